What follows belongs to an exercise in optimizing a design on an open flow for small area; a production flow would make more cautious choices. In this exercise RTL edits were held to simulation tests only and were not proved equivalent to the original. Runs are listed by start time; runs that overlapped did not see each other's results, and the first one shown may already differ from the original design. Not every run is shown, and edits may drop behaviour that the tests do not exercise. Power figures rest on the tool's default switching activity, not on a simulated workload.

===== flow/config.mk =====
export PLATFORM = sky130hd
export DESIGN_NAME = Remoto
export DESIGN_NICKNAME = Remoto
export VERILOG_FILES = /design/flow/design.v
export SDC_FILE = /design/flow/constraint.sdc
export NUM_CORES = 4
export LEC_CHECK = 0
export CAP_MARGIN = 20
export CORE_MARGIN = 2
export CORE_UTILIZATION = 40
export SLEW_MARGIN = 20

===== flow/constraint.sdc =====
create_clock -name core_clock -period 14.0 [get_ports {clk}]
set_input_delay 2.8000 -clock core_clock [delete_from_list [all_inputs] [get_ports {clk}]]
set_output_delay 2.8000 -clock core_clock [all_outputs]
set_load 0.01 [all_outputs]

===== flow/design.v =====
module ula(clock,rst,a,b,r,op,sb,sa,enable,sinA, sinB);
	input [7:0]a;
	input [7:0]b;
	input op;
	input clock;
	input rst;
	output reg [8:0]r;
	output sa, sb;
	input sinA;
	input sinB;
	reg saa;
	reg sbb;
	reg sinal;
	input enable;
	reg [6:0]aa;
	reg [6:0]bb;
	reg [7:0]rr;
	reg [7:0]rr_n;
	reg sinal_n;
	always @(*) begin
		saa = sinA;
		sbb = sinB;
		aa = a[6:0];
		bb = b[6:0];
		rr_n = rr;
		sinal_n = sinal;
		case(op)
			0: begin
				if(saa == 0 && sbb == 0)begin
					rr_n = aa + bb;
					sinal_n = 0;
				end
				if(saa == 1 && sbb == 0)begin
					if(aa > bb)begin
						rr_n = aa - bb;
						sinal_n = saa;
					end
					else begin
						rr_n = bb - aa;
						sinal_n = sbb;
					end
				end
				if(saa == 0 && sbb == 1)begin
					if(aa > bb)begin
						rr_n = aa - bb;
						sinal_n = saa;
					end
					else begin
						rr_n = bb - aa;
						sinal_n = sbb;
					end
				end
				if(saa == 1 && sbb == 1)begin
					rr_n = aa + bb;
					sinal_n = 1;
				end
			end	
			1: begin
			sbb = ~sbb;
			if(saa == 0 && sbb == 0)begin
					rr_n = aa + bb;
					sinal_n = 0;
				end
				if(saa == 1 && sbb == 0)begin
					if(aa > bb)begin
						rr_n = aa - bb;
						sinal_n = saa;
					end
					else begin
						rr_n = bb - aa;
						sinal_n = sbb;
					end
				end
				if(saa == 0 && sbb == 1)begin
					if(aa > bb)begin
						rr_n = aa - bb;
						sinal_n = saa;
					end
					else begin
						rr_n = bb - aa;
						sinal_n = sbb;
					end
				end
				if(saa == 1 && sbb == 1)begin
					rr_n = aa + bb;
					sinal_n = 1;
				end
			end	
		endcase
	end
	always @(posedge clock) begin
		if (rst) begin
			rr <= 0;
			sinal <= 0;
		end
		else begin
			rr <= rr_n;
			sinal <= sinal_n;
		end
	end
	always @(posedge clock) begin
		if (rst) begin
			r <= 0;
		end
		else if (rr==0) begin
			r[8] <= 1;
			r[7:0] <= rr;
		end
		else begin
			r[8] <= ~sinal;
			r[7:0] <= rr;
		end
	end
	assign sa = saa;
	assign sb = sbb;
endmodule
module bcdout(saida,saida1,saida2,in,enable);
	input [8:0] in;
	output reg [6:0]saida;
	output reg [6:0]saida1;
	output reg [6:0]saida2;
	input enable;
	reg sinal;
	reg [7:0]uni;
	reg [7:0]dez;
	reg [7:0]dezz;
	reg [7:0]cen;
	reg [6:0] su, sd, sc;
	reg [7:0] aux;
	always @(*) begin
		sinal = 0;
		aux = 0;
		uni = 0;
		dezz = 0;
		dez = 0;
		cen = 0;
		if (enable) begin
			sinal = in[8];
			aux[7:0] = in[7:0];
			uni = aux%10;
			dezz = aux%100;
			dez = dezz/10;
			cen = aux/100;
			case(uni)
				8'b00000000: 
					saida = 7'b0000001;
	            8'b00000001: 
					saida = 7'b1001111;
	            8'b00000010: 
					saida = 7'b0010010;
	            8'b00000011: 
					saida = 7'b0000110;
	            8'b00000100: 
					saida = 7'b1001100;
	            8'b00000101: 
					saida = 7'b0100100;
	            8'b00000110: 
					saida = 7'b0100000;
	            8'b00000111: 
					saida = 7'b0001111;
	            8'b00001000: 
					saida = 7'b0000000;
	            8'b00001001: 
					saida = 7'b0000100;
				default:
					saida = 7'b1111110;
        endcase
        		case(dez)
				8'b00000000: 
					saida1 = 7'b0000001;
	            8'b00000001: 
					saida1 = 7'b1001111;
	            8'b00000010: 
					saida1 = 7'b0010010;
	            8'b00000011: 
					saida1 = 7'b0000110;
	            8'b00000100: 
					saida1 = 7'b1001100;
	            8'b00000101: 
					saida1 = 7'b0100100;
	            8'b00000110: 
					saida1 = 7'b0100000;
	            8'b00000111: 
					saida1 = 7'b0001111;
	            8'b00001000: 
					saida1 = 7'b0000000;
	            8'b00001001: 
					saida1 = 7'b0000100;
				default:
					saida1 = 7'b1111110;
        endcase
        case(cen)
				8'b00000000: 
					saida2 = 7'b0000001;
	            8'b00000001: 
					saida2 = 7'b1001111;
				8'b00000010: 
					saida2 = 7'b0010010;
				default:
					saida2 = 7'b1111110;
        endcase
		end
		else begin
				saida = 7'b1111111;
				saida1 = 7'b1111111;
				saida2 = 7'b1111111;
			end	
	end
endmodule
module Remoto(clk,rst,entrada,comando,su,sd,suB,sdB,saida_1,saida1_1,saida2_1,soma_result_1,sinal_A,sinal_B);
parameter inicia            = 2'b00;   
parameter inicia_1          = 2'b01;    
parameter leitura           = 2'b10; 
parameter zera_B    = 3'b010;
parameter zera_tudo = 3'b011;
parameter soma      = 3'b100;
parameter sub       = 3'b101;
parameter muda_sinal= 3'b110;
parameter  DESLIGADO = 0;
parameter  ESPERA = 1;
parameter limite_um      =  4095; 
parameter lid_zero      =  3594;  
parameter  RECEBE_A_DEZ = 2;
parameter  RECEBE_A_UNI = 3;
parameter  MUDA_SINAL_A = 4;
parameter  RECEBE_A_DEZ_B = 5;
parameter  RECEBE_A_UNI_B = 6;
parameter  MUDA_SINAL_B = 7;
parameter  ZERA_TUDO = 8;	
parameter lid_um  			=  3281;  
parameter tempo_zero      =  648;
parameter tempo_bit  =  312;
input         clk;      
input         rst;
input         entrada;    
output reg [7:0] comando;
output reg[6:0] su;
output reg[6:0] sd;
output reg[6:0] suB;
output reg[6:0] sdB; 
wire [8:0] soma_result;
output reg [8:0] soma_result_1;
reg [4:0] estado_m;
reg [7:0] vetorA;
reg [7:0] vetorA_aux;
reg [7:0] vetorA_2;
reg [7:0] vetorA_1;
reg [7:0] vetorB;
reg [7:0] vetorB_aux;
reg [7:0] vetorB_1;
reg [7:0] vetorB_2;
reg on;
output reg sinal_A;
output reg sinal_B;
reg    [11:0] contado_inicial;            
reg           contado_inicial_flag;      
reg [26:0]delay;
reg [2:0]op;
wire [6:0] saida;
wire [6:0] saida1;
wire [6:0] saida2;
output [6:0] saida_1;
output [6:0] saida1_1;
output [6:0] saida2_1;
reg    [11:0] contador_inicial;           
reg           contador_inicial_flag;    
reg    [11:0] contagem;           
reg           contagem_flag;     
reg     [5:0] bitcount;              
reg     [1:0] estado;             
reg    [31:0] dados_control;        
reg nova_mensagem;
reg    [8:0] sr;
reg   [26:0] dl;        
assign saida_1 = saida;
assign saida1_1 = saida1;
assign saida2_1 = saida2;
ula G1(.clock(clk),.rst(rst),.a(vetorA),.b(vetorB),.r(soma_result),.op(op), .enable(on), .sinA(sinal_A),.sinB(sinal_B));
bcdout G2(.saida(saida),.saida1(saida1),.saida2(saida2),.in(soma_result_1),.enable(on));
always @(posedge clk )
if (rst)
			 contado_inicial <= 0;
else if ((estado == inicia) && !entrada)
			 contado_inicial <= contado_inicial + 1'b1;
		else                           
			 contado_inicial <= 0;	              		 	
always @(posedge clk)	
if (rst)
			 contador_inicial <= 0;
else if ((estado == inicia_1) && entrada)
			 contador_inicial <= contador_inicial + 1'b1;
		else  
			 contador_inicial <= 0;	            		 	
always @(posedge clk )
if (rst)
			 contagem <= 0;
else if ((estado == leitura) && entrada)
			 contagem <= contagem + 1'b1;
		else
			 contagem <= 1'b0;        
always @(posedge clk)
if (rst)
	     bitcount <= 6'b0;
else if (estado == leitura)
		begin
			if (contagem == tempo_bit)
					bitcount <= bitcount + 1'b1; 
		end   
	  else
	     bitcount <= 6'b0;
always @(posedge clk) 
		if (rst)
			estado <= inicia;
		else
			case (estado)
 			    inicia  : if (contado_inicial > lid_zero)  
			  	              estado <= inicia_1; 
			    inicia_1: if (contador_inicial > lid_um)
			  	              estado <= leitura;
			    leitura : if ((contagem >= limite_um) || (bitcount >= 33))
			  					      estado <= inicia;
	        default  : estado <= inicia; 
			 endcase
always @(posedge clk)
	  if (rst)
			 dados_control <= 0;
	  else if (estado == leitura)
		begin
			 if (contagem >= tempo_zero) 
			    dados_control[bitcount-1'b1] <= 1'b1;  
		end
		else
			 dados_control <= 0;
always @(posedge clk)
	  if (rst) begin
			comando <= 0;
			nova_mensagem <= 1'b0;
	  end
	  else if (bitcount == 32) begin
			 if (dados_control[31:24] == ~dados_control[23:16])
			 begin		
				comando[7:0] <= dados_control[23:16]; 
			 	nova_mensagem <= 1'b1;
			 end
			 else
				  nova_mensagem <= 1'b0 ;
		end
		else begin
			nova_mensagem <= 1'b0 ;
		end
always @(posedge clk) begin
	sr = soma_result_1;
	dl = delay;
	if (rst) begin
		estado_m <= DESLIGADO;
		on <= 0;
		op <= 1;
		vetorA <= 8'b11111111;
		vetorB <= 8'b11111111;
		sinal_A <= 0;
		sinal_B <= 0;
		soma_result_1 <= 0;
		delay <= 0;
	end
	else begin
	if(sr==0)begin
		sr=9'b000000000;
	end
	else if(!on && sr[8]==0) begin
		sr[8]=1'b1;
	end
	case(estado_m)
		DESLIGADO: begin
				if(comando == 8'b00010010 && nova_mensagem)begin
					estado_m <= ESPERA;
					on <= 1;
					vetorA<=0;
					vetorB<=0;
					op<=0;
					if(soma_result==0)begin
						sr=9'b000000000;
					end
				end
			end
		ESPERA:begin
				if(comando == 8'b00010010 && nova_mensagem)begin 
					vetorA<=8'b11111111;
					vetorB<=8'b11111111;
					sr = 9'b100000000;
					estado_m <= DESLIGADO;
					on<=0;
				end
				else if(comando == 8'b00001111)begin  
					estado_m <=  RECEBE_A_DEZ;
					vetorA<=0;
					sinal_A<=0;
					sr = 9'b100000000;
				end
				else if(comando == 8'b00010000)begin  
					estado_m <=  ZERA_TUDO;
					vetorA<=0;
					vetorB<=0;
					sinal_A<=0;
					sinal_B<=0;
					sr = 9'b100000000;
				end
				else if(comando == 8'b00010011)begin 
					estado_m <= RECEBE_A_DEZ_B;
					vetorB<=0;
					sinal_B<=0;
					sr = 9'b100000000;
				end
				else if(comando == 8'b00011010)begin 
					op<=0;
					if(soma_result==0)begin
						sr=9'b000000000;
					end
					else begin
						sr = soma_result;
					end
				end
				else if(comando == 8'b00011110)begin 
					op<=1;
					if(soma_result==0)begin
						sr=9'b000000000;
					end
					else begin
					sr = soma_result;
					end
				end
			end
		ZERA_TUDO:begin
				estado_m <= RECEBE_A_DEZ;
				sr = 9'b100000000;
		end
		RECEBE_A_DEZ_B:begin
				if(comando >= 0 && comando < 10)begin
					vetorB <=comando;
					sinal_B <=0;
					estado_m <= RECEBE_A_UNI_B;
					dl = 0;
				end
			end	
		RECEBE_A_DEZ:begin
				if(comando >= 0 && comando < 10)begin
					vetorA <= comando;
					sinal_A <=0;
					estado_m <= RECEBE_A_UNI;
					dl = 0;
				end
			end	
		RECEBE_A_UNI:begin
			dl = dl + 1'b1;
				if((dl > 78125 && (comando >= 0 && comando < 10)) && nova_mensagem)begin
					vetorA<=vetorA * 10 + comando;
					estado_m <= MUDA_SINAL_A;
					dl = 0;
				end
				else if((dl > 78125 && comando > 9) && nova_mensagem)begin
					estado_m <= MUDA_SINAL_A;
					dl = 0;
				end
			end
		RECEBE_A_UNI_B:begin
			dl = dl + 1'b1;
				if((dl > 78125 && (comando >= 0 && comando < 10)) && nova_mensagem)begin
					vetorB<=vetorB * 10 + comando;
					estado_m <= MUDA_SINAL_B;
					dl = 0;
				end
				else if((dl > 78125 && comando > 9) && nova_mensagem)begin
					estado_m <= MUDA_SINAL_B;
					dl = 0;
				end
			end
		MUDA_SINAL_A:begin
			if(comando == 8'b00001100)begin
				sinal_A<=~sinal_A;
				estado_m <=ESPERA;
			end
			else if(comando > 9 && comando != 8'b00001100)begin
				estado_m <=ESPERA;
			end
		end
		MUDA_SINAL_B:begin
			if(comando == 8'b00001100 )begin
				sinal_B<=~sinal_B;
				estado_m <=ESPERA;
			end
			else if(comando > 9 && comando != 8'b00001100)begin
				estado_m <=ESPERA;
			end
		end
	endcase	
	soma_result_1 <= sr;
	delay <= dl;
	end
end
always @(*) begin
		vetorA_1 = 0;
		vetorA_2 = 0;
		su = 7'b1111111;
		sd = 7'b1111111;
		if(vetorA > 200) begin
			su = 7'b1111111;
			sd = 7'b1111111;
		end
		else begin
			vetorA_1 = vetorA%10;
			vetorA_2 = vetorA/10;
			case(vetorA_1)
				0: 
					su = 7'b0000001;
	            1: 
					su = 7'b1001111;
	            2: 
					su = 7'b0010010;
	            3: 
					su = 7'b0000110;
	            4: 
					su = 7'b1001100;
	            5: 
					su = 7'b0100100;
	            6: 
					su = 7'b0100000;
	            7: 
					su = 7'b0001111;
	            8: 
					su = 7'b0000000;
	            9: 
					su = 7'b0000100;
        endcase
	        case(vetorA_2)
		        	0: 
		        		sd = 7'b0000001;
			        1: 
			        	sd = 7'b1001111;
			        2: 
			        	sd = 7'b0010010;
			        3: 
			        	sd = 7'b0000110;
			        4: 
			        	sd = 7'b1001100;
			        5: 
			        	sd = 7'b0100100;
			        6: 
			        	sd = 7'b0100000;
			        7: 
			        	sd = 7'b0001111;
			        8: 
			        	sd = 7'b0000000;
			        9: 
			        	sd = 7'b0000100;
			endcase
		end	
	end
	always @(*) begin
		vetorB_1 = 0;
		vetorB_2 = 0;
		suB = 7'b1111111;
		sdB = 7'b1111111;
		if(vetorB > 200) begin
			suB = 7'b1111111;
			sdB = 7'b1111111;
		end
		else begin
			vetorB_1 = vetorB%10;
			vetorB_2 = vetorB/10;
			case(vetorB_1)
					0: 
						suB = 7'b0000001;
		            1: 
						suB = 7'b1001111;
		            2: 
						suB = 7'b0010010;
		            3: 
						suB = 7'b0000110;
		            4: 
						suB = 7'b1001100;
		            5: 
						suB = 7'b0100100;
		            6: 
						suB = 7'b0100000;
		            7: 
						suB = 7'b0001111;
		            8: 
						suB = 7'b0000000;
		            9: 
						suB = 7'b0000100;
	        endcase
	        case(vetorB_2)
		        	0: 
		        		sdB = 7'b0000001;
			        1: 
			        	sdB = 7'b1001111;
			        2: 
			        	sdB = 7'b0010010;
			        3: 
			        	sdB = 7'b0000110;
			        4: 
			        	sdB = 7'b1001100;
			        5: 
			        	sdB = 7'b0100100;
			        6: 
			        	sdB = 7'b0100000;
			        7: 
			        	sdB = 7'b0001111;
			        8: 
			        	sdB = 7'b0000000;
			        9: 
			        	sdB = 7'b0000100;
			endcase
		end
	end	
endmodule

===== flow/run.sh =====
#!/bin/bash
# synth_recipe.tcl (not shown) runs the flow's synth.tcl, then flattens the netlist and writes it again
# the make line also repeats each setting of config.mk as NAME=value (left out here)
make -C /OpenROAD-flow-scripts/flow DESIGN_CONFIG=/design/flow/config.mk WORK_HOME=/design/flow/orfs CLKGATE_MAP_FILE= SYNTH_SCRIPT=/design/flow/synth_recipe.tcl finish

==> notes.md, run 1 <==
Run status - finished clean
Number of vias per cell - 5.84
Syn. warnings - 4
Fin area - 16,200 um2
Worst hold path depth - 1
Seq/Total Area, Yosys - 20.1%
GP Congestion - 0.899
Post-synthesis cell count - 1,971
Setup bufs post-CTS - 0
PD cells - 277 nW/um2
CP Class - reg2out
CP arrival - 6860 ps
Total grt overflow - 0
Per-cell routed wire length - 15.5 um
CP max FO - 26
Syn Area/Cell - 7.43 um2
Layout Cells excl Fill - 2,460
Max-cap violation count - 0
Cell Area, Placed - 15,600 um2
Hold buffer count at CTS - 0
DP Cell Count - 2,428
Largest net degree at the start of global routing - 62
Longest Clk Path Bufs - 2
Rel. slew slack - 33.2%
Worst Path Required - 11,200 ps
Initial Utilization - 40.3%
CTS buffer count - 17
Core box area - 36,300 um2
Detailed Route WL - 38.1 mm
Initial DRC count - 895
Worst hold slack - 436 ps
Fillers - 3,598
I/O pin cnt - 71
Worst Hold Class - reg2reg
Clock slew at reported path FFs - 70 ps
Post-synth cell types - 104
Peak supply drop - 0.257 mV
Synth Net Count - 2,095
Detail Placement HPWL - 27.9 mm
Tightest Pin Transition - 997 ps
Root Buffer - clkbuf_16
Most frequent cells in the layout - nor2_1 (232), nand2_1 (153), dfxtp_1 (147), a21oi_1 (147), o21ai_0 (127)
Yosys reg bits - 147
Die area - 38,200 um2
Unrepaired setup endpoints after global routing - false
Final min period - 9660 ps
Total chip power - 4.49 mW
Total Neg Setup Slack - 0 ps
Crit path launch type - flop
Nets - 2,103
Vias - 14,400
GRT Util Overall - 19.5%
# DRC - 0
Share of cells above drive strength 1 - 6.02%
Final setup vio count - 0
# rows - 70
Initial antenna violation count - 0
Number of global-route vias before repair - 13,100
CTS tree - yes
Worst Reg-to-Reg Cells - 13
Die H - 195 um
Number of hold violations in the final report - 0
Clock latency (worst-skew pair) - 430 ps
Synthesized cell area - 14,600 um2
Post-synth top flop - dfxtp_1
Crit. End Element - primary output
Leakage power - 6.47 nW
Die width - 195 um
DRT Pass-1 Iters - 5
PostCTS Resize Cnt - 0
FMAX - 103 MHz
Pre-CTS WS - 4860 ps
I/O Buffers - 70
Global-route wire length before repair - 64.0 mm
Synth async-reset ratio - 0%
Final worst slack - 4340 ps
Number of flops mapped to enable cells by yosys - 0
Sink Count - 147
N_diodes - 0
Final period util - 69.0%
Final Skew - 15.4 ps
Post-route antenna net violation count - 0
Slew Limit Fails - 0
Final Util - 44.7%
H-tree lvl count - 4
Commonest non-fill, non-tap cell in the layout - nor2_1
Area grow syn2layout - 10.9%
registers in the layout, summed over array words and instances, names as in the netlist:
register	flops
delay	27
estado	2
vetorA	8
nova_mensagem	1
contagem	12
sinal_B	1
comando	8
contador_inicial	12
contado_inicial	12
soma_result_1	9
dados_control	16
sinal_A	1
G1.rr	8
estado_m	4
G1.r	9
on	1
G1.sinal	1
vetorB	8
bitcount	6
op	1
worst paths after layout:
check	from	end	slack (ps)
worst min register to register	G1.sinal	G1.r[8]	440
worst min-delay path	G1.sinal	G1.r[8]	440
worst max-delay path	soma_result_1[6]	saida1_1[0]	4340
worst max register to register	vetorB[3]	G1.rr[5]	9880
layer usage:
metal	up-vias	global-route usage, %	share of wire, %
met1	6760	26.5	49
met5	-	0	0
li1	7216	-	-
met4	0	4.04	1.2
met2	351	33.4	46
met3	31	2.28	4.0
critical path, stage by stage, from the launching register on:
cell,delay [ps]
dfxtp_1,880
o31ai_1,270
inv_1,110
ha_1,240
o21a_1,260
nor3_1,500
mux2i_1,270
nor2_1,60
ha_1,210
a21oi_1,160
inv_1,90
ha_1,290
o21ai_1,380
nand2b_1,190
nor3_1,400
a21oi_1,180
a221o_1,370
nor3_1,210
nor2_1,100
and2_1,180
inv_1,60
ha_1,150
a21oi_1,70
o31ai_1,260
clkdlybuf4s50_1,570
synth_stat cells (18+ instances only):
cell type  instances  area share (%)
nor3_1            65             2.2
nand3_1           78             2.7
inv_1             79             2.0
a21oi_1          147             5.0
nand2b_1          24             1.0
nor2_1           232             5.9
xor2_1            38             2.3
ha_1             114             9.7
nand2_1          153             3.9
xnor2_1           62             3.7
a21o_1            27             1.4
buf_2             18            0.62
o21a_1            21             1.1
mux2i_1           59             4.0
dfxtp_1          147              20
o21ai_0          127             4.3
o211ai_1          22             1.1
o31ai_1           29             1.5
clkbuf_1          68             1.7
and2_1            20            0.85
nor4_1            22            0.94
nor2b_1           35             1.5
and3_1            32             1.4
a31oi_1           22            0.94
power breakdown:
group | switching [mW] | internal, mW
clock | 0.217 | 0.242
sequential | 0.0844 | 0.459
combinational | 2.04 | 1.45
layout make-up:
type | instances | area [um2] | share of cell area [%]
Tap cell | 468 | 586 | 3.61
Timing Repair Buffer | 90 | 846 | 5.21
Multi-Input combinational cell | 1643 | 11000 | 67.4
Clock inverter | 15 | 188 | 1.16
Sequential cell | 147 | 2940 | 18.1
Inverter | 80 | 300 | 1.85
Clock buffer | 17 | 425 | 2.62
cells by family (layout without fill, tap and decap cells):
family,Yosys count,count (layout),share of synthesized area [%]
buffers and inverters,181,202,5.18
adders and majority gates,127,127,11.1
xor gates and xnor gates,102,102,6.20
and+or+nand+nor,760,760,25.6
AOI/OAI and AO/OA,577,577,26.3
muxes,77,77,5.52
DFF,147,147,20.1
==> inputs of run 2 (changes only) <==
==> flow/design.v (replaced) <==
module ula(clock,a_dez,a_uni,b_dez,b_uni,op,sinA,sinB,r);
	input clock;
	input [3:0] a_dez, a_uni, b_dez, b_uni;
	input op;
	input sinA;
	input sinB;
	output reg [9:0] r;
	reg [8:0] rr;
	reg sinal;
	wire sub = sinA ^ sinB ^ op;
	wire ge = {a_dez, a_uni} >= {b_dez, b_uni};
	wire ca = sub & ~ge;
	wire cb = sub & ge;
	wire [3:0] au = ca ? 4'd9 - a_uni : a_uni;
	wire [3:0] at = ca ? 4'd9 - a_dez : a_dez;
	wire [3:0] bu = cb ? 4'd9 - b_uni : b_uni;
	wire [3:0] bt = cb ? 4'd9 - b_dez : b_dez;
	wire [4:0] s0 = au + bu + sub;
	wire c0 = (s0 >= 5'd10);
	wire [3:0] u = c0 ? s0 - 5'd10 : s0;
	wire [4:0] s1 = at + bt + c0;
	wire c1 = (s1 >= 5'd10);
	wire [3:0] t = c1 ? s1 - 5'd10 : s1;
	always @(posedge clock) begin
		rr <= {c1 & ~sub, t, u};
		sinal <= sinA ^ ca;
		r <= {(rr == 9'd0) | ~sinal, rr};
	end
endmodule
module bcdout(saida,saida1,saida2,h,t,u,enable);
	input h;
	input [3:0] t;
	input [3:0] u;
	input enable;
	output [6:0] saida;
	output [6:0] saida1;
	output [6:0] saida2;
	seg7 U(.d(u), .off(~enable), .s(saida));
	seg7 D(.d(t), .off(~enable), .s(saida1));
	assign saida2 = enable ? (h ? 7'b1001111 : 7'b0000001) : 7'b1111111;
endmodule
module Remoto(clk,rst,entrada,comando,su,sd,suB,sdB,saida_1,saida1_1,saida2_1,soma_result_1,sinal_A,sinal_B);
input         clk;
input         rst;
input         entrada;
output reg [7:0] comando;
output [6:0] su;
output [6:0] sd;
output [6:0] suB;
output [6:0] sdB;
output [6:0] saida_1;
output [6:0] saida1_1;
output [6:0] saida2_1;
output [8:0] soma_result_1;
output reg sinal_A;
output reg sinal_B;
localparam [1:0] INICIA = 2'b00, INICIA_1 = 2'b01, LEITURA = 2'b10;
reg [1:0]  estado;
reg [11:0] cnt;         
reg [5:0]  bitcount;    
reg [7:0]  rbuf;        
reg        cur;         
reg        chk;         
reg        nova_mensagem;
wire st_ini  = (estado == INICIA);
wire st_ini1 = (estado == INICIA_1);
wire st_leit = (estado == LEITURA);
wire t_ini   = &{cnt[11], cnt[10], cnt[9], cnt[3], cnt[1], cnt[0]};         
wire t_ini1  = &{cnt[11], cnt[10], cnt[7], cnt[6], cnt[4], cnt[1]};         
wire c_full  = &cnt;                                                      
wire c_bit   = (cnt == 12'd312);
wire c_one   = (cnt >= 12'd648);
wire bc33    = bitcount[5] & bitcount[0];                                 
wire bc32    = bitcount[5] & ~bitcount[0];                                
wire lvl     = st_ini ? ~entrada : entrada;
wire leave   = (st_ini & t_ini) | (st_ini1 & t_ini1) | (st_leit & (c_full | bc33));
always @(posedge clk)
	if (rst | leave | ~lvl)
		cnt <= 12'd0;
	else
		cnt <= cnt + 1'b1;
always @(posedge clk)
	if (rst)
		estado <= INICIA;
	else if (st_ini & t_ini)
		estado <= INICIA_1;
	else if (st_ini1 & t_ini1)
		estado <= LEITURA;
	else if (leave)
		estado <= INICIA;
always @(posedge clk)
	if (rst | ~st_leit)
		bitcount <= 6'd0;
	else if (c_bit)
		bitcount <= bitcount + 1'b1;
always @(posedge clk)
	if (st_leit) begin
		if (c_bit) begin
			cur <= 1'b0;
			if (bitcount <= 6'd24) begin
				rbuf <= {cur, rbuf[7:1]};
				chk  <= 1'b1;
			end else begin
				rbuf <= {rbuf[0], rbuf[7:1]};
				chk  <= chk & (cur ^ rbuf[0]);
			end
		end else if (c_one)
			cur <= 1'b1;
	end
wire valido = chk & (cur ^ rbuf[0]);
always @(posedge clk)
	if (rst) begin
		comando <= 8'd0;
		nova_mensagem <= 1'b0;
	end else begin
		nova_mensagem <= bc32 & valido;
		if (bc32 & valido)
			comando <= {rbuf[0], rbuf[7:1]};
	end
localparam [3:0] DESLIGADO = 4'b0000,
                 ESPERA    = 4'b0001,
                 ZERA_TUDO = 4'b0011,
                 DEZ_A     = 4'b0100,
                 DEZ_B     = 4'b0101,
                 UNI_A     = 4'b1000,
                 UNI_B     = 4'b1001,
                 MUDA_A    = 4'b1100,
                 MUDA_B    = 4'b1101;
reg [3:0]  estado_m;
reg [3:0]  a_dez, a_uni, b_dez, b_uni;
reg        op;
reg [26:0] delay;
wire off     = (estado_m == DESLIGADO);
wire digito  = (comando < 8'd10);
wire liga    = (comando == 8'h12) & nova_mensagem;
wire em_uni  = estado_m[3] & ~estado_m[2];
wire [26:0] dl = delay + 1'b1;
wire espera  = dl > 27'd78125;
wire [9:0] soma_result;
reg  [9:0] res;
assign soma_result_1 = {res[9], res[8] * 8'd100 + res[7:4] * 8'd10 + res[3:0]};
always @(posedge clk)
	if (em_uni)
		delay <= dl;
	else
		delay <= 27'd0;
always @(posedge clk)
	if (rst) begin
		estado_m <= DESLIGADO;
		sinal_A <= 1'b0;
		sinal_B <= 1'b0;
		res <= 10'd0;
	end else
		case (estado_m)
			DESLIGADO:
				if (liga) begin
					estado_m <= ESPERA;
					a_dez <= 4'd0; a_uni <= 4'd0;
					b_dez <= 4'd0; b_uni <= 4'd0;
					op <= 1'b0;
				end
			ESPERA:
				if (liga) begin
					estado_m <= DESLIGADO;
					res <= 10'h200;
				end else if (comando == 8'h0F) begin
					estado_m <= DEZ_A;
					a_dez <= 4'd0; a_uni <= 4'd0;
					sinal_A <= 1'b0;
					res <= 10'h200;
				end else if (comando == 8'h10) begin
					estado_m <= ZERA_TUDO;
					a_dez <= 4'd0; a_uni <= 4'd0;
					b_dez <= 4'd0; b_uni <= 4'd0;
					sinal_A <= 1'b0;
					sinal_B <= 1'b0;
					res <= 10'h200;
				end else if (comando == 8'h13) begin
					estado_m <= DEZ_B;
					b_dez <= 4'd0; b_uni <= 4'd0;
					sinal_B <= 1'b0;
					res <= 10'h200;
				end else if (comando == 8'h1A) begin
					op <= 1'b0;
					res <= soma_result;
				end else if (comando == 8'h1E) begin
					op <= 1'b1;
					res <= soma_result;
				end
			ZERA_TUDO: begin
				estado_m <= DEZ_A;
				res <= 10'h200;
			end
			DEZ_A:
				if (digito) begin
					a_uni <= comando[3:0];
					sinal_A <= 1'b0;
					estado_m <= UNI_A;
				end
			DEZ_B:
				if (digito) begin
					b_uni <= comando[3:0];
					sinal_B <= 1'b0;
					estado_m <= UNI_B;
				end
			UNI_A:
				if (espera & nova_mensagem) begin
					if (digito) begin
						a_dez <= a_uni; a_uni <= comando[3:0];
					end
					estado_m <= MUDA_A;
				end
			UNI_B:
				if (espera & nova_mensagem) begin
					if (digito) begin
						b_dez <= b_uni; b_uni <= comando[3:0];
					end
					estado_m <= MUDA_B;
				end
			MUDA_A:
				if (comando == 8'h0C) begin
					sinal_A <= ~sinal_A;
					estado_m <= ESPERA;
				end else if (~digito)
					estado_m <= ESPERA;
			MUDA_B:
				if (comando == 8'h0C) begin
					sinal_B <= ~sinal_B;
					estado_m <= ESPERA;
				end else if (~digito)
					estado_m <= ESPERA;
			default: ;
		endcase
ula G1(.clock(clk), .a_dez(a_dez), .a_uni(a_uni), .b_dez(b_dez), .b_uni(b_uni),
       .op(op), .sinA(sinal_A), .sinB(sinal_B), .r(soma_result));
bcdout G2(.saida(saida_1), .saida1(saida1_1), .saida2(saida2_1),
          .h(res[8]), .t(res[7:4]), .u(res[3:0]), .enable(~off));
seg7 DA0(.d(a_uni), .off(off), .s(su));
seg7 DA1(.d(a_dez), .off(off), .s(sd));
seg7 DB0(.d(b_uni), .off(off), .s(suB));
seg7 DB1(.d(b_dez), .off(off), .s(sdB));
endmodule
module seg7(input [3:0] d, input off, output [6:0] s);
	wire A = d[3], B = d[2], C = d[1], D = d[0];
	wire sa = A | C | (B & D) | (~B & ~D);
	wire sb = ~B | (~C & ~D) | (C & D);
	wire sc = B | ~C | D;
	wire sd = A | (~B & ~D) | (~B & C) | (C & ~D) | (B & ~C & D);
	wire se = (~B & ~D) | (C & ~D);
	wire sf = A | (~C & ~D) | (B & ~C) | (B & ~D);
	wire sg = A | (~B & C) | (B & ~C) | (C & ~D);
	assign s = ~({sa, sb, sc, sd, se, sf, sg} & {7{~off}});
endmodule
--- a/flow/config.mk
+++ b/flow/config.mk
@@ -5,6 +5,7 @@
 export SDC_FILE = /design/flow/constraint.sdc
 export NUM_CORES = 4
 export LEC_CHECK = 0
+export ABC_AREA = 1
 export CAP_MARGIN = 20
 export CORE_MARGIN = 2
 export CORE_UTILIZATION = 40
==> run 2 against run 1 <==
  * Sequential power fell by 15%
  * First-iteration DRC count fell by 59%
  * Register-to-register slack got worse by 2200 ps
  * Area after synthesis fell by 49%
  * Critical endpoint is now soma_result_1[7]
==> notes.md, run 2 <==
Most frequent cells in the layout - nand2_1 (204), nor2_1 (179), inv_1 (144)
CP max FO - 7 (-73%)
Crit path launch type - flop
CTS tree - yes
Max-cap violation count - 0 (unchanged)
Top-count cell post-synth - nand2_1
Number of hold violations in the final report - 0 (unchanged)
Synthesized cell area - 7450 um2 (-49%)
Die area - 19,700 um2 (-48%)
Peak supply drop - 0.121 mV (-53%)
Leakage power - 3.63 nW (-44%)
Worst Path Required - 11,200 ps (about the same)
Rel. slew slack - 30.9% (-2.3 points)
PD cells - 212 nW/um2 (-23%)
Nets - 1,169 (-44%)
Die width - 140 um (-28%)
Top reg by flops - delay
Grt peak-use layer - met2
Longest Clk Path Bufs - 2 (unchanged)
Sw Share - 39.2% (-13 points)
Detailed Route WL - 17.6 mm (-54%)
Total Neg Setup Slack - 0 ps (unchanged)
Biggest regs - delay (27), cnt (12)
Psw - 0.743 mW (-68%)
CP Class - reg2out
Final min period - 6380 ps (-3280 ps)
Top area cells in the synthesized netlist - dfxtp_1 (25%), edfxtp_1 (11%), nand2_1 (10%)
GP Congestion - 0.869 (-3.3%)
Core box area - 18,100 um2 (-50%)
Largest register FFs - 27 (unchanged)
Met3 Track Usage GR - 3.28% (+1.0 points)
Synth Net Count - 1,106 (-47%)
Per-cell routed wire length - 13.0 um (-16%)
PostCTS Resize Cnt - 0 (unchanged)
Clock slew at reported path FFs - 50 ps (-20 ps)
Synth async-reset ratio - 0% (unchanged)
Number of vias per cell - 4.93 (-15%)
Tightest Pin Transition - 1030 ps (+38.1 ps)
Setup bufs post-CTS - 0 (unchanged)
Worst Hold Class - reg2reg
Vias - 6,672 (-54%)
Total grt overflow - 0 (unchanged)
Die H - 140 um (-28%)
I/O pin cnt - 71 (unchanged)
Worst hold slack - 351 ps (-84.7 ps)
Initial antenna violation count - 0 (unchanged)
Global-route wire length before repair - 30.2 mm (-53%)
Syn Area/Cell - 7.12 um2 (-4.2%)
N_diodes - 0 (unchanged)
# rows - 49 (-30%)
Internal power - 1.15 mW (-47%)
Slew Limit Fails - 0 (unchanged)
Final period util - 45.6% (-23 points)
Reg power frac - 24.2% (+12 points)
Clock latency (worst-skew pair) - 420 ps (about the same)
CP arrival - 3580 ps (-3280 ps)
Fillers - 1,830 (-49%)
Hold buffer count at CTS - 0 (unchanged)
DRT Pass-1 Iters - 5 (unchanged)
Cell taking the most area after synthesis - dfxtp_1
Final setup vio count - 0 (unchanged)
Syn. warnings - 2 (-2)
Post-synthesis cell count - 1,047 (-47%)
Post-synth top flop - dfxtp_1
Area grow syn2layout - 19.7%
H-tree lvl count - 4 (unchanged)
Number of flops mapped to enable cells by yosys - 27 (+27)
Commonest non-fill, non-tap cell in the layout - nand2_1
# DRC - 0 (unchanged)
Sink Count - 119 (-19%)
Final Skew - 11.6 ps (-3.78 ps)
Post-route antenna net violation count - 0 (unchanged)
Post-synth top cells - nand2_1 (204), nor2_1 (179), inv_1 (144), dfxtp_1 (92), a21oi_1 (65)
Clk pwr share - 23.6% (+13 points)
Share of cells above drive strength 1 - 4.72% (-1.3 points)
Largest net degree at the start of global routing - 31 (-50%)
GRT Util Overall - 18.7% (-0.83 points)
Final Util - 49.1% (+4.4 points)
Seq/Total Area, Yosys - 35.6% (+16 points)
Number of global-route vias before repair - 6,470 (-51%)
Met2 capacity usage during global routing - 31.5% (-1.9 points)
Combinational Power Share - 52.2% (-26 points)
Total chip power - 1.89 mW (-58%)
Crit. End Element - primary output
GRT met1 Usage - 24.5% (-1.9 points)
FMAX - 157 MHz (+51%)
Root Buffer - clkbuf_16
Unrepaired setup endpoints after global routing - false
Run status - finished clean
Yosys reg bits - 119 (-19%)
Initial Utilization - 41.1% (+0.75 points)
Initial DRC count - 368 (-59%)
Detail Placement HPWL - 13.6 mm (-51%)
Post-synth cell types - 47 (-55%)
CTS buffer count - 17 (unchanged)
Area share of the largest cell type after synthesis - 24.7% (+4.6 points)
I/O Buffers - 69 (-1.4%)
[run 2: cell types whose count changed after synthesis, sizes merged, moves of 56 or more]
| cell | delta |
|---|---|
| nand2 | +56 |
| o21ai | -74 |
| inv | +67 |
| ha | -64 |
| mux2i | -60 |
| a21oi | -84 |
[run 2: kinds of logic (layout without fill, tap and decap cells)]
family / count (synthesis) / after routing / synth area share [%]
fa+ha+maj: 56 / 56 / 10.0
compound gates: 171 / 171 / 13.3
xor+xnor: 28 / 28 / 3.29
flops: 119 / 119 / 35.6
simple gates: 498 / 498 / 28.5
buf+inv: 174 / 250 / 9.20
other cells: 1 / 1 / 0.0503
[run 2: critical path, cell delays in order, from the launching register on]
cell and delay (ps):
dfxtp_1 460, inv_1 130, ha_1 320, ha_1 230, fa_1 390, xor2_1 160
ha_1 280, ha_1 320, a21oi_1 180, xor2_1 150, clkdlybuf4s50_1 550
[run 2: path summary, 6_finish.rpt]
check / startpoint / endpoint / slack, ps / cells past startpoint
worst max-delay path: res[5] / soma_result_1[7] / 7620 / 10
worst max register to register: b_uni[1] / G1.rr[7] / 7690 / 31
worst min register to register: G1.rr[2] / G1.r[2] / 350 / 0
worst min-delay path: G1.rr[2] / G1.r[2] / 350 / 0
[run 2: area by class of cell]
cell class / instances / area [um2] / share of cell area, %
multi-input cells: 754 / 4120 / 46.2
flip-flops and latches: 119 / 2650 / 29.8
repair buffers: 71 / 706 / 7.92
inverters: 147 / 552 / 6.19
clock buffers: 18 / 429 / 4.81
well taps: 229 / 287 / 3.21
clock inverters: 14 / 173 / 1.94
[run 2: metal layers]
layer | vias to the layer above | wire (um)
met5 | - | 0
met4 | 0 | 192
met3 | 13 | 518
met2 | 110 | 8200
met1 | 3007 | 8650
li1 | 3542 | -
[run 2: power by group through the flow]
stage	Sequential, mW	Clock, mW	Combinational (mW)
finish	0.459	0.446	0.989
global route	0.466	0.471	1.11
CTS	0.460	0.454	0.997
detailed placement	0.466	0	0.989
global placement	0.466	0	0.977
floorplan	0.450	0	0.643
[run 2: metrics by stage]
step,area [um2],setup WS [ps],cells
3_3_place_gp,8310,8040,1320
3_5_place_dp,8310,7780,1320
5_1_grt,8910,6980,1352
4_1_cts,8910,7590,1352
2_1_floorplan,7450,8470,1047
6_report,8910,7620,1352
==> inputs of run 3 (changes only) <==
--- a/flow/config.mk
+++ b/flow/config.mk
@@ -8,5 +8,5 @@
 export ABC_AREA = 1
 export CAP_MARGIN = 20
 export CORE_MARGIN = 2
-export CORE_UTILIZATION = 40
+export CORE_UTILIZATION = 70
 export SLEW_MARGIN = 20
==> run 3 against run 2 <==
  * Design area decreased by 2.0%
  * Still clean
  * Utilization is 35 points higher
  * Die area decreased by 42%
==> notes.md, run 3 <==
Run status - finished clean
Number of flops mapped to enable cells by yosys - 27 (unchanged)
PD cells - 214 nW/um2 (+0.94%)
Longest Clk Path Bufs - 2 (unchanged)
Tightest Pin Transition - 986 ps (-49.0 ps)
GRT met1 Usage - 41.8% (+17 points)
Most frequent cells in the layout - nand2_1 (204), nor2_1 (179), inv_1 (144)
CTS buffer count - 17 (unchanged)
WP buf/inv - 7 (+5)
Number of global-route vias before repair - 6,507 (+0.57%)
Biggest regs - delay (27), cnt (12)
I/O Buffers - 69 (unchanged)
Total grt overflow - 0 (unchanged)
Synth async-reset ratio - 0% (unchanged)
Worst hold slack - 353 ps (+2.31 ps)
Met2 capacity usage during global routing - 53.2% (+22 points)
Setup bufs post-CTS - 0 (unchanged)
# rows - 37 (-24%)
Crit. End Element - flop
Nets - 1,168 (-0.086%)
Final Skew - 4.99 ps (-6.62 ps)
Critical-path cell with the highest stage delay - nor2_1
Fillers - 653 (-64%)
Initial Utilization - 72.2% (+31 points)
CP peak stage delay - 490 ps (-60 ps)
Commonest non-fill, non-tap cell in the layout - nand2_1
Largest register FFs - 27 (unchanged)
Clock slew at reported path FFs - 60 ps (about the same)
Post-synth top flop - dfxtp_1
Rel. slew slack - 34.2% (+3.3 points)
Total chip power - 1.87 mW (-1.1%)
I/O pin cnt - 71 (unchanged)
Final worst slack - 7390 ps (-229 ps)
Syn. warnings - 2 (unchanged)
Critical R2R Launch - b_uni[1]
Seq/Total Area, Yosys - 35.6% (unchanged)
Top-count cell post-synth - nand2_1
Detailed Route WL - 17.9 mm (+2.1%)
Grt peak-use layer - met2
H-tree lvl count - 4 (unchanged)
Initial DRC count - 612 (+66%)
Largest net degree at the start of global routing - 47 (+52%)
Final period util - 47.2% (+1.6 points)
Number of hold violations in the final report - 0 (unchanged)
DP Cell Count - 1,226 (-7.1%)
CTS tree - yes
N_diodes - 0 (unchanged)
FMAX - 151 MHz (-3.5%)
Clock latency (worst-skew pair) - 530 ps (+110 ps)
CP dominant cell by count - inv_1
# DRC - 0 (unchanged)
Post-route antenna net violation count - 0 (unchanged)
Peak supply drop - 0.319 mV (+160%)
Vias - 7,089 (+6.3%)
Leakage power - 3.60 nW (-0.92%)
Post-synth cell types - 47 (unchanged)
Syn Area/Cell - 7.12 um2 (unchanged)
DRT Pass-1 Iters - 5 (unchanged)
GP Congestion - 0.919 (+5.7%)
CP Class - reg2reg
Slew Limit Fails - 0 (unchanged)
Worst Reg-to-Reg Cells - 31 (unchanged)
Area grow syn2layout - 17.3%
Worst hold path depth - 0 (unchanged)
Synth Net Count - 1,106 (unchanged)
Worst Path Required - 14,410 ps (+3210 ps)
Initial antenna violation count - 0 (unchanged)
Top area cells in the synthesized netlist - dfxtp_1 (25%), edfxtp_1 (11%), nand2_1 (10%)
Yosys reg bits - 119 (unchanged)
Post-synth top cells - nand2_1 (204), nor2_1 (179), inv_1 (144), dfxtp_1 (92), a21oi_1 (65)
Delay-heaviest family, CP - adder cells
CP arrival - 7020 ps (+3440 ps)
Root Buffer - clkbuf_8
Met3 Track Usage GR - 7.48% (+4.2 points)
Layout Cells excl Fill - 1,258 (-7.0%)
R2r setup slk - 7390 ps (-300 ps)
Share of cells above drive strength 1 - 4.55% (-0.17 points)
Die width - 107 um (-24%)
Total Neg Setup Slack - 0 ps (unchanged)
Final setup vio count - 0 (unchanged)
Post-synthesis cell count - 1,047 (unchanged)
RR Endpoint - G1.rr[7]
Core box area - 10,300 um2 (-43%)
PostCTS Resize Cnt - 0 (unchanged)
Area share of the largest cell type after synthesis - 24.7% (unchanged)
Crit path launch type - flop
Hold buffer count at CTS - 0 (unchanged)
Die H - 107 um (-24%)
GRT Util Overall - 32.5% (+14 points)
Worst hold start - G1.rr[7]
Number of vias per cell - 5.64 (+14%)
Top reg by flops - delay
Pre-CTS WS - 7800 ps (+21.2 ps)
Unrepaired setup endpoints after global routing - false
Die area - 11,500 um2 (-42%)
Destination of the worst hold path - G1.r[7]
Worst Hold Class - reg2reg
Detail Placement HPWL - 12.5 mm (-7.9%)
Synthesized cell area - 7450 um2 (unchanged)
Per-cell routed wire length - 14.3 um (+9.7%)
Max-cap violation count - 0 (unchanged)
Final min period - 6610 ps (+229 ps)
Cell taking the most area after synthesis - dfxtp_1
CP max FO - 9 (+2)
Sink Count - 119 (unchanged)
Global-route wire length before repair - 29.7 mm (-1.7%)
[run 3: cell counts after synthesis]
No cell type changed its count.
[run 3: stage by stage]
stage | util [%] | cell area (um2)
after global routing | 84.6 | 8740
final | 84.6 | 8740
after global placement | 79.3 | 8190
after CTS | 84.5 | 8730
after detailed placement | 79.3 | 8190
after floorplan | - | 7450
[run 3: power breakdown]
part | internal (mW) | total, mW | switching, mW | leakage (nW)
Sequential | 0.419 | 0.460 | 0.0412 | 1.00
Combinational | 0.451 | 1.02 | 0.565 | 2.34
Clock | 0.238 | 0.397 | 0.158 | 0.253
[run 3: metal layers]
metal  part of all wire (%)  wire length (um)
met1                     43              7760
met3                    6.0              1080
met5                      0                 0
met2                     48              8660
met4                    2.4               434
[run 3: final cells by class]
class | instances | area (um2) | area share (%)
Inverter | 147 | 552 | 6.32
Sequential cell | 119 | 2650 | 30.4
Tap cell | 136 | 170 | 1.95
Clock inverter | 12 | 103 | 1.17
Clock buffer | 20 | 435 | 4.98
Multi-Input combinational cell | 754 | 4130 | 47.2
Timing Repair Buffer | 70 | 698 | 7.99
[run 3: how the worst max path moves through the flow]
stage	to	from	cells past startpoint	slack (ps)
2_1_floorplan	G1.rr[7]	b_uni[1]	31	8470
3_3_place_gp	G1.rr[7]	b_uni[1]	31	8140
3_5_place_dp	G1.rr[7]	b_uni[1]	31	7800
4_1_cts	soma_result_1[7]	res[5]	10	7430
5_1_grt	G1.rr[7]	b_uni[1]	31	6960
6_report	G1.rr[7]	b_uni[1]	31	7390
[run 3: cell families (layout without fill, tap and decap cells)]
| kind of cell | Yosys count | after routing | share of synthesized area, % |
|---|---|---|---|
| DFF | 119 | 119 | 35.6 |
| adders and majority gates | 56 | 56 | 10.0 |
| other | 1 | 1 | 0.0503 |
| AOI/OAI and AO/OA | 171 | 171 | 13.3 |
| xor gates and xnor gates | 28 | 28 | 3.29 |
| and+or+nand+nor | 498 | 498 | 28.5 |
| buffers and inverters | 174 | 249 | 9.20 |
[run 3: worst register-to-register path: cells and delay by family (launching register included)]
family                   cells  cell delay (ps)
flip-flops                   1              470
buffers and inverters        7              810
XOR/XNOR                     4              770
AND/OR/NAND/NOR              8             1150
AO/OA/AOI/OAI                5              980
adder cells (fa/ha/maj)      7             2280
==> inputs of run 4 (changes only) <==
--- a/flow/config.mk
+++ b/flow/config.mk
@@ -9,4 +9,7 @@
 export CAP_MARGIN = 20
 export CORE_MARGIN = 2
 export CORE_UTILIZATION = 70
+export CTS_BUF_LIST = sky130_fd_sc_hd__clkbuf_4
+export CTS_CLUSTER_DIAMETER = 100
+export CTS_CLUSTER_SIZE = 30
 export SLEW_MARGIN = 20
==> run 4 against run 3 <==
  * Still clean
  * Register-to-register slack gained 290 ps
  * Cell count is the same
  * Clock skew grew 10 ps
  * Worst hold slack gained 4.3 ps
  * Via count shrank 2.4%
  * Critical endpoint is now soma_result_1[7]
==> notes.md, run 4 <==
Run status - finished clean
Slew Limit Fails - 0 (unchanged)
Global-route wire length before repair - 27.8 mm (-6.6%)
GRT Util Overall - 30.1% (-2.4 points)
Worst Reg-to-Reg Cells - 31 (unchanged)
Final min period - 6570 ps (-38.7 ps)
Top reg by flops - delay
Post-synth top flop - dfxtp_1
Final setup vio count - 0 (unchanged)
Nets - 1,168 (unchanged)
Number of hold violations in the final report - 0 (unchanged)
Critical-path cell with the highest stage delay - clkdlybuf4s50_1
# rows - 37 (unchanged)
Peak supply drop - 0.288 mV (-9.8%)
CP max FO - 7 (-2)
Number of flops mapped to enable cells by yosys - 27 (unchanged)
Max-cap violation count - 0 (unchanged)
Final Skew - 15.3 ps (+10.3 ps)
Synth async-reset ratio - 0% (unchanged)
Detailed Route WL - 16.6 mm (-7.4%)
CP dominant cell by count - ha_1
Die width - 107 um (unchanged)
CTS tree - yes
H-tree lvl count - 4 (unchanged)
Sink Count - 119 (unchanged)
Post-synthesis cell count - 1,047 (unchanged)
I/O pin cnt - 71 (unchanged)
Cell taking the most area after synthesis - dfxtp_1
Leakage power - 3.47 nW (-3.5%)
Number of global-route vias before repair - 6,190 (-4.9%)
Tightest Pin Transition - 1020 ps (+29.5 ps)
Worst Hold Class - reg2reg
Critical R2R Launch - b_uni[1]
WP buf/inv - 2 (-5)
Share of cells above drive strength 1 - 4.63% (+0.089 points)
RR Endpoint - G1.rr[7]
Initial DRC count - 478 (-22%)
Commonest non-fill, non-tap cell in the layout - nand2_1
CP arrival - 3770 ps (-3250 ps)
Die H - 107 um (unchanged)
Largest register FFs - 27 (unchanged)
Total Neg Setup Slack - 0 ps (unchanged)
Seq/Total Area, Yosys - 35.6% (unchanged)
Synth Net Count - 1,106 (unchanged)
PostCTS Resize Cnt - 0 (unchanged)
Destination of the worst hold path - G1.r[7]
Hold buffer count at CTS - 0 (unchanged)
Yosys reg bits - 119 (unchanged)
Met3 Wirelength - 851 um (-21%)
Final worst slack - 7430 ps (+38.7 ps)
Worst Path Required - 11,200 ps (-3210 ps)
I/O Buffers - 69 (unchanged)
Top area cells in the synthesized netlist - dfxtp_1 (25%), edfxtp_1 (11%), nand2_1 (10%)
Worst hold start - G1.rr[7]
Top-count cell post-synth - nand2_1
Post-synthesis xor/xnor area fraction - 3.29% (unchanged)
Clock slew at reported path FFs - 100 ps (+40 ps)
Worst hold path depth - 0 (unchanged)
Area share of the largest cell type after synthesis - 24.7% (unchanged)
FMAX - 152 MHz (+0.59%)
Post-synth top cells - nand2_1 (204), nor2_1 (179), inv_1 (144), dfxtp_1 (92), a21oi_1 (65)
Longest Clk Path Bufs - 2 (unchanged)
Number of vias per cell - 5.50 (-2.4%)
GP Congestion - 0.919 (unchanged)
Post-route antenna net violation count - 0 (unchanged)
Setup bufs post-CTS - 0 (unchanged)
# DRC - 0 (unchanged)
R2r setup slk - 7680 ps (+290 ps)
Area grow syn2layout - 13.4%
Largest net degree at the start of global routing - 47 (unchanged)
CP peak stage delay - 550 ps (+60 ps)
Mux share of post-synthesis cell area - 0% (unchanged)
Pre-CTS WS - 7800 ps (unchanged)
Die area - 11,500 um2 (unchanged)
Biggest regs - delay (27), cnt (12)
Root Buffer - clkbuf_4
Initial antenna violation count - 0 (unchanged)
PD cells - 198 nW/um2 (-7.7%)
Largest family of logic cells by synthesized area - simple AND/OR/NAND/NOR gates
Most frequent cells in the layout - nand2_1 (204), nor2_1 (179), inv_1 (144)
Total grt overflow - 0 (unchanged)
Fillers - 724 (+11%)
Top sig layer - met4
DRT Pass-1 Iters - 5 (unchanged)
Met2 wire len - 7.89 mm (-8.9%)
Post-synth cell types - 47 (unchanged)
Syn. warnings - 2 (unchanged)
CP Class - reg2out
Syn Area/Cell - 7.12 um2 (unchanged)
Core box area - 10,300 um2 (unchanged)
WL met1 - 7.58 mm (-2.3%)
Clock latency (worst-skew pair) - 550 ps (+20 ps)
Rel. slew slack - 32.2% (-2.0 points)
Synthesized cell area - 7450 um2 (unchanged)
Crit path launch type - flop
CTS buffer count - 17 (unchanged)
Adder-Cell Fraction of Synth Area - 10.0% (unchanged)
Detail Placement HPWL - 12.5 mm (unchanged)
Delay-heaviest family, CP - adder cells
Unrepaired setup endpoints after global routing - false
Crit. End Element - primary output
Synth Area in Compound Gates - 13.3% (unchanged)
Cell Chain, Critical Path - inv_1, ha_1, ha_1, fa_1, xor2_1, ha_1, ha_1, a21oi_1, xor2_1, clkdlybuf4s50_1
Final period util - 46.9% (-0.28 points)
Vias - 6,917 (-2.4%)
Post-synthesis simple-gate area fraction - 28.5% (unchanged)
Initial Utilization - 72.2% (unchanged)
Per-cell routed wire length - 13.2 um (-7.4%)
N_diodes - 0 (unchanged)
[run 4: cell counts after synthesis]
No cell type changed its count.
[run 4: cell families (layout without fill, tap and decap cells)]
logic type               after synthesis  in the layout
buffers and inverters                174            249
XOR/XNOR                              28             28
AND/OR/NAND/NOR                      498            498
flip-flops                           119            119
adder cells (fa/ha/maj)               56             56
other                                  1              1
AO/OA/AOI/OAI                        171            171
[run 4: final cells by class]
class | count | area [um2] | share of cell area, %
inverters | 147 | 552 | 6.53
flip-flops and latches | 119 | 2650 | 31.4
clock inverters | 13 | 106 | 1.26
well taps | 136 | 170 | 2.01
clock buffers | 19 | 143 | 1.69
multi-input cells | 754 | 4130 | 48.8
repair buffers | 70 | 698 | 8.27
[run 4: worst max-delay path by stage]
stage / from / endpoint / slack, ps / depth (start not counted)
2_1_floorplan: b_uni[1] / G1.rr[7] / 8470 / 31
3_3_place_gp: b_uni[1] / G1.rr[7] / 8140 / 31
3_5_place_dp: b_uni[1] / G1.rr[7] / 7800 / 31
4_1_cts: res[5] / soma_result_1[7] / 7400 / 10
5_1_grt: b_uni[1] / G1.rr[7] / 7140 / 31
6_report: res[5] / soma_result_1[7] / 7430 / 10
[run 4: power breakdown]
group / switching (mW) / internal (mW) / leakage, nW
clock network: 0.133 / 0.0900 / 0.128
logic: 0.542 / 0.450 / 2.34
registers: 0.0392 / 0.418 / 1.00
total: 0.714 / 0.958 / 3.47
[run 4: routing by layer]
layer / up-vias / GRT usage (%)
met3: 31 / 7.48
met1: 3173 / 39.8
met2: 179 / 48.9
met4: 0 / 8.81
met5: - / 0
li1: 3534 / -
[run 4: through the flow]
stage                     cell area, um2  util (%)  instances  hold slack [ps]  total power [mW]
after floorplan                     7450         -       1047              326              1.09
after global placement              8190      79.3       1226              342              1.42
after detailed placement            8190      79.3       1226              340              1.45
after CTS                           8440      81.7       1258              357              1.67
after global routing                8450      81.8       1258              366              1.80
final                               8450      81.8       1258              357              1.67
==> inputs of run 5 (changes only) <==
--- a/flow/design.v
+++ b/flow/design.v
@@ -4,10 +4,13 @@
 	input op;
 	input sinA;
 	input sinB;
-	output reg [9:0] r;
-	reg [8:0] rr;
-	reg sinal;
-	wire sub = sinA ^ sinB ^ op;
+	output [9:0] r;
+	reg op1, op2;
+	always @(posedge clock) begin
+		op1 <= op;
+		op2 <= op1;
+	end
+	wire sub = sinA ^ sinB ^ op2;
 	wire ge = {a_dez, a_uni} >= {b_dez, b_uni};
 	wire ca = sub & ~ge;
 	wire cb = sub & ge;
@@ -21,11 +24,8 @@
 	wire [4:0] s1 = at + bt + c0;
 	wire c1 = (s1 >= 5'd10);
 	wire [3:0] t = c1 ? s1 - 5'd10 : s1;
-	always @(posedge clock) begin
-		rr <= {c1 & ~sub, t, u};
-		sinal <= sinA ^ ca;
-		r <= {(rr == 9'd0) | ~sinal, rr};
-	end
+	wire [8:0] mag = {c1 & ~sub, t, u};
+	assign r = {(mag == 9'd0) | ~(sinA ^ ca), mag};
 endmodule
 module bcdout(saida,saida1,saida2,h,t,u,enable);
 	input h;
@@ -69,16 +69,29 @@
 wire t_ini1  = &{cnt[11], cnt[10], cnt[7], cnt[6], cnt[4], cnt[1]};         
 wire c_full  = &cnt;                                                      
 wire c_bit   = (cnt == 12'd312);
-wire c_one   = (cnt >= 12'd648);
+wire c_one   = (cnt == 12'd648);
 wire bc33    = bitcount[5] & bitcount[0];                                 
 wire bc32    = bitcount[5] & ~bitcount[0];                                
 wire lvl     = st_ini ? ~entrada : entrada;
 wire leave   = (st_ini & t_ini) | (st_ini1 & t_ini1) | (st_leit & (c_full | bc33));
+wire [12:0] cnt_c;
+wire [6:0]  bc_c;
+assign cnt_c[0] = 1'b1;
+assign bc_c[0]  = 1'b1;
+genvar gi;
+generate
+	for (gi = 0; gi < 12; gi = gi + 1) begin : cnt_inc
+		assign cnt_c[gi+1] = cnt_c[gi] & cnt[gi];
+	end
+	for (gi = 0; gi < 6; gi = gi + 1) begin : bc_inc
+		assign bc_c[gi+1] = bc_c[gi] & bitcount[gi];
+	end
+endgenerate
 always @(posedge clk)
 	if (rst | leave | ~lvl)
 		cnt <= 12'd0;
 	else
-		cnt <= cnt + 1'b1;
+		cnt <= cnt ^ cnt_c[11:0];
 always @(posedge clk)
 	if (rst)
 		estado <= INICIA;
@@ -92,7 +105,7 @@
 	if (rst | ~st_leit)
 		bitcount <= 6'd0;
 	else if (c_bit)
-		bitcount <= bitcount + 1'b1;
+		bitcount <= bitcount ^ bc_c[5:0];
 always @(posedge clk)
 	if (st_leit) begin
 		if (c_bit) begin
@@ -130,20 +143,25 @@
 reg [3:0]  a_dez, a_uni, b_dez, b_uni;
 reg        op;
 reg [26:0] delay;
+reg        espera;
 wire off     = (estado_m == DESLIGADO);
 wire digito  = (comando < 8'd10);
 wire liga    = (comando == 8'h12) & nova_mensagem;
 wire em_uni  = estado_m[3] & ~estado_m[2];
-wire [26:0] dl = delay + 1'b1;
-wire espera  = dl > 27'd78125;
+wire dl_z26 = ~|delay[25:0];
+wire dl_fb  = delay[26] ^ delay[4] ^ delay[1] ^ delay[0] ^ dl_z26;
 wire [9:0] soma_result;
 reg  [9:0] res;
-assign soma_result_1 = {res[9], res[8] * 8'd100 + res[7:4] * 8'd10 + res[3:0]};
-always @(posedge clk)
-	if (em_uni)
-		delay <= dl;
-	else
-		delay <= 27'd0;
+wire [6:0] res_meio = {res[7:4], 2'b00} + res[7:4] + res[3:1] + (res[8] ? 7'd50 : 7'd0);
+assign soma_result_1 = {res[9], res_meio, res[0]};
+always @(posedge clk)
+	if (em_uni) begin
+		delay  <= {delay[25:0], dl_fb};
+		espera <= (delay == 27'h2e182ff) | (espera & ~(delay[26] & dl_z26));
+	end else begin
+		delay  <= 27'd1;
+		espera <= 1'b0;
+	end
 always @(posedge clk)
 	if (rst) begin
 		estado_m <= DESLIGADO;
--- a/flow/config.mk
+++ b/flow/config.mk
@@ -9,7 +9,7 @@
 export CAP_MARGIN = 20
 export CORE_MARGIN = 2
 export CORE_UTILIZATION = 70
-export CTS_BUF_LIST = sky130_fd_sc_hd__clkbuf_4
+export CTS_BUF_LIST = sky130_fd_sc_hd__clkbuf_8
 export CTS_CLUSTER_DIAMETER = 100
 export CTS_CLUSTER_SIZE = 30
 export SLEW_MARGIN = 20
==> run 5 against run 4 <==
  * Clock-buffer cell count is 10 lower
  * Design area is 14% lower
  * Sequential share of layout area is 0.56 points higher
  * Utilization is 1.1 points higher
  * Worst setup slack worse by 80 ps
  * Wire length is 10% lower
  * Critical endpoint is now res[9]
  * Largest cell class unchanged
  * Highest routed layer unchanged
==> notes.md, run 5 <==
Vias - 5,782 (-16%)
Final min period - 6650 ps (+80.1 ps)
GRT Util Overall - 31.4% (+1.3 points)
N_diodes - 0 (unchanged)
Total grt overflow - 0 (unchanged)
Critical-path cell with the highest stage delay - edfxtp_1
Largest register FFs - 27 (unchanged)
Seq. cell area - 2310 um2 (-13%)
PostCTS Resize Cnt - 0 (unchanged)
Critical R2R Launch - b_uni[1]
CP arrival - 6960 ps (+3190 ps)
Number of flops mapped to enable cells by yosys - 27 (unchanged)
Die width - 98.8 um (-7.8%)
Post-synth top flop - dfxtp_1
Post-synth top cells - inv_1 (133), nand2_1 (120), nor2_1 (120), dfxtp_1 (75), a21oi_1 (62)
RR Endpoint - res[9]
Core box area - 8720 um2 (-16%)
Critical path depth - 34 (+24)
Run status - finished clean
Initial DRC count - 381 (-20%)
Initial antenna violation count - 0 (unchanged)
Clock latency (worst-skew pair) - 370 ps (-180 ps)
Hold buffer count at CTS - 0 (unchanged)
I/O Buffers - 69 (unchanged)
R2r setup slk - 7350 ps (-330 ps)
Delay-heaviest family, CP - adder cells
Commonest non-fill, non-tap cell in the layout - inv_1
# rows - 34 (-8.1%)
Per-cell routed wire length - 14.8 um (+12%)
Synth async-reset ratio - 0% (unchanged)
GP Congestion - 0.908 (-1.2%)
Worst Hold Class - reg2reg
Destination of the worst hold path - G1.op2
Synth Net Count - 900 (-19%)
CP dominant cell by count - nand2_1
Die area - 9770 um2 (-15%)
DP Cell Count - 989 (-19%)
Share of cells above drive strength 1 - 4.90% (+0.27 points)
Most frequent cells in the layout - inv_1 (132), nand2_1 (120), nor2_1 (120)
Slew Limit Fails - 0 (unchanged)
Worst hold start - G1.op1
Rel. slew slack - 38.2% (+6.0 points)
Max-cap violation count - 0 (unchanged)
Peak supply drop - 0.130 mV (-55%)
Top area cells in the synthesized netlist - dfxtp_1 (24%), edfxtp_1 (13%), ha_1 (11%)
Nets - 957 (-18%)
Detailed Route WL - 14.9 mm (-10%)
Final period util - 47.5% (+0.57 points)
Number of global-route vias before repair - 5,760 (-6.9%)
Biggest regs - delay (27), cnt (12), res (10)
I/O pin cnt - 71 (unchanged)
FMAX - 150 MHz (-1.2%)
Tightest Pin Transition - 918 ps (-97.2 ps)
Longest Clk Path Bufs - 2 (unchanged)
Seq/Total Area, Yosys - 36.7% (+1.1 points)
CP max FO - 8 (+1)
Initial Utilization - 72.2% (about the same)
Worst hold path depth - 0 (unchanged)
Crit. End Element - flop
DRT Pass-1 Iters - 7 (+2)
Area grow syn2layout - 14.9%
Final setup vio count - 0 (unchanged)
Unrepaired setup endpoints after global routing - false
Area share of the largest cell type after synthesis - 23.8% (-0.88 points)
CP Class - reg2reg
Detail Placement HPWL - 11.3 mm (-9.7%)
PD cells - 223 nW/um2 (+13%)
Root Buffer - clkbuf_8
Syn. warnings - 2 (unchanged)
Layout Cells excl Fill - 1,006 (-20%)
CTS buffer count - 9 (-8)
Multi-input logic area - 3320 um2 (-19%)
Top-count cell post-synth - inv_1
Final Skew - 12.9 ps (-2.43 ps)
Setup bufs post-CTS - 0 (unchanged)
Global-route wire length before repair - 25.3 mm (-8.7%)
Number of vias per cell - 5.75 (+4.5%)
Sink Count - 102 (-14%)
Worst Path Required - 14,310 ps (+3110 ps)
Top reg by flops - delay
CTS tree - yes
CP peak stage delay - 470 ps (-80 ps)
Crit path launch type - flop
Clock slew at reported path FFs - 110 ps (about the same)
Synthesized cell area - 6300 um2 (-15%)
Syn Area/Cell - 7.53 um2 (+5.8%)
Number of hold violations in the final report - 0 (unchanged)
Fillers - 550 (-24%)
Die H - 98.8 um (-7.8%)
WP buf/inv - 5 (+3)
Total Neg Setup Slack - 0 ps (unchanged)
Largest net degree at the start of global routing - 44 (-6.4%)
Post-synth cell types - 46 (-2.1%)
Leakage power - 2.99 nW (-14%)
H-tree lvl count - 3 (-1)
Worst Reg-to-Reg Cells - 34 (+9.7%)
Cell taking the most area after synthesis - dfxtp_1
Post-synthesis cell count - 836 (-20%)
Post-route antenna net violation count - 0 (unchanged)
# DRC - 0 (unchanged)
Yosys reg bits - 102 (-14%)
==> run 5: cell count changes after synthesis, moves of 6 or more <==
cell,delta
nor2_1,-59
nand2_1,-84
nand3b_1,-7
inv_1,-11
inv_2,+8
nand4_1,+6
nor3_1,-10
dfxtp_1,-17
nand3_1,-10
==> run 5: cell families (layout without fill, tap and decap cells) <==
logic type | Yosys count | after routing | synth area share (%)
AND/OR/NAND/NOR | 328 | 328 | 22.9
XOR/XNOR | 19 | 19 | 2.86
AO/OA/AOI/OAI | 156 | 156 | 14.1
adder cells (fa/ha/maj) | 61 | 61 | 12.8
buffers and inverters | 169 | 231 | 10.5
flip-flops | 102 | 102 | 36.7
other | 1 | 1 | 0.0596
==> run 5: final cells by class <==
| class | count | area share, % |
|---|---|---|
| Inverter | 144 | 7.47 |
| Timing Repair Buffer | 71 | 9.86 |
| Multi-Input combinational cell | 565 | 45.9 |
| Clock inverter | 7 | 1.19 |
| Tap cell | 108 | 1.87 |
| Clock buffer | 9 | 1.71 |
| Sequential cell | 102 | 32.0 |
==> run 5: per-stage QoR <==
stage / hold slack (ps) / setup slack (ps) / utilization (%) / total power, mW / instance area, um2
floorplan: 310 / 8270 / - / 1.04 / 6300
global placement: 317 / 7970 / 80.4 / 1.36 / 7010
detailed placement: 316 / 7540 / 80.4 / 1.40 / 7010
CTS: 347 / 7500 / 82.8 / 1.59 / 7220
global route: 369 / 6600 / 82.9 / 1.75 / 7230
finish: 350 / 7350 / 82.9 / 1.62 / 7230
==> run 5: report_power, final <==
group / switching, mW / total (mW) / internal [mW]
clock: 0.118 / 0.190 / 0.0725
combinational: 0.601 / 1.06 / 0.461
sequential: 0.0314 / 0.363 / 0.331
==> run 5: how the worst max path moves through the flow <==
stage | start | to | slack, ps
floorplan | b_uni[1] | res[9] | 8270
global placement | b_uni[1] | res[9] | 7970
detailed placement | b_uni[1] | res[9] | 7540
CTS | b_uni[1] | res[9] | 7500
global route | b_uni[1] | res[9] | 6600
finish | b_uni[1] | res[9] | 7350
==> run 5: metal layers <==
metal	vias to the layer above	part of all wire, %	global-route usage [%]
met4	0	3.3	14.0
met2	231	52	55.7
li1	2845	-	-
met1	2656	39	36.5
met3	50	6.3	6.31
met5	-	0	0
==> run 5: worst register-to-register path, delay by kind of cell, from the launching register on <==
family / cells / cell delay, ps
AO/OA/AOI/OAI: 6 / 780
XOR/XNOR: 3 / 670
adder cells (fa/ha/maj): 7 / 2410
buffers and inverters: 5 / 550
flip-flops: 1 / 470
AND/OR/NAND/NOR: 13 / 1700
==> inputs of run 6 (changes only) <==
==> flow/flow/run.sh (new file) <==
#!/bin/bash
# The standard layout with three changes:
#  - synthesis leaves adders to ABC instead of mapping them to the library's
#    adder cells first (ADDER_MAP_FILE empty);
#  - ABC maps for area without the buffering and upsizing passes of ORFS's
#    area script (flow/abc_area.script, used through a copy of ORFS's scripts
#    folder for the synthesis step only);
#  - the port buffers are the smallest buffer instead of the one buffer_ports
#    picks by default.
set -euo pipefail
here=$(pwd)
rm -rf "$here/synth_scripts"
cp -r "$FLOW_HOME/scripts" "$here/synth_scripts"
cp "$here/flow/abc_area.script" "$here/synth_scripts/abc_area.script"
export ADDER_MAP_FILE=
export BUFFER_PORTS_ARGS="-buffer_cell sky130_fd_sc_hd__buf_1"
SCRIPTS_DIR="$here/synth_scripts" bash standard.sh synth > synth.log 2>&1
bash standard.sh > layout.log 2>&1
==> flow/flow/abc_area.script (new file) <==
strash
dc2
dch -f
map -a
topo
dnsize -c
==> flow/standard.sh (new file) <==
#!/bin/bash
# synth_recipe.tcl (not shown) runs the flow's synth.tcl, then flattens the netlist and writes it again
# the make line also repeats each setting of config.mk as NAME=value (left out here)
make -C /OpenROAD-flow-scripts/flow DESIGN_CONFIG=/design/flow/config.mk WORK_HOME=/design/flow/orfs CLKGATE_MAP_FILE= SYNTH_SCRIPT=/design/flow/synth_recipe.tcl "${@:-finish}"
removed: flow/run.sh
==> run 6 against run 5 <==
  * Still clean on timing, DRC and antenna
  * Sequential share of layout area is 6.2 points higher
  * Worst hold slack worse by 11 ps
  * Critical endpoint is now saida1_1[0]
  * Register-to-register slack improved by 1000 ps
==> notes.md, run 6 <==
Run status - finished clean
Destination of the worst hold path - G1.op2
Clk pwr share - 15.6% (+3.8 points)
Combinational Power Share - 54.6% (-11 points)
CP arrival - 3040 ps (-3920 ps)
Worst Path Required - 11,200 ps (-3110 ps)
RR Endpoint - res[9]
Reg power frac - 29.7% (+7.3 points)
Sw Share - 49.4% (+2.9 points)
Post-route antenna net violation count - 0 (unchanged)
Die H - 92.7 um (-6.2%)
Longest Clk Path Bufs - 2 (unchanged)
Detailed Route WL - 13.1 mm (-12%)
Number of global-route vias before repair - 4,982 (-14%)
Synth async-reset ratio - 0% (unchanged)
I/O pin cnt - 71 (unchanged)
Crit path launch type - flop
Rel. slew slack - 33.8% (-4.5 points)
Die width - 92.7 um (-6.2%)
Synth Net Count - 781 (-13%)
Psw - 0.601 mW (-20%)
Top area cells in the synthesized netlist - dfxtp_1 (27%), edfxtp_1 (15%), nor2_1 (12%)
Critical R2R Launch - a_uni[1]
Tightest Pin Transition - 987 ps (+69.2 ps)
Number of flops mapped to enable cells by yosys - 27 (unchanged)
Final Util - 78.7% (-4.2 points)
Peak supply drop - 0.105 mV (-19%)
Unrepaired setup endpoints after global routing - false
Final period util - 41.7% (-5.7 points)
Largest register FFs - 27 (unchanged)
Worst Reg-to-Reg Cells - 34 (unchanged)
Seq/Total Area, Yosys - 42.0% (+5.3 points)
N_diodes - 0 (unchanged)
Internal power - 0.616 mW (-29%)
GP Congestion - 1.01 (+11%)
Total chip power - 1.22 mW (-25%)
Post-synthesis cell count - 778 (-6.9%)
Cell Area, Placed - 5850 um2 (-17%)
Root Buffer - clkbuf_8
Hold buffer count at CTS - 0 (unchanged)
Number of hold violations in the final report - 0 (unchanged)
GRT Util Overall - 31.0% (-0.34 points)
DRT Pass-1 Iters - 8 (+1)
Slew Limit Fails - 0 (unchanged)
Final setup vio count - 0 (unchanged)
Nets - 855 (-11%)
Area share of the largest cell type after synthesis - 27.3% (+3.4 points)
Setup bufs post-CTS - 0 (unchanged)
R2r setup slk - 8370 ps (+1020 ps)
Core box area - 7690 um2 (-12%)
Leakage power - 2.15 nW (-28%)
Cell taking the most area after synthesis - dfxtp_1
Critical-path cell with the highest stage delay - clkinv_1
Worst Hold Class - reg2reg
Worst hold start - G1.op1
CP Class - reg2out
Global-route wire length before repair - 21.7 mm (-14%)
Area grow syn2layout - 9.88%
Layout Cells excl Fill - 959 (-4.7%)
Syn Area/Cell - 7.08 um2 (-6.0%)
Post-synth cell types - 34 (-26%)
# rows - 32 (-5.9%)
Most frequent cells in the layout - nor2_1 (174), clkinv_1 (133), nand2_1 (97)
PostCTS Resize Cnt - 0 (unchanged)
PD cells - 201 nW/um2 (-9.9%)
DP Cell Count - 943 (-4.7%)
Clock latency (worst-skew pair) - 380 ps (about the same)
CP peak stage delay - 920 ps (+450 ps)
H-tree lvl count - 3 (unchanged)
Clock slew at reported path FFs - 100 ps (about the same)
Initial Utilization - 71.6% (-0.55 points)
Commonest non-fill, non-tap cell in the layout - nor2_1
FMAX - 171 MHz (+14%)
CTS tree - yes
Crit. End Element - primary output
Sink Count - 102 (unchanged)
Fin area - 6050 um2 (-16%)
Yosys reg bits - 102 (unchanged)
Top-count cell post-synth - nor2_1
CTS buffer count - 9 (unchanged)
Final min period - 5840 ps (-805 ps)
Vias - 5,422 (-6.2%)
CP max FO - 43 (+35)
Detail Placement HPWL - 9.78 mm (-14%)
Number of vias per cell - 5.65 (-1.6%)
Largest net degree at the start of global routing - 44 (unchanged)
Post-synth top cells - nor2_1 (174), clkinv_1 (133), nand2_1 (97), dfxtp_1 (75), o21ai_0 (74)
Syn. warnings - 2 (unchanged)
Worst hold path depth - 0 (unchanged)
CP dominant cell by count - nor2_1
I/O Buffers - 69 (unchanged)
Initial antenna violation count - 0 (unchanged)
# DRC - 0 (unchanged)
Total grt overflow - 0 (unchanged)
Worst hold slack - 339 ps (-11.2 ps)
Post-synth top flop - dfxtp_1
Per-cell routed wire length - 13.6 um (-8.0%)
Cell Chain, Critical Path - nor2_1, nand2_1, nor2_1, clkinv_1, o21ai_0, buf_1
Max-cap violation count - 0 (unchanged)
Share of cells above drive strength 1 - 1.98% (-2.9 points)
Pre-CTS WS - 8580 ps (+1030 ps)
Die area - 8590 um2 (-12%)
Initial DRC count - 375 (-1.6%)
Final worst slack - 8160 ps (+805 ps)
Top reg by flops - delay
Total Neg Setup Slack - 0 ps (unchanged)
Synthesized cell area - 5510 um2 (-13%)
Biggest regs - delay (27), cnt (12), res (10)
Final Skew - 10.8 ps (-2.06 ps)
## run 6: cell count changes after synthesis, moves of 6 or more
cell      change
inv_1       -133
o21ai_0      +14
inv_2        -10
a31oi_1      +10
nand3_1      -12
clkinv_1    +132
nand2_1      -23
clkbuf_1     -16
fa_1          -6
nor2_1       +54
a22oi_1      +13
xor2_1       +11
a21oi_1      -20
ha_1         -55
## run 6: cell families (layout without fill, tap and decap cells)
family	count (synthesis)	count (layout)	synth area share [%]
simple gates	329	329	24.3
other cells	1	1	0.0681
compound gates	170	170	17.9
flops	102	102	42.0
buf+inv	140	219	10.0
xor+xnor	33	33	5.25
fa+ha+maj	3	3	0.545
## run 6: worst max path at each step
stage | start | to | slack (ps) | cells after the start
3_5_place_dp | a_uni[1] | res[9] | 8580 | 33
6_report | estado_m[0] | saida1_1[0] | 8160 | 6
4_1_cts | estado_m[0] | saida1_1[0] | 8190 | 6
3_3_place_gp | estado_m[0] | saida2_1[2] | 8650 | 6
2_1_floorplan | estado_m[0] | saida2_1[2] | 9160 | 6
5_1_grt | a_uni[1] | res[9] | 7840 | 33
## run 6: power groups by stage
stage	Sequential (mW)	Combinational [mW]	Clock (mW)
CTS	0.361	0.659	0.190
finish	0.362	0.665	0.190
floorplan	0.361	0.498	0
global placement	0.367	0.636	0
detailed placement	0.368	0.655	0
global route	0.366	0.745	0.203
## run 6: layer usage
layer  vias up  part of all wire (%)  track usage (%)
met5         -                     0                0
met3        26                   6.0             5.61
met2       211                    50             55.6
met4         0                   1.8             10.4
li1       2719                     -                -
met1      2466                    42             37.7
## run 6: worst max-delay path, delay by kind of cell, from the launching register on
kind	cells	cell delay, ps
buffers and inverters	2	1110
AND/OR/NAND/NOR	3	790
AO/OA/AOI/OAI	1	400
flip-flops	1	380
## run 6: cell type report
type                            count  area, um2
Clock buffer                        9        124
Clock inverter                      7       78.8
Fill cell                         576       1640
Inverter                          133        499
Multi-Input combinational cell    536       2640
Sequential cell                   102       2310
Tap cell                          102        128
Timing Repair Buffer               70        267
==> inputs of run 7 (changes only) <==
--- a/flow/design.v
+++ b/flow/design.v
@@ -11,21 +11,32 @@
 		op2 <= op1;
 	end
 	wire sub = sinA ^ sinB ^ op2;
-	wire ge = {a_dez, a_uni} >= {b_dez, b_uni};
-	wire ca = sub & ~ge;
-	wire cb = sub & ge;
-	wire [3:0] au = ca ? 4'd9 - a_uni : a_uni;
-	wire [3:0] at = ca ? 4'd9 - a_dez : a_dez;
-	wire [3:0] bu = cb ? 4'd9 - b_uni : b_uni;
-	wire [3:0] bt = cb ? 4'd9 - b_dez : b_dez;
-	wire [4:0] s0 = au + bu + sub;
-	wire c0 = (s0 >= 5'd10);
-	wire [3:0] u = c0 ? s0 - 5'd10 : s0;
-	wire [4:0] s1 = at + bt + c0;
-	wire c1 = (s1 >= 5'd10);
-	wire [3:0] t = c1 ? s1 - 5'd10 : s1;
+	wire [3:0] bu, bt;
+	bcd9 N2(.d(b_uni), .c(sub), .q(bu));
+	bcd9 N3(.d(b_dez), .c(sub), .q(bt));
+	wire c0, c1;
+	wire [3:0] xu, xt;
+	bcdadd S0(.a(a_uni), .b(bu), .ci(sub), .s(xu), .co(c0));
+	bcdadd S1(.a(a_dez), .b(bt), .ci(c0), .s(xt), .co(c1));
+	wire neg = sub & ~c1;
+	wire uz = (xu == 4'd0);
+	wire [3:0] nu = uz ? 4'd0 : 4'd10 - xu;
+	wire [3:0] nt = uz ? 4'd10 - xt : 4'd9 - xt;
+	wire [3:0] u = neg ? nu : xu;
+	wire [3:0] t = neg ? nt : xt;
+	wire ca = neg;
 	wire [8:0] mag = {c1 & ~sub, t, u};
 	assign r = {(mag == 9'd0) | ~(sinA ^ ca), mag};
+endmodule
+module bcd9(input [3:0] d, input c, output [3:0] q);
+	assign q = c ? {~(d[3] | d[2] | d[1]), d[2] ^ d[1], d[1], ~d[0]} : d;
+endmodule
+module bcdadd(input [3:0] a, input [3:0] b, input ci, output [3:0] s, output co);
+	wire [4:0] x = a + b + ci;
+	assign co = x[4] | (x[3] & (x[2] | x[1]));
+	wire k1 = x[1] & co;
+	wire k2 = (x[2] & co) | (x[2] & k1) | (co & k1);
+	assign s = {x[3] ^ k2, x[2] ^ co ^ k1, x[1] ^ co, x[0]};
 endmodule
 module bcdout(saida,saida1,saida2,h,t,u,enable);
 	input h;
@@ -65,24 +76,22 @@
 wire st_ini  = (estado == INICIA);
 wire st_ini1 = (estado == INICIA_1);
 wire st_leit = (estado == LEITURA);
-wire t_ini   = &{cnt[11], cnt[10], cnt[9], cnt[3], cnt[1], cnt[0]};         
-wire t_ini1  = &{cnt[11], cnt[10], cnt[7], cnt[6], cnt[4], cnt[1]};         
-wire c_full  = &cnt;                                                      
-wire c_bit   = (cnt == 12'd312);
-wire c_one   = (cnt == 12'd648);
+localparam [11:0] CNT_312 = 12'h548, CNT_648 = 12'h270, CNT_3282 = 12'h4d6, CNT_3595 = 12'hd00;
+wire cnt_z11 = ~|cnt[10:0];
+wire cnt_fb  = cnt[11] ^ cnt[5] ^ cnt[3] ^ cnt[0] ^ cnt_z11;
+wire t_ini   = (cnt[10:0] == CNT_3595[10:0]);                             
+wire t_ini1  = ({cnt[11:4], cnt[2:1]} == {CNT_3282[11:4], CNT_3282[2:1]});  
+wire c_full  = cnt[11] & cnt_z11;                                         
+wire c_bit   = (cnt == CNT_312);
+wire c_one   = (cnt == CNT_648);
 wire bc33    = bitcount[5] & bitcount[0];                                 
 wire bc32    = bitcount[5] & ~bitcount[0];                                
 wire lvl     = st_ini ? ~entrada : entrada;
 wire leave   = (st_ini & t_ini) | (st_ini1 & t_ini1) | (st_leit & (c_full | bc33));
-wire [12:0] cnt_c;
 wire [6:0]  bc_c;
-assign cnt_c[0] = 1'b1;
 assign bc_c[0]  = 1'b1;
 genvar gi;
 generate
-	for (gi = 0; gi < 12; gi = gi + 1) begin : cnt_inc
-		assign cnt_c[gi+1] = cnt_c[gi] & cnt[gi];
-	end
 	for (gi = 0; gi < 6; gi = gi + 1) begin : bc_inc
 		assign bc_c[gi+1] = bc_c[gi] & bitcount[gi];
 	end
@@ -91,7 +100,7 @@
 	if (rst | leave | ~lvl)
 		cnt <= 12'd0;
 	else
-		cnt <= cnt ^ cnt_c[11:0];
+		cnt <= {cnt[10:0], cnt_fb};
 always @(posedge clk)
 	if (rst)
 		estado <= INICIA;
==> run 7 against run 6 <==
  * Still clean
  * Wire length decreased by 0.38%
  * Global-route usage is 0.064 points higher
  * Cell count fell by 0.83%
  * Worst hold slack better by 16 ps
  * Clock skew up 2.9 ps
  * Non-clock buffer count unchanged
  * Maximum frequency up 4.8%
  * Utilization hardly changed
  * Sequential share of layout area increased by 0.21 points
  * Sequential cell count unchanged
  * Highest routed layer unchanged
==> notes.md, run 7 <==
Unrepaired setup endpoints after global routing - false
Syn. warnings - 2 (unchanged)
Met3 Wirelength - 768 um (-1.7%)
Post-synthesis cell count - 770 (-1.0%)
Top reg by flops - delay
Yosys reg bits - 102 (unchanged)
DRT Pass-1 Iters - 8 (unchanged)
CP Class - reg2out
Setup bufs post-CTS - 0 (unchanged)
Nets - 847 (-0.94%)
Crit. End Element - primary output
N_diodes - 0 (unchanged)
Seq/Total Area, Yosys - 42.2% (+0.20 points)
Post-synth top flop - dfxtp_1
Total Neg Setup Slack - 0 ps (unchanged)
Synth async-reset ratio - 0% (unchanged)
Top-count cell post-synth - nor2_1
Final period util - 39.8% (-1.9 points)
Max-cap violation count - 0 (unchanged)
Worst Hold Class - reg2reg
Clock latency (worst-skew pair) - 360 ps (-20 ps)
Post-route antenna net violation count - 0 (unchanged)
Synth Net Count - 773 (-1.0%)
CTS tree - yes
Commonest non-fill, non-tap cell in the layout - nor2_1
Fin area - 6020 um2 (-0.56%)
Number of flops mapped to enable cells by yosys - 27 (unchanged)
Number of hold violations in the final report - 0 (unchanged)
Cell Chain, Critical Path - clkinv_1, nor2_1, nor2_1, xor2_1, nand2_1, o21ai_0, maj3_1, a21oi_1, clkinv_1, nor2_1, o31ai_1, buf_1
Final setup vio count - 0 (unchanged)
PostCTS Resize Cnt - 0 (unchanged)
CP dominant cell by count - nor2_1
# DRC - 0 (unchanged)
# rows - 32 (unchanged)
Critical-path cell with the highest stage delay - dfxtp_1
Crit path launch type - flop
CP arrival - 2780 ps (-260 ps)
I/O Buffers - 69 (unchanged)
Cell Area, Placed - 5820 um2 (-0.45%)
Core box area - 7650 um2 (-0.52%)
Clock slew at reported path FFs - 110 ps (about the same)
Area share of the largest cell type after synthesis - 27.4% (+0.13 points)
Area grow syn2layout - 9.79% (about the same)
Worst Path Required - 11,200 ps (about the same)
Largest net degree at the start of global routing - 45 (+2.3%)
Number of global-route vias before repair - 4,911 (-1.4%)
CP max FO - 7 (-84%)
FMAX - 179 MHz (+4.8%)
Final min period - 5580 ps (-269 ps)
Tightest Pin Transition - 886 ps (-101 ps)
Largest register FFs - 27 (unchanged)
Die width - 92.5 um (-0.23%)
Post-synth cell types - 32 (-5.9%)
Top sig layer - met4
Syn Area/Cell - 7.12 um2 (+0.56%)
Initial antenna violation count - 0 (unchanged)
Biggest regs - delay (27), cnt (12), res (10)
Die area - 8550 um2 (-0.46%)
Total grt overflow - 0 (unchanged)
Longest Clk Path Bufs - 2 (unchanged)
CP peak stage delay - 470 ps (-450 ps)
Root Buffer - clkbuf_8
Hold buffer count at CTS - 0 (unchanged)
GRT Util Overall - 31.1% (+0.064 points)
Run status - finished clean
Initial Utilization - 71.7% (about the same)
Detail Placement HPWL - 9.83 mm (+0.54%)
Die H - 92.5 um (-0.23%)
WL met1 - 5.62 mm (+1.1%)
Slew Limit Fails - 0 (unchanged)
Number of vias per cell - 5.75 (+1.8%)
Final Skew - 13.8 ps (+2.94 ps)
Cell taking the most area after synthesis - dfxtp_1
GP Congestion - 0.925 (-8.3%)
Rel. slew slack - 40.7% (+6.9 points)
H-tree lvl count - 3 (unchanged)
Most frequent cells in the layout - nor2_1 (160), clkinv_1 (126), nand2_1 (110)
Sink Count - 102 (unchanged)
Global-route wire length before repair - 21.8 mm (+0.25%)
I/O pin cnt - 71 (unchanged)
Detailed Route WL - 13.0 mm (-0.38%)
Met2 wire len - 6.40 mm (-1.8%)
Synthesized cell area - 5480 um2 (-0.48%)
CTS buffer count - 9 (unchanged)
Vias - 5,472 (+0.92%)
Worst hold slack - 354 ps (+15.6 ps)
Post-synth top cells - nor2_1 (160), clkinv_1 (127), nand2_1 (110), dfxtp_1 (75), o21ai_0 (57)
WP buf/inv - 3 (+1)
Per-cell routed wire length - 13.7 um (+0.46%)
Delay-heaviest family, CP - compound AO/OA/AOI/OAI gates
Share of cells above drive strength 1 - 2.47% (+0.49 points)
Fillers - 595 (+3.3%)
Initial DRC count - 394 (+5.1%)
Top area cells in the synthesized netlist - dfxtp_1 (27%), edfxtp_1 (15%), nor2_1 (11%)
[run 7: cell types whose count changed in the layout (fill, tap and decap cells not counted), sizes merged, moves of 6 or more]
| cell | delta |
|---|---|
| o21ai | -17 |
| nor2 | -14 |
| nand2 | +13 |
| nor3 | +13 |
| nor4 | +7 |
| clkinv | -6 |
| o31ai | +6 |
[run 7: worst paths after layout]
path,startpoint,cells after the start,slack [ps],to
max,res[5],12,8420,soma_result_1[7]
min,G1.op1,0,350,G1.op2
max reg2reg,sinal_B,26,9000,res[9]
min reg2reg,G1.op1,0,350,G1.op2
[run 7: through the flow]
| step | std cells | worst slack (ps) | util, % |
|---|---|---|---|
| final | 951 | 8420 | 78.7 |
| after global routing | 951 | 8200 | 78.7 |
| after CTS | 951 | 8200 | 78.7 |
| after detailed placement | 935 | 8590 | 76.1 |
| after global placement | 935 | 8740 | 76.1 |
| after floorplan | 770 | 8960 | - |
[run 7: area by class of cell]
cell class              count  area [um2]  share of cell area, %
clock buffers               9         124                   2.06
clock inverters             7        71.3                   1.19
inverters                 127         477                   7.92
multi-input cells         534        2640                   43.9
flip-flops and latches    102        2310                   38.4
well taps                 102         128                   2.12
repair buffers             70         267                   4.43
[run 7: kinds of logic after synthesis]
| kind of cell | after synthesis | synth area share, % |
|---|---|---|
| other | 1 | 0.0684 |
| XOR/XNOR | 35 | 5.59 |
| AND/OR/NAND/NOR | 348 | 26.4 |
| flip-flops | 102 | 42.2 |
| AO/OA/AOI/OAI | 148 | 15.7 |
| buffers and inverters | 134 | 9.66 |
| adder cells (fa/ha/maj) | 2 | 0.365 |
[run 7: layer usage]
metal	track usage [%]	vias up
met5	0	-
met4	11.2	0
met3	3.58	30
met2	54.2	238
li1	-	2718
met1	40.0	2486
[run 7: worst reg2reg max path: cells and delay by family (launching register included)]
kind | cells | cell delay [ps]
simple gates | 16 | 2330
compound gates | 5 | 1010
flops | 1 | 400
xor+xnor | 2 | 380
fa+ha+maj | 1 | 380
buf+inv | 2 | 340
Power of run 7 is not shown: the default activity estimate is doubtful for this run.
==> inputs of run 8 (changes only) <==
--- a/flow/flow/run.sh
+++ b/flow/flow/run.sh
@@ -2,7 +2,8 @@
 # The standard layout with three changes:
 #  - synthesis leaves adders to ABC instead of mapping them to the library's
 #    adder cells first (ADDER_MAP_FILE empty);
-#  - ABC maps for area without the buffering and upsizing passes of ORFS's
+#  - ABC restructures the logic (&deepsyn) and maps it for area (amap),
+#    without the buffering and upsizing passes of ORFS's
 #    area script (flow/abc_area.script, used through a copy of ORFS's scripts
 #    folder for the synthesis step only);
 #  - the port buffers are the smallest buffer instead of the one buffer_ports
==> flow/flow/abc_area.script (replaced) <==
strash
&get -n
&deepsyn -T 20
&put
dch -f
amap -m -F 3 -A 10
topo
dnsize -c
==> run 8 against run 7 <==
  * Still clean
  * Cell count is 11% lower
  * Sequential share of layout area is 2.5 points higher
  * Worst setup slack worse by 340 ps
  * Non-clock buffer count is 2 higher
  * Design area is 6.2% lower
  * Register-to-register slack worse by 920 ps
  * Clock-buffer cell count stayed put
  * Die area is 6.7% lower
  * Critical path depth is 25 higher
  * Critical endpoint is now res[9]
  * Largest cell class unchanged
==> notes.md, run 8 <==
Run status - finished clean
CP max FO - 11 (+4)
Critical-path cell with the highest stage delay - dfxtp_1
Hold buffer count at CTS - 0 (unchanged)
GP Congestion - 0.985 (+6.5%)
Final worst slack - 8080 ps (-341 ps)
Clock latency (worst-skew pair) - 360 ps (about the same)
Max-cap violation count - 0 (unchanged)
DP Cell Count - 830 (-11%)
I/O pin cnt - 71 (unchanged)
FMAX - 169 MHz (-5.8%)
Final min period - 5920 ps (+341 ps)
Yosys reg bits - 102 (unchanged)
Biggest regs - delay (27), cnt (12), res (10)
Synth async-reset ratio - 0% (unchanged)
Pre-CTS WS - 8210 ps (-382 ps)
# rows - 31 (-3.1%)
Worst hold slack - 347 ps (-7.42 ps)
Syn Area/Cell - 7.65 um2 (+7.5%)
Final period util - 42.3% (+2.4 points)
Tightest Pin Transition - 1090 ps (+204 ps)
Root Buffer - clkbuf_8
Worst Hold Class - reg2reg
Initial Utilization - 71.4% (-0.26 points)
Total grt overflow - 0 (unchanged)
CP Class - reg2reg
Final setup vio count - 0 (unchanged)
Global-route wire length before repair - 19.5 mm (-11%)
Rel. slew slack - 26.5% (-14 points)
Die H - 89.3 um (-3.4%)
Synthesized cell area - 5100 um2 (-7.0%)
Detailed Route WL - 12.1 mm (-7.4%)
Seq/Total Area, Yosys - 45.4% (+3.2 points)
Number of flops mapped to enable cells by yosys - 27 (unchanged)
Worst Path Required - 14,310 ps (+3110 ps)
Nets - 745 (-12%)
Vias - 5,102 (-6.8%)
Initial antenna violation count - 0 (unchanged)
Unrepaired setup endpoints after global routing - false
Crit path launch type - flop
Die width - 89.3 um (-3.4%)
Top reg by flops - delay
Initial DRC count - 384 (-2.5%)
Total Neg Setup Slack - 0 ps (unchanged)
Area grow syn2layout - 10.8%
# DRC - 0 (unchanged)
Area share of the largest cell type after synthesis - 29.5% (+2.1 points)
N_diodes - 0 (unchanged)
Clock slew at reported path FFs - 100 ps (about the same)
CTS tree - yes
Die area - 7980 um2 (-6.7%)
Core box area - 7140 um2 (-6.7%)
Longest Clk Path Bufs - 2 (unchanged)
I/O Buffers - 69 (unchanged)
Post-synth cell types - 44 (+38%)
Number of vias per cell - 6.03 (+4.8%)
Slew Limit Fails - 0 (unchanged)
Share of cells above drive strength 1 - 2.41% (-0.064 points)
Post-synth top cells - nor2_1 (128), clkinv_1 (102), dfxtp_1 (75), nand2_1 (49), o21ai_0 (49)
Most frequent cells in the layout - nor2_1 (128), clkinv_1 (102), dfxtp_1 (75)
CTS buffer count - 9 (unchanged)
Crit. End Element - flop
CP arrival - 6230 ps (+3450 ps)
Detail Placement HPWL - 9.03 mm (-8.2%)
H-tree lvl count - 3 (unchanged)
Post-synth top flop - dfxtp_1
Cell taking the most area after synthesis - dfxtp_1
Sink Count - 102 (unchanged)
Post-synthesis cell count - 666 (-14%)
WP buf/inv - 5 (+2)
Delay-heaviest family, CP - compound AO/OA/AOI/OAI gates
Setup bufs post-CTS - 0 (unchanged)
GRT Util Overall - 31.1% (about the same)
Top-count cell post-synth - nor2_1
Post-route antenna net violation count - 0 (unchanged)
Top area cells in the synthesized netlist - dfxtp_1 (29%), edfxtp_1 (16%), nor2_1 (9.4%)
Largest net degree at the start of global routing - 31 (-31%)
Synth Net Count - 669 (-13%)
Number of global-route vias before repair - 4,500 (-8.4%)
DRT Pass-1 Iters - 5 (-3)
Syn. warnings - 2 (unchanged)
PostCTS Resize Cnt - 0 (unchanged)
Layout Cells excl Fill - 846 (-11%)
Commonest non-fill, non-tap cell in the layout - nor2_1
Largest register FFs - 27 (unchanged)
CP peak stage delay - 400 ps (-70 ps)
Number of hold violations in the final report - 0 (unchanged)
Per-cell routed wire length - 14.3 um (+4.1%)
Final Skew - 9.56 ps (-4.21 ps)
-- run 8: cell types whose count changed after synthesis, moves of 9 or more --
cell | previous run | this run
nor2_1 | 160 | 128
or2_0 | 0 | 9
clkinv_1 | 127 | 102
xnor2_1 | 14 | 1
xor2_1 | 21 | 1
o22ai_1 | 2 | 35
nand2_1 | 110 | 49
-- run 8: logic make-up (layout without fill, tap and decap cells) --
kind of cell    count (synthesis)  after routing  share of synthesized area (%)
compound gates                173            173                           21.0
xor+xnor                        2              2                          0.344
buf+inv                       109            190                           8.54
simple gates                  279            279                           24.6
other cells                     1              1                         0.0736
flops                         102            102                           45.4
-- run 8: cell type report --
cell class              count  area (um2)
well taps                  99         124
inverters                 102         383
clock buffers               9         124
multi-input cells         455        2350
clock inverters             7        73.8
flip-flops and latches    102        2310
fillers                   520        1490
repair buffers             72         282
-- run 8: final timing paths --
path	start	to	slack, ps	cells after the start
worst max-delay path	sinal_B	res[9]	8080	37
worst min-delay path	G1.op1	G1.op2	350	0
worst max register to register	sinal_B	res[9]	8080	37
worst min register to register	G1.op1	G1.op2	350	0
-- run 8: per-layer routing --
| metal | global-route usage (%) | vias to the layer above | part of all wire (%) |
|---|---|---|---|
| li1 | - | 2506 | - |
| met2 | 52.7 | 261 | 49 |
| met4 | 13.0 | 0 | 2.3 |
| met1 | 39.0 | 2301 | 41 |
| met5 | 0 | - | 0 |
| met3 | 5.91 | 34 | 8.3 |
-- run 8: through the flow --
step                      utilization [%]  area (um2)
final                                79.1        5650
after global routing                 79.1        5650
after CTS                            79.1        5650
after detailed placement             76.4        5450
after global placement               76.4        5450
after floorplan                         -        5100
Power of run 8 is not shown: the default activity estimate is doubtful for this run.
==> inputs of run 9 (changes only) <==
--- a/flow/design.v
+++ b/flow/design.v
@@ -157,20 +157,18 @@
 wire digito  = (comando < 8'd10);
 wire liga    = (comando == 8'h12) & nova_mensagem;
 wire em_uni  = estado_m[3] & ~estado_m[2];
-wire dl_z26 = ~|delay[25:0];
+wire dl_z25 = ~|delay[24:0];
+wire dl_z26 = dl_z25 & ~delay[25];
 wire dl_fb  = delay[26] ^ delay[4] ^ delay[1] ^ delay[0] ^ dl_z26;
 wire [9:0] soma_result;
 reg  [9:0] res;
 wire [6:0] res_meio = {res[7:4], 2'b00} + res[7:4] + res[3:1] + (res[8] ? 7'd50 : 7'd0);
 assign soma_result_1 = {res[9], res_meio, res[0]};
-always @(posedge clk)
-	if (em_uni) begin
-		delay  <= {delay[25:0], dl_fb};
-		espera <= (delay == 27'h2e182ff) | (espera & ~(delay[26] & dl_z26));
-	end else begin
-		delay  <= 27'd1;
-		espera <= 1'b0;
-	end
+always @(posedge clk) begin
+	delay  <= {delay[25:0], em_uni & dl_fb};
+	espera <= em_uni & ((delay == 27'h170c17f) |
+	                    (espera & ~(~delay[26] & delay[25] & dl_z25)));
+end
 always @(posedge clk)
 	if (rst) begin
 		estado_m <= DESLIGADO;
==> run 9 against run 8 <==
  * Synthesized cell count is 4.7% lower
  * Clock-buffer cell count stayed put
  * Global-route usage is 1.6 points lower
  * Wire length is 5.1% lower
  * Register-to-register slack worse by 90 ps
  * Area after synthesis is 2.7% lower
  * Largest cell class is now flip-flops and latches
==> notes.md, run 9 <==
Sink Count - 102 (unchanged)
Global-route wire length before repair - 18.1 mm (-7.1%)
Number of vias per cell - 6.05 (+0.35%)
# DRC - 0 (unchanged)
Final min period - 6490 ps (+569 ps)
Initial Utilization - 72.6% (+1.2 points)
Total Neg Setup Slack - 0 ps (unchanged)
Largest register FFs - 27 (unchanged)
FMAX - 154 MHz (-8.8%)
Post-synthesis cell count - 635 (-4.7%)
GRT Util Overall - 29.5% (-1.6 points)
Pre-CTS WS - 7980 ps (-235 ps)
Top reg by flops - delay
Detailed Route WL - 11.5 mm (-5.1%)
Number of global-route vias before repair - 4,252 (-5.5%)
Biggest regs - delay (27), cnt (12), res (10)
PD cells - 208 nW/um2
Clock slew at reported path FFs - 100 ps (about the same)
Largest net degree at the start of global routing - 29 (-6.5%)
CTS tree - yes
Die H - 88.2 um (-1.3%)
Worst Reg-to-Reg Cells - 32 (-14%)
Most frequent cells in the layout - nor2_1 (110), clkinv_1 (89), dfxtp_1 (75)
Worst Hold Class - reg2reg
Final Skew - 9.18 ps (-0.379 ps)
Final setup vio count - 0 (unchanged)
Per-cell routed wire length - 14.1 um (-1.0%)
CP Class - reg2out
Seq/Total Area, Yosys - 46.6% (+1.3 points)
Core box area - 6830 um2 (-4.3%)
Final worst slack - 7510 ps (-569 ps)
Peak supply drop - 0.157 mV
Root Buffer - clkbuf_8
Detail Placement HPWL - 8.57 mm (-5.1%)
Post-route antenna net violation count - 0 (unchanged)
Tightest Pin Transition - 940 ps (-150 ps)
Post-synth top flop - dfxtp_1
Multi-input logic area - 2260 um2 (-3.6%)
Vias - 4,908 (-3.8%)
Seq. cell area - 2310 um2 (unchanged)
Syn Area/Cell - 7.81 um2 (+2.1%)
CP max FO - 9 (-2)
Cell taking the most area after synthesis - dfxtp_1
Post-synth cell types - 40 (-9.1%)
Initial antenna violation count - 0 (unchanged)
Top-count cell post-synth - nor2_1
Run status - finished clean
Hold buffer count at CTS - 0 (unchanged)
I/O Buffers - 69 (unchanged)
Setup bufs post-CTS - 0 (unchanged)
Area share of the largest cell type after synthesis - 30.3% (+0.82 points)
Total chip power - 1.14 mW
Slew Limit Fails - 0 (unchanged)
Worst hold path depth - 0 (unchanged)
PostCTS Resize Cnt - 0 (unchanged)
Syn. warnings - 2 (unchanged)
H-tree lvl count - 3 (unchanged)
Initial DRC count - 301 (-22%)
Crit path launch type - flop
Rel. slew slack - 36.4% (+9.9 points)
Number of hold violations in the final report - 0 (unchanged)
Longest Clk Path Bufs - 2 (unchanged)
N_diodes - 0 (unchanged)
I/O pin cnt - 71 (unchanged)
Commonest non-fill, non-tap cell in the layout - nor2_1
Final period util - 46.3% (+4.1 points)
Leakage power - 1.83 nW
Area grow syn2layout - 10.8% (about the same)
Max-cap violation count - 0 (unchanged)
Die area - 7770 um2 (-2.6%)
Clock latency (worst-skew pair) - 360 ps (about the same)
Unrepaired setup endpoints after global routing - false
Share of cells above drive strength 1 - 2.24% (-0.17 points)
Yosys reg bits - 102 (unchanged)
Nets - 713 (-4.3%)
Die width - 88.2 um (-1.3%)
Fillers - 514 (-1.2%)
CP arrival - 3690 ps (-2540 ps)
DRT Pass-1 Iters - 5 (unchanged)
Total grt overflow - 0 (unchanged)
GP Congestion - 0.935 (-5.1%)
Crit. End Element - primary output
Post-synth top cells - nor2_1 (110), clkinv_1 (88), dfxtp_1 (75), o21ai_0 (60)
Number of flops mapped to enable cells by yosys - 27 (unchanged)
Synthesized cell area - 4960 um2 (-2.7%)
Worst Path Required - 11,200 ps (-3110 ps)
# rows - 30 (-3.2%)
Top area cells in the synthesized netlist - dfxtp_1 (30%), edfxtp_1 (16%), nor2_1 (8.3%)
Synth async-reset ratio - 0% (unchanged)
CTS buffer count - 9 (unchanged)
Synth Net Count - 638 (-4.6%)
==> run 9: cell count changes in the layout (fill, tap and decap cells not counted), sizes merged, moves of 3 or more <==
| cell | delta |
|---|---|
| or2 | +4 |
| a311o | -3 |
| a21o | -3 |
| nand2 | -7 |
| o21ai | +11 |
| a21oi | +7 |
| clkinv | -16 |
| nand4 | -7 |
| or3 | +3 |
| nor4 | -4 |
| nor2 | -18 |
==> run 9: worst max-delay path, stage by stage, from the launching register on <==
cell	delay, ps
dfxtp_1	490
clkinv_1	220
o22ai_1	200
a21oi_1	120
nor2_1	140
nor2_1	60
nor2_1	140
nor2_1	70
a31oi_1	230
o22ai_1	120
and2_0	200
nor2_1	150
nor2_1	70
nor2_1	130
or2_0	150
and2_0	190
a31oi_1	120
nor2_1	180
nor2_1	70
a21oi_1	110
buf_1	160
==> run 9: final timing paths <==
path / startpoint / end / slack (ps)
worst max register to register: sinal_B / res[9] / 7990
worst min register to register: G1.op1 / G1.op2 / 350
worst max-delay path: res[5] / soma_result_1[7] / 7510
worst min-delay path: G1.op1 / G1.op2 / 350
==> run 9: cell families (layout without fill, tap and decap cells) <==
kind of cell,after synthesis,in the layout,share of synthesized area [%]
flops,102,102,46.6
other cells,1,1,0.0756
simple gates,253,253,23.6
compound gates,184,184,22.0
buf+inv,95,175,7.72
==> run 9: stage by stage <==
| step | util (%) | hold WS, ps | cells | area, um2 |
|---|---|---|---|---|
| floorplan | - | 310 | 635 | 4960 |
| global placement | 77.6 | 315 | 795 | 5300 |
| detailed placement | 77.6 | 313 | 795 | 5300 |
| CTS | 80.4 | 352 | 811 | 5500 |
| global route | 80.4 | 354 | 811 | 5500 |
| finish | 80.4 | 350 | 811 | 5500 |
==> run 9: metal layers <==
metal | vias to the layer above | global-route usage [%] | share of wire (%)
met5 | - | 0 | 0
met4 | 0 | 11.0 | 2.2
met3 | 34 | 5.00 | 6.5
met2 | 202 | 50.2 | 48
met1 | 2247 | 37.7 | 43
li1 | 2425 | - | -
==> run 9: where the power goes <==
part | total (mW) | switching (mW) | internal [mW]
Clock | 0.185 | 0.101 | 0.0836
Sequential | 0.390 | 0.0378 | 0.352
Combinational | 0.568 | 0.380 | 0.188
==> run 9: layout make-up <==
class | count | area share (%)
flip-flops and latches | 102 | 42.1
multi-input cells | 438 | 41.2
inverters | 88 | 6.01
repair buffers | 71 | 4.99
clock buffers | 9 | 2.25
well taps | 96 | 2.19
clock inverters | 7 | 1.28
==> inputs of run 10 (changes only) <==
--- a/flow/config.mk
+++ b/flow/config.mk
@@ -8,7 +8,7 @@
 export ABC_AREA = 1
 export CAP_MARGIN = 20
 export CORE_MARGIN = 2
-export CORE_UTILIZATION = 70
+export CORE_UTILIZATION = 85
 export CTS_BUF_LIST = sky130_fd_sc_hd__clkbuf_8
 export CTS_CLUSTER_DIAMETER = 100
 export CTS_CLUSTER_SIZE = 30
==> run 10 against run 9 <==
  * The run now fails in 3_1_place_gp_skip_io
  * Synthesized cell count is the same
  * Area after synthesis is the same
==> notes.md, run 10 <==
Top-count cell post-synth - nor2_1
Seq/Total Area, Yosys - 46.6% (unchanged)
Post-synth cell types - 40 (unchanged)
Synth async-reset ratio - 0% (unchanged)
Failed at - 3_1_place_gp_skip_io
Area share of the largest cell type after synthesis - 30.3% (unchanged)
Cell taking the most area after synthesis - dfxtp_1
Post-synth top cells - nor2_1 (110), clkinv_1 (88), dfxtp_1 (75), o21ai_0 (60)
Post-synthesis cell count - 635 (unchanged)
Run status - aborted with a tool error
Syn. warnings - 2 (unchanged)
Die H - 80.4 um (-8.8%)
Initial Utilization - 89.0% (+16 points)
# rows - 27 (-10%)
Yosys reg bits - 102 (unchanged)
Top area cells in the synthesized netlist - dfxtp_1 (30%), edfxtp_1 (16%), nor2_1 (8.3%)
Synthesized cell area - 4960 um2 (unchanged)
Error msg - [ERROR GPL-0301] Utilization 103.022 % exceeds 100%.
Synth Net Count - 638 (unchanged)
Die width - 80.4 um (-8.8%)
Post-synth top flop - dfxtp_1
Syn Area/Cell - 7.81 um2 (unchanged)
Number of flops mapped to enable cells by yosys - 27 (unchanged)
[run 10: cell counts after synthesis]
No cell type changed its count.
[run 10: kinds of logic after synthesis]
kind of cell | synth area share [%]
other | 0.0756
AO/OA/AOI/OAI | 22.0
AND/OR/NAND/NOR | 23.6
buffers and inverters | 7.72
flip-flops | 46.6
==> inputs of run 11 (changes only) <==
--- a/flow/config.mk
+++ b/flow/config.mk
@@ -8,8 +8,8 @@
 export ABC_AREA = 1
 export CAP_MARGIN = 20
 export CORE_MARGIN = 2
-export CORE_UTILIZATION = 85
+export CORE_UTILIZATION = 70
 export CTS_BUF_LIST = sky130_fd_sc_hd__clkbuf_8
-export CTS_CLUSTER_DIAMETER = 100
-export CTS_CLUSTER_SIZE = 30
+export CTS_CLUSTER_DIAMETER = 150
+export CTS_CLUSTER_SIZE = 50
 export SLEW_MARGIN = 20
==> run 11 against run 10 <==
  * Now clean on timing, DRC and antenna
  * Synthesized cell count unchanged
  * Area after synthesis unchanged
==> notes.md, run 11 <==
Total grt overflow - 0
Leakage power - 1.83 nW
Synth Net Count - 638 (unchanged)
Setup bufs post-CTS - 0
Share of cells above drive strength 1 - 2.24%
Commonest non-fill, non-tap cell in the layout - nor2_1
Multi-input logic area - 2260 um2
Post-synthesis cell count - 635 (unchanged)
Total chip power - 1.14 mW
Global-route wire length before repair - 18.1 mm
Unrepaired setup endpoints after global routing - false
Top-count cell post-synth - nor2_1
Tightest Pin Transition - 940 ps
CTS tree - yes
CP max FO - 9
Worst Path Required - 11,200 ps
Nets - 713
Syn. warnings - 2 (unchanged)
CTS buffer count - 9
R2r setup slk - 7990 ps
CP Class - reg2out
Final period util - 46.3%
Rel. slew slack - 36.4%
Initial Utilization - 72.6% (-16 points)
Largest net degree at the start of global routing - 29
Initial DRC count - 301
Area share of the largest cell type after synthesis - 30.3% (unchanged)
Number of global-route vias before repair - 4,252
GRT Util Overall - 29.5%
Final Util - 80.4%
Post-route antenna net violation count - 0
Total Neg Setup Slack - 0 ps
Area grow syn2layout - 10.8%
Syn Area/Cell - 7.81 um2 (unchanged)
Synth async-reset ratio - 0% (unchanged)
Detail Placement HPWL - 8.57 mm
PD cells - 208 nW/um2
Sink Count - 102
Max-cap violation count - 0
Post-synth top flop - dfxtp_1
Run status - finished clean
Clock latency (worst-skew pair) - 360 ps
CP arrival - 3690 ps
Peak supply drop - 0.157 mV
Top reg by flops - delay
Fillers - 514
Per-cell routed wire length - 14.1 um
Layout Cells excl Fill - 811
Detailed Route WL - 11.5 mm
Top area cells in the synthesized netlist - dfxtp_1 (30%), edfxtp_1 (16%), nor2_1 (8.3%)
Die width - 88.2 um (+9.7%)
Most frequent cells in the layout - nor2_1 (110), clkinv_1 (89), dfxtp_1 (75)
Number of vias per cell - 6.05
Worst Reg-to-Reg Cells - 32
Fin area - 5500 um2
DP Cell Count - 795
Die H - 88.2 um (+9.7%)
GP Congestion - 0.935
# rows - 30 (+11%)
Cell Area, Placed - 5300 um2
Hold buffer count at CTS - 0
Synthesized cell area - 4960 um2 (unchanged)
Post-synth top cells - nor2_1 (110), clkinv_1 (88), dfxtp_1 (75), o21ai_0 (60)
Clock slew at reported path FFs - 100 ps
Root Buffer - clkbuf_8
Die area - 7770 um2
Seq. cell area - 2310 um2
# DRC - 0
Seq/Total Area, Yosys - 46.6% (unchanged)
Vias - 4,908
Final min period - 6490 ps
PostCTS Resize Cnt - 0
Final Skew - 9.18 ps
Largest register FFs - 27
DRT Pass-1 Iters - 5
FMAX - 154 MHz
Core box area - 6830 um2
Number of hold violations in the final report - 0
Biggest regs - delay (27), cnt (12), res (10)
Crit path launch type - flop
Post-synth cell types - 40 (unchanged)
I/O Buffers - 69
N_diodes - 0
Slew Limit Fails - 0
Worst hold path depth - 0
Cell taking the most area after synthesis - dfxtp_1
Number of flops mapped to enable cells by yosys - 27 (unchanged)
Longest Clk Path Bufs - 2
Final setup vio count - 0
Yosys reg bits - 102 (unchanged)
H-tree lvl count - 3
Initial antenna violation count - 0
Worst Hold Class - reg2reg
Crit. End Element - primary output
I/O pin cnt - 71
[run 11: cell counts after synthesis]
No cell type changed its count.
[run 11: cells by family (layout without fill, tap and decap cells)]
group | count (synthesis) | in the layout | synth area share, %
and+or+nand+nor | 253 | 253 | 23.6
AOI/OAI and AO/OA | 184 | 184 | 22.0
DFF | 102 | 102 | 46.6
buffers and inverters | 95 | 175 | 7.72
other | 1 | 1 | 0.0756
[run 11: per-stage QoR]
step	hold slack, ps	setup WS, ps
after floorplan	310	8380
after global routing	354	7130
after detailed placement	313	7980
final	350	7510
after CTS	352	7560
after global placement	315	8150
[run 11: area by class of cell]
cell class                      instances  area share (%)
Clock buffer                            9            2.25
Clock inverter                          7            1.28
Inverter                               88            6.01
Multi-Input combinational cell        438            41.2
Sequential cell                       102            42.1
Tap cell                               96            2.19
Timing Repair Buffer                   71            4.99
[run 11: critical path, stage by stage, from the launching register on]
cell and delay, ps:
dfxtp_1 490, clkinv_1 220, o22ai_1 200, a21oi_1 120
nor2_1 140, nor2_1 60, nor2_1 140, nor2_1 70
a31oi_1 230, o22ai_1 120, and2_0 200, nor2_1 150
nor2_1 70, nor2_1 130, or2_0 150, and2_0 190
a31oi_1 120, nor2_1 180, nor2_1 70, a21oi_1 110
buf_1 160
[run 11: layer usage]
layer,global-route usage (%),wire (um),vias up,part of all wire (%)
li1,-,-,2425,-
met1,37.7,4910,2247,43
met2,50.2,5550,202,48
met3,5.00,740,34,6.5
met4,11.0,254,0,2.2
met5,0,0,-,0
[run 11: power by group]
group | internal [mW] | switching [mW]
clock network | 0.0836 | 0.101
registers | 0.352 | 0.0378
logic | 0.188 | 0.380
total | 0.624 | 0.519
[run 11: path summary, 6_finish.rpt]
| path | startpoint | end |
|---|---|---|
| hold reg to reg | G1.op1 | G1.op2 |
| hold / removal | G1.op1 | G1.op2 |
| setup / recovery | res[5] | soma_result_1[7] |
| setup reg to reg | sinal_B | res[9] |
==> inputs of run 12 (changes only) <==
--- a/flow/design.v
+++ b/flow/design.v
@@ -212,20 +212,16 @@
 					op <= 1'b1;
 					res <= soma_result;
 				end
-			ZERA_TUDO: begin
+			ZERA_TUDO:
 				estado_m <= DEZ_A;
-				res <= 10'h200;
-			end
 			DEZ_A:
 				if (digito) begin
 					a_uni <= comando[3:0];
-					sinal_A <= 1'b0;
 					estado_m <= UNI_A;
 				end
 			DEZ_B:
 				if (digito) begin
 					b_uni <= comando[3:0];
-					sinal_B <= 1'b0;
 					estado_m <= UNI_B;
 				end
 			UNI_A:
--- a/flow/config.mk
+++ b/flow/config.mk
@@ -10,6 +10,6 @@
 export CORE_MARGIN = 2
 export CORE_UTILIZATION = 70
 export CTS_BUF_LIST = sky130_fd_sc_hd__clkbuf_8
-export CTS_CLUSTER_DIAMETER = 150
-export CTS_CLUSTER_SIZE = 50
+export CTS_CLUSTER_DIAMETER = 100
+export CTS_CLUSTER_SIZE = 30
 export SLEW_MARGIN = 20
==> run 12 against run 11 <==
  * Still clean
  * Sequential cell count did not move
  * Synthesized cell count decreased by 1.9%
  * Sequential share of layout area up 0.16 points
  * Maximum frequency fell by 0.82%
  * Non-clock buffer count shrank 1
  * First-iteration DRC count rose by 32%
  * Utilization down 0.31 points
  * Combinational power fell by 0.7%
  * Clock power decreased by 5%
==> notes.md, run 12 <==
Run status - finished clean
WP buf/inv - 3 (+1)
H-tree lvl count - 3 (unchanged)
Area grow syn2layout - 10.5%
Core box area - 6830 um2 (unchanged)
Detail Placement HPWL - 8.69 mm (+1.3%)
Commonest non-fill, non-tap cell in the layout - nor2_1
I/O pin cnt - 71 (unchanged)
Clock slew at reported path FFs - 90 ps (about the same)
Seq/Total Area, Yosys - 46.7% (+0.071 points)
Nets - 700 (-1.8%)
Final Util - 80.1% (-0.31 points)
Crit. End Element - flop
# rows - 30 (unchanged)
Syn. warnings - 2 (unchanged)
Delay-heaviest family, CP - compound AO/OA/AOI/OAI gates
Most frequent cells in the layout - nor2_1 (114), clkinv_1 (79), dfxtp_1 (75)
Total grt overflow - 0 (unchanged)
Synth async-reset ratio - 0% (unchanged)
Synthesized cell area - 4950 um2 (-0.15%)
Met3 Track Usage GR - 4.81% (-0.19 points)
Cell taking the most area after synthesis - dfxtp_1
CP Class - reg2reg
Hold buffer count at CTS - 0 (unchanged)
Final setup vio count - 0 (unchanged)
# DRC - 0 (unchanged)
FMAX - 153 MHz (-0.82%)
Sink Count - 102 (unchanged)
Die width - 88.1 um (about the same)
Clock latency (worst-skew pair) - 370 ps (about the same)
Yosys reg bits - 102 (unchanged)
Root Buffer - clkbuf_8
Post-synth cell types - 39 (-2.5%)
Peak supply drop - 0.152 mV (-3.6%)
Critical-path cell with the highest stage delay - or4_1
DRT Pass-1 Iters - 6 (+1)
Cell Area, Placed - 5290 um2 (-0.28%)
Number of global-route vias before repair - 4,434 (+4.3%)
Post-synth top cells - nor2_1 (114), clkinv_1 (79), dfxtp_1 (75), o21ai_0 (53), nand2_1 (51)
Fin area - 5470 um2 (-0.39%)
Per-cell routed wire length - 15.0 um (+6.3%)
Number of vias per cell - 6.19 (+2.3%)
PD cells - 209 nW/um2 (+0.30%)
Final period util - 46.7% (+0.38 points)
Met2 capacity usage during global routing - 54.3% (+4.2 points)
CP max FO - 10 (+1)
CP dominant cell by count - nor2_1
Largest net degree at the start of global routing - 32 (+10%)
Share of cells above drive strength 1 - 2.42% (+0.18 points)
GRT met1 Usage - 39.4% (+1.6 points)
Setup bufs post-CTS - 0 (unchanged)
Tightest Pin Transition - 826 ps (-114 ps)
Vias - 4,942 (+0.69%)
CP arrival - 6840 ps (+3150 ps)
Number of hold violations in the final report - 0 (unchanged)
Initial DRC count - 396 (+32%)
Die H - 88.1 um (about the same)
CTS tree - yes
Detailed Route WL - 12.0 mm (+4.6%)
Die area - 7760 um2 (-0.15%)
GRT Util Overall - 31.6% (+2.1 points)
Crit path launch type - flop
Post-synth top flop - dfxtp_1
Initial antenna violation count - 0 (unchanged)
Max-cap violation count - 0 (unchanged)
Worst Hold Class - reg2reg
Global-route wire length before repair - 19.5 mm (+7.6%)
Number of flops mapped to enable cells by yosys - 27 (unchanged)
Total Neg Setup Slack - 0 ps (unchanged)
Layout Cells excl Fill - 798 (-1.6%)
Rel. slew slack - 44.6% (+8.2 points)
Post-synthesis cell count - 623 (-1.9%)
Leakage power - 1.86 nW (+1.7%)
PostCTS Resize Cnt - 0 (unchanged)
CTS buffer count - 9 (unchanged)
Top area cells in the synthesized netlist - dfxtp_1 (30%), edfxtp_1 (16%), nor2_1 (8.6%)
DP Cell Count - 782 (-1.6%)
Slew Limit Fails - 0 (unchanged)
Initial Utilization - 72.5% (-0.11 points)
Top-count cell post-synth - nor2_1
Final min period - 6540 ps (+53.5 ps)
CP peak stage delay - 540 ps (+50 ps)
Final Skew - 12.5 ps (+3.33 ps)
Unrepaired setup endpoints after global routing - false
I/O Buffers - 69 (unchanged)
Longest Clk Path Bufs - 2 (unchanged)
Post-route antenna net violation count - 0 (unchanged)
N_diodes - 0 (unchanged)
Grt peak-use layer - met2
GP Congestion - 0.892 (-4.6%)
Top reg by flops - delay
Synth Net Count - 626 (-1.9%)
Worst Path Required - 14,300 ps (+3100 ps)
Biggest regs - delay (27), cnt (12), res (10)
Area share of the largest cell type after synthesis - 30.3% (+0.046 points)
Syn Area/Cell - 7.95 um2 (+1.8%)
Largest register FFs - 27 (unchanged)
[run 12: cell count changes in the layout (fill, tap and decap cells not counted), sizes merged, moves of 6 or more]
cell    delta
nor4       +7
clkinv     -9
nand2      +9
a31oi      -6
o22ai     -10
o21ai      -7
a32o       +8
nor3      -10
[run 12: final cells by class]
| class | count | area, um2 |
|---|---|---|
| tap | 96 | 120 |
| clock inverter | 6 | 50.0 |
| timing repair buffer | 70 | 267 |
| clock buffer | 10 | 138 |
| fill | 516 | 1360 |
| inverter | 79 | 297 |
| sequential | 102 | 2310 |
| multi-input combinational | 435 | 2290 |
[run 12: cell families after synthesis]
logic type	count (synthesis)	synth area share, %
buffers and inverters	86	7.05
other	1	0.0757
AND/OR/NAND/NOR	260	24.2
flip-flops	102	46.7
AO/OA/AOI/OAI	174	22.0
[run 12: layer usage]
metal,vias up,part of all wire (%),wire (um)
li1,2389,-,-
met1,2271,41,4960
met2,248,49,5910
met3,34,6.9,822
met4,0,2.4,282
met5,-,0,0
[run 12: worst paths after layout]
kind	start	to	slack, ps	depth (start not counted)
min	G1.op1	G1.op2	340	0
min reg2reg	G1.op1	G1.op2	340	0
max reg2reg	sinal_B	res[9]	7460	33
max	sinal_B	res[9]	7460	33
[run 12: report_power, final]
part	internal [mW]	switching, mW	leakage (nW)
Clock	0.0726	0.104	0.100
Sequential	0.356	0.0453	0.864
Combinational	0.184	0.380	0.892
[run 12: worst register-to-register path, delay by kind of cell, from the launching register on]
family | cells | cell delay (ps)
AOI/OAI and AO/OA | 16 | 2800
and+or+nand+nor | 14 | 2540
DFF | 1 | 410
buffers and inverters | 3 | 750
[run 12: metrics by stage]
stage	hold WS [ps]	total power [mW]	setup WS, ps
6_report	343	1.14	7460
5_1_grt	350	1.22	6830
4_1_cts	345	1.13	7590
3_3_place_gp	316	0.933	7810
3_5_place_dp	320	0.954	7620
2_1_floorplan	310	0.804	7960
==> inputs of run 13 (changes only) <==
--- a/flow/flow/run.sh
+++ b/flow/flow/run.sh
@@ -7,7 +7,8 @@
 #    area script (flow/abc_area.script, used through a copy of ORFS's scripts
 #    folder for the synthesis step only);
 #  - the port buffers are the smallest buffer instead of the one buffer_ports
-#    picks by default.
+#    picks by default;
+#  - clock tree synthesis adds no dummy loads (CTS_ARGS).
 set -euo pipefail
 here=$(pwd)
 rm -rf "$here/synth_scripts"
@@ -16,4 +17,5 @@
 export ADDER_MAP_FILE=
 export BUFFER_PORTS_ARGS="-buffer_cell sky130_fd_sc_hd__buf_1"
 SCRIPTS_DIR="$here/synth_scripts" bash standard.sh synth > synth.log 2>&1
+export CTS_ARGS="-sink_clustering_enable -repair_clock_nets -dont_use_dummy_load -buf_list sky130_fd_sc_hd__clkbuf_8 -sink_clustering_size 30 -sink_clustering_max_diameter 100"
 bash standard.sh > layout.log 2>&1
==> run 13 against run 12 <==
  * Design area down 1.2%
  * Utilization down 0.93 points
  * Non-clock buffer count unchanged
  * Cell count down 0.88%
  * Area after synthesis unchanged
==> notes.md, run 13 <==
Syn Area/Cell - 7.95 um2 (unchanged)
Biggest regs - delay (27), cnt (12), res (10)
Worst Path Required - 14,290 ps (about the same)
GRT Util Overall - 30.6% (-1.0 points)
Number of flops mapped to enable cells by yosys - 27 (unchanged)
Synthesized cell area - 4950 um2 (unchanged)
Leakage power - 1.82 nW (-1.9%)
Largest family of logic cells by synthesized area - simple AND/OR/NAND/NOR gates
Final Util - 79.2% (-0.93 points)
Total Neg Setup Slack - 0 ps (unchanged)
Max-cap violation count - 0 (unchanged)
Run status - finished clean
I/O Buffers - 69 (unchanged)
Area grow syn2layout - 9.25%
Post-synth top flop - dfxtp_1
Sink Count - 102 (unchanged)
Top area cells in the synthesized netlist - dfxtp_1 (30%), edfxtp_1 (16%), nor2_1 (8.6%)
Nets - 700 (unchanged)
Crit path launch type - flop
Met2 wire len - 5.72 mm (-3.3%)
# DRC - 0 (unchanged)
Hold buffer count at CTS - 0 (unchanged)
Detailed Route WL - 11.6 mm (-3.5%)
# rows - 30 (unchanged)
Final Skew - 23.7 ps (+11.2 ps)
WL met1 - 4.81 mm (-3.1%)
Largest net degree at the start of global routing - 32 (unchanged)
Seq/Total Area, Yosys - 46.7% (unchanged)
Post-synthesis simple-gate area fraction - 24.2% (unchanged)
CP peak stage delay - 540 ps (about the same)
PostCTS Resize Cnt - 0 (unchanged)
CP dominant cell by count - nor2_1
Initial DRC count - 338 (-15%)
Post-synth cell types - 39 (unchanged)
Synth Area in Compound Gates - 22.0% (unchanged)
Tightest Pin Transition - 809 ps (-16.4 ps)
Largest register FFs - 27 (unchanged)
Clock latency (worst-skew pair) - 370 ps (about the same)
CTS tree - yes
Cell taking the most area after synthesis - dfxtp_1
Most frequent cells in the layout - nor2_1 (114), clkinv_1 (79), dfxtp_1 (75)
Top-count cell post-synth - nor2_1
Peak supply drop - 0.133 mV (-13%)
Commonest non-fill, non-tap cell in the layout - nor2_1
Post-synthesis cell count - 623 (unchanged)
Yosys reg bits - 102 (unchanged)
Top sig layer - met4
Final setup vio count - 0 (unchanged)
Layout Cells excl Fill - 791 (-0.88%)
Post-synthesis xor/xnor area fraction - 0% (unchanged)
CP arrival - 6820 ps (-20 ps)
Core box area - 6830 um2 (unchanged)
Unrepaired setup endpoints after global routing - false
Top reg by flops - delay
Number of hold violations in the final report - 0 (unchanged)
Crit. End Element - flop
H-tree lvl count - 3 (unchanged)
PD cells - 203 nW/um2 (-2.4%)
Global-route wire length before repair - 18.8 mm (-3.3%)
Die area - 7760 um2 (unchanged)
Longest Clk Path Bufs - 2 (unchanged)
DP Cell Count - 782 (unchanged)
Synth Net Count - 626 (unchanged)
Final period util - 46.7% (-0.054 points)
Setup bufs post-CTS - 0 (unchanged)
CP max FO - 10 (unchanged)
Worst hold start - G1.op1
Detail Placement HPWL - 8.69 mm (unchanged)
Area share of the largest cell type after synthesis - 30.3% (unchanged)
Met3 Wirelength - 766 um (-6.8%)
Pre-CTS WS - 7620 ps (unchanged)
Mux share of post-synthesis cell area - 0% (unchanged)
CP Class - reg2reg
Initial antenna violation count - 0 (unchanged)
Number of global-route vias before repair - 4,299 (-3.0%)
Die H - 88.1 um (unchanged)
Fillers - 520 (+0.78%)
Number of vias per cell - 6.18 (-0.22%)
Syn. warnings - 2 (unchanged)
CTS buffer count - 9 (unchanged)
DRT Pass-1 Iters - 5 (-1)
Worst Hold Class - reg2reg
I/O pin cnt - 71 (unchanged)
Share of cells above drive strength 1 - 1.44% (-0.98 points)
Post-route antenna net violation count - 0 (unchanged)
Critical R2R Launch - sinal_B
Per-cell routed wire length - 14.6 um (-2.6%)
Die width - 88.1 um (unchanged)
Rel. slew slack - 45.7% (+1.1 points)
Slew Limit Fails - 0 (unchanged)
Clock slew at reported path FFs - 70 ps (-20 ps)
Synth async-reset ratio - 0% (unchanged)
GP Congestion - 0.892 (unchanged)
Post-synth top cells - nor2_1 (114), clkinv_1 (79), dfxtp_1 (75), o21ai_0 (53), nand2_1 (51)
FMAX - 153 MHz (+0.12%)
Total grt overflow - 0 (unchanged)
Critical path origin - sinal_B
Final worst slack - 7470 ps (+7.59 ps)
Vias - 4,888 (-1.1%)
Initial Utilization - 72.5% (unchanged)
Root Buffer - clkbuf_8
Adder-Cell Fraction of Synth Area - 0% (unchanged)
N_diodes - 0 (unchanged)
Final min period - 6530 ps (-7.59 ps)
Critical-path cell with the highest stage delay - or4_1
[run 13: cell count changes in the layout (fill, tap and decap cells not counted)]
cell,previous run,this run
inv_8,1,0
inv_4,2,0
inv_6,2,0
clkinv_4,1,0
clkbuf_8,10,9
[run 13: worst paths after layout]
path         endpoint  slack (ps)  cells past startpoint
min reg2reg    G1.op2         330                      0
min            G1.op2         330                      0
max            res[9]        7470                     33
max reg2reg    res[9]        7470                     33
[run 13: critical path: cells and delay by family (launching register included)]
kind | cells | cell delay [ps]
flops | 1 | 400
compound gates | 16 | 2820
simple gates | 14 | 2500
buf+inv | 3 | 750
[run 13: area by class of cell]
| class | count | area, um2 | share of cell area [%] |
|---|---|---|---|
| Timing Repair Buffer | 70 | 267 | 4.93 |
| Clock buffer | 9 | 124 | 2.29 |
| Multi-Input combinational cell | 435 | 2290 | 42.3 |
| Sequential cell | 102 | 2310 | 42.7 |
| Tap cell | 96 | 120 | 2.22 |
| Inverter | 79 | 297 | 5.48 |
[run 13: through the flow]
step	cell area [um2]	power [mW]	hold WS, ps
2_1_floorplan	4950	0.804	310
3_3_place_gp	5290	0.933	316
3_5_place_dp	5290	0.954	320
4_1_cts	5410	1.09	334
5_1_grt	5410	1.19	340
6_report	5410	1.10	332
[run 13: cell families after synthesis]
logic type	Yosys count
AOI/OAI and AO/OA	174
DFF	102
buffers and inverters	86
other	1
and+or+nand+nor	260
[run 13: routing by layer]
layer  GRT usage (%)  vias to the layer above
li1                -                     2378
met1            39.1                     2251
met2            51.9                      229
met3            4.81                       30
met4            12.8                        0
met5               0                        -
[run 13: power breakdown]
group,internal (mW),switching (mW),total [mW]
combinational,0.184,0.374,0.558
clock,0.0578,0.0849,0.143
sequential,0.356,0.0440,0.400
==> inputs of run 14 (changes only) <==
--- a/flow/flow/run.sh
+++ b/flow/flow/run.sh
@@ -1,5 +1,5 @@
 #!/bin/bash
-# The standard layout with three changes:
+# The standard layout with these changes:
 #  - synthesis leaves adders to ABC instead of mapping them to the library's
 #    adder cells first (ADDER_MAP_FILE empty);
 #  - ABC restructures the logic (&deepsyn) and maps it for area (amap),
@@ -17,5 +17,5 @@
 export ADDER_MAP_FILE=
 export BUFFER_PORTS_ARGS="-buffer_cell sky130_fd_sc_hd__buf_1"
 SCRIPTS_DIR="$here/synth_scripts" bash standard.sh synth > synth.log 2>&1
-export CTS_ARGS="-sink_clustering_enable -repair_clock_nets -dont_use_dummy_load -buf_list sky130_fd_sc_hd__clkbuf_8 -sink_clustering_size 30 -sink_clustering_max_diameter 100"
+export CTS_ARGS="-sink_clustering_enable -repair_clock_nets -dont_use_dummy_load -buf_list sky130_fd_sc_hd__clkbuf_16 -sink_clustering_size 110 -sink_clustering_max_diameter 500"
 bash standard.sh > layout.log 2>&1
==> run 14 against run 13 <==
  * Synthesized cell count is the same
  * Maximum frequency fell by 1.3%
  * Highest routed layer unchanged
  * Largest power group unchanged
  * Sequential share of layout area down 0.79 points
  * Area after synthesis stayed put
  * Still clean
==> notes.md, run 14 <==
Run status - finished clean
Largest register FFs - 27 (unchanged)
DRT Pass-1 Iters - 7 (+2)
Worst Hold Class - reg2reg
I/O Buffers - 69 (unchanged)
Fillers - 498 (-4.2%)
Detailed Route WL - 12.1 mm (+4.3%)
CTS buffer count - 9 (unchanged)
Fin area - 5510 um2 (+1.9%)
Vias - 4,981 (+1.9%)
Sink Count - 102 (unchanged)
Die width - 88.1 um (unchanged)
PD cells - 212 nW/um2 (+4.4%)
Post-synth top cells - nor2_1 (114), clkinv_1 (79), dfxtp_1 (75), o21ai_0 (53), nand2_1 (51)
Worst Path Required - 14,270 ps (-20 ps)
N_diodes - 0 (unchanged)
Initial DRC count - 394 (+17%)
Destination of the worst hold path - G1.op2
Total grt overflow - 0 (unchanged)
Syn. warnings - 2 (unchanged)
Total Neg Setup Slack - 0 ps (unchanged)
Clock latency (worst-skew pair) - 340 ps (-30 ps)
Synth Net Count - 626 (unchanged)
Setup bufs post-CTS - 0 (unchanged)
Post-synthesis cell count - 623 (unchanged)
Worst hold slack - 335 ps (+2.96 ps)
Post-synth top flop - dfxtp_1
Biggest regs - delay (27), cnt (12), res (10)
Top-count cell post-synth - nor2_1
Max-cap violation count - 0 (unchanged)
Worst Reg-to-Reg Cells - 33 (unchanged)
Number of vias per cell - 6.30 (+1.9%)
CP dominant cell by count - nor2_1
Clock slew at reported path FFs - 60 ps (about the same)
Unrepaired setup endpoints after global routing - false
Final setup vio count - 0 (unchanged)
# rows - 30 (unchanged)
Hold buffer count at CTS - 0 (unchanged)
Largest net degree at the start of global routing - 32 (unchanged)
CP max FO - 10 (unchanged)
CTS tree - yes
Leakage power - 1.87 nW (+2.5%)
Post-synth cell types - 39 (unchanged)
R2r setup slk - 7380 ps (-90 ps)
Rel. slew slack - 43.9% (-1.8 points)
Initial Utilization - 72.5% (unchanged)
PostCTS Resize Cnt - 0 (unchanged)
Post-route antenna net violation count - 0 (unchanged)
GRT Util Overall - 31.8% (+1.2 points)
Core box area - 6830 um2 (unchanged)
Critical R2R Launch - sinal_B
Detail Placement HPWL - 8.69 mm (unchanged)
Seq/Total Area, Yosys - 46.7% (unchanged)
Cell taking the most area after synthesis - dfxtp_1
Synth async-reset ratio - 0% (unchanged)
# DRC - 0 (unchanged)
Worst hold path depth - 0 (unchanged)
Longest Clk Path Bufs - 2 (unchanged)
Share of cells above drive strength 1 - 1.44% (unchanged)
CP Class - reg2reg
Die H - 88.1 um (unchanged)
Initial antenna violation count - 0 (unchanged)
Nets - 700 (unchanged)
Tightest Pin Transition - 838 ps (+28.8 ps)
Final period util - 47.3% (+0.62 points)
Die area - 7760 um2 (unchanged)
I/O pin cnt - 71 (unchanged)
FMAX - 151 MHz (-1.3%)
Most frequent cells in the layout - nor2_1 (114), clkinv_1 (79), dfxtp_1 (75)
Final Skew - 13.0 ps (-10.7 ps)
GP Congestion - 0.892 (unchanged)
Top area cells in the synthesized netlist - dfxtp_1 (30%), edfxtp_1 (16%), nor2_1 (8.6%)
Root Buffer - clkbuf_16
Yosys reg bits - 102 (unchanged)
Slew Limit Fails - 0 (unchanged)
H-tree lvl count - 3 (unchanged)
Per-cell routed wire length - 15.2 um (+4.3%)
Number of flops mapped to enable cells by yosys - 27 (unchanged)
Global-route wire length before repair - 19.5 mm (+3.7%)
Crit path launch type - flop
Area share of the largest cell type after synthesis - 30.3% (unchanged)
Top reg by flops - delay
Critical-path cell with the highest stage delay - or4_1
Commonest non-fill, non-tap cell in the layout - nor2_1
Crit. End Element - flop
Number of global-route vias before repair - 4,474 (+4.1%)
Final min period - 6620 ps (+86.9 ps)
Synthesized cell area - 4950 um2 (unchanged)
Total chip power - 1.17 mW (+6.3%)
RR Endpoint - res[9]
Worst hold start - G1.op1
Number of hold violations in the final report - 0 (unchanged)
CP arrival - 6880 ps (+60 ps)
Cell Area, Placed - 5290 um2 (unchanged)
CP peak stage delay - 540 ps (about the same)
Area grow syn2layout - 11.3%
Peak supply drop - 0.134 mV (+0.74%)
Syn Area/Cell - 7.95 um2 (unchanged)
-- run 14: final cells by class --
cell class,count,area [um2],area share [%]
Clock buffer,9,225,4.09
Inverter,79,297,5.38
Multi-Input combinational cell,435,2290,41.6
Sequential cell,102,2310,42.0
Tap cell,96,120,2.18
Timing Repair Buffer,70,267,4.84
-- run 14: how the worst max path moves through the flow --
| stage | to | from | slack, ps | cells after the start |
|---|---|---|---|---|
| after floorplan | res[9] | sinal_B | 7960 | 29 |
| after global placement | res[9] | sinal_B | 7810 | 32 |
| after detailed placement | res[9] | sinal_B | 7620 | 32 |
| after CTS | res[9] | sinal_B | 7520 | 32 |
| after global routing | res[9] | sinal_B | 6760 | 32 |
| final | res[9] | sinal_B | 7380 | 33 |
-- run 14: worst max-delay path, delay by kind of cell (launching register included) --
family / cells / cell delay [ps]
simple gates: 14 / 2540
buf+inv: 3 / 790
flops: 1 / 400
compound gates: 16 / 2820
-- run 14: cell families (layout without fill, tap and decap cells) --
| group | after synthesis | count (layout) | synth area share [%] |
|---|---|---|---|
| AOI/OAI and AO/OA | 174 | 174 | 22.0 |
| other | 1 | 1 | 0.0757 |
| DFF | 102 | 102 | 46.7 |
| and+or+nand+nor | 260 | 260 | 24.2 |
| buffers and inverters | 86 | 158 | 7.05 |
-- run 14: power by group --
part           switching, mW  leakage, nW  internal [mW]
combinational          0.380        0.892          0.184
sequential            0.0445        0.864          0.357
clock                 0.0917        0.111          0.113
total                  0.516         1.87          0.654
-- run 14: metrics by stage --
step	setup slack, ps	utilization [%]	std cells
6_report	7380	80.7	791
5_1_grt	6760	80.7	791
4_1_cts	7520	80.7	791
3_5_place_dp	7620	77.4	782
3_3_place_gp	7810	77.4	782
2_1_floorplan	7960	-	623
-- run 14: routing by layer --
layer	wire, um	track usage [%]	share of wire (%)
met1	4930	39.5	41
met2	5910	54.1	49
met3	850	6.69	7.1
met4	362	12.8	3.0
met5	0	0	0
==> inputs of run 15 (changes only) <==
--- a/flow/flow/run.sh
+++ b/flow/flow/run.sh
@@ -17,5 +17,5 @@
 export ADDER_MAP_FILE=
 export BUFFER_PORTS_ARGS="-buffer_cell sky130_fd_sc_hd__buf_1"
 SCRIPTS_DIR="$here/synth_scripts" bash standard.sh synth > synth.log 2>&1
-export CTS_ARGS="-sink_clustering_enable -repair_clock_nets -dont_use_dummy_load -buf_list sky130_fd_sc_hd__clkbuf_16 -sink_clustering_size 110 -sink_clustering_max_diameter 500"
+export CTS_ARGS="-sink_clustering_enable -repair_clock_nets -dont_use_dummy_load -buf_list {sky130_fd_sc_hd__clkbuf_4 sky130_fd_sc_hd__clkbuf_8} -sink_clustering_size 20 -sink_clustering_max_diameter 100"
 bash standard.sh > layout.log 2>&1
--- a/flow/config.mk
+++ b/flow/config.mk
@@ -8,7 +8,7 @@
 export ABC_AREA = 1
 export CAP_MARGIN = 20
 export CORE_MARGIN = 2
-export CORE_UTILIZATION = 70
+export CORE_UTILIZATION = 80
 export CTS_BUF_LIST = sky130_fd_sc_hd__clkbuf_8
 export CTS_CLUSTER_DIAMETER = 100
 export CTS_CLUSTER_SIZE = 30
==> run 15 against run 14 <==
  * Clock skew increased by 19 ps
  * Critical path depth is 2 lower
  * Worst setup slack got worse by 420 ps
  * Largest cell class unchanged
  * Highest routed layer unchanged
  * Sequential power grew 2%
  * Worst hold slack improved by 12 ps
  * Sequential share of layout area grew 1.1 points
==> notes.md, run 15 <==
Run status - finished clean
Clock slew at reported path FFs - 70 ps (about the same)
Post-synthesis simple-gate area fraction - 24.2% (unchanged)
Vias - 5,460 (+9.6%)
Number of hold violations in the final report - 0 (unchanged)
Number of global-route vias before repair - 4,738 (+5.9%)
GRT Util Overall - 44.5% (+13 points)
Detailed Route WL - 15.0 mm (+24%)
Crit path launch type - flop
PostCTS Resize Cnt - 0 (unchanged)
Max-cap violation count - 0 (unchanged)
Detail Placement HPWL - 9.81 mm (+13%)
Initial DRC count - 846 (+110%)
Worst Path Required - 14,280 ps (about the same)
DRT Pass-1 Iters - 8 (+1)
Clock latency (worst-skew pair) - 370 ps (+30 ps)
Global-route wire length before repair - 22.7 mm (+17%)
Worst Hold Class - reg2reg
GP Congestion - 0.980 (+9.8%)
Initial antenna violation count - 0 (unchanged)
Crit. End Element - flop
Die width - 82.7 um (-6.2%)
FMAX - 142 MHz (-5.9%)
Area share of the largest cell type after synthesis - 30.3% (unchanged)
I/O Buffers - 69 (unchanged)
Post-synthesis cell count - 623 (unchanged)
Delay-heaviest family, CP - compound AO/OA/AOI/OAI gates
CP arrival - 7320 ps (+440 ps)
CP max FO - 10 (unchanged)
Synth async-reset ratio - 0% (unchanged)
Most frequent cells in the layout - nor2_1 (114), clkinv_1 (79), dfxtp_1 (75)
Nets - 699 (-0.14%)
N_diodes - 0 (unchanged)
Total Neg Setup Slack - 0 ps (unchanged)
Peak supply drop - 0.183 mV (+37%)
Worst Reg-to-Reg Cells - 31 (-6.1%)
Setup bufs post-CTS - 0 (unchanged)
Core box area - 5960 um2 (-13%)
Longest Clk Path Bufs - 2 (unchanged)
Critical-path cell with the highest stage delay - or4_1
PD cells - 213 nW/um2 (+0.23%)
Seq/Total Area, Yosys - 46.7% (unchanged)
Number of flops mapped to enable cells by yosys - 27 (unchanged)
# DRC - 0 (unchanged)
Post-synthesis xor/xnor area fraction - 0% (unchanged)
Cell taking the most area after synthesis - dfxtp_1
Top area cells in the synthesized netlist - dfxtp_1 (30%), edfxtp_1 (16%), nor2_1 (8.6%)
Per-cell routed wire length - 19.5 um (+28%)
Die H - 82.7 um (-6.2%)
Commonest non-fill, non-tap cell in the layout - nor2_1
Post-route antenna net violation count - 0 (unchanged)
Final period util - 50.2% (+3.0 points)
Final Skew - 32.4 ps (+19.3 ps)
Pre-CTS WS - 6790 ps (-821 ps)
Post-synth cell types - 39 (unchanged)
Synthesized cell area - 4950 um2 (unchanged)
# rows - 28 (-6.7%)
Hold buffer count at CTS - 0 (unchanged)
WP buf/inv - 1 (-2)
Mux share of post-synthesis cell area - 0% (unchanged)
Final worst slack - 6970 ps (-415 ps)
CTS tree - yes
Syn. warnings - 2 (unchanged)
Slew Limit Fails - 0 (unchanged)
Critical path depth - 31 (-6.1%)
Sink Count - 102 (unchanged)
Initial Utilization - 83.2% (+11 points)
Share of cells above drive strength 1 - 1.30% (-0.14 points)
Yosys reg bits - 102 (unchanged)
CP dominant cell by count - a21oi_1
Tightest Pin Transition - 900 ps (+62.3 ps)
Leakage power - 1.82 nW (-2.7%)
Rel. slew slack - 39.7% (-4.2 points)
Syn Area/Cell - 7.95 um2 (unchanged)
Final setup vio count - 0 (unchanged)
Largest net degree at the start of global routing - 32 (unchanged)
Post-synth top flop - dfxtp_1
Biggest regs - delay (27), cnt (12), res (10)
Top reg by flops - delay
I/O pin cnt - 71 (unchanged)
Largest register FFs - 27 (unchanged)
Root Buffer - clkbuf_8
CP peak stage delay - 530 ps (about the same)
Unrepaired setup endpoints after global routing - false
Synth Area in Compound Gates - 22.0% (unchanged)
Die area - 6840 um2 (-12%)
Top-count cell post-synth - nor2_1
Worst hold path depth - 0 (unchanged)
Area grow syn2layout - 8.56%
Synth Net Count - 626 (unchanged)
Total grt overflow - 0 (unchanged)
Final min period - 7030 ps (+415 ps)
Number of vias per cell - 7.10 (+13%)
Worst hold slack - 348 ps (+12.1 ps)
Post-synth top cells - nor2_1 (114), clkinv_1 (79), dfxtp_1 (75), o21ai_0 (53), nand2_1 (51)
CTS buffer count - 9 (unchanged)
Adder-Cell Fraction of Synth Area - 0% (unchanged)
H-tree lvl count - 3 (unchanged)
Largest family of logic cells by synthesized area - simple AND/OR/NAND/NOR gates
CP Class - reg2reg
[run 15: changes by cell type in the layout (fill, tap and decap cells not counted), sizes merged]
cell  change
buf       -1
[run 15: kinds of logic after synthesis]
group	count (synthesis)
flops	102
compound gates	174
other cells	1
buf+inv	86
simple gates	260
[run 15: cell type report]
type | count | area, um2
Timing Repair Buffer | 69 | 259
Inverter | 79 | 297
Tap cell | 75 | 93.8
Fill cell | 279 | 579
Clock buffer | 9 | 124
Multi-Input combinational cell | 435 | 2290
Sequential cell | 102 | 2310
[run 15: stage by stage]
step	util [%]	area [um2]	std cells	power (mW)
2_1_floorplan	-	4950	623	0.804
3_3_place_gp	88.2	5250	760	0.924
3_5_place_dp	88.2	5250	760	0.961
4_1_cts	90.3	5380	769	1.12
5_1_grt	90.3	5380	769	1.21
6_report	90.3	5380	769	1.14
[run 15: routing by layer]
metal / wire length (um) / vias to the layer above / GRT usage [%]
met5: 0 / - / 0
met4: 970 / 0 / 23.4
met3: 1810 / 146 / 11.2
met2: 7080 / 517 / 76.5
met1: 5120 / 2424 / 51.1
li1: - / 2373 / -
[run 15: report_power, final]
group	leakage [nW]	internal, mW	switching (mW)
Sequential	0.864	0.357	0.0512
Combinational	0.888	0.183	0.406
Clock	0.0647	0.0579	0.0897
[run 15: path summary, 6_finish.rpt]
| kind | to | slack, ps | startpoint |
|---|---|---|---|
| worst min register to register | G1.op1 | 350 | op |
| worst max-delay path | res[9] | 6970 | sinal_B |
| worst max register to register | res[9] | 6970 | sinal_B |
| worst min-delay path | G1.op1 | 350 | op |
==> inputs of run 16 (changes only) <==
--- a/flow/flow/run.sh
+++ b/flow/flow/run.sh
@@ -17,5 +17,5 @@
 export ADDER_MAP_FILE=
 export BUFFER_PORTS_ARGS="-buffer_cell sky130_fd_sc_hd__buf_1"
 SCRIPTS_DIR="$here/synth_scripts" bash standard.sh synth > synth.log 2>&1
-export CTS_ARGS="-sink_clustering_enable -repair_clock_nets -dont_use_dummy_load -buf_list {sky130_fd_sc_hd__clkbuf_4 sky130_fd_sc_hd__clkbuf_8} -sink_clustering_size 20 -sink_clustering_max_diameter 100"
+export CTS_ARGS="-sink_clustering_enable -repair_clock_nets -dont_use_dummy_load -buf_list sky130_fd_sc_hd__clkbuf_8 -sink_clustering_size 30 -sink_clustering_max_diameter 100"
 bash standard.sh > layout.log 2>&1
==> run 16 against run 15 <==
  * Largest cell class unchanged
  * Clock-buffer cell count unchanged
  * Largest power group unchanged
  * Synthesized cell count unchanged
  * Total power is the same
  * Cell count did not move
  * Sequential share of layout area is the same
  * Global-route usage is the same
==> notes.md, run 16 <==
CP peak stage delay - 530 ps (about the same)
PostCTS Resize Cnt - 0 (unchanged)
Hold buffer count at CTS - 0 (unchanged)
CP arrival - 7320 ps (about the same)
Seq/Total Area, Yosys - 46.7% (unchanged)
Post-route antenna net violation count - 0 (unchanged)
Psw - 0.547 mW (unchanged)
Sink Count - 102 (unchanged)
WP buf/inv - 1 (unchanged)
DRT Pass-1 Iters - 8 (unchanged)
Most frequent cells in the layout - nor2_1 (114), clkinv_1 (79), dfxtp_1 (75)
Top area cells in the synthesized netlist - dfxtp_1 (30%), edfxtp_1 (16%), nor2_1 (8.6%)
CP max FO - 10 (unchanged)
I/O Buffers - 69 (unchanged)
Initial Utilization - 83.2% (unchanged)
Nets - 699 (unchanged)
Total Neg Setup Slack - 0 ps (unchanged)
Post-synth top cells - nor2_1 (114), clkinv_1 (79), dfxtp_1 (75), o21ai_0 (53), nand2_1 (51)
Final Skew - 32.4 ps (unchanged)
GRT Util Overall - 44.5% (unchanged)
Initial antenna violation count - 0 (unchanged)
Worst Hold Class - reg2reg
CTS buffer count - 9 (unchanged)
Yosys reg bits - 102 (unchanged)
Core box area - 5960 um2 (unchanged)
Run status - finished clean
Share of cells above drive strength 1 - 1.30% (unchanged)
Final setup vio count - 0 (unchanged)
H-tree lvl count - 3 (unchanged)
Peak supply drop - 0.183 mV (unchanged)
PD cells - 213 nW/um2 (unchanged)
Final min period - 7030 ps (unchanged)
Clock latency (worst-skew pair) - 370 ps (about the same)
Longest Clk Path Bufs - 2 (unchanged)
Clk pwr share - 12.9% (about the same)
Crit path launch type - flop
Synth async-reset ratio - 0% (unchanged)
Top reg by flops - delay
Initial DRC count - 846 (unchanged)
Reg power frac - 35.6% (about the same)
GP Congestion - 0.980 (unchanged)
# DRC - 0 (unchanged)
Cell taking the most area after synthesis - dfxtp_1
Area share of the largest cell type after synthesis - 30.3% (unchanged)
Synthesized cell area - 4950 um2 (unchanged)
Detail Placement HPWL - 9.81 mm (unchanged)
Root Buffer - clkbuf_8
Syn. warnings - 2 (unchanged)
Number of flops mapped to enable cells by yosys - 27 (unchanged)
Critical-path cell with the highest stage delay - or4_1
Die width - 82.7 um (unchanged)
Vias - 5,460 (unchanged)
Leakage power - 1.82 nW (unchanged)
Area grow syn2layout - 8.56% (unchanged)
Global-route wire length before repair - 22.7 mm (unchanged)
Post-synthesis cell count - 623 (unchanged)
CP Class - reg2reg
Internal power - 0.597 mW (unchanged)
Rel. slew slack - 39.7% (unchanged)
Number of hold violations in the final report - 0 (unchanged)
Clock slew at reported path FFs - 70 ps (about the same)
Tightest Pin Transition - 900 ps (unchanged)
# rows - 28 (unchanged)
Worst hold slack - 348 ps (unchanged)
Sw Share - 47.8% (unchanged)
Syn Area/Cell - 7.95 um2 (unchanged)
Worst Path Required - 14,280 ps (about the same)
Commonest non-fill, non-tap cell in the layout - nor2_1
Per-cell routed wire length - 19.5 um (unchanged)
CP dominant cell by count - a21oi_1
Detailed Route WL - 15.0 mm (unchanged)
I/O pin cnt - 71 (unchanged)
Largest net degree at the start of global routing - 32 (unchanged)
Die area - 6840 um2 (unchanged)
N_diodes - 0 (unchanged)
Number of vias per cell - 7.10 (unchanged)
Biggest regs - delay (27), cnt (12), res (10)
FMAX - 142 MHz (unchanged)
Total grt overflow - 0 (unchanged)
Top-count cell post-synth - nor2_1
Delay-heaviest family, CP - compound AO/OA/AOI/OAI gates
Post-synth top flop - dfxtp_1
Combinational Power Share - 51.5% (about the same)
Final period util - 50.2% (unchanged)
Die H - 82.7 um (unchanged)
Synth Net Count - 626 (unchanged)
Largest register FFs - 27 (unchanged)
Max-cap violation count - 0 (unchanged)
CTS tree - yes
Unrepaired setup endpoints after global routing - false
Post-synth cell types - 39 (unchanged)
Crit. End Element - flop
Slew Limit Fails - 0 (unchanged)
Setup bufs post-CTS - 0 (unchanged)
Number of global-route vias before repair - 4,738 (unchanged)
run 16: power groups by stage:
stage                     clock, mW  sequential [mW]  combinational (mW)
after floorplan                   0            0.393               0.411
after CTS                     0.143            0.404               0.568
after global routing          0.154            0.410               0.646
after detailed placement          0            0.406               0.555
after global placement            0            0.401               0.523
final                         0.148            0.408               0.589
run 16: routing by layer:
layer	GRT usage (%)	wire length, um	vias up	part of all wire [%]
li1	-	-	2373	-
met1	51.1	5120	2424	34
met2	76.5	7080	517	47
met3	11.2	1810	146	12
met4	23.4	970	0	6.5
met5	0	0	-	0
run 16: path summary, 6_finish.rpt:
kind	startpoint	endpoint	cells after the start	slack [ps]
min	op	G1.op1	0	350
max	sinal_B	res[9]	31	6970
max reg2reg	sinal_B	res[9]	31	6970
min reg2reg	op	G1.op1	0	350
run 16: area by class of cell:
class                           instances  area, um2
Timing Repair Buffer                   69        259
Inverter                               79        297
Multi-Input combinational cell        435       2290
Tap cell                               75       93.8
Fill cell                             279        579
Sequential cell                       102       2310
Clock buffer                            9        124
run 16: through the flow:
| step | util [%] | setup WS (ps) | cell area, um2 | power [mW] | cells |
|---|---|---|---|---|---|
| after global routing | 90.3 | 6390 | 5380 | 1.21 | 769 |
| after global placement | 88.2 | 7410 | 5250 | 0.924 | 760 |
| after detailed placement | 88.2 | 6790 | 5250 | 0.961 | 760 |
| final | 90.3 | 6970 | 5380 | 1.14 | 769 |
| after CTS | 90.3 | 6720 | 5380 | 1.12 | 769 |
| after floorplan | - | 7960 | 4950 | 0.804 | 623 |
run 16: cells by family (layout without fill, tap and decap cells):
logic type | Yosys count | in the layout | share of synthesized area [%]
compound gates | 174 | 174 | 22.0
buf+inv | 86 | 157 | 7.05
flops | 102 | 102 | 46.7
other cells | 1 | 1 | 0.0757
simple gates | 260 | 260 | 24.2
run 16: worst register-to-register path: cells and delay by family, from the launching register on:
| family | cells | cell delay [ps] |
|---|---|---|
| AND/OR/NAND/NOR | 12 | 2690 |
| buffers and inverters | 1 | 450 |
| flip-flops | 1 | 410 |
| AO/OA/AOI/OAI | 18 | 3390 |
==> inputs of run 17 (changes only) <==
==> flow/flow/run.sh (replaced) <==
#!/bin/bash
# The standard layout with these changes:
#  - synthesis leaves adders to ABC instead of mapping them to the library's
#    adder cells first (ADDER_MAP_FILE empty);
#  - ABC restructures the logic (&deepsyn) and maps it for area (amap),
#    without the buffering and upsizing passes of ORFS's area script
#    (flow/abc_area.script, used through a copy of ORFS's scripts folder for
#    the synthesis step only); synthesis is run with four &deepsyn seeds, each
#    in a work folder of its own, and the smallest netlist is laid out;
#  - the port buffers are the smallest buffer instead of the one buffer_ports
#    picks by default;
#  - clock tree synthesis adds no dummy loads (CTS_ARGS).
set -euo pipefail
here=$(pwd)
res=orfs/results/sky130hd/Remoto/base
rep=orfs/reports/sky130hd/Remoto/base
lg=orfs/logs/sky130hd/Remoto/base
export ADDER_MAP_FILE=
export BUFFER_PORTS_ARGS="-buffer_cell sky130_fd_sc_hd__buf_1"
best=""
best_area=""
for seed in 1 2 3 4; do
	d="$here/synth_$seed"
	rm -rf "$d"
	mkdir -p "$d"
	cp -r "$FLOW_HOME/scripts" "$d/scripts"
	sed "s/@SEED@/$seed/" "$here/flow/abc_area.script" > "$d/scripts/abc_area.script"
	sed "s|WORK_HOME=[^ ]*|WORK_HOME=$d/orfs|" "$here/standard.sh" > "$d/standard.sh"
	if SCRIPTS_DIR="$d/scripts" bash "$d/standard.sh" synth > "$here/synth_$seed.log" 2>&1; then
		area=$(awk '/Chip area for module/ {print $NF}' "$d/$rep/synth_stat.txt")
		echo "seed $seed: synthesis area $area" >> "$here/synth_choice.log"
		if [[ -z "$best" ]] || awk -v a="$area" -v b="$best_area" 'BEGIN {exit !(a < b)}'; then
			best=$seed
			best_area=$area
		fi
	else
		echo "seed $seed: synthesis failed" >> "$here/synth_choice.log"
	fi
done
[[ -n "$best" ]]
echo "using seed $best" >> "$here/synth_choice.log"
mkdir -p "$here/$res" "$here/$rep" "$here/$lg" "$here/orfs"
cp -rp "$here/synth_$best/orfs/objects" "$here/orfs/"
cp -p "$here/synth_$best/$res/"* "$here/$res/"
cp -p "$here/synth_$best/$rep/"* "$here/$rep/"
cp -p "$here/synth_$best/$lg/"* "$here/$lg/"
export CTS_ARGS="-sink_clustering_enable -repair_clock_nets -dont_use_dummy_load -buf_list sky130_fd_sc_hd__clkbuf_8 -sink_clustering_size 30 -sink_clustering_max_diameter 100"
bash standard.sh > layout.log 2>&1
==> flow/flow/abc_area.script (replaced) <==
strash
&get -n
&deepsyn -T 20 -S @SEED@
&put
dch -f
amap -m -F 3 -A 10
topo
dnsize -c
==> run 17 against run 16 <==
  * Via count shrank 5.0%
  * Clock power is essentially flat
  * Synthesized cell count shrank 0.16%
  * Global-route usage shrank 3.1 points
  * Area after synthesis shrank 0.68%
  * Clock skew grew 5.4 ps
  * Critical endpoint unchanged
==> notes.md, run 17 <==
Largest register FFs - 27 (unchanged)
Syn Area/Cell - 7.91 um2 (-0.52%)
Worst Reg-to-Reg Cells - 35 (+13%)
Vias - 5,185 (-5.0%)
Number of flops mapped to enable cells by yosys - 27 (unchanged)
CP arrival - 7110 ps (-210 ps)
Max-cap violation count - 0 (unchanged)
H-tree lvl count - 3 (unchanged)
Longest Clk Path Bufs - 2 (unchanged)
Share of cells above drive strength 1 - 1.73% (+0.43 points)
Final min period - 6830 ps (-205 ps)
CTS buffer count - 9 (unchanged)
# DRC - 0 (unchanged)
Leakage power - 1.76 nW (-2.9%)
Seq/Total Area, Yosys - 47.0% (+0.32 points)
Run status - finished clean
Critical-path cell with the highest stage delay - a21oi_1
Crit. End Element - flop
Number of global-route vias before repair - 4,632 (-2.2%)
GP Congestion - 0.963 (-1.7%)
Die area - 6790 um2 (-0.65%)
Destination of the worst hold path - G1.op2
GRT Util Overall - 41.4% (-3.1 points)
Number of vias per cell - 6.73 (-5.2%)
Root Buffer - clkbuf_8
Worst hold start - G1.op1
Sink Count - 102 (unchanged)
Synthesized cell area - 4920 um2 (-0.68%)
CP max FO - 12 (+2)
Worst hold slack - 323 ps (-24.1 ps)
Cell taking the most area after synthesis - dfxtp_1
Detail Placement HPWL - 9.64 mm (-1.7%)
RR Endpoint - res[9]
Critical R2R Launch - sinal_B
Slew Limit Fails - 0 (unchanged)
Peak supply drop - 0.201 mV (+9.4%)
Setup bufs post-CTS - 0 (unchanged)
Die width - 82.4 um (-0.33%)
Top area cells in the synthesized netlist - dfxtp_1 (31%), edfxtp_1 (16%), nor2_1 (7.0%)
Initial antenna violation count - 0 (unchanged)
Final Skew - 37.7 ps (+5.37 ps)
I/O pin cnt - 71 (unchanged)
R2r setup slk - 7170 ps (+210 ps)
Final setup vio count - 0 (unchanged)
Most frequent cells in the layout - nor2_1 (92), clkinv_1 (80), dfxtp_1 (75)
Area share of the largest cell type after synthesis - 30.5% (+0.21 points)
Initial Utilization - 83.1% (about the same)
DRT Pass-1 Iters - 5 (-3)
Syn. warnings - 2 (unchanged)
CP Class - reg2reg
Post-synth top cells - nor2_1 (92), clkinv_1 (80), dfxtp_1 (75), o21ai_0 (64), nand2_1 (58)
Initial DRC count - 524 (-38%)
Yosys reg bits - 102 (unchanged)
CTS tree - yes
Clock slew at reported path FFs - 80 ps (about the same)
Rel. slew slack - 39.9% (+0.11 points)
Nets - 700 (+0.14%)
Total grt overflow - 0 (unchanged)
Top-count cell post-synth - nor2_1
Detailed Route WL - 13.5 mm (-9.7%)
Clock latency (worst-skew pair) - 370 ps (about the same)
Biggest regs - delay (27), cnt (12), res (10)
Unrepaired setup endpoints after global routing - false
Post-synth cell types - 40 (+2.6%)
Total Neg Setup Slack - 0 ps (unchanged)
Post-synth top flop - dfxtp_1
PostCTS Resize Cnt - 0 (unchanged)
Multi-input logic area - 2260 um2 (-1.4%)
Worst Hold Class - reg2reg
Worst Path Required - 14,280 ps (about the same)
Per-cell routed wire length - 17.6 um (-9.8%)
Fillers - 278 (-0.36%)
Global-route wire length before repair - 21.1 mm (-7.1%)
CP dominant cell by count - nor2_1
Synth async-reset ratio - 0% (unchanged)
Commonest non-fill, non-tap cell in the layout - nor2_1
Number of hold violations in the final report - 0 (unchanged)
FMAX - 146 MHz (+3.0%)
Tightest Pin Transition - 893 ps (-7.74 ps)
Area grow syn2layout - 9.03%
Top reg by flops - delay
Worst hold path depth - 0 (unchanged)
# rows - 28 (unchanged)
I/O Buffers - 69 (unchanged)
Die H - 82.4 um (-0.33%)
Post-synthesis cell count - 622 (-0.16%)
Largest net degree at the start of global routing - 30 (-6.3%)
CP peak stage delay - 700 ps (+170 ps)
Synth Net Count - 625 (-0.16%)
Crit path launch type - flop
Seq. cell area - 2310 um2 (unchanged)
PD cells - 228 nW/um2 (+7.3%)
Post-route antenna net violation count - 0 (unchanged)
N_diodes - 0 (unchanged)
Core box area - 5920 um2 (-0.59%)
Final period util - 48.8% (-1.5 points)
Hold buffer count at CTS - 0 (unchanged)
-- run 17: cells by family after synthesis --
family,Yosys count,share of synthesized area (%)
AND/OR/NAND/NOR,255,23.9
AO/OA/AOI/OAI,177,21.9
flip-flops,102,47.0
buffers and inverters,87,7.17
other,1,0.0762
-- run 17: worst max-delay path by stage --
stage | from | end | slack (ps) | cells after the start
6_report | sinal_B | res[9] | 7170 | 35
3_3_place_gp | sinal_B | res[9] | 7860 | 35
5_1_grt | sinal_B | res[9] | 6430 | 35
2_1_floorplan | estado_m[3] | sdB[3] | 8300 | 9
3_5_place_dp | sinal_B | res[9] | 7420 | 35
4_1_cts | sinal_B | res[9] | 7340 | 35
-- run 17: routing by layer --
| metal | GRT usage [%] | part of all wire (%) | wire length (um) | vias to the layer above |
|---|---|---|---|---|
| li1 | - | - | - | 2378 |
| met1 | 46.5 | 36 | 4810 | 2280 |
| met2 | 68.8 | 48 | 6470 | 429 |
| met3 | 10.4 | 11 | 1500 | 98 |
| met4 | 29.0 | 5.5 | 750 | 0 |
| met5 | 0 | 0 | 0 | - |
-- run 17: area by class of cell --
type | count | share of cell area [%]
multi-input combinational | 433 | 42.1
inverter | 80 | 5.60
sequential | 102 | 43.1
timing repair buffer | 71 | 5.11
clock buffer | 9 | 2.31
tap | 75 | 1.75
-- run 17: critical path, delay by kind of cell (launching register included) --
family	cells	cell delay, ps
buffers and inverters	3	700
AOI/OAI and AO/OA	14	3160
DFF	1	400
and+or+nand+nor	18	2490
-- run 17: through the flow --
step / power, mW / util, % / cells / setup WS (ps) / area, um2
CTS: 1.20 / 90.6 / 770 / 7340 / 5360
floorplan: 0.871 / - / 622 / 8300 / 4920
detailed placement: 1.05 / 88.5 / 761 / 7420 / 5240
finish: 1.23 / 90.6 / 770 / 7170 / 5360
global route: 1.31 / 90.6 / 770 / 6430 / 5360
global placement: 1.01 / 88.4 / 761 / 7860 / 5230
-- run 17: power by group --
group | internal, mW | switching [mW] | total, mW
clock network | 0.0578 | 0.0869 | 0.145
registers | 0.362 | 0.0540 | 0.416
logic | 0.210 | 0.454 | 0.664
total | 0.630 | 0.595 | 1.23
==> inputs of run 18 (changes only) <==
--- a/flow/design.v
+++ b/flow/design.v
@@ -24,9 +24,8 @@
 	wire [3:0] nt = uz ? 4'd10 - xt : 4'd9 - xt;
 	wire [3:0] u = neg ? nu : xu;
 	wire [3:0] t = neg ? nt : xt;
-	wire ca = neg;
 	wire [8:0] mag = {c1 & ~sub, t, u};
-	assign r = {(mag == 9'd0) | ~(sinA ^ ca), mag};
+	assign r = {(mag == 9'd0) | ~(sinA ^ neg), mag};
 endmodule
 module bcd9(input [3:0] d, input c, output [3:0] q);
 	assign q = c ? {~(d[3] | d[2] | d[1]), d[2] ^ d[1], d[1], ~d[0]} : d;
==> run 18 against run 17 <==
  * Clock-buffer cell count stayed put
  * First-iteration DRC count stayed put
  * Total power stayed put
  * Sequential power hardly changed
  * Via count stayed put
  * Non-clock buffer count stayed put
  * Worst hold slack stayed put
  * Area after synthesis stayed put
  * Sequential cell count stayed put
  * Clock power hardly changed
  * Combinational power hardly changed
  * Critical path type unchanged
  * Highest routed layer unchanged
==> notes.md, run 18 <==
Run status - finished clean
Number of hold violations in the final report - 0 (unchanged)
Per-cell routed wire length - 17.6 um (unchanged)
Number of vias per cell - 6.73 (unchanged)
Global-route wire length before repair - 21.1 mm (unchanged)
Number of flops mapped to enable cells by yosys - 27 (unchanged)
I/O Buffers - 69 (unchanged)
Post-synth top cells - nor2_1 (92), clkinv_1 (80), dfxtp_1 (75), o21ai_0 (64), nand2_1 (58)
Longest Clk Path Bufs - 2 (unchanged)
Commonest non-fill, non-tap cell in the layout - nor2_1
Unrepaired setup endpoints after global routing - false
Nets - 700 (unchanged)
Syn. warnings - 2 (unchanged)
Fillers - 278 (unchanged)
CP arrival - 7110 ps (about the same)
Post-synth cell types - 40 (unchanged)
Post-synthesis cell count - 622 (unchanged)
Peak supply drop - 0.201 mV (unchanged)
CTS tree - yes
Synth Net Count - 625 (unchanged)
Sink Count - 102 (unchanged)
DP Cell Count - 761 (unchanged)
Share of cells above drive strength 1 - 1.73% (unchanged)
Worst Path Required - 14,280 ps (about the same)
FMAX - 146 MHz (unchanged)
Final Skew - 37.7 ps (unchanged)
Die area - 6790 um2 (unchanged)
Post-synth top flop - dfxtp_1
Final period util - 48.8% (unchanged)
Cell taking the most area after synthesis - dfxtp_1
PostCTS Resize Cnt - 0 (unchanged)
GRT Util Overall - 41.4% (unchanged)
Slew Limit Fails - 0 (unchanged)
Crit. End Element - flop
Initial Utilization - 83.1% (unchanged)
H-tree lvl count - 3 (unchanged)
RR Endpoint - res[9]
R2r setup slk - 7170 ps (about the same)
Worst Hold Class - reg2reg
Rel. slew slack - 39.9% (unchanged)
Core box area - 5920 um2 (unchanged)
Most frequent cells in the layout - nor2_1 (92), clkinv_1 (80), dfxtp_1 (75)
Tightest Pin Transition - 893 ps (unchanged)
Detail Placement HPWL - 9.64 mm (unchanged)
Seq. cell area - 2310 um2 (unchanged)
# DRC - 0 (unchanged)
Critical-path cell with the highest stage delay - a21oi_1
Top area cells in the synthesized netlist - dfxtp_1 (31%), edfxtp_1 (16%), nor2_1 (7.0%)
Seq/Total Area, Yosys - 47.0% (unchanged)
Largest register FFs - 27 (unchanged)
CP Class - reg2reg
Crit path launch type - flop
CP peak stage delay - 700 ps (about the same)
Layout Cells excl Fill - 770 (unchanged)
Synthesized cell area - 4920 um2 (unchanged)
Total Neg Setup Slack - 0 ps (unchanged)
# rows - 28 (unchanged)
Critical Path End - res[9]
Vias - 5,185 (unchanged)
Largest net degree at the start of global routing - 30 (unchanged)
Critical path origin - sinal_B
Die H - 82.4 um (unchanged)
Root Buffer - clkbuf_8
Syn Area/Cell - 7.91 um2 (unchanged)
CTS buffer count - 9 (unchanged)
I/O pin cnt - 71 (unchanged)
Area share of the largest cell type after synthesis - 30.5% (unchanged)
Detailed Route WL - 13.5 mm (unchanged)
Worst Reg-to-Reg Cells - 35 (unchanged)
Max-cap violation count - 0 (unchanged)
Clock slew at reported path FFs - 80 ps (about the same)
Critical R2R Launch - sinal_B
Setup bufs post-CTS - 0 (unchanged)
Post-route antenna net violation count - 0 (unchanged)
N_diodes - 0 (unchanged)
Hold buffer count at CTS - 0 (unchanged)
GP Congestion - 0.963 (unchanged)
Multi-input logic area - 2260 um2 (unchanged)
Top-count cell post-synth - nor2_1
PD cells - 228 nW/um2 (unchanged)
CP dominant cell by count - nor2_1
Biggest regs - delay (27), cnt (12), res (10)
Die width - 82.4 um (unchanged)
Final min period - 6830 ps (unchanged)
Clock latency (worst-skew pair) - 370 ps (about the same)
Pre-CTS WS - 7420 ps (unchanged)
CP max FO - 12 (unchanged)
Final setup vio count - 0 (unchanged)
DRT Pass-1 Iters - 5 (unchanged)
Initial antenna violation count - 0 (unchanged)
Top reg by flops - delay
Number of global-route vias before repair - 4,632 (unchanged)
Final worst slack - 7170 ps (unchanged)
Total grt overflow - 0 (unchanged)
Leakage power - 1.76 nW (unchanged)
Total chip power - 1.23 mW (unchanged)
Area grow syn2layout - 9.03% (unchanged)
Synth async-reset ratio - 0% (unchanged)
Initial DRC count - 524 (unchanged)
Yosys reg bits - 102 (unchanged)
==> run 18: report_power, final <==
group	switching, mW	internal, mW	total [mW]	leakage, nW
Combinational	0.454	0.210	0.664	0.836
Sequential	0.0540	0.362	0.416	0.863
Clock	0.0869	0.0578	0.145	0.0647
Total	0.595	0.630	1.23	1.76
==> run 18: final cells by class <==
type | count | area share, %
Inverter | 80 | 5.60
Clock buffer | 9 | 2.31
Multi-Input combinational cell | 433 | 42.1
Sequential cell | 102 | 43.1
Tap cell | 75 | 1.75
Timing Repair Buffer | 71 | 5.11
==> run 18: metal layers <==
metal / share of wire (%) / global-route usage (%)
met4: 5.5 / 29.0
met3: 11 / 10.4
met1: 36 / 46.5
met5: 0 / 0
met2: 48 / 68.8
==> run 18: stage by stage <==
| step | utilization, % | cell area (um2) | hold slack [ps] |
|---|---|---|---|
| 2_1_floorplan | - | 4920 | 310 |
| 3_3_place_gp | 88.4 | 5230 | 313 |
| 5_1_grt | 90.6 | 5360 | 331 |
| 3_5_place_dp | 88.5 | 5240 | 339 |
| 6_report | 90.6 | 5360 | 323 |
| 4_1_cts | 90.6 | 5360 | 330 |
==> run 18: logic make-up after synthesis <==
group / after synthesis / share of synthesized area (%)
DFF: 102 / 47.0
and+or+nand+nor: 255 / 23.9
other: 1 / 0.0762
AOI/OAI and AO/OA: 177 / 21.9
buffers and inverters: 87 / 7.17
==> run 18: critical path: cells and delay by family (launching register included) <==
| kind | cells | cell delay [ps] |
|---|---|---|
| buf+inv | 3 | 700 |
| flops | 1 | 400 |
| simple gates | 18 | 2490 |
| compound gates | 14 | 3160 |
==> run 18: worst min-delay path by stage <==
stage / startpoint / to / slack [ps] / depth (start not counted)
global placement: G1.op1 / G1.op2 / 310 / 0
global route: G1.op1 / G1.op2 / 330 / 0
detailed placement: G1.op1 / G1.op2 / 340 / 0
CTS: G1.op1 / G1.op2 / 330 / 0
floorplan: G1.op1 / G1.op2 / 310 / 0
finish: G1.op1 / G1.op2 / 320 / 0

static timing again, ports no longer ideal:
No port has a modelled driver above. Below, the same layouts with a new extraction and two added sets of constraints.
Step 1: set_driving_cell puts a clkbuf_16 on clk and a buf_2 on each other input, an assumption about the parent block.
Step 2, shift: input delay + t, output delay - t, t = (earliest + latest rising clock arrival at the registers) / 2. This alone moves slack from input paths to output paths.
Three values: ideal ports, drivers, drivers and shift; two values: the first two.
run | t (ns) | setup WS [ns] | worst setup path after step 2 | cell pins on the clock port's net
run 1 | 0.466 | 4.338 / 4.293 / 4.758 | register to output | 1
run 2 | 0.459 | 7.621 / 7.576 / 7.693 | register to register | 1
run 3 | 0.569 | 7.392 / 7.392 / 7.392 | register to register | 1
run 4 | 0.572 | 7.430 / 7.398 / 7.681 | register to register | 1
run 5 | 0.402 | 7.350 / 7.350 / 7.350 | register to register | 1
run 6 | 0.405 | 8.155 / 8.123 / 8.372 | register to register | 1
run 7 | 0.383 | 8.424 / 8.394 / 8.777 | register to output | 1
run 8 | 0.391 | 8.083 / 8.083 / 8.083 | register to register | 1
run 9 | 0.391 | 7.514 / 7.482 / 7.873 | register to output | 1
run 11 | 0.391 | 7.514 / 7.482 / 7.873 | register to output | 1
run 12 | 0.390 | 7.461 / 7.461 / 7.461 | register to register | 1
run 13 | 0.384 | 7.468 / 7.468 / 7.468 | register to register | 1
run 14 | 0.366 | 7.381 / 7.381 / 7.381 | register to register | 1
run 15 | 0.385 | 6.966 / 6.966 / 6.966 | register to register | 1
run 16 | 0.385 | 6.966 / 6.966 / 6.966 | register to register | 1
run 17 | 0.387 | 7.171 / 7.171 / 7.171 | register to register | 1
run 18 | 0.387 | 7.171 / 7.171 / 7.171 | register to register | 1
After both steps setup and hold are still met in every run listed.
